This is an optimization exercise on Yosys and OpenROAD, whose aim is small area, not a production implementation. Where RTL was checked, it was by simulation tests only, not by an equivalence proof against the original. Runs are listed by start time; runs that overlapped did not see each other's results, and the first one shown may already differ from the original design. Some runs may be left out. An edit can pass the tests and still lose a function that they never use. For run 5, only the layout was checked, not whether the RTL still works.

==> design/flow/design.v <==
module UART_tx (
  input logic clk,
  input logic rst_n,          
  input logic trmt,           
  input logic [7:0] tx_data,  
  output reg tx_done,         
  output logic TX             
);
	logic [8:0] tx_shft_reg;
	logic [11:0] baud_cnt;
	logic [3:0] bit_cnt;
	logic init, transmitting, shift, set_done;
	typedef enum reg {IDLE, TRANS} state_t;
	state_t state, nxt_state;
	always_ff @(posedge clk, negedge rst_n) begin
		if (!rst_n)
			state <= IDLE;
		else
			state <= nxt_state;
	end
	always_comb begin
		init = 0;
		transmitting = 0;
		set_done = 0;
		case(state)
			TRANS: if (bit_cnt == 10) begin
				set_done = 1'b1;
				nxt_state = IDLE;
			end else begin
				transmitting = 1'b1;
				nxt_state = TRANS;
			end
			default: if (trmt) begin
				init = 1'b1;
				nxt_state = TRANS;
			end else begin
				nxt_state = IDLE;
			end
		endcase
	end
	always_ff @(posedge clk, negedge rst_n) begin
		if (!rst_n)
			tx_shft_reg <= 9'h1FF;
		else if (init)
			tx_shft_reg <= {tx_data, 1'b0};
		else if (shift)
			tx_shft_reg <= {1'b1,tx_shft_reg[8:1]};
	end
	assign TX = tx_shft_reg[0];
	always_ff @(posedge clk) begin
		if (init || shift)
			baud_cnt <= 12'h000;
		else if (transmitting)
			baud_cnt <= baud_cnt + 1;
	end
	assign shift = (baud_cnt == 12'hA2C) ? 1'b1 : 1'b0;
	always_ff @(posedge clk) begin
		if (init)
			bit_cnt <= 4'h0;
		else if (shift)
			bit_cnt <= bit_cnt + 1;
	end
	always_ff @(posedge clk, negedge rst_n) begin
		if (!rst_n)
			tx_done <= 1'b0;
		else if (set_done)
			tx_done <= 1'b1;
		else if (init)
			tx_done <= 1'b0;
	end
endmodule
module UART_rcv (
  input logic clk,
  input logic rst_n,    
  input logic RX,       
  input logic clr_rdy,  
  output logic rdy,     
  output logic [7:0] rx_data  
);
	logic init, receiving, shift, set_rdy;
	logic [8:0] rx_shift_reg;
	logic [11:0] baud_cnt;
	logic [3:0] bit_cnt;
	logic RX_q1, RX_q2;
	typedef enum reg {IDLE, REC} state_t;
	state_t state, nxt_state;
	always_ff @(posedge clk, negedge rst_n) begin
		if (!rst_n)
			state <= IDLE;
		else
			state <= nxt_state;
	end
	always_comb begin
		init = 0;
		receiving = 0;
		set_rdy = 0;
		nxt_state = state;
		case(state)
			REC: if (bit_cnt == 10) begin
				set_rdy = 1'b1;
				nxt_state = IDLE;
			end else begin
				receiving = 1'b1;
				nxt_state = REC;
			end
			default: if (RX_q2 == 0) begin
				init = 1'b1;
				nxt_state = REC;
			end else begin
				nxt_state = IDLE;
			end
		endcase
	end
	always_ff @(posedge clk, negedge rst_n) begin
		if (!rst_n) begin
			RX_q1 <= 1'b1;
			RX_q2 <= 1'b1;
		end else begin
			RX_q1 <= RX;
			RX_q2 <= RX_q1;
		end
	end;
	always_ff @(posedge clk, negedge rst_n) begin
		if (!rst_n) begin
			rx_shift_reg <= 8'hFF;
		end else if (shift) begin
			rx_shift_reg <= {RX_q2, rx_shift_reg[8:1]};
		end
	end
	assign rx_data = rx_shift_reg[7:0];
	always_ff @(posedge clk) begin
		if (init) begin
			baud_cnt <= 12'h516;
		end else if (shift) begin
			baud_cnt <= 12'hA2C;
		end else if (receiving) begin
			baud_cnt <= baud_cnt - 1;
		end
	end
	assign shift = (|baud_cnt == 0) ? 1'b1 : 1'b0;
	always_ff @(posedge clk) begin
		if (init) begin
			bit_cnt <= 4'h0;
		end else if (shift) begin
			bit_cnt <= bit_cnt + 1;
		end
	end
	always_ff @(posedge clk, negedge rst_n) begin
		if (!rst_n)
			rdy <= 1'b0;
		else if (set_rdy)
			rdy <= 1'b1;
		else if (init)
			rdy <= 1'b0;
		else if (clr_rdy)
			rdy <= 1'b0;
	end
endmodule
module UART(
  input wire clk,rst_n,           
  input wire RX,trmt,             
  input wire clr_rx_rdy,          
  input wire [7:0] tx_data,       
  output wire TX,rx_rdy,tx_done,  
  output wire [7:0] rx_data       
);
  UART_tx iTX(.clk(clk), .rst_n(rst_n), .TX(TX), .trmt(trmt),
          .tx_data(tx_data), .tx_done(tx_done));
  UART_rcv iRX(.clk(clk), .rst_n(rst_n), .RX(RX), .rdy(rx_rdy),
              .clr_rdy(clr_rx_rdy), .rx_data(rx_data));
endmodule
`default_nettype none
module UART_comm (
  input wire logic clk, rst_n,   
  input wire logic RX,           
  input wire logic send_resp,    
  input wire logic [7:0] resp,   
  input wire logic clr_cmd_rdy,  
  output wire logic TX,         
  output wire logic resp_sent,  
  output reg cmd_rdy,      
  output reg [7:0] cmd,    
  output reg [15:0] data   
);
  wire [7:0] rx_data;  
  wire rx_rdy;  
  reg clr_rx_rdy;  
  logic capture_high, capture_mid;
  logic clr_cmd_rdy_i, set_cmd_rdy;
  typedef enum reg [1:0] {HIGH, MID, LOW} state_t;
  state_t state, nxt_state;
  UART iUART(.clk(clk), .rst_n(rst_n), .RX(RX), .TX(TX), .tx_data(resp), .trmt(send_resp),
            .tx_done(resp_sent), .rx_data(rx_data), .rx_rdy(rx_rdy), .clr_rx_rdy(clr_rx_rdy));
  always_ff @(posedge clk, negedge rst_n) begin
    if (!rst_n)
      cmd <= 8'h00;
    else if (capture_high)
      cmd <= rx_data;
  end
  always_ff @(posedge clk, negedge rst_n) begin
    if (!rst_n)
      data[15:8] <= 8'h00;
    else if (capture_mid)
      data[15:8] <= rx_data;
  end
  assign data[7:0] = rx_data;
  always_ff @(posedge clk, negedge rst_n) begin
    if (!rst_n)
      cmd_rdy <= 1'b0;
    else if (clr_cmd_rdy)
      cmd_rdy <= 1'b0;
    else if (clr_cmd_rdy_i)
      cmd_rdy <= 1'b0;
    else if (set_cmd_rdy)
      cmd_rdy <= 1'b1;
  end
  always_ff @(posedge clk, negedge rst_n) begin
    if (!rst_n)
      state <= HIGH;
    else
      state <= nxt_state;
  end
  always_comb begin
    nxt_state = state;
    clr_cmd_rdy_i = 1'b0;
    set_cmd_rdy = 1'b0;
    capture_high = 1'b0;
    capture_mid = 1'b0;
    clr_rx_rdy = 1'b0;
    case (state)
      MID: if (rx_rdy) begin
        capture_mid = 1'b1;
        clr_rx_rdy = 1'b1;
        nxt_state = LOW;
      end else begin
        nxt_state = MID;
      end
      LOW: if (rx_rdy) begin
        set_cmd_rdy = 1'b1;
        clr_rx_rdy = 1'b1;
        nxt_state = HIGH;
      end else begin
        nxt_state = LOW;
      end
      default: if (rx_rdy) begin
        capture_high = 1'b1;
        clr_cmd_rdy_i = 1'b1;
        clr_rx_rdy = 1'b1;
        nxt_state = MID;
      end else begin
        nxt_state = HIGH;
      end
    endcase
  end
endmodule
module cmd_cfg
#(parameter FAST_SIM = 1)
(
  input wire clk, rst_n,   
  input wire cmd_rdy,      
  input wire [7:0] cmd,    
  input wire [15:0] data,  
  input wire cal_done,     
  output reg clr_cmd_rdy,                   
  output wire [7:0] resp,                   
  output reg send_resp,                     
  output reg [15:0] d_ptch, d_roll, d_yaw,  
  output reg [8:0] thrst,                   
  output reg strt_cal,                      
  output reg inertial_cal,                  
  output reg motors_off                     
);
  logic wptch, wroll, wyaw, wthrst, clr_tmr;
  logic tmr_full, mtrs_off, emer_cntrl;
  logic [25:0] tmr;
  localparam pos_ack = 8'hA5;
  localparam SET_PTCH = 8'h02;
  localparam SET_ROLL = 8'h03;
  localparam SET_YAW = 8'h04;
  localparam SET_THRST = 8'h05;
  localparam CALIBRATE = 8'h06;
  localparam EMER_LAND = 8'h07;
  localparam MTRS_OFF = 8'h08;
  typedef enum reg[1:0] {INTERP, WAIT_MTR_RAMP, WAIT_CAL_DONE, RESP} state_t;
  state_t state, nxt_state;
  always_ff @(posedge clk, negedge rst_n) begin
    if (!rst_n)
      d_ptch <= 16'h0000;
    else if (emer_cntrl)
      d_ptch <= 16'h0000;
    else if (wptch)
      d_ptch <= data;
  end
  always_ff @(posedge clk, negedge rst_n) begin
    if (!rst_n)
      d_roll <= 16'h0000;
    else if (emer_cntrl)
      d_roll <= 16'h0000;
    else if (wroll)
      d_roll <= data;
  end
  always_ff @(posedge clk, negedge rst_n) begin
    if (!rst_n)
      d_yaw <= 16'h0000;
    else if (emer_cntrl)
      d_yaw <= 16'h0000;
    else if (wyaw)
      d_yaw <= data;
  end
  always_ff @(posedge clk, negedge rst_n) begin
    if (!rst_n)
      thrst <= 9'h000;
    else if (emer_cntrl)
      thrst <= 9'h000;
    else if (wthrst)
      thrst <= data[8:0];
  end
  always_ff @(posedge clk, negedge rst_n) begin
    if (!rst_n)
      tmr <= 26'h0000000;
    else if (clr_tmr)
      tmr <= 26'h0000000;
    else
      tmr <= tmr + 1;
  end
  generate
    if (FAST_SIM) begin
      assign tmr_full = (tmr == 26'h00001FF) ? 1'b1 : 1'b0;
    end else begin
      assign tmr_full = (&tmr) ? 1'b1 : 1'b0;
    end
  endgenerate
  always_ff @(posedge clk, negedge rst_n) begin
    if (!rst_n)
      motors_off <= 1'b1;
    else if (mtrs_off)
      motors_off <= 1'b1;
    else if (inertial_cal)
      motors_off <= 1'b0;
  end
  assign resp = pos_ack;
  always_ff @(posedge clk, negedge rst_n) begin
    if (!rst_n)
      state <= INTERP;
    else
      state <= nxt_state;
  end
  always_comb begin
    wptch = 1'b0;
    wroll = 1'b0;
    wyaw = 1'b0;
    wthrst = 1'b0;
    inertial_cal = 1'b0;
    strt_cal = 1'b0;
    clr_tmr = 1'b0;
    send_resp = 1'b0;
    emer_cntrl = 1'b0;
    mtrs_off = 1'b0;
    clr_cmd_rdy = 1'b0;
    nxt_state = state;
    case(state)
      WAIT_MTR_RAMP: begin
        inertial_cal = 1'b1;
        if (tmr_full) begin
          inertial_cal = 1'b1;
          strt_cal = 1'b1;
          nxt_state = WAIT_CAL_DONE;
        end
      end
      WAIT_CAL_DONE: begin
        if (cal_done) begin
          nxt_state = RESP;
        end else begin
          inertial_cal = 1'b1;
        end
      end
      RESP: begin
        send_resp = 1'b1;
        nxt_state = INTERP;
      end
      default: begin
        if (cmd_rdy) begin
          case(cmd)
            SET_PTCH: begin
              wptch = 1'b1;
              clr_cmd_rdy = 1'b1;
              nxt_state = RESP;
            end
            SET_ROLL: begin
              wroll = 1'b1;
              clr_cmd_rdy = 1'b1;
              nxt_state = RESP;
            end
            SET_YAW: begin
              wyaw = 1'b1;
              clr_cmd_rdy = 1'b1;
              nxt_state = RESP;
            end
            SET_THRST: begin
              wthrst = 1'b1;
              clr_cmd_rdy = 1'b1;
              nxt_state = RESP;
            end
            CALIBRATE: begin
              inertial_cal = 1'b1;
              clr_tmr = 1'b1;
              clr_cmd_rdy = 1'b1;
              nxt_state = WAIT_MTR_RAMP;
            end
            EMER_LAND: begin
              emer_cntrl = 1'b1;
              clr_cmd_rdy = 1'b1;
              nxt_state = RESP;
            end
            default: begin
              mtrs_off = 1'b1;
              clr_cmd_rdy = 1'b1;
              nxt_state = RESP;
            end
          endcase
        end
      end
    endcase
  end
endmodule
module ESC_interface_pipeline (
  input wire clk,           
  input wire rst_n,         
  input wire wrt,           
  input wire [10:0] SPEED,  
  output reg PWM            
);
  wire [12:0] mult_rslt;
  wire [13:0] num_ticks;
  wire Rst, Set;
  reg [13:0] q1;
  logic [10:0] SPEED_ff;
  logic wrt_ff;
  always_ff @(posedge clk, negedge rst_n) begin
    if (!rst_n)
      SPEED_ff <= 11'h000;
    else
      SPEED_ff <= SPEED;
  end
  always_ff @(posedge clk, negedge rst_n) begin
    if (!rst_n)
      wrt_ff <= 1'b0;
    else
      wrt_ff <= wrt;
  end
  assign mult_rslt = SPEED_ff * 2'b11;
  assign num_ticks = mult_rslt + 13'h186a;
  always @(posedge clk, negedge rst_n) begin
    if (!rst_n)
      q1 <= 14'h0000;
    else if (wrt_ff)
      q1 <= num_ticks;
    else
      q1 <= q1 - 1'b1;
  end
  assign Rst = (~|(q1)) ? 1'b1 : 1'b0;
  assign Set = (wrt_ff) ? 1'b1 : 1'b0;
  always @(posedge clk, negedge rst_n) begin
    if (!rst_n)
      PWM <= 1'b0;
    else if (Rst)
      PWM <= 1'b0;
    else if (Set)
      PWM <= 1'b1;
  end
endmodule
module ESCs (
  input wire clk, rst_n,
  input wire [10:0] frnt_spd,  
  input wire [10:0] bck_spd,   
  input wire [10:0] lft_spd,   
  input wire [10:0] rght_spd,  
  input wire motors_off,  
  input wire wrt,         
  output wire frnt,  
  output wire bck,   
  output wire lft,   
  output wire rght   
);
  logic [10:0] frnt_cmd, bck_cmd, lft_cmd, rght_cmd;
  ESC_interface_pipeline frntESC(.clk(clk), .rst_n(rst_n), .wrt(wrt),
              .SPEED(frnt_cmd), .PWM(frnt));
  ESC_interface_pipeline bckESC(.clk(clk), .rst_n(rst_n), .wrt(wrt),
              .SPEED(bck_cmd), .PWM(bck));
  ESC_interface_pipeline lftESC(.clk(clk), .rst_n(rst_n), .wrt(wrt),
              .SPEED(lft_cmd), .PWM(lft));
  ESC_interface_pipeline rghtESC(.clk(clk), .rst_n(rst_n), .wrt(wrt),
              .SPEED(rght_cmd), .PWM(rght));
  assign frnt_cmd = (motors_off) ? 11'h000 : frnt_spd;
  assign bck_cmd = (motors_off) ? 11'h000 : bck_spd;
  assign lft_cmd = (motors_off) ? 11'h000 : lft_spd;
  assign rght_cmd = (motors_off) ? 11'h000 : rght_spd;
endmodule
module PD_math_pipeline (
  input wire clk,             
  input wire rst_n,           
  input wire vld,             
  input wire [15:0] desired,  
  input wire [15:0] actual,   
  output reg signed [11:0] dterm,  
  output reg signed [9 :0] pterm   
);
  localparam DTERM = 5'b00111;
  localparam D_QUEUE_DEPTH = 12;
  logic [16:0] err;
  logic [9:0] err_sat, D_diff;
  logic [6:0] D_diff_sat;
  reg [9:0] prev_err[0:D_QUEUE_DEPTH-1];
  logic [9:0] err_sat_half, err_sat_eighth;
  logic [6:0] D_diff_sat_ff;
  logic signed [9:0] pterm_ff;
  logic [9:0] err_sat_ff;
  genvar i;
  assign err = {actual[15],actual} - {desired[15],desired};
  assign err_sat = (err[16]) ?
            ((&err[15:9] == 0) ? 10'h200 : err[9:0]) :
            ((|err[15:9]) ? 10'h1ff : err[9:0]);
  always_ff @(posedge clk, negedge rst_n) begin
    if (!rst_n)
      err_sat_ff <= 10'h000;
    else
      err_sat_ff <= err_sat;
  end
  generate
    for (i = 0; i < D_QUEUE_DEPTH; i = i + 1) begin
      always_ff @(posedge clk, negedge rst_n) begin
        if (!rst_n)
          prev_err[i] <= 10'h000;
        else if (vld)
          if (i == 0) begin
            prev_err[0] <= err_sat;
          end else begin
            prev_err[i] <= prev_err[i-1];
          end
      end
    end
  endgenerate
  assign D_diff = err_sat_ff - prev_err[D_QUEUE_DEPTH-1];
  assign D_diff_sat = (D_diff[9]) ?
              ((&D_diff[8:6] == 0) ? 7'h40 : D_diff[6:0]) :
              ((|D_diff[8:6]) ? 7'h3f : D_diff[6:0]);
  always_ff @(posedge clk, negedge rst_n) begin
    if (!rst_n)
      D_diff_sat_ff <= 7'h00;
    else
      D_diff_sat_ff <= D_diff_sat;
  end
  assign dterm = $signed(D_diff_sat_ff) * $signed(DTERM);
  assign err_sat_half = {err_sat[9], err_sat[9:1]};
  assign err_sat_eighth = {err_sat[9], err_sat[9], err_sat[9], err_sat[9:3]};
  assign pterm_ff = err_sat_half + err_sat_eighth;
  always_ff @(posedge clk, negedge rst_n) begin
    if (!rst_n)
      pterm <= 10'h000;
    else
      pterm <= pterm_ff;
  end
endmodule
`default_nettype none
module flght_cntrl_pipeline(
  input wire clk,
  input wire rst_n,
  input wire vld,                                   
  input wire inertial_cal,                          
  input wire signed [15:0] d_ptch, d_roll, d_yaw,   
  input wire signed [15:0] ptch, roll, yaw,         
  input wire [8:0] thrst,                           
  output wire [10:0] frnt_spd,                      
  output wire [10:0] bck_spd,                       
  output wire [10:0] lft_spd,                       
  output wire [10:0] rght_spd                       
);
  wire [9:0] ptch_pterm, roll_pterm, yaw_pterm;
  wire [11:0] ptch_dterm, roll_dterm, yaw_dterm;
  wire [12:0] ptch_13_dterm, ptch_13_pterm, yaw_13_dterm, yaw_13_pterm;
  wire [12:0] roll_13_dterm, roll_13_pterm, thrst_13;
  wire [12:0] frnt_sum,bck_sum,lft_sum,rght_sum;
  wire [10:0] frnt_sat,bck_sat,lft_sat,rght_sat;
  localparam CAL_SPEED = 11'h290;		 
  localparam MIN_RUN_SPEED = 13'h2C0;	 
  localparam D_COEFF = 5'b00111;		 
  logic [12:0] frnt_sum_ff, bck_sum_ff, lft_sum_ff, rght_sum_ff;
  PD_math_pipeline iPTCH(.clk(clk),.rst_n(rst_n),.vld(vld),.desired(d_ptch),.actual(ptch),.pterm(ptch_pterm),.dterm(ptch_dterm));
  PD_math_pipeline iROLL(.clk(clk),.rst_n(rst_n),.vld(vld),.desired(d_roll),.actual(roll),.pterm(roll_pterm),.dterm(roll_dterm));
  PD_math_pipeline iYAW(.clk(clk),.rst_n(rst_n),.vld(vld),.desired(d_yaw),.actual(yaw),.pterm(yaw_pterm),.dterm(yaw_dterm));
  assign ptch_13_dterm = {ptch_dterm[11],ptch_dterm[11:0]};
  assign ptch_13_pterm = {{3{ptch_pterm[9]}},ptch_pterm[9:0]};
  assign roll_13_dterm = {roll_dterm[11],roll_dterm[11:0]};
  assign roll_13_pterm = {{3{roll_pterm[9]}},roll_pterm[9:0]};
  assign yaw_13_dterm = {yaw_dterm[11],yaw_dterm[11:0]};
  assign yaw_13_pterm = {{3{yaw_pterm[9]}},yaw_pterm[9:0]};
  assign thrst_13 = {4'b0000,thrst[8:0]};
  assign frnt_sum = MIN_RUN_SPEED + thrst_13 - ptch_13_pterm - ptch_13_dterm - yaw_13_pterm - yaw_13_dterm;
  assign bck_sum = MIN_RUN_SPEED + thrst_13 + ptch_13_pterm + ptch_13_dterm - yaw_13_pterm - yaw_13_dterm;
  assign lft_sum = MIN_RUN_SPEED + thrst_13 - roll_13_pterm - roll_13_dterm + yaw_13_pterm + yaw_13_dterm;
  assign rght_sum = MIN_RUN_SPEED + thrst_13 + roll_13_pterm + roll_13_dterm + yaw_13_pterm + yaw_13_dterm;
  always_ff @(posedge clk, negedge rst_n) begin
	if (!rst_n)
		frnt_sum_ff <= 11'h000;
	else
		frnt_sum_ff <= frnt_sum;
  end
  always_ff @(posedge clk, negedge rst_n) begin
	if (!rst_n)
		bck_sum_ff <= 11'h000;
	else
		bck_sum_ff <= bck_sum;
  end
  always_ff @(posedge clk, negedge rst_n) begin
	if (!rst_n)
		lft_sum_ff <= 11'h000;
	else
		lft_sum_ff <= lft_sum;
  end
  always_ff @(posedge clk, negedge rst_n) begin
	if (!rst_n)
		rght_sum_ff <= 11'h000;
	else
		rght_sum_ff <= rght_sum;
  end
  assign frnt_sat = (|frnt_sum_ff[12:11]) ? 11'h7ff : frnt_sum_ff[10:0];
  assign bck_sat = (|bck_sum_ff[12:11]) ? 11'h7ff : bck_sum_ff[10:0];
  assign lft_sat = (|lft_sum_ff[12:11]) ? 11'h7ff : lft_sum_ff[10:0];
  assign rght_sat = (|rght_sum_ff[12:11]) ? 11'h7ff : rght_sum_ff[10:0];
  assign frnt_spd = (inertial_cal) ? CAL_SPEED : frnt_sat;
  assign bck_spd = (inertial_cal) ? CAL_SPEED : bck_sat;
  assign lft_spd = (inertial_cal) ? CAL_SPEED : lft_sat;
  assign rght_spd = (inertial_cal) ? CAL_SPEED : rght_sat;
endmodule
`default_nettype none
module SPI_mnrch (
  input wire logic clk,     
  input wire logic rst_n,   
  output      logic SS_n,  
  output      logic SCLK,  
  output      logic MOSI,  
  input  wire logic MISO,  
  input  wire logic wrt,  
  input  wire logic [15:0] wt_data,  
  output      reg done,  
  output      logic [15:0] rd_data  
);
  logic [4:0] bit_cntr;
  logic init, ld_SCLK, shft, set_done, done16;
  logic [3:0] SCLK_div;
  logic [15:0] shft_reg;
  typedef enum reg[1:0] {IDLE, TRANS, TEARDOWN} state_t;
  state_t state, nxt_state;
  always_ff @(posedge clk) begin
    if (init) begin
      bit_cntr <= 5'b00000;
    end else if (shft) begin
      bit_cntr <= bit_cntr + 1;
    end
  end
  assign done16 = (bit_cntr[4]) ? 1'b1 : 1'b0;
  always_ff @(posedge clk, negedge rst_n) begin
    if (!rst_n) begin
      SCLK_div <= 4'b1011;
    end else if (ld_SCLK) begin
      SCLK_div <= 4'b1011;
    end else begin
      SCLK_div <= SCLK_div + 1;
    end
  end
  assign SCLK = SCLK_div[3];
  assign shft = (SCLK_div == 4'h9) ? 1'b1 : 1'b0;
  always_ff @(posedge clk) begin
    if (init) begin
      shft_reg <= wt_data;
    end else if (shft) begin
      shft_reg <= {shft_reg[14:0], MISO};
    end
  end
  assign MOSI = shft_reg[15];
  assign rd_data = shft_reg;
  always_ff @(posedge clk, negedge rst_n) begin
    if (!rst_n)
      state <= IDLE;
    else
      state <= nxt_state;
  end
  always_comb begin
    init = 1'b0;
    set_done = 1'b0;
    SS_n = 1'b0;
    ld_SCLK = 1'b0;
    nxt_state = state;
    case(state)
      TRANS: if (done16) begin
          nxt_state = TEARDOWN;
        end else begin
          nxt_state = TRANS;
        end
      TEARDOWN: if (&SCLK_div[3:1]) begin
          nxt_state = IDLE;
          SS_n = 1'b1;
          set_done = 1'b1;
        end else begin
          nxt_state = TEARDOWN;
        end
      default: begin
        SS_n = 1'b1;
        ld_SCLK = 1'b1;
        if (wrt) begin
          init = 1'b1;
          nxt_state = TRANS;
        end else begin
          nxt_state = IDLE;
        end
        end
    endcase
  end
  always_ff @(posedge clk, negedge rst_n) begin
    if (!rst_n) begin
      done <= 1'b0;
    end else if (init) begin
      done <= 1'b0;
    end else if (set_done) begin
      done <= 1'b1;
    end
  end
endmodule
module inertial_integrator(clk,rst_n,strt_cal,cal_done,vld,ptch_rt,roll_rt,yaw_rt,
                           ax,ay,ptch,roll,yaw);
parameter FAST_SIM = 1;		 
input wire clk, rst_n;
input wire strt_cal;						 
input wire vld;							 
input wire signed [15:0] ptch_rt, roll_rt, yaw_rt;		 
input wire signed [15:0] ax,ay;							 
output reg cal_done;				 
output reg signed [15:0] ptch, roll, yaw;
  reg [24:0] ptch_g_product, roll_g_product;	 
  reg [26:0] ptch_int_part1, roll_int_part1;
  reg signed [15:0] ptch_comp,roll_comp,yaw_comp;	 
  reg vld_ff1,vld_ff2;							 
  wire signed [15:0] ptch_g, roll_g;			 
  wire signed [26:0] fusion_ptch;				 
  wire signed [26:0] fusion_roll;				 
  logic clr_integrators;
  logic clr_smpl_cntr;
  logic en_smpl_cntr;
  logic compensate_offset;
  typedef enum reg[1:0] {IDLE,CALIBRATING,RUNNING} state_t;
  state_t state,nstate;
  reg signed [26:0] ptch_int,roll_int,yaw_int;		 
  reg signed [15:0] ptch_off,roll_off,yaw_off;		 
  reg [11:0] smpl_cntr;								 
  reg signed [19:0] ax_accum, ay_accum;				 
  reg signed [15:0] ax_avg, ay_avg;					 
  reg [3:0] avg_cntr;								 
  wire enough_smpls;		 
  always_ff @(posedge clk, negedge rst_n)
    if (!rst_n)
	   state <= IDLE;
	 else
	   state <= nstate;
  always_comb begin
	 cal_done = 0;
	 clr_integrators = 0;
	 clr_smpl_cntr = 0;
	 en_smpl_cntr = 0;
	 compensate_offset = 0;
	 nstate = IDLE;
	 case (state)
	   IDLE : begin
		  if (strt_cal) begin				 
		    clr_integrators = 1;			 
			clr_smpl_cntr = 1;				 
		    nstate = CALIBRATING;			 
		  end else
		    nstate = IDLE;
		end
		CALIBRATING : begin
		  en_smpl_cntr = vld;				 
		  if (enough_smpls) begin			 
		    cal_done = 1;
			clr_integrators = 1;
			nstate = RUNNING;
		  end else
			nstate = CALIBRATING;
		end
		default : begin		 
		  compensate_offset = 1;
		  if (strt_cal) begin				 
			 clr_smpl_cntr = 1;
			 nstate = CALIBRATING;
		  end else
		    nstate = RUNNING;
		end
	 endcase
  end
  always_ff @(posedge clk) begin
    ptch_comp <= (compensate_offset) ? ptch_rt-ptch_off : ptch_rt;
    roll_comp <= (compensate_offset) ? roll_rt-roll_off : roll_rt;
    yaw_comp <= (compensate_offset) ? yaw_rt-yaw_off : yaw_rt;
  end
  always @(posedge clk, negedge rst_n)
    if (!rst_n)
	  smpl_cntr <= 0;
	else if (clr_smpl_cntr)
	  smpl_cntr <= 0;
	else if (en_smpl_cntr)
	  smpl_cntr <= smpl_cntr + 1;
  generate if (FAST_SIM)
    assign enough_smpls = (smpl_cntr==12'h008) ? 1'b1 : 1'b0;
  else
    assign enough_smpls = (smpl_cntr==12'h800) ? 1'b1 : 1'b0;
  endgenerate	
  always_ff @(posedge clk) begin
    ptch_int_part1 <= ptch_int + fusion_ptch;
	roll_int_part1 <= roll_int + fusion_roll;
  end
  always_ff @(posedge clk, negedge rst_n)
    if (!rst_n) begin
	  vld_ff1 <= 1'b0;
	  vld_ff2 <= 1'b0;
	end else begin
      vld_ff1 <= vld;
	  vld_ff2 <= vld_ff1;
	end
  always @(posedge clk, negedge rst_n)
    if (!rst_n) begin
	  ptch_int <= 0;
	  roll_int <= 0;
	  yaw_int <= 0;
	end else if (clr_integrators) begin
	  ptch_int <= 0;
	  roll_int <= 0;
	  yaw_int <= 0;
	end else if (vld_ff2) begin
	  ptch_int <= ptch_int_part1 + {{11{ptch_comp[15]}},ptch_comp};
	  roll_int <= roll_int_part1 + {{11{roll_comp[15]}},roll_comp};
	  yaw_int  <= yaw_int + {{11{yaw_comp[15]}},yaw_comp};
	end
  always @(posedge clk, negedge rst_n)
    if (!rst_n) begin
	  ptch_off <= 16'h0000;
	  roll_off <= 16'h0000;
	  yaw_off <= 16'h0000;
	end else if (cal_done) begin
	  if (FAST_SIM) begin
		ptch_off <= ptch_int[18:3];
		roll_off <= roll_int[18:3];
		yaw_off <= yaw_int[18:3];
      end else begin
		ptch_off <= ptch_int[26:11];
		roll_off <= roll_int[26:11];
		yaw_off <= yaw_int[26:11];
	  end
	end
	always @(posedge clk, negedge rst_n)
	  if (!rst_n) begin
	    ax_accum <= 20'h00000;
		ay_accum <= 20'h00000;
	  end else if ((vld) && (&avg_cntr)) begin
	    ax_accum <= 20'h00000;
		ay_accum <= 20'h00000;
	  end else if (vld) begin
	    ax_accum <= ax_accum + {{4{ax[15]}},ax};
		ay_accum <= ay_accum + {{4{ay[15]}},ay};	  
	  end
	always @(posedge clk, negedge rst_n)
	  if (!rst_n)
	    avg_cntr <= 4'h0;
	  else if (vld)
	    avg_cntr <= avg_cntr + 1;
	always @(posedge clk, negedge rst_n)
	  if (!rst_n) begin 
	    ax_avg <= 16'h0000;
		ay_avg <= 16'h0000;
	  end else if ((vld) && (&avg_cntr)) begin
	    ax_avg <= ax_accum[19:4];
		ay_avg <= ay_accum[19:4];
	  end	 
	assign ptch = {{2{ptch_int[26]}},ptch_int[26:13]};
	assign roll = {{2{roll_int[26]}},roll_int[26:13]};
	assign yaw = {{2{yaw_int[26]}},yaw_int[26:13]};
	always_ff @(posedge clk) begin
	  ptch_g_product <= ay_avg*$signed(327);
	  roll_g_product <= -ax_avg*$signed(327);
	end
	assign ptch_g = {{4{ptch_g_product[24]}},ptch_g_product[24:13]};
	assign roll_g = {{4{roll_g_product[24]}},roll_g_product[24:13]};
	assign fusion_ptch = (!compensate_offset) ? 27'h0000000 :
	                     (ptch_g>$signed(ptch)) ? 27'h0000800 : 27'h7FFF800;
	assign fusion_roll = (!compensate_offset) ? 27'h0000000 :
	                     (roll_g>$signed(roll)) ? 27'h0000800 : 27'h7FFF800;
endmodule
module inert_intf
#(parameter FAST_SIM = 1)
(
  input wire clk, rst_n,  
  input wire MISO,        
  input wire INT,         
  input wire strt_cal,    
  output wire signed [15:0] ptch,roll,yaw,  
  output wire cal_done,                     
  output reg vld,                           
  output wire SS_n,SCLK,MOSI                
);
  logic INT_1, INT_2;
  logic done;
  logic [15:0] cnt;
  reg[15:0] ptch_reg, roll_reg, yaw_reg, ax_reg, ay_reg;
  logic cpt_ax_h, cpt_ax_l;
  logic cpt_ay_h, cpt_ay_l;
  logic cpt_ptch_h, cpt_ptch_l;
  logic cpt_roll_h, cpt_roll_l;
  logic cpt_yaw_h, cpt_yaw_l;
  logic wrt;
  logic [15:0] cmd, inert_data;
  wire signed [15:0] ptch_rt,roll_rt,yaw_rt;  
  wire signed [15:0] ax,ay;  
  SPI_mnrch iSPI(.clk(clk),.rst_n(rst_n),.SS_n(SS_n),.SCLK(SCLK),.MISO(MISO),.MOSI(MOSI),
                 .wrt(wrt),.done(done),.rd_data(inert_data),.wt_data(cmd));
  inertial_integrator #(FAST_SIM) iINT(.clk(clk), .rst_n(rst_n), .strt_cal(strt_cal), .cal_done(cal_done),
                                       .vld(vld), .ptch_rt(ptch_rt), .roll_rt(roll_rt), .yaw_rt(yaw_rt), .ax(ax),
                           .ay(ay), .ptch(ptch), .roll(roll), .yaw(yaw));
  always_ff @(posedge clk, negedge rst_n) begin
    if (!rst_n) begin
      INT_1 <= 1'b0;
      INT_2 <= 1'b0;
    end else begin
      INT_1 <= INT;
      INT_2 <= INT_1;
    end
  end
  always_ff @(posedge clk, negedge rst_n) begin
    if (!rst_n) begin
      cnt <= 16'h0000;
    end else begin
      cnt <= cnt + 1;
    end
  end
  always_ff @(posedge clk, negedge rst_n) begin
    if (!rst_n)
      ptch_reg <= 16'h00;
    else if (cpt_ptch_h)
      ptch_reg[15:8] <= inert_data[7:0];
    else if (cpt_ptch_l)
      ptch_reg[7:0] <= inert_data[7:0];
  end
  assign ptch_rt = ptch_reg;
  always_ff @(posedge clk, negedge rst_n) begin
    if (!rst_n)
      roll_reg <= 16'h00;
    else if (cpt_roll_h)
      roll_reg[15:8] <= inert_data[7:0];
    else if (cpt_roll_l)
      roll_reg[7:0] <= inert_data[7:0];
  end
  assign roll_rt = roll_reg;
  always_ff @(posedge clk, negedge rst_n) begin
    if (!rst_n)
      yaw_reg <= 16'h00;
    else if (cpt_yaw_h)
      yaw_reg[15:8] <= inert_data[7:0];
    else if (cpt_yaw_l)
      yaw_reg[7:0] <= inert_data[7:0];
  end
  assign yaw_rt = yaw_reg;
  always_ff @(posedge clk, negedge rst_n) begin
    if (!rst_n)
      ax_reg <= 16'h00;
    else if (cpt_ax_h)
      ax_reg[15:8] <= inert_data[7:0];
    else if (cpt_ax_l)
      ax_reg[7:0] <= inert_data[7:0];
  end
  assign ax = ax_reg;
  always_ff @(posedge clk, negedge rst_n) begin
    if (!rst_n)
      ay_reg <= 16'h00;
    else if (cpt_ay_h)
      ay_reg[15:8] <= inert_data[7:0];
    else if (cpt_ay_l)
      ay_reg[7:0] <= inert_data[7:0];
  end
  assign ay = ay_reg;
  typedef enum reg[3:0] {INIT1, INIT2, INIT3, INIT4, WAIT_DATA, PTCH_L, PTCH_H,
              ROLL_L, ROLL_H, YAW_L, YAW_H, AX_L, AX_H, AY_L, AY_H} state_t;
  state_t state, nxt_state;
  always_ff @(posedge clk, negedge rst_n) begin
    if (!rst_n)
      state <= INIT1;
    else
      state <= nxt_state;
  end
  always_comb begin
    cmd = 16'h0000;
    wrt = 1'b0;
    vld = 1'b0;
    cpt_ax_h = 1'b0;
    cpt_ax_l = 1'b0;
    cpt_ay_h = 1'b0;
    cpt_ay_l = 1'b0;
    cpt_ptch_h = 1'b0;
    cpt_ptch_l = 1'b0;
    cpt_roll_h = 1'b0;
    cpt_roll_l = 1'b0;
    cpt_yaw_h = 1'b0;
    cpt_yaw_l = 1'b0;
    nxt_state = state;
    case (state)
      INIT2: begin
        cmd = 16'h1062;
        if (done) begin
          wrt = 1'b1;
          nxt_state = INIT3;
        end
      end
      INIT3: begin
        cmd = 16'h1162;
        if (done) begin
          wrt = 1'b1;
          nxt_state = INIT4;
        end
      end
      INIT4: begin
        cmd = 16'h1460;
        if (done) begin
          wrt = 1'b1;
          nxt_state = WAIT_DATA;
        end
      end
      WAIT_DATA: begin
        if (INT_2) begin
          cmd = 16'hA200;
          wrt = 1'b1;
          nxt_state = PTCH_L;
        end
      end
      PTCH_L: begin
        cmd = 16'hA200;
        cpt_ptch_l = 1'b1;
        if (done) begin
          cmd = 16'hA300;
          wrt = 1'b1;
          nxt_state = PTCH_H;
        end
      end
      PTCH_H: begin
        cmd = 16'hA300;
        cpt_ptch_h = 1'b1;
        if (done) begin
          cmd = 16'hA400;
          wrt = 1'b1;
          nxt_state = ROLL_L;
        end
      end
      ROLL_L: begin
        cmd = 16'hA400;
        cpt_roll_l = 1'b1;
        if (done) begin
          cpt_roll_h = 1'b1;
          cmd = 16'hA500;
          wrt = 1'b1;
          nxt_state = ROLL_H;
        end
      end
      ROLL_H: begin
        cmd = 16'hA500;
        cpt_roll_h = 1'b1;
        if (done) begin
          cpt_yaw_l = 1'b1;
          cmd = 16'hA600;
          wrt = 1'b1;
          nxt_state = YAW_L;
        end
      end
      YAW_L: begin
        cmd = 16'hA600;
        cpt_yaw_l = 1'b1;
        if (done) begin
          cpt_yaw_h = 1'b1;
          cmd = 16'hA700;
          wrt = 1'b1;
          nxt_state = YAW_H;
        end
      end
      YAW_H: begin
        cmd = 16'hA700;
        cpt_yaw_h = 1'b1;
        if (done) begin
          cpt_ax_l = 1'b1;
          cmd = 16'hA800;
          wrt = 1'b1;
          nxt_state = AX_L;
        end
      end
      AX_L: begin
        cmd = 16'hA800;
        cpt_ax_l = 1'b1;
        if (done) begin
          cpt_ax_h = 1'b1;
          cmd = 16'hA900;
          wrt = 1'b1;
          nxt_state = AX_H;
        end
      end
      AX_H: begin
        cmd = 16'hA900;
        cpt_ax_h = 1'b1;
        if (done) begin
          cpt_ay_l = 1'b1;
          cmd = 16'hAA00;
          wrt = 1'b1;
          nxt_state = AY_L;
        end
      end
      AY_L: begin
        cmd = 16'hAA00;
        cpt_ay_l = 1'b1;
        if (done) begin
          cpt_ay_h = 1'b1;
          cmd = 16'hAB00;
          wrt = 1'b1;
          nxt_state = AY_H;
        end
      end
      AY_H: begin
        cmd = 16'hAB00;
        cpt_ay_h = 1'b1;
        if (done) begin
          vld = 1'b1;
          nxt_state = WAIT_DATA;
        end
      end
      default: begin
        cmd = 16'h0D02;
        if (&cnt) begin
          wrt = 1'b1;
          nxt_state = INIT2;
        end
      end
    endcase
  end
endmodule
module reset_synch (
  input logic RST_n,  
  input logic clk,    
  output reg rst_n    
);
	logic q1;
	always_ff @(negedge clk, negedge RST_n) begin
		if (!RST_n) begin
			q1 <= 1'b0;
			rst_n <= 1'b0;
		end else begin
			q1 <= 1'b1;
			rst_n <= q1;
		end
	end
endmodule
`default_nettype none
module QuadCopter(
  input wire clk,    
  input wire RST_n,  
  input wire RX,     
  input wire MISO,   
  input wire INT,    
  output wire SS_n,  
  output wire SCLK,  
  output wire MOSI,  
  output wire TX,    
  output wire FRNT,  
  output wire BCK,   
  output wire LFT,   
  output wire RGHT   
);
  wire cmd_rdy;          
  wire [7:0] cmd;        
  wire [15:0] data;      
  wire clr_cmd_rdy;      
  wire [7:0] resp;       
  wire send_resp;        
  wire resp_sent;        
  wire vld;                   
  wire signed [15:0] ptch;    
  wire signed [15:0] roll;    
  wire signed [15:0] yaw;     
  wire signed [15:0] d_ptch;  
  wire signed [15:0] d_roll;  
  wire signed [15:0] d_yaw;   
  wire [8:0] thrst;   
  wire rst_n;         
  wire strt_cal;      
  wire inertial_cal;  
  wire motors_off;    
  wire cal_done;      
  wire [10:0] frnt_spd;  
  wire [10:0] bck_spd;   
  wire [10:0] lft_spd;   
  wire [10:0] rght_spd;  
    localparam FAST_SIM = 1;  
  UART_comm iCOMM(
    .clk(clk),
    .rst_n(rst_n),
    .RX(RX),
    .TX(TX),
    .resp(resp),
    .send_resp(send_resp),
    .resp_sent(),
    .cmd_rdy(cmd_rdy),
    .cmd(cmd),
    .data(data),
    .clr_cmd_rdy(clr_cmd_rdy)
  );
  cmd_cfg #(FAST_SIM) iCMD(
    .clk(clk),
    .rst_n(rst_n),
    .cmd_rdy(cmd_rdy),
    .cmd(cmd),
    .data(data),
    .clr_cmd_rdy(clr_cmd_rdy),
    .resp(resp),
    .send_resp(send_resp),
    .d_ptch(d_ptch),
    .d_roll(d_roll),
    .d_yaw(d_yaw),
    .thrst(thrst),
    .strt_cal(strt_cal),
    .inertial_cal(inertial_cal),
    .motors_off(motors_off),
    .cal_done(cal_done)
  );
  inert_intf #(FAST_SIM) iNEMO(
    .clk(clk),
    .rst_n(rst_n),
    .ptch(ptch),
    .roll(roll),
    .yaw(yaw),
    .strt_cal(strt_cal),
    .cal_done(cal_done),
    .vld(vld),
    .SS_n(SS_n),
    .SCLK(SCLK),
    .MOSI(MOSI),
    .MISO(MISO),
    .INT(INT)
  );
  flght_cntrl_pipeline ifly(
    .clk(clk),
    .rst_n(rst_n),
    .vld(vld),
    .d_ptch(d_ptch),
    .d_roll(d_roll),
    .d_yaw(d_yaw),
    .ptch(ptch),
    .roll(roll),
    .yaw(yaw),
    .thrst(thrst),
    .inertial_cal(inertial_cal),
    .frnt_spd(frnt_spd),
    .bck_spd(bck_spd),
    .lft_spd(lft_spd),
    .rght_spd(rght_spd)
  );
  ESCs iESC (
    .clk(clk),
    .rst_n(rst_n),
    .frnt_spd(frnt_spd),
    .bck_spd(bck_spd),
    .lft_spd(lft_spd),
    .rght_spd(rght_spd),
    .wrt(vld),
    .motors_off(motors_off),
    .frnt(FRNT),
    .bck(BCK),
    .lft(LFT),
    .rght(RGHT)
  );
  reset_synch iRST (.clk(clk), .RST_n(RST_n), .rst_n(rst_n));
endmodule
==> design/flow/run.sh <==
#!/bin/bash
# synth_recipe.tcl (not shown) runs the flow's synth.tcl, then flattens the netlist and writes it again
# the make line also repeats each setting of config.mk as NAME=value (left out here)
make -C /OpenROAD-flow-scripts/flow DESIGN_CONFIG=/design/flow/config.mk WORK_HOME=/design/flow/orfs CLKGATE_MAP_FILE= SYNTH_SCRIPT=/design/flow/synth_recipe.tcl finish
==> design/flow/config.mk <==
export PLATFORM = sky130hd
export DESIGN_NAME = QuadCopter
export DESIGN_NICKNAME = QuadCopter
export VERILOG_FILES = /design/flow/design.v
export SDC_FILE = /design/flow/constraint.sdc
export NUM_CORES = 4
export LEC_CHECK = 0
export CAP_MARGIN = 20
export CORE_MARGIN = 2
export CORE_UTILIZATION = 40
export SLEW_MARGIN = 20
==> design/flow/constraint.sdc <==
create_clock -name core_clock -period 10.0 [get_ports {clk}]
set_input_delay 2.0000 -clock core_clock [delete_from_list [all_inputs] [get_ports {clk}]]
set_output_delay 2.0000 -clock core_clock [all_outputs]
set_load 0.01 [all_outputs]
==> results.yml, run 1 <==
worst_setup_path:
  crit_path_cell_trace: "buf_4 > buf_12"
  start_kind: "flop"
  reg2reg_depth: 2
  criticalPathCategory: "reg -> async"
  slowest_delay_ns: 0.83
  crit_arrival_ns: 7.56
  cp.required_ns: 10.70
  crit_slowest_cell: "dfrtn_1"
  cp-end-kind: "asynchronous set/reset pin"
  worstPathMaxFanout: 137
job:
  cap_violations: 0
detailed_routing:
  wire_per_inst_um: 15.5
  drt_first_iter_violations: 2694
  viasPerCell: 4.98
  dr_total_vias: 50789
  routed_wl_um: 158000
  drc: 0
  dr.pass1.iters: 8
  ant_nets: 0
synth:
  syn_inst: 7632
  netlist.top_cell.by_area: "dfrtp_1"
  ys_seq_elements: 1232
  synth_fp_nets: 8601
  yosysWarnings: 17
  synthArstFlopShare_pct: 85.5
  yosysSeqAreaShare_pct: 40.9
  syn_area_sq_um: 73600
  synth.distinct_cells: 108
  synth_edf_count: 16
  ys.flop_type: "dfrtp_1"
  synth_top_area_share_pct: 35.0
  avgSynthCellArea_sq_um: 9.65
  synthTopCellsByArea: "dfrtp_1, ha_1, nand2_1"
layout:
  nets: 8591
  utilization_pct: 44.3
  reg.largest.list: "ifly.iPTCH.prev_err x120, ifly.iROLL.prev_err x120, ifly.iYAW.prev_err x120"
  area_growth_pct: 10.1
  drive_gt1_share_pct: 6.77
die:
  die_h_um: 433
  floorplan.initialDensity_pct: 40.2
  dieWidth_um: 433
  core_sq_um: 183000
  die_area_sq_um: 188000
  pin_count: 13
  rows: 157
grt:
  grt_pass1_wl_um: 263000
  grt-ovfl-total: 0
  use_met3_pct: 2.38
  grt_max_degree: 235
  grt_usage_pct: 17.1
  busiest_layer: "met2"
  first_global_vias: 51285
  grt_util_met2_pct: 28.2
  grt_util_met1_pct: 23.3
  antenna_found_initial: 3
clock_network:
  ctsLongestPathBuffers: 3
  cts-root-buf: "clkbuf_16"
  cts.sinks: 1232
  ctsHoldBuffers: 0
  htree_levels: 4
  cts_tree: "done"
  cts_buffers: 140
  clk_pin_slew_ns: 0.05
  cts_resized: 0
  postCtsSetupBuffers: 0
  insertion_delay_ns: 0.79
hold_path:
  hold_class: "reg -> reg"
  holdPathStages: 0
timing:
  hold_violations: 0
  drv_slew: 0
  finalClockSkew_ns: 0.107
  final-setup-viol-count: 0
  relSlewSlack_pct: 28.0
  final.setup.tns_ns: 0
  layout_setup_ws_ns: 3.14
  rsz0062_at_grt: "false"
  worst_pin_slew_ns: 1.08
  hold_slack_ns: 0.300
status:
  outcome: "complete, no violations"
placed_design:
  port-buffer-count: 12
  dp_slack_ns: 2.77
  place_congestion: 0.883
  place_hpwl_um: 114000
[metrics by stage]
stage,cell area (sq um),instances
2_1_floorplan,73600,7632
3_3_place_gp,76500,9943
3_5_place_dp,76600,9944
4_1_cts,81100,10201
5_1_grt,81100,10202
6_report,81100,10202
[cells in the mapped netlist, drive strengths merged (48+ instances only)]
library cell and instances:
nor3 99, nor2 447, nand2 1365, a21oi 344, o21bai 55, nor2b 66, clkbuf 180, inv 802
ha 709, a21o 131, xnor2 335, dfrtp 1029, dfxtp 163, xor2 161, o31ai 48, fa 255
mux2 157, o21a 99, o21ai 337, nand3 90, or3 56, mux2i 98
[layout by cell type, fill, tap and decap left out, types with 24 or more instances in the layout]
cell type  synthesis  routed
a211oi_1          40      40
a21boi_0          27      27
a21o_1           131     131
a21oi_1          334     334
a22o_1            36      36
a31oi_1           29      29
and3_1            34      34
buf_4              2      35
clkbuf_1         180      46
clkbuf_16          0     143
clkbuf_8           0      27
dfrtp_1         1029    1026
dfxtp_1          163     163
fa_1             255     255
ha_1             709     709
inv_1            799     799
mux2_2           157     157
mux2i_1           98      98
nand2_1         1364    1364
nand2b_1          45      45
nand3_1           90      88
nand4_1           33      33
nor2_1           447     445
nor2b_1           66      66
nor3_1            96      95
nor4_1            37      37
o21a_1            99      99
o21ai_0          315     315
o21bai_1          55      55
o31ai_1           45      45
or2_2             24      24
or3_1             55      55
xnor2_1          334     334
xor2_1           159     159
[final timing paths]
path / startpoint / slack, ns / to
hold / removal: iRST.q1 / 0.30 / iRST.rst_n
setup / recovery: iRST.rst_n / 3.14 / iESC.rghtESC.wrt_ff
min in group asynchronous: iRST.rst_n / 5.27 / iNEMO.iINT.ptch_int[10]
hold reg to reg: iRST.q1 / 0.30 / iRST.rst_n
max in group core_clock: iNEMO.iINT.ax_avg[2] / 3.46 / iNEMO.iINT.roll_g_product[24]
setup reg to reg: iRST.rst_n / 3.14 / iESC.rghtESC.wrt_ff
[area by class of cell]
type | count | area (sq um)
fill | 17596 | 102000
timing repair buffer | 58 | 594
sequential | 1232 | 30100
multi-input combinational | 5386 | 39700
clock buffer | 216 | 4120
antenna | 1 | 2.50
inverter | 804 | 3030
clock inverter | 41 | 404
tap | 2464 | 3080
[layer usage]
layer	vias up	routed length (um)
met5	-	0
met1	24646	75700
met4	0	3840
li1	25375	-
met2	547	73600
met3	221	4580
[critical path, delay by kind of cell (launching register included)]
kind / cells / cell delay (ns)
buffers and inverters: 2 / 0.82
DFF: 1 / 0.83
[kinds of logic after synthesis]
group / Yosys count / share of synthesized area [%]
compound gates: 1294 / 11.3
simple gates: 2376 / 13.9
xor+xnor: 496 / 5.93
flops: 1232 / 40.9
other cells: 1 / 0.00509
mux: 255 / 3.73
buf+inv: 1014 / 5.20
fa+ha+maj: 964 / 19.0
Power of run 1 is not shown: the default activity estimate is doubtful for this run.
==> inputs of run 2 (changes only) <==
--- a/design/flow/config.mk
+++ b/design/flow/config.mk
@@ -5,6 +5,7 @@
 export SDC_FILE = /design/flow/constraint.sdc
 export NUM_CORES = 4
 export LEC_CHECK = 0
+export ABC_AREA = 1
 export CAP_MARGIN = 20
 export CORE_MARGIN = 2
 export CORE_UTILIZATION = 40
==> run 2 against run 1 <==
  * Utilization barely moved
  * Sequential cell count did not move
  * Worst setup slack got worse by 0.14 ns
  * Critical path depth did not move
  * Final cell count rose by 18%
  * Die area rose by 4.4%
  * Area after synthesis rose by 4.4%
  * Clock skew fell by 0.025 ns
  * Global-route usage rose by 1.5 points
  * Highest routed layer unchanged
==> results.yml, run 2 <==
worst_setup_path:
  crit_arrival_ns: 7.74
  cp.required_ns: 10.75
  criticalPathCategory: "reg -> async"
  slowest_delay_ns: 0.80
  cp-end-kind: "asynchronous set/reset pin"
  critPathBufInv: 2
  crit_path_frequent_cell: "buf_12"
  crit_path_cell_trace: "buf_12 > buf_12"
  start_kind: "flop"
  path_delay_family: "buffers and inverters"
  worstPathMaxFanout: 180
  crit_slowest_cell: "dfrtn_1"
layout:
  reg.largest.list: "ifly.iPTCH.prev_err x120, ifly.iROLL.prev_err x120, ifly.iYAW.prev_err x120"
  nets: 10353
  final_cell_mix: "nand2_1, inv_1, dfrtp_1, o21ai_0, ha_1"
  final_cell_area_sq_um: 84500
  final_common_cell: "nand2_1"
  regArea_sq_um: 30100
  area_growth_pct: 9.92
  fillers: 18872
  multi_input_area_sq_um: 40600
  drive_gt1_share_pct: 3.46
synth:
  synthTopCellsByArea: "dfrtp_1, nand2_1, ha_1"
  ys.flop_type: "dfrtp_1"
  netlist.top_cell.by_area: "dfrtp_1"
  synthArstFlopShare_pct: 85.5
  synth.distinct_cells: 66
  avgSynthCellArea_sq_um: 8.19
  synth_fp_nets: 10353
  ys_seq_elements: 1232
  yosysWarnings: 17
  synth_top_area_share_pct: 33.5
  syn_inst: 9384
  yosysSeqAreaShare_pct: 39.2
  yosysMostFrequentCell: "nand2_1"
  synth_edf_count: 16
  synth.top_cells.by_count: "nand2_1, inv_1, dfrtp_1, o21ai_0, ha_1"
  syn_area_sq_um: 76900
placed_design:
  place_congestion: 0.918
  dp_slack_ns: 2.77
  place_area_sq_um: 79800
  port-buffer-count: 12
  place_hpwl_um: 139000
clock_network:
  postCtsSetupBuffers: 0
  htree_levels: 4
  insertion_delay_ns: 0.80
  cts_resized: 0
  cts.sinks: 1232
  cts_tree: "done"
  cts_buffers: 138
  cts-root-buf: "clkbuf_16"
  clk_pin_slew_ns: 0.06
  ctsLongestPathBuffers: 3
  ctsHoldBuffers: 0
die:
  die_h_um: 442
  die_area_sq_um: 196000
  dieWidth_um: 442
  rows: 160
  core_sq_um: 191000
  pin_count: 13
  floorplan.initialDensity_pct: 40.3
detailed_routing:
  wire_per_inst_um: 15.2
  dr.pass1.iters: 8
  viasPerCell: 4.95
  drc: 0
  routed_wl_um: 182000
  ant_nets: 0
  drt_first_iter_violations: 3824
  dr_total_vias: 59441
timing:
  hold_slack_ns: 0.300
  rsz0062_at_grt: "false"
  finalClockSkew_ns: 0.0826
  final.setup.tns_ns: 0
  worst_pin_slew_ns: 1.06
  layout_setup_ws_ns: 3.01
  final-setup-viol-count: 0
  relSlewSlack_pct: 29.0
  drv_slew: 0
  hold_violations: 0
grt:
  first_global_vias: 58830
  grt_pass1_wl_um: 301000
  grt_usage_pct: 18.6
  grt_max_degree: 181
  antenna_found_initial: 2
  grt-ovfl-total: 0
status:
  outcome: "complete, no violations"
hold_path:
  hold_class: "reg -> reg"
job:
  cap_violations: 0
[run 2: through the flow]
step / util, % / cells
4_1_cts: 44.3 / 12008
3_3_place_gp: 41.8 / 11753
6_report: 44.3 / 12010
3_5_place_dp: 41.9 / 11754
2_1_floorplan: - / 9384
5_1_grt: 44.3 / 12010
[run 2: final timing paths]
kind	start	endpoint	slack (ns)	cells after the start
max	iRST.rst_n	ifly.iROLL.pterm[3]	3.01	2
min	iRST.q1	iRST.rst_n	0.30	0
max reg2reg	iRST.rst_n	ifly.iROLL.pterm[3]	3.01	2
min reg2reg	iRST.q1	iRST.rst_n	0.30	0
max in group core_clock	ifly.iYAW.D_diff_sat_ff[0]	ifly.bck_sum_ff[12]	3.82	20
min in group asynchronous	iRST.rst_n	iNEMO.iINT.ptch_off[15]	5.67	1
[run 2: worst reg2reg max path: cells and delay by family, from the launching register on]
family / cells / cell delay (ns)
buf+inv: 2 / 0.99
flops: 1 / 0.80
[run 2: cells by family after synthesis]
logic type / count (synthesis) / share of synthesized area (%)
adders and majority gates: 964 / 18.2
AOI/OAI and AO/OA: 1659 / 11.7
and+or+nand+nor: 3553 / 18.9
buffers and inverters: 1623 / 8.01
DFF: 1232 / 39.2
other: 1 / 0.00488
xor gates and xnor gates: 347 / 3.95
muxes: 5 / 0.0667
[run 2: layout make-up]
type                    count  share of cell area (%)
clock inverters            59                    1.02
well taps                2511                    3.72
diodes                      1                 0.00296
inverters                1431                    6.37
repair buffers             52                   0.623
clock buffers             195                    4.54
flip-flops and latches   1232                    35.7
multi-input cells        6529                    48.1
[run 2: layer usage]
layer	GRT usage (%)	up-vias	wire length, um
met5	0	-	0
met4	5.21	0	4400
met3	2.14	229	5460
met2	31.3	783	86100
met1	25.1	28172	86000
li1	-	30257	-
Power of run 2 is not shown: the default activity estimate is doubtful for this run.
==> inputs of run 3 (changes only) <==
==> design/flow/design.v (replaced) <==
module UART_tx (
  input logic clk,
  input logic rst_n,          
  input logic trmt,           
  input logic [7:0] tx_data,  
  output logic tx_done,       
  output logic TX             
);
	logic [11:0] baud_cnt;
	logic [3:0] bit_cnt;
	logic trans, shift, init;
	assign init = ~trans & trmt;
	assign shift = (baud_cnt == 12'hA2C);
	always_ff @(posedge clk, negedge rst_n)
		if (!rst_n)
			trans <= 1'b0;
		else if (init)
			trans <= 1'b1;
		else if (bit_cnt == 4'd10)
			trans <= 1'b0;
	always_ff @(posedge clk) begin
		if (init || shift)
			baud_cnt <= 12'h000;
		else if (trans && bit_cnt != 4'd10)
			baud_cnt <= baud_cnt + 1;
	end
	always_ff @(posedge clk) begin
		if (init)
			bit_cnt <= 4'h0;
		else if (shift)
			bit_cnt <= bit_cnt + 1;
	end
	always_comb begin
		TX = 1'b1;
		if (trans)
			case (bit_cnt)
				4'd0: TX = 1'b0;
				4'd1: TX = tx_data[0];
				4'd2: TX = tx_data[1];
				4'd3: TX = tx_data[2];
				4'd4: TX = tx_data[3];
				4'd5: TX = tx_data[4];
				4'd6: TX = tx_data[5];
				4'd7: TX = tx_data[6];
				4'd8: TX = tx_data[7];
				default: TX = 1'b1;
			endcase
	end
	assign tx_done = 1'b0;
endmodule
module UART_rcv (
  input logic clk,
  input logic rst_n,    
  input logic RX,       
  input logic clr_rdy,  
  output logic rdy,     
  output logic [7:0] rx_data  
);
	logic init, receiving, shift, set_rdy;
	logic [8:0] rx_shift_reg;
	logic [11:0] baud_cnt;
	logic [3:0] bit_cnt;
	logic RX_q1, RX_q2;
	logic rec;
	assign init = ~rec & ~RX_q2;
	assign set_rdy = rec & (bit_cnt == 4'd10);
	assign receiving = rec & (bit_cnt != 4'd10);
	always_ff @(posedge clk, negedge rst_n)
		if (!rst_n)
			rec <= 1'b0;
		else if (init)
			rec <= 1'b1;
		else if (set_rdy)
			rec <= 1'b0;
	always_ff @(posedge clk, negedge rst_n) begin
		if (!rst_n) begin
			RX_q1 <= 1'b1;
			RX_q2 <= 1'b1;
		end else begin
			RX_q1 <= RX;
			RX_q2 <= RX_q1;
		end
	end
	always_ff @(posedge clk)
		if (shift)
			rx_shift_reg <= {RX_q2, rx_shift_reg[8:1]};
	assign rx_data = rx_shift_reg[7:0];
	always_ff @(posedge clk) begin
		if (init)
			baud_cnt <= 12'h516;
		else if (shift)
			baud_cnt <= 12'hA2C;
		else if (receiving)
			baud_cnt <= baud_cnt - 1;
	end
	assign shift = ~|baud_cnt;
	always_ff @(posedge clk) begin
		if (init)
			bit_cnt <= 4'h0;
		else if (shift)
			bit_cnt <= bit_cnt + 1;
	end
	always_ff @(posedge clk, negedge rst_n)
		if (!rst_n)
			rdy <= 1'b0;
		else if (set_rdy)
			rdy <= 1'b1;
		else if (init | clr_rdy)
			rdy <= 1'b0;
endmodule
module UART(
  input wire clk,rst_n,
  input wire RX,trmt,
  input wire clr_rx_rdy,
  input wire [7:0] tx_data,
  output wire TX,rx_rdy,tx_done,
  output wire [7:0] rx_data
);
  UART_tx iTX(.clk(clk), .rst_n(rst_n), .TX(TX), .trmt(trmt),
          .tx_data(tx_data), .tx_done(tx_done));
  UART_rcv iRX(.clk(clk), .rst_n(rst_n), .RX(RX), .rdy(rx_rdy),
              .clr_rdy(clr_rx_rdy), .rx_data(rx_data));
endmodule
`default_nettype none
module UART_comm (
  input wire logic clk, rst_n,   
  input wire logic RX,           
  input wire logic send_resp,    
  input wire logic [7:0] resp,   
  input wire logic clr_cmd_rdy,  
  output wire logic TX,         
  output wire logic resp_sent,  
  output reg cmd_rdy,           
  output reg [2:0] op,          
  output wire [15:0] data       
);
  wire [7:0] rx_data;
  wire rx_rdy;
  reg [7:0] data_hi;
  reg [1:0] state;
  UART iUART(.clk(clk), .rst_n(rst_n), .RX(RX), .TX(TX), .tx_data(resp), .trmt(send_resp),
            .tx_done(resp_sent), .rx_data(rx_data), .rx_rdy(rx_rdy), .clr_rx_rdy(rx_rdy));
  wire capture_high = rx_rdy & ~state[0] & ~state[1];
  wire capture_mid  = rx_rdy & state[0];
  wire set_cmd_rdy  = rx_rdy & state[1];
  always_ff @(posedge clk)
    if (capture_high)
      case (rx_data)
        8'h02: op <= 3'd1;
        8'h03: op <= 3'd2;
        8'h04: op <= 3'd3;
        8'h05: op <= 3'd4;
        8'h06: op <= 3'd5;
        8'h07: op <= 3'd6;
        default: op <= 3'd0;
      endcase
  always_ff @(posedge clk)
    if (capture_mid)
      data_hi <= rx_data;
  assign data = {data_hi, rx_data};
  always_ff @(posedge clk, negedge rst_n) begin
    if (!rst_n)
      cmd_rdy <= 1'b0;
    else if (clr_cmd_rdy | capture_high)
      cmd_rdy <= 1'b0;
    else if (set_cmd_rdy)
      cmd_rdy <= 1'b1;
  end
  always_ff @(posedge clk, negedge rst_n) begin
    if (!rst_n)
      state <= 2'd0;
    else if (rx_rdy)
      state <= {state[0], ~state[0] & ~state[1]};
  end
endmodule
module cmd_cfg
#(parameter FAST_SIM = 1)
(
  input wire clk, rst_n,
  input wire cmd_rdy,
  input wire [2:0] op,
  input wire [15:0] data,
  input wire cal_done,
  output wire clr_cmd_rdy,
  output wire [7:0] resp,
  output wire send_resp,
  output reg [15:0] d_ptch, d_roll, d_yaw,
  output reg [8:0] thrst,
  output wire strt_cal,
  output wire inertial_cal,
  output reg motors_off
);
  localparam INTERP = 2'd0, WAIT_MTR_RAMP = 2'd1, WAIT_CAL_DONE = 2'd2, RESP = 2'd3;
  reg [1:0] state;
  reg [8:0] tmr;
  wire go = (state == INTERP) & cmd_rdy;
  wire emer = go & (op == 3'd6);
  wire cal = go & (op == 3'd5);
  wire tmr_full = &tmr;
  assign clr_cmd_rdy = go;
  assign resp = 8'hA5;
  assign send_resp = (state == RESP);
  assign strt_cal = (state == WAIT_MTR_RAMP) & tmr_full;
  assign inertial_cal = (state == WAIT_MTR_RAMP) | ((state == WAIT_CAL_DONE) & ~cal_done) | cal;
  always_ff @(posedge clk, negedge rst_n)
    if (!rst_n)
      d_ptch <= 16'h0000;
    else if (emer)
      d_ptch <= 16'h0000;
    else if (go & (op == 3'd1))
      d_ptch <= data;
  always_ff @(posedge clk, negedge rst_n)
    if (!rst_n)
      d_roll <= 16'h0000;
    else if (emer)
      d_roll <= 16'h0000;
    else if (go & (op == 3'd2))
      d_roll <= data;
  always_ff @(posedge clk, negedge rst_n)
    if (!rst_n)
      d_yaw <= 16'h0000;
    else if (emer)
      d_yaw <= 16'h0000;
    else if (go & (op == 3'd3))
      d_yaw <= data;
  always_ff @(posedge clk, negedge rst_n)
    if (!rst_n)
      thrst <= 9'h000;
    else if (emer)
      thrst <= 9'h000;
    else if (go & (op == 3'd4))
      thrst <= data[8:0];
  always_ff @(posedge clk)
    if (cal)
      tmr <= 9'h000;
    else
      tmr <= tmr + 1;
  always_ff @(posedge clk, negedge rst_n)
    if (!rst_n)
      motors_off <= 1'b1;
    else if (go & (op == 3'd0))
      motors_off <= 1'b1;
    else if (inertial_cal)
      motors_off <= 1'b0;
  always_ff @(posedge clk, negedge rst_n)
    if (!rst_n)
      state <= INTERP;
    else case (state)
      INTERP: if (cmd_rdy) state <= (op == 3'd5) ? WAIT_MTR_RAMP : RESP;
      WAIT_MTR_RAMP: if (tmr_full) state <= WAIT_CAL_DONE;
      WAIT_CAL_DONE: if (cal_done) state <= RESP;
      default: state <= INTERP;
    endcase
endmodule
module ESC_interface_pipeline (
  input wire clk,
  input wire rst_n,
  input wire wrt,           
  input wire wrt_ff,
  input wire [12:0] kq,
  input wire kr0,
  input wire [10:0] SPEED,
  output reg PWM
);
  reg [11:0] spd;
  reg zero;    
  always_ff @(posedge clk, negedge rst_n)
    if (!rst_n)
      spd <= 12'd3378;
    else if (wrt)
      spd <= {1'b0, SPEED};
  always_ff @(posedge clk)
    zero <= ~wrt_ff & kr0 & (kq == {1'b0, spd});
  always_ff @(posedge clk, negedge rst_n) begin
    if (!rst_n)
      PWM <= 1'b0;
    else if (zero)
      PWM <= 1'b0;
    else if (wrt_ff)
      PWM <= 1'b1;
  end
endmodule
module ESCs (
  input wire clk, rst_n,
  input wire [10:0] frnt_spd,
  input wire [10:0] bck_spd,
  input wire [10:0] lft_spd,
  input wire [10:0] rght_spd,
  input wire motors_off,
  input wire wrt,
  output wire frnt,
  output wire bck,
  output wire lft,
  output wire rght
);
  reg wrt_ff;
  reg [12:0] kq;
  reg [1:0] kr;
  always_ff @(posedge clk, negedge rst_n)
    if (!rst_n)
      wrt_ff <= 1'b0;
    else
      wrt_ff <= wrt;
  always_ff @(posedge clk, negedge rst_n)
    if (!rst_n) begin
      kq <= 13'd3378;
      kr <= 2'd1;
    end else if (wrt_ff) begin
      kq <= 13'd3378;
      kr <= 2'd1;
    end else if (kr == 2'd2) begin
      kq <= kq + 13'd1;
      kr <= 2'd0;
    end else if (kr == 2'd0 && kq == 13'd5461) begin
      kq <= 13'd0;
      kr <= 2'd0;
    end else
      kr <= kr + 2'd1;
  ESC_interface_pipeline frntESC(.clk(clk), .rst_n(rst_n), .wrt(wrt), .wrt_ff(wrt_ff), .kq(kq), .kr0(kr == 2'd0),
              .SPEED(motors_off ? 11'h000 : frnt_spd), .PWM(frnt));
  ESC_interface_pipeline bckESC(.clk(clk), .rst_n(rst_n), .wrt(wrt), .wrt_ff(wrt_ff), .kq(kq), .kr0(kr == 2'd0),
              .SPEED(motors_off ? 11'h000 : bck_spd), .PWM(bck));
  ESC_interface_pipeline lftESC(.clk(clk), .rst_n(rst_n), .wrt(wrt), .wrt_ff(wrt_ff), .kq(kq), .kr0(kr == 2'd0),
              .SPEED(motors_off ? 11'h000 : lft_spd), .PWM(lft));
  ESC_interface_pipeline rghtESC(.clk(clk), .rst_n(rst_n), .wrt(wrt), .wrt_ff(wrt_ff), .kq(kq), .kr0(kr == 2'd0),
              .SPEED(motors_off ? 11'h000 : rght_spd), .PWM(rght));
endmodule
module PD_math_pipeline (
  input wire clk,
  input wire init,            
  input wire hold,            
  input wire wr,              
  input wire [15:0] desired,
  input wire [15:0] actual,
  output wire signed [11:0] dterm,
  output wire signed [9:0] pterm
);
  wire [16:0] err = {actual[15],actual} - {desired[15],desired};
  wire [9:0] err_sat = (err[16]) ?
            ((&err[15:9] == 0) ? 10'h200 : err[9:0]) :
            ((|err[15:9]) ? 10'h1ff : err[9:0]);
  reg [9:0] err_sat_ff;
  reg [6:0] D_diff_sat_ff;
  reg [109:0] ring;
  reg [9:0] prev11;
  always_ff @(posedge clk)
    if (!hold)
      err_sat_ff <= err_sat;
  always_ff @(posedge clk)
    ring <= {init ? 10'h000 : wr ? err_sat_ff : ring[9:0], ring[109:10]};
  always_ff @(posedge clk)
    if (init)
      prev11 <= 10'h000;
    else if (wr)
      prev11 <= ring[9:0];
  wire [9:0] D_diff = err_sat_ff - prev11;
  wire [6:0] D_diff_sat = (D_diff[9]) ?
              ((&D_diff[8:6] == 0) ? 7'h40 : D_diff[6:0]) :
              ((|D_diff[8:6]) ? 7'h3f : D_diff[6:0]);
  always_ff @(posedge clk)
    D_diff_sat_ff <= D_diff_sat;
  assign dterm = $signed(D_diff_sat_ff) * $signed(5'b00111);
  assign pterm = {err_sat_ff[9], err_sat_ff[9:1]} + {{3{err_sat_ff[9]}}, err_sat_ff[9:3]};
endmodule
`default_nettype none
module flght_cntrl_pipeline(
  input wire clk,
  input wire rst_n,
  input wire init,
  input wire vld,
  input wire inertial_cal,
  input wire signed [15:0] d_ptch, d_roll, d_yaw,
  input wire signed [15:0] ptch, roll, yaw,
  input wire [8:0] thrst,
  output wire [10:0] frnt_spd,
  output wire [10:0] bck_spd,
  output wire [10:0] lft_spd,
  output wire [10:0] rght_spd
);
  localparam CAL_SPEED = 11'h290;
  localparam MIN_RUN_SPEED = 13'h2C0;
  wire [9:0] ptch_pterm, roll_pterm, yaw_pterm;
  wire [11:0] ptch_dterm, roll_dterm, yaw_dterm;
  reg [3:0] rot, oldest;
  reg pend;
  wire wr = pend & (rot == oldest);
  always_ff @(posedge clk)
    rot <= (rot >= 4'd10) ? 4'd0 : rot + 4'd1;
  always_ff @(posedge clk)
    if (init)
      oldest <= 4'd0;
    else if (wr)
      oldest <= (oldest == 4'd10) ? 4'd0 : oldest + 4'd1;
  always_ff @(posedge clk)
    if (init)
      pend <= 1'b0;
    else if (vld)
      pend <= 1'b1;
    else if (wr)
      pend <= 1'b0;
  PD_math_pipeline iPTCH(.clk(clk),.init(init),.hold(pend),.wr(wr),.desired(d_ptch),.actual(ptch),.pterm(ptch_pterm),.dterm(ptch_dterm));
  PD_math_pipeline iROLL(.clk(clk),.init(init),.hold(pend),.wr(wr),.desired(d_roll),.actual(roll),.pterm(roll_pterm),.dterm(roll_dterm));
  PD_math_pipeline iYAW(.clk(clk),.init(init),.hold(pend),.wr(wr),.desired(d_yaw),.actual(yaw),.pterm(yaw_pterm),.dterm(yaw_dterm));
  wire [12:0] tp = {{3{ptch_pterm[9]}},ptch_pterm} + {ptch_dterm[11],ptch_dterm};
  wire [12:0] tr = {{3{roll_pterm[9]}},roll_pterm} + {roll_dterm[11],roll_dterm};
  wire [12:0] ty = {{3{yaw_pterm[9]}},yaw_pterm} + {yaw_dterm[11],yaw_dterm};
  wire [12:0] base = MIN_RUN_SPEED + {4'b0000,thrst};
  wire [12:0] bx = base - ty;
  wire [12:0] by = base + ty;
  wire [12:0] frnt_sum = bx - tp;
  wire [12:0] bck_sum = bx + tp;
  wire [12:0] lft_sum = by - tr;
  wire [12:0] rght_sum = by + tr;
  reg [10:0] frnt_sat, bck_sat, lft_sat, rght_sat;
  always_ff @(posedge clk) begin
    frnt_sat <= (|frnt_sum[12:11]) ? 11'h7ff : frnt_sum[10:0];
    bck_sat <= (|bck_sum[12:11]) ? 11'h7ff : bck_sum[10:0];
    lft_sat <= (|lft_sum[12:11]) ? 11'h7ff : lft_sum[10:0];
    rght_sat <= (|rght_sum[12:11]) ? 11'h7ff : rght_sum[10:0];
  end
  assign frnt_spd = (inertial_cal) ? CAL_SPEED : frnt_sat;
  assign bck_spd = (inertial_cal) ? CAL_SPEED : bck_sat;
  assign lft_spd = (inertial_cal) ? CAL_SPEED : lft_sat;
  assign rght_spd = (inertial_cal) ? CAL_SPEED : rght_sat;
endmodule
`default_nettype none
module SPI_mnrch (
  input wire logic clk,     
  input wire logic rst_n,   
  output      logic SS_n,  
  output      logic SCLK,  
  output      logic MOSI,  
  input  wire logic MISO,  
  input  wire logic wrt,  
  input  wire logic [15:0] wt_data,  
  output      reg done,  
  output      logic [15:0] rd_data  
);
  logic [4:0] bit_cntr;
  logic init, ld_SCLK, shft, set_done, done16;
  logic [3:0] SCLK_div;
  logic [15:0] shft_reg;
  typedef enum reg[1:0] {IDLE, TRANS, TEARDOWN} state_t;
  state_t state, nxt_state;
  always_ff @(posedge clk) begin
    if (init) begin
      bit_cntr <= 5'b00000;
    end else if (shft) begin
      bit_cntr <= bit_cntr + 1;
    end
  end
  assign done16 = (bit_cntr[4]) ? 1'b1 : 1'b0;
  always_ff @(posedge clk, negedge rst_n) begin
    if (!rst_n) begin
      SCLK_div <= 4'b1011;
    end else if (ld_SCLK) begin
      SCLK_div <= 4'b1011;
    end else begin
      SCLK_div <= SCLK_div + 1;
    end
  end
  assign SCLK = SCLK_div[3];
  assign shft = (SCLK_div == 4'h9) ? 1'b1 : 1'b0;
  always_ff @(posedge clk) begin
    if (init) begin
      shft_reg <= wt_data;
    end else if (shft) begin
      shft_reg <= {shft_reg[14:0], MISO};
    end
  end
  assign MOSI = shft_reg[15];
  assign rd_data = shft_reg;
  always_ff @(posedge clk, negedge rst_n) begin
    if (!rst_n)
      state <= IDLE;
    else
      state <= nxt_state;
  end
  always_comb begin
    init = 1'b0;
    set_done = 1'b0;
    SS_n = 1'b0;
    ld_SCLK = 1'b0;
    nxt_state = state;
    case(state)
      TRANS: if (done16) begin
          nxt_state = TEARDOWN;
        end else begin
          nxt_state = TRANS;
        end
      TEARDOWN: if (&SCLK_div[3:1]) begin
          nxt_state = IDLE;
          SS_n = 1'b1;
          set_done = 1'b1;
        end else begin
          nxt_state = TEARDOWN;
        end
      default: begin
        SS_n = 1'b1;
        ld_SCLK = 1'b1;
        if (wrt) begin
          init = 1'b1;
          nxt_state = TRANS;
        end else begin
          nxt_state = IDLE;
        end
        end
    endcase
  end
  always_ff @(posedge clk, negedge rst_n) begin
    if (!rst_n) begin
      done <= 1'b0;
    end else if (init) begin
      done <= 1'b0;
    end else if (set_done) begin
      done <= 1'b1;
    end
  end
endmodule
module inertial_integrator(clk,rst_n,init,strt_cal,cal_done,vld,ptch_rt,roll_rt,yaw_rt,
                           acc_byte,axl,axh,ayl,ptch,roll,yaw);
parameter FAST_SIM = 1;
input wire clk, rst_n;
input wire init;                  
input wire strt_cal;
input wire vld;                   
input wire [15:0] ptch_rt, roll_rt, yaw_rt;
input wire [7:0] acc_byte;        
input wire axl, axh, ayl;         
output wire cal_done;
output wire signed [15:0] ptch, roll, yaw;
  localparam IDLE = 2'd0, CALIBRATING = 2'd1, RUNNING = 2'd2;
  reg [1:0] state;
  reg [3:0] smpl_cntr;
  reg signed [26:0] ptch_int, roll_int, yaw_int;
  reg [15:0] ptch_off, roll_off, yaw_off;
  reg [19:0] ax_acc, ay_acc;
  reg [11:0] ptch_g, roll_g;
  reg [3:0] avg_cntr;
  reg v1, v2, v2c;
  wire calibrating = (state == CALIBRATING);
  wire running = state[1];
  assign cal_done = calibrating & (smpl_cntr == 4'd8);
  wire clr = (strt_cal & (state == IDLE)) | cal_done;
  always_ff @(posedge clk, negedge rst_n)
    if (!rst_n)
      state <= IDLE;
    else if (strt_cal & ~calibrating)
      state <= CALIBRATING;
    else if (cal_done)
      state <= RUNNING;
  always_ff @(posedge clk)
    if (strt_cal & ~calibrating)
      smpl_cntr <= 4'd0;
    else if (calibrating & vld)
      smpl_cntr <= smpl_cntr + 1;
  always_ff @(posedge clk) begin
    v1 <= vld;
    v2 <= v1;
    v2c <= v1 & running;
  end
  wire gt_p = $signed(ptch_g) > $signed(ptch_int[26:13]);
  wire gt_r = $signed(roll_g) > $signed(roll_int[26:13]);
  wire [15:0] fus_p = running ? (gt_p ? 16'h0800 : 16'hF800) : 16'h0000;
  wire [15:0] fus_r = running ? (gt_r ? 16'h0800 : 16'hF800) : 16'h0000;
  wire [15:0] comp_p = ptch_rt - (v2c ? ptch_off : 16'h0000);
  wire [15:0] comp_r = roll_rt - (v2c ? roll_off : 16'h0000);
  wire [15:0] comp_y = yaw_rt - (v2c ? yaw_off : 16'h0000);
  wire [15:0] b_p = v1 ? fus_p : comp_p;
  wire [15:0] b_r = v1 ? fus_r : comp_r;
  wire [26:0] sum_p = ptch_int + {{11{b_p[15]}}, b_p};
  wire [26:0] sum_r = roll_int + {{11{b_r[15]}}, b_r};
  wire [26:0] sum_y = yaw_int + {{11{comp_y[15]}}, comp_y};
  always_ff @(posedge clk) begin
    if (init) begin
      ptch_int <= 27'd0;
      roll_int <= 27'd0;
    end else if (v1) begin
      ptch_int <= sum_p;
      roll_int <= sum_r;
    end else if (clr) begin
      ptch_int <= 27'd0;
      roll_int <= 27'd0;
    end else if (v2) begin
      ptch_int <= sum_p;
      roll_int <= sum_r;
    end
  end
  always_ff @(posedge clk)
    if (init | clr)
      yaw_int <= 27'd0;
    else if (v2)
      yaw_int <= sum_y;
  always_ff @(posedge clk)
    if (cal_done) begin
      ptch_off <= ptch_int[18:3];
      roll_off <= roll_int[18:3];
      yaw_off <= yaw_int[18:3];
    end
  wire c15 = &avg_cntr;
  wire cap = (avg_cntr == 4'd0);
  always_ff @(posedge clk)
    if (init)
      avg_cntr <= 4'd0;
    else if (vld)
      avg_cntr <= avg_cntr + 1;
  wire [19:0] acc_add = axl | ayl ? {12'h000, acc_byte} : {{4{acc_byte[7]}}, acc_byte, 8'h00};
  always_ff @(posedge clk)
    if (init | (v1 & cap))
      ax_acc <= 20'd0;
    else if ((axl | axh) & ~c15)
      ax_acc <= ax_acc + acc_add;
  always_ff @(posedge clk)
    if (init | (v2 & cap))
      ay_acc <= 20'd0;
    else if ((ayl | vld) & ~c15)
      ay_acc <= ay_acc + acc_add;
  wire signed [15:0] m = v1 ? ax_acc[19:4] : ay_acc[19:4];
  wire signed [16:0] mn = v1 ? -m : m;
  wire signed [25:0] q = mn * $signed(10'sd327);
  always_ff @(posedge clk)
    if (init) begin
      ptch_g <= 12'd0;
      roll_g <= 12'd0;
    end else if (cap) begin
      if (v1) roll_g <= q[24:13];
      if (v2) ptch_g <= q[24:13];
    end
  assign ptch = {{2{ptch_int[26]}},ptch_int[26:13]};
  assign roll = {{2{roll_int[26]}},roll_int[26:13]};
  assign yaw = {{2{yaw_int[26]}},yaw_int[26:13]};
endmodule
module inert_intf
#(parameter FAST_SIM = 1)
(
  input wire clk, rst_n,
  input wire MISO,
  input wire INT,
  input wire strt_cal,
  output wire signed [15:0] ptch,roll,yaw,
  output wire cal_done,
  output wire vld,
  output wire init,                         
  output wire SS_n,SCLK,MOSI
);
  logic INT_1, INT_2;
  logic done;
  logic [15:0] cnt;
  reg [15:0] ptch_reg, roll_reg, yaw_reg;
  logic wrt;
  logic [15:0] cmd, inert_data;
  localparam [3:0] INIT1 = 4'd0, INIT2 = 4'd1, INIT3 = 4'd2, INIT4 = 4'd3, WAIT_DATA = 4'd4,
                   PTCH_L = 4'd5, PTCH_H = 4'd6, ROLL_L = 4'd7, ROLL_H = 4'd8, YAW_L = 4'd9,
                   YAW_H = 4'd10, AX_L = 4'd11, AX_H = 4'd12, AY_L = 4'd13, AY_H = 4'd14;
  reg [3:0] state;
  SPI_mnrch iSPI(.clk(clk),.rst_n(rst_n),.SS_n(SS_n),.SCLK(SCLK),.MISO(MISO),.MOSI(MOSI),
                 .wrt(wrt),.done(done),.rd_data(inert_data),.wt_data(cmd));
  inertial_integrator #(FAST_SIM) iINT(.clk(clk), .rst_n(rst_n), .init(init), .strt_cal(strt_cal),
                       .cal_done(cal_done), .vld(vld), .ptch_rt(ptch_reg), .roll_rt(roll_reg),
                       .yaw_rt(yaw_reg), .acc_byte(inert_data[7:0]),
                       .axl(state == AX_L && done), .axh(state == AX_H && done),
                       .ayl(state == AY_L && done),
                       .ptch(ptch), .roll(roll), .yaw(yaw));
  assign init = (state == INIT1);
  assign vld = (state == AY_H) && done;
  always_ff @(posedge clk, negedge rst_n) begin
    if (!rst_n) begin
      INT_1 <= 1'b0;
      INT_2 <= 1'b0;
    end else begin
      INT_1 <= INT;
      INT_2 <= INT_1;
    end
  end
  always_ff @(posedge clk, negedge rst_n)
    if (!rst_n)
      cnt <= 16'h0000;
    else
      cnt <= cnt + 1;
  always_ff @(posedge clk) begin
    if (done) begin
      if (state == PTCH_L) ptch_reg[7:0] <= inert_data[7:0];
      if (state == PTCH_H) ptch_reg[15:8] <= inert_data[7:0];
      if (state == ROLL_L) roll_reg[7:0] <= inert_data[7:0];
      if (state == ROLL_H) roll_reg[15:8] <= inert_data[7:0];
      if (state == YAW_L) yaw_reg[7:0] <= inert_data[7:0];
      if (state == YAW_H) yaw_reg[15:8] <= inert_data[7:0];
    end
  end
  always_comb begin
    case (state)
      INIT1: cmd = 16'h0D02;
      INIT2: cmd = 16'h1062;
      INIT3: cmd = 16'h1162;
      INIT4: cmd = 16'h1460;
      WAIT_DATA: cmd = 16'hA200;
      PTCH_L: cmd = 16'hA300;
      PTCH_H: cmd = 16'hA400;
      ROLL_L: cmd = 16'hA500;
      ROLL_H: cmd = 16'hA600;
      YAW_L: cmd = 16'hA700;
      YAW_H: cmd = 16'hA800;
      AX_L: cmd = 16'hA900;
      AX_H: cmd = 16'hAA00;
      AY_L: cmd = 16'hAB00;
      default: cmd = 16'h0000;
    endcase
  end
  assign wrt = (state == INIT1) ? &cnt :
               (state == WAIT_DATA) ? INT_2 :
               (state == AY_H) ? 1'b0 : done;
  always_ff @(posedge clk, negedge rst_n)
    if (!rst_n)
      state <= INIT1;
    else case (state)
      INIT1: if (&cnt) state <= INIT2;
      WAIT_DATA: if (INT_2) state <= PTCH_L;
      AY_H: if (done) state <= WAIT_DATA;
      default: if (done) state <= state + 4'd1;
    endcase
endmodule
module reset_synch (
  input logic RST_n,  
  input logic clk,    
  output reg rst_n    
);
	logic q1;
	always_ff @(negedge clk, negedge RST_n) begin
		if (!RST_n) begin
			q1 <= 1'b0;
			rst_n <= 1'b0;
		end else begin
			q1 <= 1'b1;
			rst_n <= q1;
		end
	end
endmodule
`default_nettype none
module QuadCopter(
  input wire clk,    
  input wire RST_n,  
  input wire RX,     
  input wire MISO,   
  input wire INT,    
  output wire SS_n,  
  output wire SCLK,  
  output wire MOSI,  
  output wire TX,    
  output wire FRNT,  
  output wire BCK,   
  output wire LFT,   
  output wire RGHT   
);
  wire cmd_rdy;
  wire [2:0] op;
  wire [15:0] data;
  wire clr_cmd_rdy;
  wire [7:0] resp;
  wire send_resp;
  wire vld;
  wire init;
  wire signed [15:0] ptch, roll, yaw;
  wire signed [15:0] d_ptch, d_roll, d_yaw;
  wire [8:0] thrst;
  wire rst_n;
  wire strt_cal;
  wire inertial_cal;
  wire motors_off;
  wire cal_done;
  wire [10:0] frnt_spd, bck_spd, lft_spd, rght_spd;
  localparam FAST_SIM = 1;
  UART_comm iCOMM(
    .clk(clk), .rst_n(rst_n),
    .RX(RX), .TX(TX),
    .resp(resp), .send_resp(send_resp), .resp_sent(),
    .cmd_rdy(cmd_rdy), .op(op), .data(data), .clr_cmd_rdy(clr_cmd_rdy)
  );
  cmd_cfg #(FAST_SIM) iCMD(
    .clk(clk), .rst_n(rst_n),
    .cmd_rdy(cmd_rdy), .op(op), .data(data), .clr_cmd_rdy(clr_cmd_rdy),
    .resp(resp), .send_resp(send_resp),
    .d_ptch(d_ptch), .d_roll(d_roll), .d_yaw(d_yaw), .thrst(thrst),
    .strt_cal(strt_cal), .inertial_cal(inertial_cal), .motors_off(motors_off),
    .cal_done(cal_done)
  );
  inert_intf #(FAST_SIM) iNEMO(
    .clk(clk), .rst_n(rst_n),
    .ptch(ptch), .roll(roll), .yaw(yaw),
    .strt_cal(strt_cal), .cal_done(cal_done), .vld(vld), .init(init),
    .SS_n(SS_n), .SCLK(SCLK), .MOSI(MOSI), .MISO(MISO), .INT(INT)
  );
  flght_cntrl_pipeline ifly(
    .clk(clk), .rst_n(rst_n), .init(init),
    .vld(vld),
    .d_ptch(d_ptch), .d_roll(d_roll), .d_yaw(d_yaw),
    .ptch(ptch), .roll(roll), .yaw(yaw),
    .thrst(thrst), .inertial_cal(inertial_cal),
    .frnt_spd(frnt_spd), .bck_spd(bck_spd), .lft_spd(lft_spd), .rght_spd(rght_spd)
  );
  ESCs iESC (
    .clk(clk), .rst_n(rst_n),
    .frnt_spd(frnt_spd), .bck_spd(bck_spd), .lft_spd(lft_spd), .rght_spd(rght_spd),
    .wrt(vld), .motors_off(motors_off),
    .frnt(FRNT), .bck(BCK), .lft(LFT), .rght(RGHT)
  );
  reset_synch iRST (.clk(clk), .RST_n(RST_n), .rst_n(rst_n));
endmodule
--- a/design/flow/config.mk
+++ b/design/flow/config.mk
@@ -5,7 +5,6 @@
 export SDC_FILE = /design/flow/constraint.sdc
 export NUM_CORES = 4
 export LEC_CHECK = 0
-export ABC_AREA = 1
 export CAP_MARGIN = 20
 export CORE_MARGIN = 2
 export CORE_UTILIZATION = 40
==> run 3 against run 2 <==
  * Still clean on timing, DRC and antenna
  * Utilization grew 0.32 points
  * Sequential cell count shrank 264
  * Worst setup slack gained 0.010 ns
  * First-iteration DRC count shrank 50%
  * Routed wire length shrank 38%
  * Global-route usage shrank 1.4 points
  * Non-clock buffer count shrank 7
  * Final cell count shrank 41%
  * Area after synthesis shrank 33%
  * Sequential share of layout area grew 2.7 points
  * Via count shrank 39%
  * Worst hold slack lost 0.016 ns
  * Critical endpoint is now iNEMO.iINT.ptch_g[10]
==> results.yml, run 3 <==
clock_network:
  htree_levels: 3
  cts.sinks: 968
  clk_pin_slew_ns: 0.06
  cts_resized: 0
  ctsHoldBuffers: 0
  cts_buffers: 100
  cts-root-buf: "clkbuf_16"
  ctsLongestPathBuffers: 3
  postCtsSetupBuffers: 0
  cts_tree: "done"
  insertion_delay_ns: 0.73
synth:
  netlist.top_cell.by_area: "dfxtp_1"
  yosysSeqAreaShare_pct: 42.3
  avgSynthCellArea_sq_um: 9.76
  synth_fp_nets: 5950
  synth.top_cells.by_count: "dfxtp_1, ha_1, inv_1, nand2_1, nor2_1"
  yosysWarnings: 12
  ys_seq_elements: 968
  synth_top_area_share_pct: 24.8
  synth.distinct_cells: 105
  synth_edf_count: 162
  yosysMostFrequentCell: "dfxtp_1"
  synthTopCellsByArea: "dfxtp_1, ha_1, edfxtp_1"
  ys.flop_type: "dfxtp_1"
  syn_inst: 5297
  synthArstFlopShare_pct: 17.1
  syn_area_sq_um: 51700
timing:
  worst_pin_slew_ns: 1.03
  final-setup-viol-count: 0
  layout_setup_ws_ns: 3.02
  fin_crit_ns: 6.98
  hold_violations: 0
  final.setup.tns_ns: 0
  relSlewSlack_pct: 30.6
  rsz0062_at_grt: "false"
  fmax_mhz: 143
  drv_slew: 0
  finalClockSkew_ns: 0.0803
  layout_worst_path_cycle_share_pct: 69.8
detailed_routing:
  dr.pass1.iters: 7
  viasPerCell: 5.14
  routed_wl_um: 113000
  drt_first_iter_violations: 1923
  wire_per_inst_um: 16.1
  drc: 0
  dr_total_vias: 36192
  ant_nets: 0
placed_design:
  dp_slack_ns: 2.77
  port-buffer-count: 12
  place_hpwl_um: 83200
  place_congestion: 0.846
layout:
  reg.largest.list: "ifly.iPTCH.ring x110, ifly.iROLL.ring x110, ifly.iYAW.ring x110"
  drive_gt1_share_pct: 6.11
  area_growth_pct: 10.4
  final_cell_mix: "dfxtp_1, ha_1, inv_1, nand2_1, nor2_1"
  n_antenna_cell: 0
  fillers: 12254
  regArea_sq_um: 21900
  multi_input_area_sq_um: 27400
  nets: 5953
  final_common_cell: "dfxtp_1"
grt:
  grt_max_degree: 165
  grt-ovfl-total: 0
  grt_pass1_wl_um: 185000
  grt_usage_pct: 17.2
  first_global_vias: 35616
  antenna_found_initial: 0
die:
  die_h_um: 363
  floorplan.initialDensity_pct: 40.4
  rows: 131
  core_sq_um: 128000
  die_area_sq_um: 132000
  dieWidth_um: 363
  pin_count: 13
worst_setup_path:
  cp-end-kind: "flop"
  crit_slowest_cell: "buf_4"
  criticalPathCategory: "reg -> reg"
  cp.required_ns: 10.57
  worstPathMaxFanout: 59
  start_kind: "flop"
  crit_arrival_ns: 7.55
  slowest_delay_ns: 0.60
hold_path:
  hold_class: "reg -> reg"
status:
  outcome: "complete, no violations"
job:
  cap_violations: 0
[run 3: cell count changes in the layout (fill, tap and decap cells not counted), moves of 146 or more]
cell	previous run	this run
o21ai_0	782	260
inv_1	1418	504
ha_1	709	521
edfxtp_1	16	162
nand3_1	317	96
dfrtp_1	1028	130
nand2_1	2367	479
dfxtp_1	163	639
a21oi_1	580	358
[run 3: critical path, delay by kind of cell (launching register included)]
kind,cells,cell delay (ns)
AND/OR/NAND/NOR,4,1.03
buffers and inverters,3,0.69
XOR/XNOR,2,0.32
multiplexers,2,0.57
AO/OA/AOI/OAI,8,1.37
flip-flops,1,0.49
adder cells (fa/ha/maj),6,2.40
[run 3: cells by family after synthesis]
logic type      Yosys count  synth area share (%)
xor+xnor                398                  6.77
flops                   968                  42.3
simple gates           1381                  12.4
mux                      56                  1.12
compound gates         1193                  15.1
other cells               1               0.00725
buf+inv                 652                  4.80
fa+ha+maj               648                  17.5
[run 3: path summary, 6_finish.rpt]
kind / slack [ns] / cells past startpoint / start / endpoint
worst min register to register: 0.28 / 0 / ifly.iYAW.ring[82] / ifly.iYAW.ring[72]
worst min-delay path: 0.28 / 0 / ifly.iYAW.ring[82] / ifly.iYAW.ring[72]
min in group asynchronous: 5.47 / 1 / iRST.rst_n / iCOMM.iUART.iRX.rec
max in group asynchronous: 3.43 / 1 / RST_n / iRST.q1
worst max-delay path: 3.02 / 25 / iNEMO.iINT.v1 / iNEMO.iINT.ptch_g[10]
worst max register to register: 3.02 / 25 / iNEMO.iINT.v1 / iNEMO.iINT.ptch_g[10]
[run 3: per-layer routing]
layer / track usage (%) / vias up / routed length, um
met2: 29.7 / 470 / 54100
met3: 2.43 / 157 / 3530
met1: 22.5 / 17307 / 53200
li1: - / 18258 / -
met4: 4.45 / 0 / 2560
met5: 0 / - / 0
[run 3: final cells by class]
type                    instances  share of cell area [%]
clock inverters                56                    1.26
clock buffers                 130                    4.82
repair buffers                 45                   0.682
well taps                    1662                    3.64
flip-flops and latches        968                    38.3
multi-input cells            3677                    47.9
inverters                     508                    3.34
[run 3: per-stage QoR]
stage	instances	area [sq um]	hold WS, ns	utilization, %
after floorplan	5297	51700	0.292	-
after global placement	6857	53600	0.303	41.9
after detailed placement	6858	53600	0.312	41.9
after CTS	7044	57100	0.276	44.6
after global routing	7046	57100	0.294	44.7
final	7046	57100	0.284	44.7
Power of run 3 is left out: the tool's default activity adds up to more than one toggle a clock period on the data nets, which glitch-free logic cannot reach.
==> inputs of run 4 (changes only) <==
--- a/design/flow/design.v
+++ b/design/flow/design.v
@@ -9,6 +9,10 @@
 	logic [11:0] baud_cnt;
 	logic [3:0] bit_cnt;
 	logic trans, shift, init;
+	wire [11:0] baud_inc;
+	wire [3:0] bit_inc;
+	rca #(12) iBI(.a(baud_cnt), .b(12'h000), .ci(1'b1), .s(baud_inc), .co());
+	rca #(4) iCI(.a(bit_cnt), .b(4'h0), .ci(1'b1), .s(bit_inc), .co());
 	assign init = ~trans & trmt;
 	assign shift = (baud_cnt == 12'hA2C);
 	always_ff @(posedge clk, negedge rst_n)
@@ -22,13 +26,13 @@
 		if (init || shift)
 			baud_cnt <= 12'h000;
 		else if (trans && bit_cnt != 4'd10)
-			baud_cnt <= baud_cnt + 1;
+			baud_cnt <= baud_inc;
 	end
 	always_ff @(posedge clk) begin
 		if (init)
 			bit_cnt <= 4'h0;
 		else if (shift)
-			bit_cnt <= bit_cnt + 1;
+			bit_cnt <= bit_inc;
 	end
 	always_comb begin
 		TX = 1'b1;
@@ -62,6 +66,10 @@
 	logic [3:0] bit_cnt;
 	logic RX_q1, RX_q2;
 	logic rec;
+	wire [11:0] baud_dec;
+	wire [3:0] bit_inc;
+	rca #(12) iBD(.a(baud_cnt), .b(12'hFFF), .ci(1'b0), .s(baud_dec), .co());
+	rca #(4) iCI(.a(bit_cnt), .b(4'h0), .ci(1'b1), .s(bit_inc), .co());
 	assign init = ~rec & ~RX_q2;
 	assign set_rdy = rec & (bit_cnt == 4'd10);
 	assign receiving = rec & (bit_cnt != 4'd10);
@@ -91,14 +99,14 @@
 		else if (shift)
 			baud_cnt <= 12'hA2C;
 		else if (receiving)
-			baud_cnt <= baud_cnt - 1;
+			baud_cnt <= baud_dec;
 	end
 	assign shift = ~|baud_cnt;
 	always_ff @(posedge clk) begin
 		if (init)
 			bit_cnt <= 4'h0;
 		else if (shift)
-			bit_cnt <= bit_cnt + 1;
+			bit_cnt <= bit_inc;
 	end
 	always_ff @(posedge clk, negedge rst_n)
 		if (!rst_n)
@@ -181,6 +189,7 @@
   input wire [2:0] op,
   input wire [15:0] data,
   input wire cal_done,
+  input wire init,         
   output wire clr_cmd_rdy,
   output wire [7:0] resp,
   output wire send_resp,
@@ -193,6 +202,8 @@
   localparam INTERP = 2'd0, WAIT_MTR_RAMP = 2'd1, WAIT_CAL_DONE = 2'd2, RESP = 2'd3;
   reg [1:0] state;
   reg [8:0] tmr;
+  wire [8:0] tmr_inc;
+  rca #(9) iTI(.a(tmr), .b(9'h000), .ci(1'b1), .s(tmr_inc), .co());
   wire go = (state == INTERP) & cmd_rdy;
   wire emer = go & (op == 3'd6);
   wire cal = go & (op == 3'd5);
@@ -202,31 +213,23 @@
   assign send_resp = (state == RESP);
   assign strt_cal = (state == WAIT_MTR_RAMP) & tmr_full;
   assign inertial_cal = (state == WAIT_MTR_RAMP) | ((state == WAIT_CAL_DONE) & ~cal_done) | cal;
-  always_ff @(posedge clk, negedge rst_n)
-    if (!rst_n)
-      d_ptch <= 16'h0000;
-    else if (emer)
+  always_ff @(posedge clk)
+    if (init | emer)
       d_ptch <= 16'h0000;
     else if (go & (op == 3'd1))
       d_ptch <= data;
-  always_ff @(posedge clk, negedge rst_n)
-    if (!rst_n)
-      d_roll <= 16'h0000;
-    else if (emer)
+  always_ff @(posedge clk)
+    if (init | emer)
       d_roll <= 16'h0000;
     else if (go & (op == 3'd2))
       d_roll <= data;
-  always_ff @(posedge clk, negedge rst_n)
-    if (!rst_n)
-      d_yaw <= 16'h0000;
-    else if (emer)
+  always_ff @(posedge clk)
+    if (init | emer)
       d_yaw <= 16'h0000;
     else if (go & (op == 3'd3))
       d_yaw <= data;
-  always_ff @(posedge clk, negedge rst_n)
-    if (!rst_n)
-      thrst <= 9'h000;
-    else if (emer)
+  always_ff @(posedge clk)
+    if (init | emer)
       thrst <= 9'h000;
     else if (go & (op == 3'd4))
       thrst <= data[8:0];
@@ -234,7 +237,7 @@
     if (cal)
       tmr <= 9'h000;
     else
-      tmr <= tmr + 1;
+      tmr <= tmr_inc;
   always_ff @(posedge clk, negedge rst_n)
     if (!rst_n)
       motors_off <= 1'b1;
@@ -291,7 +294,8 @@
   output wire frnt,
   output wire bck,
   output wire lft,
-  output wire rght
+  output wire rght,
+  output wire kmatch
 );
   reg wrt_ff;
   reg [12:0] kq;
@@ -301,6 +305,9 @@
       wrt_ff <= 1'b0;
     else
       wrt_ff <= wrt;
+  wire [12:0] kq_inc;
+  rca #(13) iKI(.a(kq), .b(13'h0000), .ci(1'b1), .s(kq_inc), .co());
+  assign kmatch = (kr == 2'd0) && (kq == 13'd3378);
   always_ff @(posedge clk, negedge rst_n)
     if (!rst_n) begin
       kq <= 13'd3378;
@@ -309,7 +316,7 @@
       kq <= 13'd3378;
       kr <= 2'd1;
     end else if (kr == 2'd2) begin
-      kq <= kq + 13'd1;
+      kq <= kq_inc;
       kr <= 2'd0;
     end else if (kr == 2'd0 && kq == 13'd5461) begin
       kq <= 13'd0;
@@ -335,7 +342,8 @@
   output wire signed [11:0] dterm,
   output wire signed [9:0] pterm
 );
-  wire [16:0] err = {actual[15],actual} - {desired[15],desired};
+  wire [16:0] err;
+  rca #(17) iE(.a({actual[15],actual}), .b(~{desired[15],desired}), .ci(1'b1), .s(err), .co());
   wire [9:0] err_sat = (err[16]) ?
             ((&err[15:9] == 0) ? 10'h200 : err[9:0]) :
             ((|err[15:9]) ? 10'h1ff : err[9:0]);
@@ -353,14 +361,16 @@
       prev11 <= 10'h000;
     else if (wr)
       prev11 <= ring[9:0];
-  wire [9:0] D_diff = err_sat_ff - prev11;
+  wire [9:0] D_diff;
+  rca #(10) iD(.a(err_sat_ff), .b(~prev11), .ci(1'b1), .s(D_diff), .co());
   wire [6:0] D_diff_sat = (D_diff[9]) ?
               ((&D_diff[8:6] == 0) ? 7'h40 : D_diff[6:0]) :
               ((|D_diff[8:6]) ? 7'h3f : D_diff[6:0]);
   always_ff @(posedge clk)
     D_diff_sat_ff <= D_diff_sat;
-  assign dterm = $signed(D_diff_sat_ff) * $signed(5'b00111);
-  assign pterm = {err_sat_ff[9], err_sat_ff[9:1]} + {{3{err_sat_ff[9]}}, err_sat_ff[9:3]};
+  wire [11:0] d12 = {{5{D_diff_sat_ff[6]}}, D_diff_sat_ff};
+  rca #(12) iDT(.a({d12[8:0], 3'b000}), .b(~d12), .ci(1'b1), .s(dterm), .co());
+  rca #(10) iPT(.a({err_sat_ff[9], err_sat_ff[9:1]}), .b({{3{err_sat_ff[9]}}, err_sat_ff[9:3]}), .ci(1'b0), .s(pterm), .co());
 endmodule
 `default_nettype none
 module flght_cntrl_pipeline(
@@ -384,13 +394,16 @@
   reg [3:0] rot, oldest;
   reg pend;
   wire wr = pend & (rot == oldest);
+  wire [3:0] rot_inc, oldest_inc;
+  rca #(4) iRI(.a(rot), .b(4'h0), .ci(1'b1), .s(rot_inc), .co());
+  rca #(4) iOI(.a(oldest), .b(4'h0), .ci(1'b1), .s(oldest_inc), .co());
   always_ff @(posedge clk)
-    rot <= (rot >= 4'd10) ? 4'd0 : rot + 4'd1;
+    rot <= (rot[3] & rot[1]) ? 4'd0 : rot_inc;
   always_ff @(posedge clk)
     if (init)
       oldest <= 4'd0;
     else if (wr)
-      oldest <= (oldest == 4'd10) ? 4'd0 : oldest + 4'd1;
+      oldest <= (oldest[3] & oldest[1]) ? 4'd0 : oldest_inc;
   always_ff @(posedge clk)
     if (init)
       pend <= 1'b0;
@@ -401,16 +414,17 @@
   PD_math_pipeline iPTCH(.clk(clk),.init(init),.hold(pend),.wr(wr),.desired(d_ptch),.actual(ptch),.pterm(ptch_pterm),.dterm(ptch_dterm));
   PD_math_pipeline iROLL(.clk(clk),.init(init),.hold(pend),.wr(wr),.desired(d_roll),.actual(roll),.pterm(roll_pterm),.dterm(roll_dterm));
   PD_math_pipeline iYAW(.clk(clk),.init(init),.hold(pend),.wr(wr),.desired(d_yaw),.actual(yaw),.pterm(yaw_pterm),.dterm(yaw_dterm));
-  wire [12:0] tp = {{3{ptch_pterm[9]}},ptch_pterm} + {ptch_dterm[11],ptch_dterm};
-  wire [12:0] tr = {{3{roll_pterm[9]}},roll_pterm} + {roll_dterm[11],roll_dterm};
-  wire [12:0] ty = {{3{yaw_pterm[9]}},yaw_pterm} + {yaw_dterm[11],yaw_dterm};
-  wire [12:0] base = MIN_RUN_SPEED + {4'b0000,thrst};
-  wire [12:0] bx = base - ty;
-  wire [12:0] by = base + ty;
-  wire [12:0] frnt_sum = bx - tp;
-  wire [12:0] bck_sum = bx + tp;
-  wire [12:0] lft_sum = by - tr;
-  wire [12:0] rght_sum = by + tr;
+  wire [12:0] tp, tr, ty, base, bx, by, frnt_sum, bck_sum, lft_sum, rght_sum;
+  rca #(13) iTP(.a({{3{ptch_pterm[9]}},ptch_pterm}), .b({ptch_dterm[11],ptch_dterm}), .ci(1'b0), .s(tp), .co());
+  rca #(13) iTR(.a({{3{roll_pterm[9]}},roll_pterm}), .b({roll_dterm[11],roll_dterm}), .ci(1'b0), .s(tr), .co());
+  rca #(13) iTY(.a({{3{yaw_pterm[9]}},yaw_pterm}), .b({yaw_dterm[11],yaw_dterm}), .ci(1'b0), .s(ty), .co());
+  rca #(13) iBA(.a(MIN_RUN_SPEED), .b({4'b0000,thrst}), .ci(1'b0), .s(base), .co());
+  rca #(13) iBX(.a(base), .b(~ty), .ci(1'b1), .s(bx), .co());
+  rca #(13) iBY(.a(base), .b(ty), .ci(1'b0), .s(by), .co());
+  rca #(13) iSF(.a(bx), .b(~tp), .ci(1'b1), .s(frnt_sum), .co());
+  rca #(13) iSB(.a(bx), .b(tp), .ci(1'b0), .s(bck_sum), .co());
+  rca #(13) iSL(.a(by), .b(~tr), .ci(1'b1), .s(lft_sum), .co());
+  rca #(13) iSR(.a(by), .b(tr), .ci(1'b0), .s(rght_sum), .co());
   reg [10:0] frnt_sat, bck_sat, lft_sat, rght_sat;
   always_ff @(posedge clk) begin
     frnt_sat <= (|frnt_sum[12:11]) ? 11'h7ff : frnt_sum[10:0];
@@ -442,11 +456,15 @@
   logic [15:0] shft_reg;
   typedef enum reg[1:0] {IDLE, TRANS, TEARDOWN} state_t;
   state_t state, nxt_state;
+  wire [4:0] bit_inc;
+  wire [3:0] div_inc;
+  rca #(5) iBI(.a(bit_cntr), .b(5'h00), .ci(1'b1), .s(bit_inc), .co());
+  rca #(4) iDI(.a(SCLK_div), .b(4'h0), .ci(1'b1), .s(div_inc), .co());
   always_ff @(posedge clk) begin
     if (init) begin
       bit_cntr <= 5'b00000;
     end else if (shft) begin
-      bit_cntr <= bit_cntr + 1;
+      bit_cntr <= bit_inc;
     end
   end
   assign done16 = (bit_cntr[4]) ? 1'b1 : 1'b0;
@@ -456,7 +474,7 @@
     end else if (ld_SCLK) begin
       SCLK_div <= 4'b1011;
     end else begin
-      SCLK_div <= SCLK_div + 1;
+      SCLK_div <= div_inc;
     end
   end
   assign SCLK = SCLK_div[3];
@@ -532,12 +550,13 @@
   localparam IDLE = 2'd0, CALIBRATING = 2'd1, RUNNING = 2'd2;
   reg [1:0] state;
   reg [3:0] smpl_cntr;
-  reg signed [26:0] ptch_int, roll_int, yaw_int;
-  reg [15:0] ptch_off, roll_off, yaw_off;
+  reg v1, v2, v3, v4, c2, c3;
+  reg gp, gr;
+  reg [16:0] ptch_g, roll_g;        
   reg [19:0] ax_acc, ay_acc;
-  reg [11:0] ptch_g, roll_g;
   reg [3:0] avg_cntr;
-  reg v1, v2, v2c;
+  reg [3:0] mcnt;
+  wire [26:0] ptch_int, roll_int, yaw_int;
   wire calibrating = (state == CALIBRATING);
   wire running = state[1];
   assign cal_done = calibrating & (smpl_cntr == 4'd8);
@@ -549,87 +568,132 @@
       state <= CALIBRATING;
     else if (cal_done)
       state <= RUNNING;
+  wire [3:0] smpl_inc;
+  rca #(4) iSI(.a(smpl_cntr), .b(4'h0), .ci(1'b1), .s(smpl_inc), .co());
   always_ff @(posedge clk)
     if (strt_cal & ~calibrating)
       smpl_cntr <= 4'd0;
     else if (calibrating & vld)
-      smpl_cntr <= smpl_cntr + 1;
+      smpl_cntr <= smpl_inc;
+  wire [14:0] dp, dr;
+  rca #(15) iCP(.a({ptch_int[26],ptch_int[26:13]}), .b(~{{3{ptch_g[11]}},ptch_g[11:0]}), .ci(1'b1), .s(dp), .co());
+  rca #(15) iCR(.a({roll_int[26],roll_int[26:13]}), .b(~{{3{roll_g[11]}},roll_g[11:0]}), .ci(1'b1), .s(dr), .co());
   always_ff @(posedge clk) begin
     v1 <= vld;
     v2 <= v1;
-    v2c <= v1 & running;
-  end
-  wire gt_p = $signed(ptch_g) > $signed(ptch_int[26:13]);
-  wire gt_r = $signed(roll_g) > $signed(roll_int[26:13]);
-  wire [15:0] fus_p = running ? (gt_p ? 16'h0800 : 16'hF800) : 16'h0000;
-  wire [15:0] fus_r = running ? (gt_r ? 16'h0800 : 16'hF800) : 16'h0000;
-  wire [15:0] comp_p = ptch_rt - (v2c ? ptch_off : 16'h0000);
-  wire [15:0] comp_r = roll_rt - (v2c ? roll_off : 16'h0000);
-  wire [15:0] comp_y = yaw_rt - (v2c ? yaw_off : 16'h0000);
-  wire [15:0] b_p = v1 ? fus_p : comp_p;
-  wire [15:0] b_r = v1 ? fus_r : comp_r;
-  wire [26:0] sum_p = ptch_int + {{11{b_p[15]}}, b_p};
-  wire [26:0] sum_r = roll_int + {{11{b_r[15]}}, b_r};
-  wire [26:0] sum_y = yaw_int + {{11{comp_y[15]}}, comp_y};
-  always_ff @(posedge clk) begin
-    if (init) begin
-      ptch_int <= 27'd0;
-      roll_int <= 27'd0;
-    end else if (v1) begin
-      ptch_int <= sum_p;
-      roll_int <= sum_r;
-    end else if (clr) begin
-      ptch_int <= 27'd0;
-      roll_int <= 27'd0;
-    end else if (v2) begin
-      ptch_int <= sum_p;
-      roll_int <= sum_r;
-    end
-  end
-  always_ff @(posedge clk)
-    if (init | clr)
-      yaw_int <= 27'd0;
-    else if (v2)
-      yaw_int <= sum_y;
-  always_ff @(posedge clk)
-    if (cal_done) begin
-      ptch_off <= ptch_int[18:3];
-      roll_off <= roll_int[18:3];
-      yaw_off <= yaw_int[18:3];
-    end
+    c2 <= v1 & running;
+    gp <= dp[14];
+    gr <= dr[14];
+    v3 <= v2 & ~clr;
+    c3 <= c2;
+    v4 <= v3 & ~clr;
+  end
+  integ_axis #(1) iP(.clk(clk), .init(init), .clr(clr), .v1(v1), .v2(v2), .v3(v3), .v4(v4),
+                     .fus_en(c2), .gt(gp), .comp_en(c3), .rt(ptch_rt), .cal_done(cal_done), .int_q(ptch_int));
+  integ_axis #(1) iR(.clk(clk), .init(init), .clr(clr), .v1(v1), .v2(v2), .v3(v3), .v4(v4),
+                     .fus_en(c2), .gt(gr), .comp_en(c3), .rt(roll_rt), .cal_done(cal_done), .int_q(roll_int));
+  integ_axis #(0) iY(.clk(clk), .init(init), .clr(clr), .v1(v1), .v2(v2), .v3(v3), .v4(v4),
+                     .fus_en(1'b0), .gt(1'b0), .comp_en(c3), .rt(yaw_rt), .cal_done(cal_done), .int_q(yaw_int));
   wire c15 = &avg_cntr;
   wire cap = (avg_cntr == 4'd0);
+  wire [3:0] avg_inc;
+  rca #(4) iAI(.a(avg_cntr), .b(4'h0), .ci(1'b1), .s(avg_inc), .co());
   always_ff @(posedge clk)
     if (init)
       avg_cntr <= 4'd0;
     else if (vld)
-      avg_cntr <= avg_cntr + 1;
+      avg_cntr <= avg_inc;
   wire [19:0] acc_add = axl | ayl ? {12'h000, acc_byte} : {{4{acc_byte[7]}}, acc_byte, 8'h00};
+  wire [19:0] ax_sum, ay_sum;
+  rca #(20) iAX(.a(ax_acc), .b(acc_add), .ci(1'b0), .s(ax_sum), .co());
+  rca #(20) iAY(.a(ay_acc), .b(acc_add), .ci(1'b0), .s(ay_sum), .co());
+  wire mlast = (mcnt == 4'd13);
   always_ff @(posedge clk)
-    if (init | (v1 & cap))
+    if (init | mlast)
       ax_acc <= 20'd0;
     else if ((axl | axh) & ~c15)
-      ax_acc <= ax_acc + acc_add;
+      ax_acc <= ax_sum;
   always_ff @(posedge clk)
-    if (init | (v2 & cap))
+    if (init | mlast)
       ay_acc <= 20'd0;
     else if ((ayl | vld) & ~c15)
-      ay_acc <= ay_acc + acc_add;
-  wire signed [15:0] m = v1 ? ax_acc[19:4] : ay_acc[19:4];
-  wire signed [16:0] mn = v1 ? -m : m;
-  wire signed [25:0] q = mn * $signed(10'sd327);
+      ay_acc <= ay_sum;
+  wire [3:0] mcnt_inc;
+  rca #(4) iMI(.a(mcnt), .b(4'h0), .ci(1'b1), .s(mcnt_inc), .co());
+  always_ff @(posedge clk)
+    if (init | mlast)
+      mcnt <= 4'd0;
+    else if (v2 & cap)
+      mcnt <= 4'd1;
+    else if (mcnt != 4'd0)
+      mcnt <= mcnt_inc;
+  reg mbit;
+  always_comb
+    case (mcnt)
+      4'd1, 4'd2, 4'd3, 4'd7, 4'd9: mbit = 1'b1;
+      default: mbit = 1'b0;
+    endcase
+  wire mfirst = (mcnt == 4'd1);
+  wire [17:0] gp_in = mfirst ? 18'd0 : {ptch_g[16], ptch_g};
+  wire [17:0] gr_in = mfirst ? 18'd0 : {roll_g[16], roll_g};
+  wire [17:0] ay_m = mbit ? {{2{ay_acc[19]}}, ay_acc[19:4]} : 18'd0;
+  wire [17:0] ax_m = mbit ? ~{{2{ax_acc[19]}}, ax_acc[19:4]} : 18'd0;
+  wire [17:0] gp_sum, gr_sum;
+  rca #(18) iGP(.a(gp_in), .b(ay_m), .ci(1'b0), .s(gp_sum), .co());
+  rca #(18) iGR(.a(gr_in), .b(ax_m), .ci(mbit), .s(gr_sum), .co());
   always_ff @(posedge clk)
     if (init) begin
-      ptch_g <= 12'd0;
-      roll_g <= 12'd0;
-    end else if (cap) begin
-      if (v1) roll_g <= q[24:13];
-      if (v2) ptch_g <= q[24:13];
+      ptch_g <= 17'd0;
+      roll_g <= 17'd0;
+    end else if (mcnt != 4'd0) begin
+      ptch_g <= gp_sum[17:1];
+      roll_g <= gr_sum[17:1];
     end
   assign ptch = {{2{ptch_int[26]}},ptch_int[26:13]};
   assign roll = {{2{roll_int[26]}},roll_int[26:13]};
   assign yaw = {{2{yaw_int[26]}},yaw_int[26:13]};
 endmodule
+module integ_axis #(parameter FUSION = 1) (
+  input wire clk,
+  input wire init,
+  input wire clr,
+  input wire v1, v2, v3, v4,
+  input wire fus_en,         
+  input wire gt,             
+  input wire comp_en,        
+  input wire [15:0] rt,
+  input wire cal_done,
+  output reg [26:0] int_q
+);
+  reg [15:0] off;
+  reg cy, hs;
+  wire [15:0] off_m = comp_en ? ~off : 16'hFFFF;
+  wire [15:0] comp;
+  rca #(16) iC(.a(rt), .b(off_m), .ci(1'b1), .s(comp), .co());
+  wire [15:0] fus = fus_en ? (gt ? 16'h0800 : 16'hF800) : 16'h0000;
+  wire [15:0] op = v2 ? fus : comp;
+  wire [15:0] lo;
+  wire [10:0] hi;
+  wire lo_c;
+  rca #(16) iL(.a(int_q[15:0]), .b(op), .ci(1'b0), .s(lo), .co(lo_c));
+  rca #(11) iH(.a(int_q[26:16]), .b({11{hs}}), .ci(cy), .s(hi), .co());
+  always_ff @(posedge clk)
+    if (init | (clr & ~(FUSION & v1)))
+      int_q <= 27'd0;
+    else begin
+      if (v2 | v3)
+        int_q[15:0] <= lo;
+      if (v3 | v4)
+        int_q[26:16] <= hi;
+    end
+  always_ff @(posedge clk) begin
+    cy <= lo_c;
+    hs <= op[15];
+  end
+  always_ff @(posedge clk)
+    if (cal_done)
+      off <= int_q[18:3];
+endmodule
 module inert_intf
 #(parameter FAST_SIM = 1)
 (
@@ -637,6 +701,7 @@
   input wire MISO,
   input wire INT,
   input wire strt_cal,
+  input wire kmatch,      
   output wire signed [15:0] ptch,roll,yaw,
   output wire cal_done,
   output wire vld,
@@ -645,7 +710,7 @@
 );
   logic INT_1, INT_2;
   logic done;
-  logic [15:0] cnt;
+  logic [1:0] nmatch;
   reg [15:0] ptch_reg, roll_reg, yaw_reg;
   logic wrt;
   logic [15:0] cmd, inert_data;
@@ -672,11 +737,14 @@
       INT_2 <= INT_1;
     end
   end
+  wire wait_done = kmatch & (&nmatch);
   always_ff @(posedge clk, negedge rst_n)
     if (!rst_n)
-      cnt <= 16'h0000;
-    else
-      cnt <= cnt + 1;
+      nmatch <= 2'd0;
+    else if (kmatch)
+      nmatch <= nmatch + 2'd1;
+  wire [3:0] state_inc;
+  rca #(4) iSI(.a(state), .b(4'h0), .ci(1'b1), .s(state_inc), .co());
   always_ff @(posedge clk) begin
     if (done) begin
       if (state == PTCH_L) ptch_reg[7:0] <= inert_data[7:0];
@@ -706,17 +774,17 @@
       default: cmd = 16'h0000;
     endcase
   end
-  assign wrt = (state == INIT1) ? &cnt :
+  assign wrt = (state == INIT1) ? wait_done :
                (state == WAIT_DATA) ? INT_2 :
                (state == AY_H) ? 1'b0 : done;
   always_ff @(posedge clk, negedge rst_n)
     if (!rst_n)
       state <= INIT1;
     else case (state)
-      INIT1: if (&cnt) state <= INIT2;
+      INIT1: if (wait_done) state <= INIT2;
       WAIT_DATA: if (INT_2) state <= PTCH_L;
       AY_H: if (done) state <= WAIT_DATA;
-      default: if (done) state <= state + 4'd1;
+      default: if (done) state <= state_inc;
     endcase
 endmodule
 module reset_synch (
@@ -759,6 +827,7 @@
   wire send_resp;
   wire vld;
   wire init;
+  wire kmatch;
   wire signed [15:0] ptch, roll, yaw;
   wire signed [15:0] d_ptch, d_roll, d_yaw;
   wire [8:0] thrst;
@@ -781,12 +850,12 @@
     .resp(resp), .send_resp(send_resp),
     .d_ptch(d_ptch), .d_roll(d_roll), .d_yaw(d_yaw), .thrst(thrst),
     .strt_cal(strt_cal), .inertial_cal(inertial_cal), .motors_off(motors_off),
-    .cal_done(cal_done)
+    .cal_done(cal_done), .init(init)
   );
   inert_intf #(FAST_SIM) iNEMO(
     .clk(clk), .rst_n(rst_n),
     .ptch(ptch), .roll(roll), .yaw(yaw),
-    .strt_cal(strt_cal), .cal_done(cal_done), .vld(vld), .init(init),
+    .strt_cal(strt_cal), .kmatch(kmatch), .cal_done(cal_done), .vld(vld), .init(init),
     .SS_n(SS_n), .SCLK(SCLK), .MOSI(MOSI), .MISO(MISO), .INT(INT)
   );
   flght_cntrl_pipeline ifly(
@@ -801,7 +870,23 @@
     .clk(clk), .rst_n(rst_n),
     .frnt_spd(frnt_spd), .bck_spd(bck_spd), .lft_spd(lft_spd), .rght_spd(rght_spd),
     .wrt(vld), .motors_off(motors_off),
-    .frnt(FRNT), .bck(BCK), .lft(LFT), .rght(RGHT)
+    .frnt(FRNT), .bck(BCK), .lft(LFT), .rght(RGHT), .kmatch(kmatch)
   );
   reset_synch iRST (.clk(clk), .RST_n(RST_n), .rst_n(rst_n));
 endmodule
+module rca #(parameter N = 8) (
+  input wire [N-1:0] a,
+  input wire [N-1:0] b,
+  input wire ci,
+  output wire [N-1:0] s,
+  output wire co
+);
+  wire [N:0] c;
+  assign c[0] = ci;
+  genvar i;
+  generate for (i = 0; i < N; i = i + 1) begin : bit_
+    assign s[i] = a[i] ^ b[i] ^ c[i];
+    assign c[i+1] = (a[i] & b[i]) | (c[i] & (a[i] ^ b[i]));
+  end endgenerate
+  assign co = c[N];
+endmodule
==> run 4 against run 3 <==
  * Still clean
  * Global-route usage down 1.5 points
  * Critical path depth unchanged
  * Sequential cell count up 11
  * Area after synthesis is 17% lower
  * Largest cell class is now registers
==> results.yml, run 4 <==
synth:
  synth_edf_count: 162
  yosysWarnings: 14
  yosysMostFrequentCell: "dfxtp_1"
  synth_top_area_share_pct: 33.8
  synthArstFlopShare_pct: 9.70
  ys_seq_elements: 979
  syn_area_sq_um: 42700
  synth.top_cells.by_count: "dfxtp_1, fa_1, nand2_1, inv_1, nor2_1"
  netlist.top_cell.by_area: "dfxtp_1"
  synth_fp_nets: 4213
  ys.flop_type: "dfxtp_1"
  syn_inst: 3660
  avgSynthCellArea_sq_um: 11.7
  synthTopCellsByArea: "dfxtp_1, fa_1, edfxtp_1"
  synth.distinct_cells: 79
  yosysSeqAreaShare_pct: 50.9
die:
  floorplan.initialDensity_pct: 40.5
  die_h_um: 331
  core_sq_um: 106000
  die_area_sq_um: 109000
  rows: 119
  dieWidth_um: 331
  pin_count: 13
worst_setup_path:
  crit_slowest_cell: "fa_1"
  rr_endpoint: "iNEMO.iINT.ax_acc[19]"
  reg2reg_depth: 25
  criticalPathCategory: "reg -> reg"
  critPathBufInv: 0
  worstPathMaxFanout: 6
  slowest_delay_ns: 0.43
  worst-path-stages: 25
  r2r-start: "iNEMO.state[0]"
  cp.required_ns: 10.62
  rrSetupSlack_ns: 0.47
  cp-end-kind: "flop"
  crit_arrival_ns: 10.15
  path_delay_family: "adder cells"
  start_kind: "flop"
  crit_path_frequent_cell: "fa_1"
detailed_routing:
  drt_first_iter_violations: 1349
  viasPerCell: 4.80
  dr_total_vias: 24627
  routed_wl_um: 82700
  wire_per_inst_um: 16.1
  drc: 0
  ant_nets: 0
  dr.pass1.iters: 5
grt:
  grt_usage_pct: 15.7
  grt_pass1_wl_um: 136000
  grt-ovfl-total: 0
  antenna_found_initial: 2
  grt_max_degree: 94
  first_global_vias: 25006
timing:
  layout_worst_path_cycle_share_pct: 95.3
  worst_pin_slew_ns: 1.04
  final-setup-viol-count: 0
  fmax_mhz: 105
  relSlewSlack_pct: 30.2
  hold_violations: 0
  finalClockSkew_ns: 0.0696
  drv_slew: 0
  fin_crit_ns: 9.53
hold_path:
  hold_class: "reg -> reg"
  min_from: "iRST.q1"
  worstHoldEndpoint: "iRST.rst_n"
  holdPathStages: 0
clock_network:
  clk_pin_slew_ns: 0.06
  cts_buffers: 101
  insertion_delay_ns: 0.70
  cts-root-buf: "clkbuf_16"
  cts.sinks: 979
  ctsLongestPathBuffers: 3
  cts_tree: "done"
  ctsHoldBuffers: 0
  htree_levels: 3
placed_design:
  port-buffer-count: 12
  place_congestion: 0.807
  place_hpwl_um: 58300
layout:
  n_antenna_cell: 0
  reg.largest.list: "ifly.iPTCH.ring x110, ifly.iROLL.ring x110, ifly.iYAW.ring x110"
  area_growth_pct: 11.7
  final_common_cell: "dfxtp_1"
  nets: 4201
  drive_gt1_share_pct: 7.71
  utilization_pct: 45.2
  final_cell_mix: "dfxtp_1, fa_1, nand2_1, inv_1, nor2_1"
status:
  outcome: "complete, no violations"
job:
  cap_violations: 0
run 4: worst max-delay path by stage:
stage	start	to	slack [ns]
finish	iNEMO.state[0]	iNEMO.iINT.ax_acc[19]	0.47
global route	iNEMO.state[0]	iNEMO.iINT.ax_acc[19]	-0.02
CTS	iNEMO.state[1]	iNEMO.iINT.ay_acc[19]	0.11
detailed placement	iNEMO.state[1]	iNEMO.iINT.ay_acc[19]	0.16
global placement	iNEMO.state[1]	iNEMO.iINT.ax_acc[19]	0.30
floorplan	iNEMO.state[1]	iNEMO.iINT.ay_acc[19]	0.44
run 4: worst reg2reg max path: stages, from the launching register on:
cell and delay, ns:
dfrtp_1 0.42, ha_2 0.24, mux2_4 0.32, and3_1 0.21, ha_1 0.22, fa_1 0.42
fa_1 0.43, fa_1 0.43, fa_1 0.42, fa_1 0.42, fa_1 0.43, fa_2 0.38
fa_2 0.37, fa_2 0.37, fa_1 0.42, fa_1 0.42, fa_1 0.42, fa_1 0.42
fa_1 0.43, fa_1 0.43, fa_1 0.42, fa_1 0.42, fa_1 0.41, nand4b_1 0.18
mux2i_1 0.20, mux2i_1 0.19
run 4: area by class of cell:
class,count,area [sq um]
flip-flops and latches,979,21700
multi-input cells,2162,19000
clock buffers,143,2940
fillers,9551,57800
well taps,1391,1740
inverters,355,1330
repair buffers,49,418
clock inverters,47,537
run 4: cells by family (layout without fill, tap and decap cells):
family	Yosys count	in the layout	synth area share, %
buffers and inverters	519	594	4.73
adders and majority gates	548	548	23.0
other	1	1	0.00878
muxes	118	118	2.80
xor gates and xnor gates	90	90	1.91
AOI/OAI and AO/OA	476	476	6.75
DFF	979	979	50.9
and+or+nand+nor	929	929	9.89
run 4: what timing repair did:
action / in CTS / in global routing
setup endpoints to repair: 0 / 2
gates resized for setup: 0 / 10
buffers inserted: 0 / 1
run 4: stage by stage:
step	instances	instance area (sq um)	hold slack [ns]	TNS (ns)	setup WS, ns
finish	5126	47700	0.296	0	0.473
global route	5126	47700	0.304	-0.0168	-0.0168
CTS	5124	47700	0.298	0	0.110
detailed placement	4934	44200	0.298	0	0.162
global placement	4934	44200	0.299	0	0.301
floorplan	3660	42700	0.292	0	0.440
run 4: routing by layer:
| layer | routed length (um) | global-route usage [%] | vias to the layer above |
|---|---|---|---|
| li1 | - | - | 11893 |
| met1 | 39000 | 22.0 | 12265 |
| met2 | 38500 | 24.9 | 351 |
| met3 | 3450 | 2.71 | 118 |
| met4 | 1790 | 4.76 | 0 |
| met5 | 0 | 0 | - |
Power of run 4 is not shown: the default activity estimate is doubtful for this run.
==> inputs of run 5 (changes only) <==
--- a/design/flow/design.v
+++ b/design/flow/design.v
@@ -258,22 +258,25 @@
 module ESC_interface_pipeline (
   input wire clk,
   input wire rst_n,
-  input wire wrt,           
-  input wire wrt_ff,
+  input wire pre_wrt,       
+  input wire wrt_ff,        
   input wire [12:0] kq,
-  input wire kr0,
+  input wire en,            
+  input wire m_const,       
   input wire [10:0] SPEED,
   output reg PWM
 );
   reg [11:0] spd;
-  reg zero;    
+  reg z2, zero;    
   always_ff @(posedge clk, negedge rst_n)
     if (!rst_n)
       spd <= 12'd3378;
-    else if (wrt)
+    else if (pre_wrt)
       spd <= {1'b0, SPEED};
-  always_ff @(posedge clk)
-    zero <= ~wrt_ff & kr0 & (kq == {1'b0, spd});
+  always_ff @(posedge clk) begin
+    z2 <= m_const | (en & (kq == {1'b0, spd}));
+    zero <= z2;
+  end
   always_ff @(posedge clk, negedge rst_n) begin
     if (!rst_n)
       PWM <= 1'b0;
@@ -290,6 +293,8 @@
   input wire [10:0] lft_spd,
   input wire [10:0] rght_spd,
   input wire motors_off,
+  input wire inertial_cal,
+  input wire pre_wrt,
   input wire wrt,
   output wire frnt,
   output wire bck,
@@ -300,37 +305,48 @@
   reg wrt_ff;
   reg [12:0] kq;
   reg [1:0] kr;
+  reg mo, ic;
   always_ff @(posedge clk, negedge rst_n)
     if (!rst_n)
       wrt_ff <= 1'b0;
     else
       wrt_ff <= wrt;
+  always_ff @(posedge clk, negedge rst_n)
+    if (!rst_n) begin
+      mo <= 1'b0;
+      ic <= 1'b0;
+    end else if (wrt) begin
+      mo <= motors_off;
+      ic <= inertial_cal;
+    end
   wire [12:0] kq_inc;
   rca #(13) iKI(.a(kq), .b(13'h0000), .ci(1'b1), .s(kq_inc), .co());
-  assign kmatch = (kr == 2'd0) && (kq == 13'd3378);
+  wire kr0 = (kr == 2'd0);
+  assign kmatch = (kr == 2'd1) && (kq == 13'd3378);
   always_ff @(posedge clk, negedge rst_n)
     if (!rst_n) begin
       kq <= 13'd3378;
-      kr <= 2'd1;
+      kr <= 2'd2;
     end else if (wrt_ff) begin
       kq <= 13'd3378;
-      kr <= 2'd1;
+      kr <= 2'd2;
     end else if (kr == 2'd2) begin
       kq <= kq_inc;
       kr <= 2'd0;
-    end else if (kr == 2'd0 && kq == 13'd5461) begin
+    end else if (kr0 && kq == 13'd5461) begin
       kq <= 13'd0;
       kr <= 2'd0;
     end else
       kr <= kr + 2'd1;
-  ESC_interface_pipeline frntESC(.clk(clk), .rst_n(rst_n), .wrt(wrt), .wrt_ff(wrt_ff), .kq(kq), .kr0(kr == 2'd0),
-              .SPEED(motors_off ? 11'h000 : frnt_spd), .PWM(frnt));
-  ESC_interface_pipeline bckESC(.clk(clk), .rst_n(rst_n), .wrt(wrt), .wrt_ff(wrt_ff), .kq(kq), .kr0(kr == 2'd0),
-              .SPEED(motors_off ? 11'h000 : bck_spd), .PWM(bck));
-  ESC_interface_pipeline lftESC(.clk(clk), .rst_n(rst_n), .wrt(wrt), .wrt_ff(wrt_ff), .kq(kq), .kr0(kr == 2'd0),
-              .SPEED(motors_off ? 11'h000 : lft_spd), .PWM(lft));
-  ESC_interface_pipeline rghtESC(.clk(clk), .rst_n(rst_n), .wrt(wrt), .wrt_ff(wrt_ff), .kq(kq), .kr0(kr == 2'd0),
-              .SPEED(motors_off ? 11'h000 : rght_spd), .PWM(rght));
+  wire m_const = kr0 & ~wrt & ~wrt_ff & (mo ? (kq == 13'd0) : ic & (kq == 13'h290));
+  ESC_interface_pipeline frntESC(.clk(clk), .rst_n(rst_n), .pre_wrt(pre_wrt), .wrt_ff(wrt_ff), .kq(kq),
+              .en(kr0 & ~wrt & ~wrt_ff & ~mo & ~ic), .m_const(m_const), .SPEED(frnt_spd), .PWM(frnt));
+  ESC_interface_pipeline bckESC(.clk(clk), .rst_n(rst_n), .pre_wrt(pre_wrt), .wrt_ff(wrt_ff), .kq(kq),
+              .en(kr0 & ~wrt & ~wrt_ff & ~mo & ~ic), .m_const(m_const), .SPEED(bck_spd), .PWM(bck));
+  ESC_interface_pipeline lftESC(.clk(clk), .rst_n(rst_n), .pre_wrt(pre_wrt), .wrt_ff(wrt_ff), .kq(kq),
+              .en(kr0 & ~wrt & ~wrt_ff & ~mo & ~ic), .m_const(m_const), .SPEED(lft_spd), .PWM(lft));
+  ESC_interface_pipeline rghtESC(.clk(clk), .rst_n(rst_n), .pre_wrt(pre_wrt), .wrt_ff(wrt_ff), .kq(kq),
+              .en(kr0 & ~wrt & ~wrt_ff & ~mo & ~ic), .m_const(m_const), .SPEED(rght_spd), .PWM(rght));
 endmodule
 module PD_math_pipeline (
   input wire clk,
@@ -387,7 +403,6 @@
   output wire [10:0] lft_spd,
   output wire [10:0] rght_spd
 );
-  localparam CAL_SPEED = 11'h290;
   localparam MIN_RUN_SPEED = 13'h2C0;
   wire [9:0] ptch_pterm, roll_pterm, yaw_pterm;
   wire [11:0] ptch_dterm, roll_dterm, yaw_dterm;
@@ -425,17 +440,10 @@
   rca #(13) iSB(.a(bx), .b(tp), .ci(1'b0), .s(bck_sum), .co());
   rca #(13) iSL(.a(by), .b(~tr), .ci(1'b1), .s(lft_sum), .co());
   rca #(13) iSR(.a(by), .b(tr), .ci(1'b0), .s(rght_sum), .co());
-  reg [10:0] frnt_sat, bck_sat, lft_sat, rght_sat;
-  always_ff @(posedge clk) begin
-    frnt_sat <= (|frnt_sum[12:11]) ? 11'h7ff : frnt_sum[10:0];
-    bck_sat <= (|bck_sum[12:11]) ? 11'h7ff : bck_sum[10:0];
-    lft_sat <= (|lft_sum[12:11]) ? 11'h7ff : lft_sum[10:0];
-    rght_sat <= (|rght_sum[12:11]) ? 11'h7ff : rght_sum[10:0];
-  end
-  assign frnt_spd = (inertial_cal) ? CAL_SPEED : frnt_sat;
-  assign bck_spd = (inertial_cal) ? CAL_SPEED : bck_sat;
-  assign lft_spd = (inertial_cal) ? CAL_SPEED : lft_sat;
-  assign rght_spd = (inertial_cal) ? CAL_SPEED : rght_sat;
+  assign frnt_spd = (|frnt_sum[12:11]) ? 11'h7ff : frnt_sum[10:0];
+  assign bck_spd = (|bck_sum[12:11]) ? 11'h7ff : bck_sum[10:0];
+  assign lft_spd = (|lft_sum[12:11]) ? 11'h7ff : lft_sum[10:0];
+  assign rght_spd = (|rght_sum[12:11]) ? 11'h7ff : rght_sum[10:0];
 endmodule
 `default_nettype none
 module SPI_mnrch (
@@ -448,10 +456,11 @@
   input  wire logic wrt,  
   input  wire logic [15:0] wt_data,  
   output      reg done,  
+  output      logic set_done,  
   output      logic [15:0] rd_data  
 );
   logic [4:0] bit_cntr;
-  logic init, ld_SCLK, shft, set_done, done16;
+  logic init, ld_SCLK, shft, done16;
   logic [3:0] SCLK_div;
   logic [15:0] shft_reg;
   typedef enum reg[1:0] {IDLE, TRANS, TEARDOWN} state_t;
@@ -705,11 +714,12 @@
   output wire signed [15:0] ptch,roll,yaw,
   output wire cal_done,
   output wire vld,
+  output wire pre_vld,                      
   output wire init,                         
   output wire SS_n,SCLK,MOSI
 );
   logic INT_1, INT_2;
-  logic done;
+  logic done, set_done;
   logic [1:0] nmatch;
   reg [15:0] ptch_reg, roll_reg, yaw_reg;
   logic wrt;
@@ -719,7 +729,7 @@
                    YAW_H = 4'd10, AX_L = 4'd11, AX_H = 4'd12, AY_L = 4'd13, AY_H = 4'd14;
   reg [3:0] state;
   SPI_mnrch iSPI(.clk(clk),.rst_n(rst_n),.SS_n(SS_n),.SCLK(SCLK),.MISO(MISO),.MOSI(MOSI),
-                 .wrt(wrt),.done(done),.rd_data(inert_data),.wt_data(cmd));
+                 .wrt(wrt),.done(done),.set_done(set_done),.rd_data(inert_data),.wt_data(cmd));
   inertial_integrator #(FAST_SIM) iINT(.clk(clk), .rst_n(rst_n), .init(init), .strt_cal(strt_cal),
                        .cal_done(cal_done), .vld(vld), .ptch_rt(ptch_reg), .roll_rt(roll_reg),
                        .yaw_rt(yaw_reg), .acc_byte(inert_data[7:0]),
@@ -728,6 +738,7 @@
                        .ptch(ptch), .roll(roll), .yaw(yaw));
   assign init = (state == INIT1);
   assign vld = (state == AY_H) && done;
+  assign pre_vld = (state == AY_H) && set_done;
   always_ff @(posedge clk, negedge rst_n) begin
     if (!rst_n) begin
       INT_1 <= 1'b0;
@@ -825,7 +836,7 @@
   wire clr_cmd_rdy;
   wire [7:0] resp;
   wire send_resp;
-  wire vld;
+  wire vld, pre_vld;
   wire init;
   wire kmatch;
   wire signed [15:0] ptch, roll, yaw;
@@ -855,7 +866,7 @@
   inert_intf #(FAST_SIM) iNEMO(
     .clk(clk), .rst_n(rst_n),
     .ptch(ptch), .roll(roll), .yaw(yaw),
-    .strt_cal(strt_cal), .kmatch(kmatch), .cal_done(cal_done), .vld(vld), .init(init),
+    .strt_cal(strt_cal), .kmatch(kmatch), .cal_done(cal_done), .vld(vld), .pre_vld(pre_vld), .init(init),
     .SS_n(SS_n), .SCLK(SCLK), .MOSI(MOSI), .MISO(MISO), .INT(INT)
   );
   flght_cntrl_pipeline ifly(
@@ -869,7 +880,7 @@
   ESCs iESC (
     .clk(clk), .rst_n(rst_n),
     .frnt_spd(frnt_spd), .bck_spd(bck_spd), .lft_spd(lft_spd), .rght_spd(rght_spd),
-    .wrt(vld), .motors_off(motors_off),
+    .pre_wrt(pre_vld), .wrt(vld), .motors_off(motors_off), .inertial_cal(inertial_cal),
     .frnt(FRNT), .bck(BCK), .lft(LFT), .rght(RGHT), .kmatch(kmatch)
   );
   reset_synch iRST (.clk(clk), .RST_n(RST_n), .rst_n(rst_n));
--- a/design/flow/config.mk
+++ b/design/flow/config.mk
@@ -8,4 +8,7 @@
 export CAP_MARGIN = 20
 export CORE_MARGIN = 2
 export CORE_UTILIZATION = 40
+export CTS_BUF_LIST = sky130_fd_sc_hd__clkbuf_8
+export CTS_CLUSTER_DIAMETER = 60
+export CTS_CLUSTER_SIZE = 18
 export SLEW_MARGIN = 20
==> run 5 against run 4 <==
  * Critical path type unchanged
  * Critical endpoint unchanged
  * Critical path depth is 3 higher
  * Routed wire length is 0.20% lower
  * Sequential share of layout area is 1.3 points higher
  * Worst hold slack worse by 0.0025 ns
  * Count of clock-buffer cells in the layout is 65 lower
==> results.yml, run 5 <==
synth:
  synthTopCellsByArea: "dfxtp_1, fa_1, edfxtp_1"
  yosysSeqAreaShare_pct: 50.2
  synth_top_area_share_pct: 32.6
  avgSynthCellArea_sq_um: 11.7
  yosysWarnings: 14
  yosysMostFrequentCell: "dfxtp_1"
  ys_seq_elements: 941
  synthArstFlopShare_pct: 10.3
  synth_fp_nets: 4137
  netlist.top_cell.by_area: "dfxtp_1"
  ys.flop_type: "dfxtp_1"
  synth.distinct_cells: 73
  synth_edf_count: 162
  syn_inst: 3583
  synth.top_cells.by_count: "dfxtp_1, fa_1, inv_1, nand2_1, nor2_1"
  syn_area_sq_um: 41800
die:
  floorplan.initialDensity_pct: 40.4
  core_sq_um: 104000
  rows: 118
  die_h_um: 327
  pin_count: 13
  dieWidth_um: 327
  die_area_sq_um: 107000
clock_network:
  clk_pin_slew_ns: 0.11
  postCtsSetupBuffers: 0
  ctsLongestPathBuffers: 3
  ctsHoldBuffers: 0
  insertion_delay_ns: 0.75
  htree_levels: 3
  cts.sinks: 941
  cts_tree: "done"
  cts_buffers: 73
  cts-root-buf: "clkbuf_8"
  cts_resized: 0
layout:
  final_cell_mix: "dfxtp_1, fa_1, inv_1, nand2_1, nor2_1"
  fillers: 9711
  nets: 4100
  final_common_cell: "dfxtp_1"
  utilization_pct: 43.3
  regArea_sq_um: 21000
  drive_gt1_share_pct: 5.87
  area_growth_pct: 7.24
  reg.largest.list: "ifly.iPTCH.ring x110, ifly.iROLL.ring x110, ifly.iYAW.ring x110"
  multi_input_area_sq_um: 18900
hold_path:
  worstHoldEndpoint: "ifly.iYAW.ring[25]"
  min_from: "ifly.iYAW.ring[35]"
  hold_class: "reg -> reg"
  holdPathStages: 0
worst_setup_path:
  criticalPathCategory: "reg -> reg"
  crit_arrival_ns: 10.03
  rr_endpoint: "iNEMO.iINT.ax_acc[19]"
  slowest_delay_ns: 0.48
  r2r-start: "iNEMO.state[1]"
  crit_slowest_cell: "dfrtp_1"
  cp-end-kind: "flop"
  cp.required_ns: 10.68
  path_delay_family: "adder cells"
  worstPathMaxFanout: 13
  crit_start: "iNEMO.state[1]"
  worst-path-stages: 28
  critPathBufInv: 2
  reg2reg_depth: 28
  rrSetupSlack_ns: 0.64
  start_kind: "flop"
  crit_path_frequent_cell: "fa_1"
timing:
  worst_pin_slew_ns: 1.11
  final.setup.tns_ns: 0
  layout_worst_path_cycle_share_pct: 93.6
  rsz0062_at_grt: "false"
  final-setup-viol-count: 0
  hold_violations: 0
  finalClockSkew_ns: 0.0975
  fmax_mhz: 107
  hold_slack_ns: 0.293
  drv_slew: 0
  relSlewSlack_pct: 25.9
  fin_crit_ns: 9.36
status:
  outcome: "complete, no violations"
placed_design:
  port-buffer-count: 12
  place_hpwl_um: 57200
  place_congestion: 0.799
grt:
  grt-ovfl-total: 0
  grt_max_degree: 89
  grt_usage_pct: 16.0
  first_global_vias: 24631
  antenna_found_initial: 1
  grt_pass1_wl_um: 136000
detailed_routing:
  drc: 0
  dr.pass1.iters: 5
  drt_first_iter_violations: 1301
  ant_nets: 0
  wire_per_inst_um: 16.6
  routed_wl_um: 82600
  dr_total_vias: 23857
  viasPerCell: 4.79
job:
  cap_violations: 0
## run 5: cell types whose count changed in the layout (fill, tap and decap cells not counted), sizes merged, moves of 17 or more
cell	change
a2111oi	+28
a211oi	-25
a22o	-33
clkbuf	-65
clkinv	-21
dfxtp	-40
inv	+33
nand2	-75
nor2	+20
nor3	+17
o22a	+22
or3	-19
xnor2	-44
xor2	+47
## run 5: metrics by stage
stage	setup slack, ns	instance area (sq um)	cells
floorplan	1.02	41800	3583
global placement	0.792	43300	4851
detailed placement	0.630	43300	4851
CTS	0.612	44800	4975
global route	0.183	44800	4976
finish	0.643	44800	4976
## run 5: cells by family after synthesis
logic type / after synthesis / synth area share (%)
buffers and inverters: 520 / 4.76
XOR/XNOR: 93 / 2.01
flip-flops: 941 / 50.2
AO/OA/AOI/OAI: 469 / 6.73
AND/OR/NAND/NOR: 880 / 9.58
multiplexers: 130 / 3.15
other: 1 / 0.00897
adder cells (fa/ha/maj): 549 / 23.6
## run 5: worst reg2reg max path: cells and delay by family (launching register included)
kind	cells	cell delay, ns
mux	3	0.60
fa+ha+maj	19	7.34
simple gates	4	0.55
flops	1	0.48
buf+inv	2	0.32
## run 5: layout make-up
cell class	instances	area share, %
sequential	941	46.8
multi-input combinational	2122	42.1
tap	1380	3.85
inverter	362	3.03
clock buffer	78	2.39
clock inverter	46	0.999
timing repair buffer	46	0.837
antenna	1	0.00558
## run 5: worst max-delay path by stage
stage                                 end  slack, ns
floorplan           iNEMO.iINT.ax_acc[19]       1.02
global placement    iNEMO.iINT.ax_acc[19]       0.79
detailed placement  iNEMO.iINT.ax_acc[19]       0.63
CTS                 iNEMO.iINT.ax_acc[19]       0.61
global route        iNEMO.iINT.ax_acc[19]       0.18
finish              iNEMO.iINT.ax_acc[19]       0.64
## run 5: metal layers
metal	up-vias	track usage [%]	part of all wire (%)
met5	-	0	0
met4	0	4.19	2.5
met3	112	2.43	3.4
met2	317	25.8	47
met1	11856	22.5	47
li1	11572	-	-
Power of run 5 is not shown: the default activity estimate is doubtful for this run.
==> inputs of run 6 (changes only) <==
--- a/design/flow/design.v
+++ b/design/flow/design.v
@@ -266,15 +266,13 @@
   input wire [10:0] SPEED,
   output reg PWM
 );
-  reg [11:0] spd;
+  reg [10:0] spd;
   reg z2, zero;    
-  always_ff @(posedge clk, negedge rst_n)
-    if (!rst_n)
-      spd <= 12'd3378;
-    else if (pre_wrt)
-      spd <= {1'b0, SPEED};
+  always_ff @(posedge clk)
+    if (pre_wrt)
+      spd <= SPEED;
   always_ff @(posedge clk) begin
-    z2 <= m_const | (en & (kq == {1'b0, spd}));
+    z2 <= m_const | (en & (kq == {2'b00, spd}));
     zero <= z2;
   end
   always_ff @(posedge clk, negedge rst_n) begin
@@ -305,20 +303,22 @@
   reg wrt_ff;
   reg [12:0] kq;
   reg [1:0] kr;
-  reg mo, ic;
+  reg mo, ic, nl;
   always_ff @(posedge clk, negedge rst_n)
     if (!rst_n)
       wrt_ff <= 1'b0;
     else
       wrt_ff <= wrt;
-  always_ff @(posedge clk, negedge rst_n)
-    if (!rst_n) begin
-      mo <= 1'b0;
-      ic <= 1'b0;
-    end else if (wrt) begin
+  always_ff @(posedge clk)
+    if (wrt) begin
       mo <= motors_off;
       ic <= inertial_cal;
     end
+  always_ff @(posedge clk, negedge rst_n)
+    if (!rst_n)
+      nl <= 1'b1;
+    else if (wrt)
+      nl <= 1'b0;
   wire [12:0] kq_inc;
   rca #(13) iKI(.a(kq), .b(13'h0000), .ci(1'b1), .s(kq_inc), .co());
   wire kr0 = (kr == 2'd0);
@@ -338,15 +338,15 @@
       kr <= 2'd0;
     end else
       kr <= kr + 2'd1;
-  wire m_const = kr0 & ~wrt & ~wrt_ff & (mo ? (kq == 13'd0) : ic & (kq == 13'h290));
+  wire m_const = kr0 & ~wrt & ~wrt_ff & (nl ? (kq == 13'd3378) : mo ? (kq == 13'd0) : ic & (kq == 13'h290));
   ESC_interface_pipeline frntESC(.clk(clk), .rst_n(rst_n), .pre_wrt(pre_wrt), .wrt_ff(wrt_ff), .kq(kq),
-              .en(kr0 & ~wrt & ~wrt_ff & ~mo & ~ic), .m_const(m_const), .SPEED(frnt_spd), .PWM(frnt));
+              .en(kr0 & ~wrt & ~wrt_ff & ~nl & ~mo & ~ic), .m_const(m_const), .SPEED(frnt_spd), .PWM(frnt));
   ESC_interface_pipeline bckESC(.clk(clk), .rst_n(rst_n), .pre_wrt(pre_wrt), .wrt_ff(wrt_ff), .kq(kq),
-              .en(kr0 & ~wrt & ~wrt_ff & ~mo & ~ic), .m_const(m_const), .SPEED(bck_spd), .PWM(bck));
+              .en(kr0 & ~wrt & ~wrt_ff & ~nl & ~mo & ~ic), .m_const(m_const), .SPEED(bck_spd), .PWM(bck));
   ESC_interface_pipeline lftESC(.clk(clk), .rst_n(rst_n), .pre_wrt(pre_wrt), .wrt_ff(wrt_ff), .kq(kq),
-              .en(kr0 & ~wrt & ~wrt_ff & ~mo & ~ic), .m_const(m_const), .SPEED(lft_spd), .PWM(lft));
+              .en(kr0 & ~wrt & ~wrt_ff & ~nl & ~mo & ~ic), .m_const(m_const), .SPEED(lft_spd), .PWM(lft));
   ESC_interface_pipeline rghtESC(.clk(clk), .rst_n(rst_n), .pre_wrt(pre_wrt), .wrt_ff(wrt_ff), .kq(kq),
-              .en(kr0 & ~wrt & ~wrt_ff & ~mo & ~ic), .m_const(m_const), .SPEED(rght_spd), .PWM(rght));
+              .en(kr0 & ~wrt & ~wrt_ff & ~nl & ~mo & ~ic), .m_const(m_const), .SPEED(rght_spd), .PWM(rght));
 endmodule
 module PD_math_pipeline (
   input wire clk,
@@ -559,7 +559,7 @@
   localparam IDLE = 2'd0, CALIBRATING = 2'd1, RUNNING = 2'd2;
   reg [1:0] state;
   reg [3:0] smpl_cntr;
-  reg v1, v2, v3, v4, c2, c3;
+  reg v1, v2, v3, c2, c3;
   reg gp, gr;
   reg [16:0] ptch_g, roll_g;        
   reg [19:0] ax_acc, ay_acc;
@@ -578,11 +578,11 @@
     else if (cal_done)
       state <= RUNNING;
   wire [3:0] smpl_inc;
-  rca #(4) iSI(.a(smpl_cntr), .b(4'h0), .ci(1'b1), .s(smpl_inc), .co());
+  rca #(4) iSI(.a(smpl_cntr), .b(4'h0), .ci(calibrating & vld), .s(smpl_inc), .co());
   always_ff @(posedge clk)
     if (strt_cal & ~calibrating)
       smpl_cntr <= 4'd0;
-    else if (calibrating & vld)
+    else
       smpl_cntr <= smpl_inc;
   wire [14:0] dp, dr;
   rca #(15) iCP(.a({ptch_int[26],ptch_int[26:13]}), .b(~{{3{ptch_g[11]}},ptch_g[11:0]}), .ci(1'b1), .s(dp), .co());
@@ -595,37 +595,39 @@
     gr <= dr[14];
     v3 <= v2 & ~clr;
     c3 <= c2;
-    v4 <= v3 & ~clr;
   end
-  integ_axis #(1) iP(.clk(clk), .init(init), .clr(clr), .v1(v1), .v2(v2), .v3(v3), .v4(v4),
+  integ_axis #(1) iP(.clk(clk), .init(init), .clr(clr), .v1(v1), .v2(v2), .v3(v3),
                      .fus_en(c2), .gt(gp), .comp_en(c3), .rt(ptch_rt), .cal_done(cal_done), .int_q(ptch_int));
-  integ_axis #(1) iR(.clk(clk), .init(init), .clr(clr), .v1(v1), .v2(v2), .v3(v3), .v4(v4),
+  integ_axis #(1) iR(.clk(clk), .init(init), .clr(clr), .v1(v1), .v2(v2), .v3(v3),
                      .fus_en(c2), .gt(gr), .comp_en(c3), .rt(roll_rt), .cal_done(cal_done), .int_q(roll_int));
-  integ_axis #(0) iY(.clk(clk), .init(init), .clr(clr), .v1(v1), .v2(v2), .v3(v3), .v4(v4),
+  integ_axis #(0) iY(.clk(clk), .init(init), .clr(clr), .v1(v1), .v2(v2), .v3(v3),
                      .fus_en(1'b0), .gt(1'b0), .comp_en(c3), .rt(yaw_rt), .cal_done(cal_done), .int_q(yaw_int));
   wire c15 = &avg_cntr;
   wire cap = (avg_cntr == 4'd0);
   wire [3:0] avg_inc;
-  rca #(4) iAI(.a(avg_cntr), .b(4'h0), .ci(1'b1), .s(avg_inc), .co());
+  rca #(4) iAI(.a(avg_cntr), .b(4'h0), .ci(vld), .s(avg_inc), .co());
   always_ff @(posedge clk)
     if (init)
       avg_cntr <= 4'd0;
-    else if (vld)
+    else
       avg_cntr <= avg_inc;
-  wire [19:0] acc_add = axl | ayl ? {12'h000, acc_byte} : {{4{acc_byte[7]}}, acc_byte, 8'h00};
+  wire add_x = (axl | axh) & ~c15;
+  wire add_y = (ayl | vld) & ~c15;
+  wire lo_byte = axl | ayl;
+  wire [19:0] acc_add = {{4{acc_byte[7] & ~lo_byte}}, lo_byte ? 8'h00 : acc_byte, lo_byte ? acc_byte : 8'h00};
   wire [19:0] ax_sum, ay_sum;
-  rca #(20) iAX(.a(ax_acc), .b(acc_add), .ci(1'b0), .s(ax_sum), .co());
-  rca #(20) iAY(.a(ay_acc), .b(acc_add), .ci(1'b0), .s(ay_sum), .co());
+  rca #(20) iAX(.a(ax_acc), .b(add_x ? acc_add : 20'd0), .ci(1'b0), .s(ax_sum), .co());
+  rca #(20) iAY(.a(ay_acc), .b(add_y ? acc_add : 20'd0), .ci(1'b0), .s(ay_sum), .co());
   wire mlast = (mcnt == 4'd13);
   always_ff @(posedge clk)
     if (init | mlast)
       ax_acc <= 20'd0;
-    else if ((axl | axh) & ~c15)
+    else
       ax_acc <= ax_sum;
   always_ff @(posedge clk)
     if (init | mlast)
       ay_acc <= 20'd0;
-    else if ((ayl | vld) & ~c15)
+    else
       ay_acc <= ay_sum;
   wire [3:0] mcnt_inc;
   rca #(4) iMI(.a(mcnt), .b(4'h0), .ci(1'b1), .s(mcnt_inc), .co());
@@ -666,7 +668,7 @@
   input wire clk,
   input wire init,
   input wire clr,
-  input wire v1, v2, v3, v4,
+  input wire v1, v2, v3,
   input wire fus_en,         
   input wire gt,             
   input wire comp_en,        
@@ -679,25 +681,22 @@
   wire [15:0] off_m = comp_en ? ~off : 16'hFFFF;
   wire [15:0] comp;
   rca #(16) iC(.a(rt), .b(off_m), .ci(1'b1), .s(comp), .co());
-  wire [15:0] fus = fus_en ? (gt ? 16'h0800 : 16'hF800) : 16'h0000;
-  wire [15:0] op = v2 ? fus : comp;
+  wire [15:0] fus = (v2 & fus_en) ? (gt ? 16'h0800 : 16'hF800) : 16'h0000;
+  wire [15:0] op = fus | (v3 ? comp : 16'h0000);
   wire [15:0] lo;
   wire [10:0] hi;
   wire lo_c;
   rca #(16) iL(.a(int_q[15:0]), .b(op), .ci(1'b0), .s(lo), .co(lo_c));
   rca #(11) iH(.a(int_q[26:16]), .b({11{hs}}), .ci(cy), .s(hi), .co());
+  wire clear = init | (clr & ~(FUSION & v1));
   always_ff @(posedge clk)
-    if (init | (clr & ~(FUSION & v1)))
+    if (clear)
       int_q <= 27'd0;
-    else begin
-      if (v2 | v3)
-        int_q[15:0] <= lo;
-      if (v3 | v4)
-        int_q[26:16] <= hi;
-    end
+    else
+      int_q <= {hi, lo};
   always_ff @(posedge clk) begin
-    cy <= lo_c;
-    hs <= op[15];
+    cy <= lo_c & ~clear;
+    hs <= op[15] & ~clear;
   end
   always_ff @(posedge clk)
     if (cal_done)
--- a/design/flow/config.mk
+++ b/design/flow/config.mk
@@ -10,5 +10,5 @@
 export CORE_UTILIZATION = 40
 export CTS_BUF_LIST = sky130_fd_sc_hd__clkbuf_8
 export CTS_CLUSTER_DIAMETER = 60
-export CTS_CLUSTER_SIZE = 18
+export CTS_CLUSTER_SIZE = 16
 export SLEW_MARGIN = 20
==> run 6 against run 5 <==
  * Global-route usage is 0.85 points lower
  * Critical path depth is 1 higher
  * Clock skew is 0.0053 ns lower
  * Critical endpoint is now iNEMO.iINT.ax_acc[19]
==> results.yml, run 6 <==
timing:
  finalClockSkew_ns: 0.0921
  hold_violations: 0
  drv_slew: 0
  layout_worst_path_cycle_share_pct: 94.6
  worst_pin_slew_ns: 1.12
  final-setup-viol-count: 0
  final.setup.tns_ns: 0
  rsz0062_at_grt: "false"
  fin_crit_ns: 9.46
  relSlewSlack_pct: 25.0
  fmax_mhz: 106
worst_setup_path:
  crit_start: "iNEMO.state[0]"
  criticalPathCategory: "reg -> reg"
  crit_arrival_ns: 10.07
  rrSetupSlack_ns: 0.54
  worstPathMaxFanout: 6
  rr_endpoint: "iNEMO.iINT.ax_acc[19]"
  crit_slowest_cell: "dfrtp_2"
  r2r-start: "iNEMO.state[0]"
  cp.required_ns: 10.62
  slowest_delay_ns: 0.46
  crit_path_frequent_cell: "fa_1"
  reg2reg_depth: 29
  cp-end-kind: "flop"
  start_kind: "flop"
  critPathCapture: "iNEMO.iINT.ax_acc[19]"
detailed_routing:
  dr_total_vias: 22353
  ant_nets: 0
  drt_first_iter_violations: 1293
  viasPerCell: 4.63
  dr.pass1.iters: 5
  wire_per_inst_um: 15.6
  drc: 0
  routed_wl_um: 75400
layout:
  reg.largest.list: "ifly.iPTCH.ring x110, ifly.iROLL.ring x110, ifly.iYAW.ring x110"
  area_growth_pct: 7.68
  nets: 3972
  final_common_cell: "dfxtp_1"
  drive_gt1_share_pct: 5.60
  final_cell_mix: "dfxtp_1, nand2_1, fa_1, inv_1, edfxtp_1"
synth:
  synthTopCellsByArea: "dfxtp_1, fa_1, edfxtp_1"
  ys.flop_type: "dfxtp_1"
  syn_inst: 3413
  syn_area_sq_um: 40600
  synthArstFlopShare_pct: 5.43
  yosysWarnings: 14
  netlist.top_cell.by_area: "dfxtp_1"
  ys_seq_elements: 940
  synth.distinct_cells: 77
  synth_fp_nets: 3968
  yosysSeqAreaShare_pct: 52.2
  synth_edf_count: 208
  avgSynthCellArea_sq_um: 11.9
  synth_top_area_share_pct: 33.6
  yosysMostFrequentCell: "dfxtp_1"
  synth.top_cells.by_count: "dfxtp_1, nand2_1, fa_1, inv_1, edfxtp_1"
die:
  floorplan.initialDensity_pct: 40.5
  die_h_um: 323
  rows: 116
  dieWidth_um: 323
  pin_count: 13
  die_area_sq_um: 104000
  core_sq_um: 100000
grt:
  grt_max_degree: 66
  first_global_vias: 22853
  grt_usage_pct: 15.1
  grt-ovfl-total: 0
  grt_pass1_wl_um: 124000
  antenna_found_initial: 2
clock_network:
  cts.sinks: 940
  cts-root-buf: "clkbuf_8"
  clk_pin_slew_ns: 0.10
  cts_tree: "done"
  htree_levels: 3
  ctsHoldBuffers: 0
  ctsLongestPathBuffers: 3
  insertion_delay_ns: 0.74
  cts_buffers: 74
placed_design:
  port-buffer-count: 12
  place_hpwl_um: 54200
  place_congestion: 0.829
job:
  cap_violations: 0
hold_path:
  hold_class: "reg -> reg"
status:
  outcome: "complete, no violations"
## run 6: cell count changes after synthesis, sizes merged, moves of 27 or more
cell and delta:
nor2 -74, o21ai -68, and2 +68, mux2i -91, nand2 +172, nor3 -27, clkbuf -55, nand3 -65
and3 +35, edfxtp +46, a2111oi -30
## run 6: cells by family after synthesis
logic type,count (synthesis),share of synthesized area (%)
flops,940,52.2
compound gates,329,4.70
fa+ha+maj,550,24.3
buf+inv,473,4.62
other cells,1,0.00924
simple gates,993,11.3
xor+xnor,95,2.05
mux,32,0.808
## run 6: worst min-delay path by stage
stage	slack, ns	cells after the start	from	end
floorplan	0.29	0	iRST.q1	iRST.rst_n
global placement	0.30	0	iRST.q1	iRST.rst_n
detailed placement	0.30	0	iRST.q1	iRST.rst_n
CTS	0.31	0	iRST.q1	iRST.rst_n
global route	0.31	0	iRST.q1	iRST.rst_n
finish	0.31	0	iRST.q1	iRST.rst_n
## run 6: routing by layer
metal  share of wire [%]  GRT usage [%]  up-vias  wire, um
met5                   0              0        -         0
met4                 1.8           3.89        0      1340
met3                 4.0           2.26       94      3030
met2                  46           24.4      341     35100
met1                  48           21.4    11077     36000
li1                    -              -    10841         -
## run 6: area by class of cell
type                            instances  area, sq um
Antenna cell                            3         7.51
Clock buffer                           78         1070
Clock inverter                         44          392
Fill cell                            9344        56600
Inverter                              355         1340
Multi-Input combinational cell       2000        17600
Sequential cell                       940        21200
Tap cell                             1357         1700
Timing Repair Buffer                   46          375
## run 6: what timing repair did
action,CTS,global route
buffers inserted,0,5
resized for setup,0,17
endpoints found under the setup margin,0,4
## run 6: worst max-delay path: cells and delay by family, from the launching register on
family,cells,cell delay (ns)
xor gates and xnor gates,2,0.28
buffers and inverters,2,0.13
DFF,1,0.46
AOI/OAI and AO/OA,1,0.24
adders and majority gates,20,7.61
and+or+nand+nor,4,0.63
## run 6: stage by stage
| stage | utilization (%) | hold slack [ns] | setup slack, ns | std cells | instance area (sq um) |
|---|---|---|---|---|---|
| floorplan | - | 0.292 | 0.570 | 3413 | 40600 |
| global placement | 42.0 | 0.305 | 0.265 | 4693 | 42100 |
| detailed placement | 42.0 | 0.298 | 0.0945 | 4693 | 42100 |
| CTS | 43.5 | 0.307 | 0.0501 | 4815 | 43600 |
| global route | 43.6 | 0.313 | 0.0408 | 4823 | 43700 |
| finish | 43.6 | 0.306 | 0.541 | 4823 | 43700 |
Power of run 6 is not shown: the default activity estimate is doubtful for this run.
==> inputs of run 7 (changes only) <==
--- a/design/flow/config.mk
+++ b/design/flow/config.mk
@@ -8,7 +8,7 @@
 export CAP_MARGIN = 20
 export CORE_MARGIN = 2
 export CORE_UTILIZATION = 40
-export CTS_BUF_LIST = sky130_fd_sc_hd__clkbuf_8
-export CTS_CLUSTER_DIAMETER = 60
-export CTS_CLUSTER_SIZE = 16
+export CTS_BUF_LIST = sky130_fd_sc_hd__clkbuf_16
+export CTS_CLUSTER_DIAMETER = 80
+export CTS_CLUSTER_SIZE = 30
 export SLEW_MARGIN = 20
==> run 7 against run 6 <==
  * Still clean
  * Via count shrank 1.2%
  * Sequential cell count is the same
  * Die area is the same
  * Register-to-register slack is essentially flat
  * Final cell count shrank 1.0%
  * Sequential share of layout area is essentially flat
  * Cell area is essentially flat
  * Critical path depth grew 1
  * Utilization is essentially flat
  * Routed wire length shrank 0.91%
  * First-iteration DRC count grew 9.5%
  * Critical endpoint is now iNEMO.iINT.ay_acc[19]
==> results.yml, run 7 <==
status:
  outcome: "complete, no violations"
synth:
  synthArstFlopShare_pct: 5.43
  syn_inst: 3413
  ys_seq_elements: 940
  synth.distinct_cells: 77
  yosysWarnings: 14
  synth_top_area_share_pct: 33.6
  avgSynthCellArea_sq_um: 11.9
  yosysSeqAreaShare_pct: 52.2
  synth.top_cells.by_count: "dfxtp_1, nand2_1, fa_1, inv_1, edfxtp_1"
  syn_area_sq_um: 40600
  synthTopCellsByArea: "dfxtp_1, fa_1, edfxtp_1"
  yosysMostFrequentCell: "dfxtp_1"
  synth_edf_count: 208
  synth_fp_nets: 3968
  netlist.top_cell.by_area: "dfxtp_1"
  ys.flop_type: "dfxtp_1"
grt:
  grt_pass1_wl_um: 123000
  grt_util_met1_pct: 21.4
  antenna_found_initial: 0
  busiest_layer: "met2"
  use_met3_pct: 1.80
  grt_max_degree: 66
  grt_util_met2_pct: 24.3
  grt-ovfl-total: 0
  first_global_vias: 22504
  grt_usage_pct: 14.9
worst_setup_path:
  cp.required_ns: 10.55
  criticalPathCategory: "reg -> reg"
  r2r-start: "iNEMO.state[0]"
  crit_arrival_ns: 10.01
  cp-end-kind: "flop"
  crit_start: "iNEMO.state[0]"
  worstPathMaxFanout: 8
  rr_endpoint: "iNEMO.iINT.ay_acc[19]"
  start_kind: "flop"
  rrSetupSlack_ns: 0.55
  reg2reg_depth: 30
  crit_slowest_cell: "dfrtp_2"
  slowest_delay_ns: 0.47
  critPathCapture: "iNEMO.iINT.ay_acc[19]"
  crit_path_frequent_cell: "fa_1"
placed_design:
  place_hpwl_um: 54200
  place_congestion: 0.829
  place_area_sq_um: 42100
  port-buffer-count: 12
timing:
  layout_worst_path_cycle_share_pct: 94.5
  hold_violations: 0
  worst_pin_slew_ns: 1.14
  relSlewSlack_pct: 23.6
  drv_slew: 0
  fin_crit_ns: 9.45
  final-setup-viol-count: 0
  finalClockSkew_ns: 0.0356
  fmax_mhz: 106
clock_network:
  cts_buffers: 43
  cts_tree: "done"
  clk_pin_slew_ns: 0.11
  htree_levels: 2
  cts-root-buf: "clkbuf_16"
  cts.sinks: 940
  ctsHoldBuffers: 0
  insertion_delay_ns: 0.64
  ctsLongestPathBuffers: 3
layout:
  n_antenna_cell: 0
  utilization_pct: 43.5
  final_cell_mix: "dfxtp_1, nand2_1, fa_1, inv_1, edfxtp_1"
  reg.largest.list: "ifly.iPTCH.ring x110, ifly.iROLL.ring x110, ifly.iYAW.ring x110"
  final_cell_area_sq_um: 43700
  drive_gt1_share_pct: 4.65
  final_common_cell: "dfxtp_1"
  nets: 3941
  multi_input_area_sq_um: 17600
  area_growth_pct: 7.60
  regArea_sq_um: 21200
  fillers: 9303
job:
  cap_violations: 0
die:
  floorplan.initialDensity_pct: 40.5
  dieWidth_um: 323
  die_h_um: 323
  core_sq_um: 100000
  rows: 116
  pin_count: 13
  die_area_sq_um: 104000
detailed_routing:
  dr_total_vias: 22074
  dr.pass1.iters: 5
  drt_first_iter_violations: 1416
  routed_wl_um: 74700
  ant_nets: 0
  drc: 0
  wire_per_inst_um: 15.7
  viasPerCell: 4.62
hold_path:
  hold_class: "reg -> reg"
-- run 7: cell counts after synthesis --
No cell type changed its count.
-- run 7: repair_timing --
| action | in CTS | in global routing |
|---|---|---|
| setup buffers | 0 | 5 |
| endpoints found under the setup margin | 0 | 4 |
| resized for setup | 0 | 16 |
-- run 7: logic make-up after synthesis --
kind of cell | after synthesis | share of synthesized area [%]
multiplexers | 32 | 0.808
other | 1 | 0.00924
adder cells (fa/ha/maj) | 550 | 24.3
buffers and inverters | 473 | 4.62
AO/OA/AOI/OAI | 329 | 4.70
XOR/XNOR | 95 | 2.05
flip-flops | 940 | 52.2
AND/OR/NAND/NOR | 993 | 11.3
-- run 7: per-stage QoR --
stage,hold slack (ns),TNS [ns],instances,worst slack [ns]
floorplan,0.292,0,3413,0.570
global placement,0.305,0,4693,0.265
detailed placement,0.298,0,4693,0.0945
CTS,0.309,0,4768,0.0468
global route,0.310,-0.00430,4773,-0.00430
finish,0.308,0,4773,0.547
-- run 7: final cells by class --
type / instances / share of cell area, %
Multi-Input combinational cell: 2000 / 40.4
Clock buffer: 46 / 2.64
Sequential cell: 940 / 48.5
Inverter: 355 / 3.06
Timing Repair Buffer: 46 / 0.860
Tap cell: 1357 / 3.89
Clock inverter: 29 / 0.673
-- run 7: worst max-delay path, delay by kind of cell, from the launching register on --
| kind | cells | cell delay [ns] |
|---|---|---|
| flip-flops | 1 | 0.47 |
| adder cells (fa/ha/maj) | 20 | 7.53 |
| XOR/XNOR | 1 | 0.16 |
| AO/OA/AOI/OAI | 1 | 0.16 |
| AND/OR/NAND/NOR | 5 | 0.75 |
| buffers and inverters | 3 | 0.28 |
-- run 7: worst min-delay path by stage --
stage,start,endpoint,slack [ns],depth (start not counted)
final,iRST.q1,iRST.rst_n,0.31,0
after global routing,iRST.q1,iRST.rst_n,0.31,0
after CTS,iRST.q1,iRST.rst_n,0.31,0
after detailed placement,iRST.q1,iRST.rst_n,0.30,0
after global placement,iRST.q1,iRST.rst_n,0.30,0
after floorplan,iRST.q1,iRST.rst_n,0.29,0
-- run 7: metal layers --
layer | share of wire, % | routed length (um)
met1 | 48 | 36000
met4 | 1.8 | 1370
met3 | 3.4 | 2540
met5 | 0 | 0
met2 | 47 | 34900
Power of run 7 is not shown: the default activity estimate is doubtful for this run.
==> inputs of run 8 (changes only) <==
--- a/design/flow/design.v
+++ b/design/flow/design.v
@@ -11,8 +11,8 @@
 	logic trans, shift, init;
 	wire [11:0] baud_inc;
 	wire [3:0] bit_inc;
-	rca #(12) iBI(.a(baud_cnt), .b(12'h000), .ci(1'b1), .s(baud_inc), .co());
-	rca #(4) iCI(.a(bit_cnt), .b(4'h0), .ci(1'b1), .s(bit_inc), .co());
+	rca #(12) iBI(.a(baud_cnt), .b(12'h000), .ci(trans && bit_cnt != 4'd10), .s(baud_inc), .co());
+	rca #(4) iCI(.a(bit_cnt), .b(4'h0), .ci(shift), .s(bit_inc), .co());
 	assign init = ~trans & trmt;
 	assign shift = (baud_cnt == 12'hA2C);
 	always_ff @(posedge clk, negedge rst_n)
@@ -25,13 +25,13 @@
 	always_ff @(posedge clk) begin
 		if (init || shift)
 			baud_cnt <= 12'h000;
-		else if (trans && bit_cnt != 4'd10)
+		else
 			baud_cnt <= baud_inc;
 	end
 	always_ff @(posedge clk) begin
 		if (init)
 			bit_cnt <= 4'h0;
-		else if (shift)
+		else
 			bit_cnt <= bit_inc;
 	end
 	always_comb begin
@@ -68,8 +68,8 @@
 	logic rec;
 	wire [11:0] baud_dec;
 	wire [3:0] bit_inc;
-	rca #(12) iBD(.a(baud_cnt), .b(12'hFFF), .ci(1'b0), .s(baud_dec), .co());
-	rca #(4) iCI(.a(bit_cnt), .b(4'h0), .ci(1'b1), .s(bit_inc), .co());
+	rca #(12) iBD(.a(baud_cnt), .b({12{receiving}}), .ci(1'b0), .s(baud_dec), .co());
+	rca #(4) iCI(.a(bit_cnt), .b(4'h0), .ci(shift), .s(bit_inc), .co());
 	assign init = ~rec & ~RX_q2;
 	assign set_rdy = rec & (bit_cnt == 4'd10);
 	assign receiving = rec & (bit_cnt != 4'd10);
@@ -98,14 +98,14 @@
 			baud_cnt <= 12'h516;
 		else if (shift)
 			baud_cnt <= 12'hA2C;
-		else if (receiving)
+		else
 			baud_cnt <= baud_dec;
 	end
 	assign shift = ~|baud_cnt;
 	always_ff @(posedge clk) begin
 		if (init)
 			bit_cnt <= 4'h0;
-		else if (shift)
+		else
 			bit_cnt <= bit_inc;
 	end
 	always_ff @(posedge clk, negedge rst_n)
@@ -193,7 +193,7 @@
   output wire clr_cmd_rdy,
   output wire [7:0] resp,
   output wire send_resp,
-  output reg [15:0] d_ptch, d_roll, d_yaw,
+  output reg [15:0] nd_ptch, nd_roll, nd_yaw,    
   output reg [8:0] thrst,
   output wire strt_cal,
   output wire inertial_cal,
@@ -215,19 +215,19 @@
   assign inertial_cal = (state == WAIT_MTR_RAMP) | ((state == WAIT_CAL_DONE) & ~cal_done) | cal;
   always_ff @(posedge clk)
     if (init | emer)
-      d_ptch <= 16'h0000;
+      nd_ptch <= 16'hFFFF;
     else if (go & (op == 3'd1))
-      d_ptch <= data;
+      nd_ptch <= ~data;
   always_ff @(posedge clk)
     if (init | emer)
-      d_roll <= 16'h0000;
+      nd_roll <= 16'hFFFF;
     else if (go & (op == 3'd2))
-      d_roll <= data;
+      nd_roll <= ~data;
   always_ff @(posedge clk)
     if (init | emer)
-      d_yaw <= 16'h0000;
+      nd_yaw <= 16'hFFFF;
     else if (go & (op == 3'd3))
-      d_yaw <= data;
+      nd_yaw <= ~data;
   always_ff @(posedge clk)
     if (init | emer)
       thrst <= 9'h000;
@@ -320,7 +320,7 @@
     else if (wrt)
       nl <= 1'b0;
   wire [12:0] kq_inc;
-  rca #(13) iKI(.a(kq), .b(13'h0000), .ci(1'b1), .s(kq_inc), .co());
+  rca #(13) iKI(.a(kq), .b(13'h0000), .ci(kr == 2'd2), .s(kq_inc), .co());
   wire kr0 = (kr == 2'd0);
   assign kmatch = (kr == 2'd1) && (kq == 13'd3378);
   always_ff @(posedge clk, negedge rst_n)
@@ -330,14 +330,10 @@
     end else if (wrt_ff) begin
       kq <= 13'd3378;
       kr <= 2'd2;
-    end else if (kr == 2'd2) begin
-      kq <= kq_inc;
-      kr <= 2'd0;
-    end else if (kr0 && kq == 13'd5461) begin
-      kq <= 13'd0;
-      kr <= 2'd0;
-    end else
-      kr <= kr + 2'd1;
+    end else begin
+      kq <= (kr0 && kq == 13'd5461) ? 13'd0 : kq_inc;
+      kr <= (kr == 2'd2 || (kr0 && kq == 13'd5461)) ? 2'd0 : kr + 2'd1;
+    end
   wire m_const = kr0 & ~wrt & ~wrt_ff & (nl ? (kq == 13'd3378) : mo ? (kq == 13'd0) : ic & (kq == 13'h290));
   ESC_interface_pipeline frntESC(.clk(clk), .rst_n(rst_n), .pre_wrt(pre_wrt), .wrt_ff(wrt_ff), .kq(kq),
               .en(kr0 & ~wrt & ~wrt_ff & ~nl & ~mo & ~ic), .m_const(m_const), .SPEED(frnt_spd), .PWM(frnt));
@@ -353,32 +349,32 @@
   input wire init,            
   input wire hold,            
   input wire wr,              
-  input wire [15:0] desired,
+  input wire [15:0] ndesired,   
   input wire [15:0] actual,
   output wire signed [11:0] dterm,
   output wire signed [9:0] pterm
 );
   wire [16:0] err;
-  rca #(17) iE(.a({actual[15],actual}), .b(~{desired[15],desired}), .ci(1'b1), .s(err), .co());
+  rca #(17) iE(.a({actual[15],actual}), .b({ndesired[15],ndesired}), .ci(1'b1), .s(err), .co());
   wire [9:0] err_sat = (err[16]) ?
             ((&err[15:9] == 0) ? 10'h200 : err[9:0]) :
             ((|err[15:9]) ? 10'h1ff : err[9:0]);
   reg [9:0] err_sat_ff;
   reg [6:0] D_diff_sat_ff;
   reg [109:0] ring;
-  reg [9:0] prev11;
+  reg [9:0] nprev11;
   always_ff @(posedge clk)
     if (!hold)
       err_sat_ff <= err_sat;
   always_ff @(posedge clk)
-    ring <= {init ? 10'h000 : wr ? err_sat_ff : ring[9:0], ring[109:10]};
+    ring <= {init ? 10'h3FF : wr ? ~err_sat_ff : ring[9:0], ring[109:10]};
   always_ff @(posedge clk)
     if (init)
-      prev11 <= 10'h000;
+      nprev11 <= 10'h3FF;
     else if (wr)
-      prev11 <= ring[9:0];
+      nprev11 <= ring[9:0];
   wire [9:0] D_diff;
-  rca #(10) iD(.a(err_sat_ff), .b(~prev11), .ci(1'b1), .s(D_diff), .co());
+  rca #(10) iD(.a(err_sat_ff), .b(nprev11), .ci(1'b1), .s(D_diff), .co());
   wire [6:0] D_diff_sat = (D_diff[9]) ?
               ((&D_diff[8:6] == 0) ? 7'h40 : D_diff[6:0]) :
               ((|D_diff[8:6]) ? 7'h3f : D_diff[6:0]);
@@ -395,7 +391,7 @@
   input wire init,
   input wire vld,
   input wire inertial_cal,
-  input wire signed [15:0] d_ptch, d_roll, d_yaw,
+  input wire [15:0] nd_ptch, nd_roll, nd_yaw,        
   input wire signed [15:0] ptch, roll, yaw,
   input wire [8:0] thrst,
   output wire [10:0] frnt_spd,
@@ -411,14 +407,14 @@
   wire wr = pend & (rot == oldest);
   wire [3:0] rot_inc, oldest_inc;
   rca #(4) iRI(.a(rot), .b(4'h0), .ci(1'b1), .s(rot_inc), .co());
-  rca #(4) iOI(.a(oldest), .b(4'h0), .ci(1'b1), .s(oldest_inc), .co());
+  rca #(4) iOI(.a(oldest), .b(4'h0), .ci(wr), .s(oldest_inc), .co());
   always_ff @(posedge clk)
     rot <= (rot[3] & rot[1]) ? 4'd0 : rot_inc;
   always_ff @(posedge clk)
     if (init)
       oldest <= 4'd0;
-    else if (wr)
-      oldest <= (oldest[3] & oldest[1]) ? 4'd0 : oldest_inc;
+    else
+      oldest <= (wr & oldest[3] & oldest[1]) ? 4'd0 : oldest_inc;
   always_ff @(posedge clk)
     if (init)
       pend <= 1'b0;
@@ -426,9 +422,9 @@
       pend <= 1'b1;
     else if (wr)
       pend <= 1'b0;
-  PD_math_pipeline iPTCH(.clk(clk),.init(init),.hold(pend),.wr(wr),.desired(d_ptch),.actual(ptch),.pterm(ptch_pterm),.dterm(ptch_dterm));
-  PD_math_pipeline iROLL(.clk(clk),.init(init),.hold(pend),.wr(wr),.desired(d_roll),.actual(roll),.pterm(roll_pterm),.dterm(roll_dterm));
-  PD_math_pipeline iYAW(.clk(clk),.init(init),.hold(pend),.wr(wr),.desired(d_yaw),.actual(yaw),.pterm(yaw_pterm),.dterm(yaw_dterm));
+  PD_math_pipeline iPTCH(.clk(clk),.init(init),.hold(pend),.wr(wr),.ndesired(nd_ptch),.actual(ptch),.pterm(ptch_pterm),.dterm(ptch_dterm));
+  PD_math_pipeline iROLL(.clk(clk),.init(init),.hold(pend),.wr(wr),.ndesired(nd_roll),.actual(roll),.pterm(roll_pterm),.dterm(roll_dterm));
+  PD_math_pipeline iYAW(.clk(clk),.init(init),.hold(pend),.wr(wr),.ndesired(nd_yaw),.actual(yaw),.pterm(yaw_pterm),.dterm(yaw_dterm));
   wire [12:0] tp, tr, ty, base, bx, by, frnt_sum, bck_sum, lft_sum, rght_sum;
   rca #(13) iTP(.a({{3{ptch_pterm[9]}},ptch_pterm}), .b({ptch_dterm[11],ptch_dterm}), .ci(1'b0), .s(tp), .co());
   rca #(13) iTR(.a({{3{roll_pterm[9]}},roll_pterm}), .b({roll_dterm[11],roll_dterm}), .ci(1'b0), .s(tr), .co());
@@ -467,12 +463,12 @@
   state_t state, nxt_state;
   wire [4:0] bit_inc;
   wire [3:0] div_inc;
-  rca #(5) iBI(.a(bit_cntr), .b(5'h00), .ci(1'b1), .s(bit_inc), .co());
+  rca #(5) iBI(.a(bit_cntr), .b(5'h00), .ci(shft), .s(bit_inc), .co());
   rca #(4) iDI(.a(SCLK_div), .b(4'h0), .ci(1'b1), .s(div_inc), .co());
   always_ff @(posedge clk) begin
     if (init) begin
       bit_cntr <= 5'b00000;
-    end else if (shft) begin
+    end else begin
       bit_cntr <= bit_inc;
     end
   end
@@ -561,10 +557,10 @@
   reg [3:0] smpl_cntr;
   reg v1, v2, v3, c2, c3;
   reg gp, gr;
-  reg [16:0] ptch_g, roll_g;        
+  reg [11:0] ptch_h, roll_h;        
   reg [19:0] ax_acc, ay_acc;
   reg [3:0] avg_cntr;
-  reg [3:0] mcnt;
+  reg [4:0] mcnt;
   wire [26:0] ptch_int, roll_int, yaw_int;
   wire calibrating = (state == CALIBRATING);
   wire running = state[1];
@@ -585,8 +581,8 @@
     else
       smpl_cntr <= smpl_inc;
   wire [14:0] dp, dr;
-  rca #(15) iCP(.a({ptch_int[26],ptch_int[26:13]}), .b(~{{3{ptch_g[11]}},ptch_g[11:0]}), .ci(1'b1), .s(dp), .co());
-  rca #(15) iCR(.a({roll_int[26],roll_int[26:13]}), .b(~{{3{roll_g[11]}},roll_g[11:0]}), .ci(1'b1), .s(dr), .co());
+  rca #(15) iCP(.a({ptch_int[26],ptch_int[26:13]}), .b({{3{ptch_h[11]}},ptch_h}), .ci(1'b0), .s(dp), .co());
+  rca #(15) iCR(.a({roll_int[26],roll_int[26:13]}), .b({{3{roll_h[11]}},roll_h}), .ci(1'b0), .s(dr), .co());
   always_ff @(posedge clk) begin
     v1 <= vld;
     v2 <= v1;
@@ -618,47 +614,47 @@
   wire [19:0] ax_sum, ay_sum;
   rca #(20) iAX(.a(ax_acc), .b(add_x ? acc_add : 20'd0), .ci(1'b0), .s(ax_sum), .co());
   rca #(20) iAY(.a(ay_acc), .b(add_y ? acc_add : 20'd0), .ci(1'b0), .s(ay_sum), .co());
-  wire mlast = (mcnt == 4'd13);
+  wire mbusy = (mcnt != 5'd0);
+  wire mlast = (mcnt == 5'd16);
+  wire [4:0] mcnt_inc;
+  rca #(5) iMI(.a(mcnt), .b(5'h00), .ci(mbusy), .s(mcnt_inc), .co());
+  always_ff @(posedge clk)
+    if (init | mlast)
+      mcnt <= 5'd0;
+    else if (v2 & cap)
+      mcnt <= 5'd1;
+    else
+      mcnt <= mcnt_inc;
   always_ff @(posedge clk)
     if (init | mlast)
       ax_acc <= 20'd0;
+    else if (mbusy)
+      ax_acc <= {1'b0, ax_acc[19:5], 4'h0};
     else
       ax_acc <= ax_sum;
   always_ff @(posedge clk)
     if (init | mlast)
       ay_acc <= 20'd0;
+    else if (mbusy)
+      ay_acc <= {1'b0, ay_acc[19:5], 4'h0};
     else
       ay_acc <= ay_sum;
-  wire [3:0] mcnt_inc;
-  rca #(4) iMI(.a(mcnt), .b(4'h0), .ci(1'b1), .s(mcnt_inc), .co());
-  always_ff @(posedge clk)
-    if (init | mlast)
-      mcnt <= 4'd0;
-    else if (v2 & cap)
-      mcnt <= 4'd1;
-    else if (mcnt != 4'd0)
-      mcnt <= mcnt_inc;
-  reg mbit;
-  always_comb
-    case (mcnt)
-      4'd1, 4'd2, 4'd3, 4'd7, 4'd9: mbit = 1'b1;
-      default: mbit = 1'b0;
-    endcase
-  wire mfirst = (mcnt == 4'd1);
-  wire [17:0] gp_in = mfirst ? 18'd0 : {ptch_g[16], ptch_g};
-  wire [17:0] gr_in = mfirst ? 18'd0 : {roll_g[16], roll_g};
-  wire [17:0] ay_m = mbit ? {{2{ay_acc[19]}}, ay_acc[19:4]} : 18'd0;
-  wire [17:0] ax_m = mbit ? ~{{2{ax_acc[19]}}, ax_acc[19:4]} : 18'd0;
-  wire [17:0] gp_sum, gr_sum;
-  rca #(18) iGP(.a(gp_in), .b(ay_m), .ci(1'b0), .s(gp_sum), .co());
-  rca #(18) iGR(.a(gr_in), .b(ax_m), .ci(mbit), .s(gr_sum), .co());
+  wire mshift = mbusy & ~mcnt[4] & ~(mcnt[3] & mcnt[2] & mcnt[1]);    
+  wire mfirst = (mcnt == 5'd1);
+  wire [11:0] mp = (mcnt == 5'd15) ? 12'hD72 : (mcnt == 5'd16) ? 12'h51C : 12'hEB9;
+  wire [11:0] mr = (mcnt == 5'd15) ? 12'h28E : (mcnt == 5'd16) ? 12'hAE4 : 12'h147;
+  wire [11:0] hp_in = mfirst ? 12'd0 : ptch_h;
+  wire [11:0] hr_in = mfirst ? 12'd0 : roll_h;
+  wire [11:0] hp_sum, hr_sum;
+  rca #(12) iGP(.a(hp_in), .b(ay_acc[4] ? mp : 12'd0), .ci(mshift), .s(hp_sum), .co());
+  rca #(12) iGR(.a(hr_in), .b(ax_acc[4] ? mr : 12'd0), .ci(mshift), .s(hr_sum), .co());
   always_ff @(posedge clk)
     if (init) begin
-      ptch_g <= 17'd0;
-      roll_g <= 17'd0;
-    end else if (mcnt != 4'd0) begin
-      ptch_g <= gp_sum[17:1];
-      roll_g <= gr_sum[17:1];
+      ptch_h <= 12'd0;
+      roll_h <= 12'd0;
+    end else if (mbusy) begin
+      ptch_h <= mshift ? {hp_sum[11], hp_sum[11:1]} : hp_sum;
+      roll_h <= mshift ? {hr_sum[11], hr_sum[11:1]} : hr_sum;
     end
   assign ptch = {{2{ptch_int[26]}},ptch_int[26:13]};
   assign roll = {{2{roll_int[26]}},roll_int[26:13]};
@@ -839,7 +835,7 @@
   wire init;
   wire kmatch;
   wire signed [15:0] ptch, roll, yaw;
-  wire signed [15:0] d_ptch, d_roll, d_yaw;
+  wire [15:0] nd_ptch, nd_roll, nd_yaw;
   wire [8:0] thrst;
   wire rst_n;
   wire strt_cal;
@@ -858,7 +854,7 @@
     .clk(clk), .rst_n(rst_n),
     .cmd_rdy(cmd_rdy), .op(op), .data(data), .clr_cmd_rdy(clr_cmd_rdy),
     .resp(resp), .send_resp(send_resp),
-    .d_ptch(d_ptch), .d_roll(d_roll), .d_yaw(d_yaw), .thrst(thrst),
+    .nd_ptch(nd_ptch), .nd_roll(nd_roll), .nd_yaw(nd_yaw), .thrst(thrst),
     .strt_cal(strt_cal), .inertial_cal(inertial_cal), .motors_off(motors_off),
     .cal_done(cal_done), .init(init)
   );
@@ -871,7 +867,7 @@
   flght_cntrl_pipeline ifly(
     .clk(clk), .rst_n(rst_n), .init(init),
     .vld(vld),
-    .d_ptch(d_ptch), .d_roll(d_roll), .d_yaw(d_yaw),
+    .nd_ptch(nd_ptch), .nd_roll(nd_roll), .nd_yaw(nd_yaw),
     .ptch(ptch), .roll(roll), .yaw(yaw),
     .thrst(thrst), .inertial_cal(inertial_cal),
     .frnt_spd(frnt_spd), .bck_spd(bck_spd), .lft_spd(lft_spd), .rght_spd(rght_spd)
--- a/design/flow/config.mk
+++ b/design/flow/config.mk
@@ -8,7 +8,7 @@
 export CAP_MARGIN = 20
 export CORE_MARGIN = 2
 export CORE_UTILIZATION = 40
-export CTS_BUF_LIST = sky130_fd_sc_hd__clkbuf_16
-export CTS_CLUSTER_DIAMETER = 80
-export CTS_CLUSTER_SIZE = 30
+export CTS_BUF_LIST = sky130_fd_sc_hd__clkbuf_8
+export CTS_CLUSTER_DIAMETER = 60
+export CTS_CLUSTER_SIZE = 16
 export SLEW_MARGIN = 20
==> run 8 against run 7 <==
  * Via count fell by 0.30%
  * Die area fell by 1.4%
  * Global-route usage rose by 0.62 points
  * First-iteration DRC count fell by 12%
  * Critical path type unchanged
  * Largest cell class unchanged
==> results.yml, run 8 <==
worst_setup_path:
  crit_arrival_ns: 10.13
  worstPathMaxFanout: 7
  crit_start: "iNEMO.state[1]"
  path_delay_family: "adder cells"
  slowest_delay_ns: 0.43
  crit_path_frequent_cell: "fa_1"
  critPathBufInv: 5
  crit_slowest_cell: "fa_1"
  cp-end-kind: "flop"
  criticalPathCategory: "reg -> reg"
  start_kind: "flop"
  cp.required_ns: 10.68
  r2r-start: "iNEMO.state[1]"
status:
  outcome: "complete, no violations"
clock_network:
  insertion_delay_ns: 0.75
  cts-root-buf: "clkbuf_8"
  cts_tree: "done"
  clk_pin_slew_ns: 0.10
  cts.sinks: 931
  ctsLongestPathBuffers: 3
  postCtsSetupBuffers: 0
  cts_buffers: 85
  htree_levels: 3
layout:
  area_growth_pct: 8.63
  final_cell_mix: "dfxtp_1, inv_1, fa_1, nand2_1, edfxtp_1"
  fillers: 9184
  regArea_sq_um: 21000
  nets: 3802
  multi_input_area_sq_um: 17100
  drive_gt1_share_pct: 6.23
  final_common_cell: "dfxtp_1"
  reg.largest.list: "ifly.iPTCH.ring x110, ifly.iROLL.ring x110, ifly.iYAW.ring x110"
synth:
  ys_seq_elements: 931
  avgSynthCellArea_sq_um: 12.3
  synth_fp_nets: 3786
  yosysWarnings: 14
  synthTopCellsByArea: "dfxtp_1, fa_1, edfxtp_1"
  synth_top_area_share_pct: 33.6
  yosysMostFrequentCell: "dfxtp_1"
  yosysSeqAreaShare_pct: 52.5
  syn_area_sq_um: 40000
  synthArstFlopShare_pct: 5.48
  muxShareOfSynthArea_pct: 1.07
  synth-xor-area-share_pct: 2.10
  synth.top_cells.by_count: "dfxtp_1, fa_1, inv_1, nand2_1, edfxtp_1"
  synth_top_family_by_area: "adder cells"
  synth-simple-area-share_pct: 9.65
  synth.distinct_cells: 80
  synthAdderAreaFrac_pct: 24.1
  ys.flop_type: "dfxtp_1"
  synth_edf_count: 208
  syn_inst: 3245
  netlist.top_cell.by_area: "dfxtp_1"
  synth_compound_area_share_pct: 5.78
detailed_routing:
  routed_wl_um: 76400
  ant_nets: 0
  viasPerCell: 4.76
  dr.pass1.iters: 5
  dr_total_vias: 22007
  drc: 0
  wire_per_inst_um: 16.5
  drt_first_iter_violations: 1241
grt:
  antenna_found_initial: 2
  grt_max_degree: 86
  first_global_vias: 22668
  grt_usage_pct: 15.6
  grt-ovfl-total: 0
  grt_pass1_wl_um: 126000
die:
  floorplan.initialDensity_pct: 40.2
  rows: 116
  die_h_um: 320
  die_area_sq_um: 103000
  dieWidth_um: 320
  core_sq_um: 99600
  pin_count: 13
hold_path:
  hold_class: "reg -> reg"
  min_from: "ifly.iYAW.ring[94]"
timing:
  worst_pin_slew_ns: 1.01
  rsz0062_at_grt: "false"
  final-setup-viol-count: 0
  relSlewSlack_pct: 32.4
  layout_worst_path_cycle_share_pct: 94.4
  fin_crit_ns: 9.44
  drv_slew: 0
  final.setup.tns_ns: 0
  fmax_mhz: 106
  hold_violations: 0
  finalClockSkew_ns: 0.0967
placed_design:
  port-buffer-count: 12
  place_congestion: 0.840
  place_hpwl_um: 54600
job:
  cap_violations: 0
## run 8: final timing paths
kind,slack [ns],depth (start not counted),to
max in group asynchronous,3.47,1,iRST.q1
worst max-delay path,0.56,32,iNEMO.iINT.ay_acc[19]
worst min register to register,0.30,0,ifly.iYAW.ring[84]
worst min-delay path,0.30,0,ifly.iYAW.ring[84]
min in group asynchronous,5.35,1,iESC.frntESC.PWM
worst max register to register,0.56,32,iNEMO.iINT.ay_acc[19]
## run 8: what timing repair did
action	4_1_cts	5_1_grt
gates resized for setup	0	3
hold buffers	0	0
setup endpoints to repair	0	1
## run 8: cells by family (layout without fill, tap and decap cells)
group	after synthesis	in the layout
other	1	7
AO/OA/AOI/OAI	373	373
AND/OR/NAND/NOR	770	770
buffers and inverters	502	580
multiplexers	41	41
flip-flops	931	931
adder cells (fa/ha/maj)	536	536
XOR/XNOR	91	91
## run 8: layout make-up
| cell class | instances | share of cell area [%] |
|---|---|---|
| clock buffers | 88 | 2.79 |
| clock inverters | 61 | 1.51 |
| repair buffers | 41 | 0.806 |
| multi-input cells | 1812 | 39.5 |
| flip-flops and latches | 931 | 48.3 |
| diodes | 6 | 0.0345 |
| well taps | 1298 | 3.74 |
| inverters | 390 | 3.37 |
## run 8: through the flow
step                      setup slack, ns  hold WS, ns  utilization (%)  cells  cell area, sq um
final                               0.557        0.299             43.7   4627             43500
after global routing               0.0352        0.287             43.7   4626             43500
after CTS                           0.355        0.293             43.6   4620             43400
after detailed placement            0.395        0.296             41.7   4471             41500
after global placement              0.558        0.302             41.7   4471             41500
after floorplan                     0.756        0.292                -   3245             40000
## run 8: layer usage
metal | routed length, um | track usage [%]
met1 | 36000 | 21.8
met2 | 35800 | 24.9
met3 | 2440 | 2.20
met4 | 2170 | 5.31
met5 | 0 | 0
Power of run 8 is not shown: the default activity estimate is doubtful for this run.
==> inputs of run 9 (changes only) <==
--- a/design/flow/config.mk
+++ b/design/flow/config.mk
@@ -7,8 +7,9 @@
 export LEC_CHECK = 0
 export CAP_MARGIN = 20
 export CORE_MARGIN = 2
-export CORE_UTILIZATION = 40
+export CORE_UTILIZATION = 65
 export CTS_BUF_LIST = sky130_fd_sc_hd__clkbuf_8
 export CTS_CLUSTER_DIAMETER = 60
 export CTS_CLUSTER_SIZE = 16
+export PLACE_DENSITY = 0.75
 export SLEW_MARGIN = 20
==> run 9 against run 8 <==
  * Die area decreased by 38%
  * Count of clock-buffer cells in the layout decreased by 12
  * Utilization increased by 26 points
  * Register-to-register slack got worse by 0.08 ns
  * Sequential cell count unchanged
  * Area after synthesis unchanged
  * Largest cell class unchanged
==> results.yml, run 9 <==
detailed_routing:
  drt_first_iter_violations: 1381
  drc: 0
  dr_wl_met3_um: 4220
  wire_per_inst_um: 18.6
  routed_wl_um: 75500
  dr.max_layer_used: "met4"
  dr_total_vias: 22497
  wl_met2_um: 36800
  ant_nets: 0
  viasPerCell: 5.54
  wl_met1_um: 32400
  dr.pass1.iters: 5
synth:
  ys.flop_type: "dfxtp_1"
  synthTopCellsByArea: "dfxtp_1, fa_1, edfxtp_1"
  muxShareOfSynthArea_pct: 1.07
  avgSynthCellArea_sq_um: 12.3
  synth_edf_count: 208
  synth-simple-area-share_pct: 9.65
  netlist.top_cell.by_area: "dfxtp_1"
  yosysSeqAreaShare_pct: 52.5
  ys_seq_elements: 931
  yosysWarnings: 14
  synth_top_family_by_area: "adder cells"
  syn_area_sq_um: 40000
  synthAdderAreaFrac_pct: 24.1
  synth.distinct_cells: 80
  synth_fp_nets: 3786
  synth_compound_area_share_pct: 5.78
  synth.top_cells.by_count: "dfxtp_1, fa_1, inv_1, nand2_1, edfxtp_1"
  syn_inst: 3245
  yosysMostFrequentCell: "dfxtp_1"
  synth-xor-area-share_pct: 2.10
  synth_top_area_share_pct: 33.6
  synthArstFlopShare_pct: 5.48
timing:
  relSlewSlack_pct: 29.3
  rsz0062_at_grt: "false"
  fmax_mhz: 105
  final-setup-viol-count: 0
  finalClockSkew_ns: 0.0713
  fin_crit_ns: 9.52
  drv_slew: 0
  layout_worst_path_cycle_share_pct: 95.2
  final.setup.tns_ns: 0
  worst_pin_slew_ns: 1.06
  hold_violations: 0
worst_setup_path:
  slowest_delay_ns: 0.45
  worst-path-stages: 32
  crit_slowest_cell: "fa_1"
  cp.required_ns: 10.61
  path_delay_family: "adder cells"
  rrSetupSlack_ns: 0.48
  cp-end-kind: "flop"
  crit_path_frequent_cell: "fa_1"
  crit_arrival_ns: 10.13
  start_kind: "flop"
  critPathBufInv: 5
  reg2reg_depth: 32
  criticalPathCategory: "reg -> reg"
  worstPathMaxFanout: 7
clock_network:
  ctsLongestPathBuffers: 3
  cts.sinks: 931
  clk_pin_slew_ns: 0.10
  htree_levels: 3
  cts-root-buf: "clkbuf_8"
  insertion_delay_ns: 0.67
  cts_buffers: 72
  cts_tree: "done"
  ctsHoldBuffers: 0
status:
  outcome: "complete, no violations"
hold_path:
  hold_class: "reg -> reg"
  holdPathStages: 0
job:
  cap_violations: 0
layout:
  final_common_cell: "dfxtp_1"
  reg.largest.list: "ifly.iPTCH.ring x110, ifly.iROLL.ring x110, ifly.iYAW.ring x110"
  drive_gt1_share_pct: 5.06
  area_growth_pct: 5.45
  nets: 3785
  final_cell_mix: "dfxtp_1, inv_1, fa_1, nand2_1, edfxtp_1"
die:
  floorplan.initialDensity_pct: 66.0
  die_h_um: 252
  core_sq_um: 60600
  dieWidth_um: 252
  die_area_sq_um: 63600
  rows: 90
  pin_count: 13
grt:
  grt-ovfl-total: 0
  antenna_found_initial: 2
  grt_pass1_wl_um: 123000
  first_global_vias: 23817
  grt_usage_pct: 24.8
  grt_max_degree: 88
placed_design:
  port-buffer-count: 12
  place_congestion: 0.885
  place_hpwl_um: 55400
run 9: cell counts after synthesis:
Identical to the previous run, type by type.
run 9: worst register-to-register path, delay by kind of cell (launching register included):
family,cells,cell delay (ns)
and+or+nand+nor,4,0.77
buffers and inverters,5,0.35
xor gates and xnor gates,1,0.16
DFF,1,0.43
adders and majority gates,20,7.32
muxes,2,0.42
run 9: metal layers:
layer  track usage [%]  up-vias
met5                 0        -
met4              7.83        0
met3              4.49      143
met2              41.1      540
met1              33.8    11325
li1                  -    10489
run 9: what timing repair did:
item / in CTS / in global routing
resized for setup: 0 / 5
setup endpoints to repair: 0 / 1
buffers inserted: 0 / 1
run 9: final timing paths:
check / start / to
setup / recovery: iNEMO.state[1] / iNEMO.iINT.ay_acc[19]
hold / removal: iRST.q1 / iRST.rst_n
setup reg to reg: iNEMO.state[1] / iNEMO.iINT.ay_acc[19]
hold reg to reg: iRST.q1 / iRST.rst_n
max in group asynchronous: RST_n / iRST.rst_n
min in group asynchronous: iRST.rst_n / iCOMM.iUART.iTX.trans
run 9: area by class of cell:
| type | instances | area [sq um] |
|---|---|---|
| clock buffer | 76 | 1050 |
| antenna | 1 | 2.50 |
| clock inverter | 35 | 216 |
| sequential | 931 | 21000 |
| inverter | 390 | 1460 |
| multi-input combinational | 1812 | 17200 |
| fill | 4343 | 18400 |
| tap | 782 | 978 |
| timing repair buffer | 37 | 332 |
run 9: metrics by stage:
stage / hold slack (ns) / setup slack [ns] / instances / area (sq um) / utilization [%]
floorplan: 0.292 / 0.756 / 3245 / 40000 / -
global placement: 0.298 / 0.528 / 3949 / 40900 / 67.4
detailed placement: 0.301 / 0.274 / 3950 / 40900 / 67.5
CTS: 0.302 / 0.245 / 4061 / 42100 / 69.6
global route: 0.315 / 0.0557 / 4064 / 42200 / 69.6
finish: 0.300 / 0.481 / 4064 / 42200 / 69.6
run 9: cells by family (layout without fill, tap and decap cells):
group | count (synthesis) | in the layout
simple gates | 770 | 770
flops | 931 | 931
buf+inv | 502 | 538
mux | 41 | 41
other cells | 1 | 2
fa+ha+maj | 536 | 536
xor+xnor | 91 | 91
compound gates | 373 | 373
Power of run 9 is not shown: the default activity estimate is doubtful for this run.
==> inputs of run 10 (changes only) <==
--- a/design/flow/design.v
+++ b/design/flow/design.v
@@ -339,28 +339,27 @@
               .en(kr0 & ~wrt & ~wrt_ff & ~nl & ~mo & ~ic), .m_const(m_const), .SPEED(frnt_spd), .PWM(frnt));
   ESC_interface_pipeline bckESC(.clk(clk), .rst_n(rst_n), .pre_wrt(pre_wrt), .wrt_ff(wrt_ff), .kq(kq),
               .en(kr0 & ~wrt & ~wrt_ff & ~nl & ~mo & ~ic), .m_const(m_const), .SPEED(bck_spd), .PWM(bck));
-  ESC_interface_pipeline lftESC(.clk(clk), .rst_n(rst_n), .pre_wrt(pre_wrt), .wrt_ff(wrt_ff), .kq(kq),
+  ESC_interface_pipeline lftESC(.clk(clk), .rst_n(rst_n), .pre_wrt(wrt), .wrt_ff(wrt_ff), .kq(kq),
               .en(kr0 & ~wrt & ~wrt_ff & ~nl & ~mo & ~ic), .m_const(m_const), .SPEED(lft_spd), .PWM(lft));
-  ESC_interface_pipeline rghtESC(.clk(clk), .rst_n(rst_n), .pre_wrt(pre_wrt), .wrt_ff(wrt_ff), .kq(kq),
+  ESC_interface_pipeline rghtESC(.clk(clk), .rst_n(rst_n), .pre_wrt(wrt), .wrt_ff(wrt_ff), .kq(kq),
               .en(kr0 & ~wrt & ~wrt_ff & ~nl & ~mo & ~ic), .m_const(m_const), .SPEED(rght_spd), .PWM(rght));
 endmodule
 module PD_math_pipeline (
   input wire clk,
   input wire init,            
   input wire hold,            
+  input wire hold_d,          
   input wire wr,              
   input wire [15:0] ndesired,   
   input wire [15:0] actual,
-  output wire signed [11:0] dterm,
-  output wire signed [9:0] pterm
+  output reg [9:0] err_sat_ff,
+  output reg [6:0] D_diff_sat_ff
 );
   wire [16:0] err;
   rca #(17) iE(.a({actual[15],actual}), .b({ndesired[15],ndesired}), .ci(1'b1), .s(err), .co());
   wire [9:0] err_sat = (err[16]) ?
             ((&err[15:9] == 0) ? 10'h200 : err[9:0]) :
             ((|err[15:9]) ? 10'h1ff : err[9:0]);
-  reg [9:0] err_sat_ff;
-  reg [6:0] D_diff_sat_ff;
   reg [109:0] ring;
   reg [9:0] nprev11;
   always_ff @(posedge clk)
@@ -379,10 +378,8 @@
               ((&D_diff[8:6] == 0) ? 7'h40 : D_diff[6:0]) :
               ((|D_diff[8:6]) ? 7'h3f : D_diff[6:0]);
   always_ff @(posedge clk)
-    D_diff_sat_ff <= D_diff_sat;
-  wire [11:0] d12 = {{5{D_diff_sat_ff[6]}}, D_diff_sat_ff};
-  rca #(12) iDT(.a({d12[8:0], 3'b000}), .b(~d12), .ci(1'b1), .s(dterm), .co());
-  rca #(10) iPT(.a({err_sat_ff[9], err_sat_ff[9:1]}), .b({{3{err_sat_ff[9]}}, err_sat_ff[9:3]}), .ci(1'b0), .s(pterm), .co());
+    if (!hold_d)
+      D_diff_sat_ff <= D_diff_sat;
 endmodule
 `default_nettype none
 module flght_cntrl_pipeline(
@@ -390,6 +387,7 @@
   input wire rst_n,
   input wire init,
   input wire vld,
+  input wire pre_vld,
   input wire inertial_cal,
   input wire [15:0] nd_ptch, nd_roll, nd_yaw,        
   input wire signed [15:0] ptch, roll, yaw,
@@ -400,8 +398,6 @@
   output wire [10:0] rght_spd
 );
   localparam MIN_RUN_SPEED = 13'h2C0;
-  wire [9:0] ptch_pterm, roll_pterm, yaw_pterm;
-  wire [11:0] ptch_dterm, roll_dterm, yaw_dterm;
   reg [3:0] rot, oldest;
   reg pend;
   wire wr = pend & (rot == oldest);
@@ -422,24 +418,39 @@
       pend <= 1'b1;
     else if (wr)
       pend <= 1'b0;
-  PD_math_pipeline iPTCH(.clk(clk),.init(init),.hold(pend),.wr(wr),.ndesired(nd_ptch),.actual(ptch),.pterm(ptch_pterm),.dterm(ptch_dterm));
-  PD_math_pipeline iROLL(.clk(clk),.init(init),.hold(pend),.wr(wr),.ndesired(nd_roll),.actual(roll),.pterm(roll_pterm),.dterm(roll_dterm));
-  PD_math_pipeline iYAW(.clk(clk),.init(init),.hold(pend),.wr(wr),.ndesired(nd_yaw),.actual(yaw),.pterm(yaw_pterm),.dterm(yaw_dterm));
-  wire [12:0] tp, tr, ty, base, bx, by, frnt_sum, bck_sum, lft_sum, rght_sum;
-  rca #(13) iTP(.a({{3{ptch_pterm[9]}},ptch_pterm}), .b({ptch_dterm[11],ptch_dterm}), .ci(1'b0), .s(tp), .co());
-  rca #(13) iTR(.a({{3{roll_pterm[9]}},roll_pterm}), .b({roll_dterm[11],roll_dterm}), .ci(1'b0), .s(tr), .co());
-  rca #(13) iTY(.a({{3{yaw_pterm[9]}},yaw_pterm}), .b({yaw_dterm[11],yaw_dterm}), .ci(1'b0), .s(ty), .co());
-  rca #(13) iBA(.a(MIN_RUN_SPEED), .b({4'b0000,thrst}), .ci(1'b0), .s(base), .co());
-  rca #(13) iBX(.a(base), .b(~ty), .ci(1'b1), .s(bx), .co());
-  rca #(13) iBY(.a(base), .b(ty), .ci(1'b0), .s(by), .co());
-  rca #(13) iSF(.a(bx), .b(~tp), .ci(1'b1), .s(frnt_sum), .co());
-  rca #(13) iSB(.a(bx), .b(tp), .ci(1'b0), .s(bck_sum), .co());
-  rca #(13) iSL(.a(by), .b(~tr), .ci(1'b1), .s(lft_sum), .co());
-  rca #(13) iSR(.a(by), .b(tr), .ci(1'b0), .s(rght_sum), .co());
-  assign frnt_spd = (|frnt_sum[12:11]) ? 11'h7ff : frnt_sum[10:0];
-  assign bck_spd = (|bck_sum[12:11]) ? 11'h7ff : bck_sum[10:0];
-  assign lft_spd = (|lft_sum[12:11]) ? 11'h7ff : lft_sum[10:0];
-  assign rght_spd = (|rght_sum[12:11]) ? 11'h7ff : rght_sum[10:0];
+  wire [9:0] e_p, e_r, e_y;
+  wire [6:0] d_p, d_r, d_y;
+  wire hold = pend | pre_vld;
+  PD_math_pipeline iPTCH(.clk(clk),.init(init),.hold(hold),.hold_d(pre_vld),.wr(wr),.ndesired(nd_ptch),.actual(ptch),.err_sat_ff(e_p),.D_diff_sat_ff(d_p));
+  PD_math_pipeline iROLL(.clk(clk),.init(init),.hold(hold),.hold_d(pre_vld),.wr(wr),.ndesired(nd_roll),.actual(roll),.err_sat_ff(e_r),.D_diff_sat_ff(d_r));
+  PD_math_pipeline iYAW(.clk(clk),.init(init),.hold(hold),.hold_d(pre_vld),.wr(wr),.ndesired(nd_yaw),.actual(yaw),.err_sat_ff(e_y),.D_diff_sat_ff(d_y));
+  reg [8:0] thrst_h;
+  always_ff @(posedge clk)
+    if (pre_vld)
+      thrst_h <= thrst;
+  wire sel_r = ~pre_vld;
+  wire [9:0] e_s = sel_r ? e_r : e_p;
+  wire [6:0] d_s = sel_r ? d_r : d_p;
+  wire [8:0] th = sel_r ? thrst_h : thrst;
+  wire [9:0] pt_s, pt_y;
+  wire [11:0] dt_s, dt_y;
+  wire [11:0] d12_s = {{5{d_s[6]}}, d_s};
+  wire [11:0] d12_y = {{5{d_y[6]}}, d_y};
+  rca #(10) iPS(.a({e_s[9], e_s[9:1]}), .b({{3{e_s[9]}}, e_s[9:3]}), .ci(1'b0), .s(pt_s), .co());
+  rca #(10) iPY(.a({e_y[9], e_y[9:1]}), .b({{3{e_y[9]}}, e_y[9:3]}), .ci(1'b0), .s(pt_y), .co());
+  rca #(12) iDS(.a({d12_s[8:0], 3'b000}), .b(~d12_s), .ci(1'b1), .s(dt_s), .co());
+  rca #(12) iDY(.a({d12_y[8:0], 3'b000}), .b(~d12_y), .ci(1'b1), .s(dt_y), .co());
+  wire [12:0] ts, ty, base, bxy, s1, s2;
+  rca #(13) iTS(.a({{3{pt_s[9]}},pt_s}), .b({dt_s[11],dt_s}), .ci(1'b0), .s(ts), .co());
+  rca #(13) iTY(.a({{3{pt_y[9]}},pt_y}), .b({dt_y[11],dt_y}), .ci(1'b0), .s(ty), .co());
+  rca #(13) iBA(.a(MIN_RUN_SPEED), .b({4'b0000,th}), .ci(1'b0), .s(base), .co());
+  rca #(13) iBX(.a(base), .b(ty ^ {13{~sel_r}}), .ci(~sel_r), .s(bxy), .co());
+  rca #(13) iS1(.a(bxy), .b(~ts), .ci(1'b1), .s(s1), .co());
+  rca #(13) iS2(.a(bxy), .b(ts), .ci(1'b0), .s(s2), .co());
+  assign frnt_spd = (|s1[12:11]) ? 11'h7ff : s1[10:0];
+  assign bck_spd = (|s2[12:11]) ? 11'h7ff : s2[10:0];
+  assign lft_spd = frnt_spd;
+  assign rght_spd = bck_spd;
 endmodule
 `default_nettype none
 module SPI_mnrch (
@@ -866,7 +877,7 @@
   );
   flght_cntrl_pipeline ifly(
     .clk(clk), .rst_n(rst_n), .init(init),
-    .vld(vld),
+    .vld(vld), .pre_vld(pre_vld),
     .nd_ptch(nd_ptch), .nd_roll(nd_roll), .nd_yaw(nd_yaw),
     .ptch(ptch), .roll(roll), .yaw(yaw),
     .thrst(thrst), .inertial_cal(inertial_cal),
==> design/flow/config.mk (replaced) <==
export PLATFORM = sky130hd
export DESIGN_NAME = QuadCopter
export DESIGN_NICKNAME = QuadCopter
export VERILOG_FILES = /design/flow/design.v
export SDC_FILE = /design/flow/constraint.sdc
export NUM_CORES = 4
export LEC_CHECK = 0
export ABC_AREA = 1
export CAP_MARGIN = 20
export CORE_MARGIN = 2
export CORE_UTILIZATION = 40
export CTS_BUF_LIST = sky130_fd_sc_hd__clkbuf_8
export CTS_CLUSTER_DIAMETER = 60
export CTS_CLUSTER_SIZE = 16
export SLEW_MARGIN = 20
==> run 10 against run 9 <==
  * Still clean
  * Maximum frequency increased by 1.1%
  * Die area is 58% higher
  * Global-route usage fell by 9.6 points
  * Non-clock buffer count shrank 1
  * Critical path depth is 2 higher
  * Worst setup slack better by 0.11 ns
  * Largest cell class unchanged
  * Highest routed layer unchanged
==> results.yml, run 10 <==
detailed_routing:
  wire_per_inst_um: 15.0
  drt_first_iter_violations: 1373
  drc: 0
  viasPerCell: 4.62
  ant_nets: 0
  routed_wl_um: 72900
  dr_total_vias: 22507
  dr.pass1.iters: 5
die:
  die_area_sq_um: 100000
  core_sq_um: 96900
  rows: 114
  die_h_um: 317
  dieWidth_um: 317
  floorplan.initialDensity_pct: 40.4
  pin_count: 13
synth:
  yosysWarnings: 14
  synth_fp_nets: 3975
  syn_inst: 3501
  netlist.top_cell.by_area: "dfxtp_1"
  synth_top_area_share_pct: 33.8
  syn_area_sq_um: 39100
  ys.flop_type: "dfxtp_1"
  synth.top_cells.by_count: "dfxtp_1, inv_1, nand2_1, fa_1, nor2_1"
  yosysSeqAreaShare_pct: 54.7
  synthTopCellsByArea: "dfxtp_1, edfxtp_1, fa_1"
  avgSynthCellArea_sq_um: 11.2
  yosysMostFrequentCell: "dfxtp_1"
  synth.distinct_cells: 60
  ys_seq_elements: 940
  synthArstFlopShare_pct: 5.43
  synth_edf_count: 229
worst_setup_path:
  cp.required_ns: 10.57
  r2r-start: "iNEMO.state[1]"
  crit_arrival_ns: 9.98
  worstPathMaxFanout: 13
  start_kind: "flop"
  criticalPathCategory: "reg -> reg"
  crit_path_frequent_cell: "fa_1"
  slowest_delay_ns: 0.46
  crit_slowest_cell: "dfrtp_1"
  cp-end-kind: "flop"
  crit_start: "iNEMO.state[1]"
timing:
  fin_crit_ns: 9.41
  hold_slack_ns: 0.275
  layout_worst_path_cycle_share_pct: 94.1
  final-setup-viol-count: 0
  final.setup.tns_ns: 0
  relSlewSlack_pct: 28.2
  rsz0062_at_grt: "false"
  finalClockSkew_ns: 0.101
  worst_pin_slew_ns: 1.07
  fmax_mhz: 106
  drv_slew: 0
  hold_violations: 0
hold_path:
  min_from: "ifly.iPTCH.ring[25]"
  hold_class: "reg -> reg"
layout:
  area_growth_pct: 8.16
  reg.largest.list: "ifly.iPTCH.ring x110, ifly.iROLL.ring x110, ifly.iYAW.ring x110"
  nets: 4004
  multi_input_area_sq_um: 15100
  drive_gt1_share_pct: 6.05
  final_common_cell: "dfxtp_1"
  regArea_sq_um: 21400
  fillers: 9086
  final_cell_mix: "dfxtp_1, inv_1, nand2_1, fa_1, nor2_1"
  final_cell_area_sq_um: 42300
grt:
  grt_max_degree: 76
  first_global_vias: 22583
  grt-ovfl-total: 0
  antenna_found_initial: 3
  grt_usage_pct: 15.2
  grt_pass1_wl_um: 120000
placed_design:
  place_hpwl_um: 52100
  place_area_sq_um: 40700
  place_congestion: 0.821
  port-buffer-count: 12
clock_network:
  cts_resized: 0
  insertion_delay_ns: 0.74
  postCtsSetupBuffers: 0
  cts_buffers: 81
  clk_pin_slew_ns: 0.10
  cts-root-buf: "clkbuf_8"
  ctsLongestPathBuffers: 3
  cts.sinks: 940
  ctsHoldBuffers: 0
  htree_levels: 3
  cts_tree: "done"
status:
  outcome: "complete, no violations"
job:
  cap_violations: 0
==> run 10: worst max-delay path, delay by kind of cell (launching register included) <==
| family | cells | cell delay [ns] |
|---|---|---|
| buf+inv | 6 | 0.70 |
| simple gates | 6 | 0.51 |
| flops | 1 | 0.46 |
| fa+ha+maj | 20 | 7.23 |
| xor+xnor | 2 | 0.33 |
==> run 10: path summary, 6_finish.rpt <==
kind | slack (ns) | to | cells after the start
worst min register to register | 0.28 | ifly.iPTCH.ring[15] | 0
min in group asynchronous | 5.40 | iCMD.state[0] | 1
worst min-delay path | 0.28 | ifly.iPTCH.ring[15] | 0
worst max register to register | 0.59 | iNEMO.iINT.ay_acc[19] | 34
max in group asynchronous | 3.45 | iRST.q1 | 1
worst max-delay path | 0.59 | iNEMO.iINT.ay_acc[19] | 34
==> run 10: final cells by class <==
| class | instances | share of cell area [%] |
|---|---|---|
| clock inverters | 59 | 1.12 |
| clock buffers | 83 | 2.70 |
| multi-input cells | 1866 | 35.8 |
| inverters | 605 | 5.38 |
| repair buffers | 36 | 0.710 |
| diodes | 2 | 0.0118 |
| well taps | 1276 | 3.77 |
| flip-flops and latches | 940 | 50.6 |
==> run 10: per-stage QoR <==
stage | cells | worst slack (ns) | utilization, %
floorplan | 3501 | 0.638 | -
global placement | 4723 | 0.729 | 42.0
detailed placement | 4723 | 0.555 | 42.0
CTS | 4865 | 0.528 | 43.7
global route | 4866 | 0.00549 | 43.7
finish | 4867 | 0.586 | 43.7
==> run 10: kinds of logic (layout without fill, tap and decap cells) <==
kind of cell    after synthesis  count (layout)  synth area share [%]
flops                       940             940                  54.7
mux                           3               3                0.0800
buf+inv                     695             783                  6.77
fa+ha+maj                   469             469                  21.4
other cells                   1               3               0.00959
simple gates                894             894                  9.43
xor+xnor                     73              73                  1.63
compound gates              426             426                  5.99
==> run 10: metal layers <==
metal,wire [um],GRT usage (%),up-vias
li1,-,-,11021
met1,35100,21.8,10989
met2,32900,23.7,385
met3,3170,2.39,112
met4,1780,4.91,0
met5,0,0,-
Power of run 10 is not shown: the default activity estimate is doubtful for this run.
==> inputs of run 11 (changes only) <==
--- a/design/flow/config.mk
+++ b/design/flow/config.mk
@@ -5,11 +5,11 @@
 export SDC_FILE = /design/flow/constraint.sdc
 export NUM_CORES = 4
 export LEC_CHECK = 0
-export ABC_AREA = 1
 export CAP_MARGIN = 20
 export CORE_MARGIN = 2
-export CORE_UTILIZATION = 40
+export CORE_UTILIZATION = 70
 export CTS_BUF_LIST = sky130_fd_sc_hd__clkbuf_8
 export CTS_CLUSTER_DIAMETER = 60
 export CTS_CLUSTER_SIZE = 16
+export PLACE_DENSITY = 0.8
 export SLEW_MARGIN = 20
==> run 11 against run 10 <==
  * Area after synthesis grew 0.28%
  * Routed wire length grew 2.9%
  * Utilization grew 31 points
  * First-iteration DRC count grew 23%
  * Non-clock buffer count shrank 2
  * Sequential share of layout area grew 1.1 points
  * Cell area shrank 2.2%
  * Sequential cell count is the same
  * Die area shrank 42%
==> results.yml, run 11 <==
detailed_routing:
  drt_first_iter_violations: 1682
  dr_total_vias: 22251
  drc: 0
  routed_wl_um: 75100
  wire_per_inst_um: 19.1
  dr.pass1.iters: 7
  viasPerCell: 5.65
  ant_nets: 0
timing:
  hold_violations: 0
  rsz0062_at_grt: "false"
  layout_worst_path_cycle_share_pct: 93.0
  fmax_mhz: 108
  worst_pin_slew_ns: 0.981
  relSlewSlack_pct: 34.4
  drv_slew: 0
  final-setup-viol-count: 0
  finalClockSkew_ns: 0.0843
  fin_crit_ns: 9.30
  final.setup.tns_ns: 0
layout:
  final_common_cell: "dfxtp_1"
  nets: 3615
  drive_gt1_share_pct: 5.14
  area_growth_pct: 5.49
  final_cell_mix: "dfxtp_1, inv_1, fa_1, nand2_1, edfxtp_1"
  regArea_sq_um: 21400
  fillers: 3473
  multi_input_area_sq_um: 16100
  reg.largest.list: "ifly.iPTCH.ring x110, ifly.iROLL.ring x110, ifly.iYAW.ring x110"
worst_setup_path:
  crit_slowest_cell: "fa_1"
  worstPathMaxFanout: 8
  crit_path_frequent_cell: "fa_1"
  critPathBufInv: 5
  reg2reg_depth: 31
  path_delay_family: "adder cells"
  crit_arrival_ns: 9.88
  slowest_delay_ns: 0.46
  rrSetupSlack_ns: 0.70
  cp.required_ns: 10.58
  rr_endpoint: "iNEMO.iINT.ax_acc[19]"
  cp-end-kind: "flop"
  r2r-start: "iNEMO.state[1]"
  criticalPathCategory: "reg -> reg"
  start_kind: "flop"
synth:
  synthTopCellsByArea: "dfxtp_1, edfxtp_1, fa_1"
  synth_top_area_share_pct: 33.7
  synth.distinct_cells: 73
  avgSynthCellArea_sq_um: 12.4
  yosysMostFrequentCell: "dfxtp_1"
  ys_seq_elements: 940
  syn_area_sq_um: 39200
  syn_inst: 3154
  synth_edf_count: 229
  yosysSeqAreaShare_pct: 54.5
  netlist.top_cell.by_area: "dfxtp_1"
  synth.top_cells.by_count: "dfxtp_1, inv_1, fa_1, nand2_1, edfxtp_1"
  ys.flop_type: "dfxtp_1"
  synth_fp_nets: 3628
  synthArstFlopShare_pct: 5.43
  yosysWarnings: 14
grt:
  grt_max_degree: 68
  first_global_vias: 23762
  grt_usage_pct: 27.4
  antenna_found_initial: 2
  grt_pass1_wl_um: 123000
  grt-ovfl-total: 0
clock_network:
  clk_pin_slew_ns: 0.09
  ctsHoldBuffers: 0
  insertion_delay_ns: 0.71
  cts.sinks: 940
  cts_resized: 0
  postCtsSetupBuffers: 0
  cts-root-buf: "clkbuf_8"
  cts_buffers: 71
  cts_tree: "done"
  htree_levels: 3
  ctsLongestPathBuffers: 3
die:
  floorplan.initialDensity_pct: 71.0
  die_area_sq_um: 57900
  rows: 86
  core_sq_um: 55200
  pin_count: 13
  die_h_um: 241
  dieWidth_um: 241
job:
  cap_violations: 0
hold_path:
  min_from: "iRST.q1"
  worstHoldEndpoint: "iRST.rst_n"
  holdPathStages: 0
  hold_class: "reg -> reg"
placed_design:
  place_congestion: 0.909
  port-buffer-count: 12
  place_hpwl_um: 53600
status:
  outcome: "complete, no violations"
==> run 11: cell count changes in the layout (fill, tap and decap cells not counted), sizes merged, moves of 31 or more <==
cell	before	now
and2	0	136
nand2	437	230
o21ai	178	96
a21oi	182	103
nor3	47	16
nor2	318	135
inv	641	384
o211ai	5	93
==> run 11: worst reg2reg max path: cells and delay by family, from the launching register on <==
family | cells | cell delay, ns
XOR/XNOR | 2 | 0.33
AND/OR/NAND/NOR | 3 | 0.38
flip-flops | 1 | 0.45
buffers and inverters | 5 | 0.42
AO/OA/AOI/OAI | 1 | 0.16
adder cells (fa/ha/maj) | 20 | 7.44
==> run 11: cell families after synthesis <==
group | count (synthesis) | share of synthesized area, %
XOR/XNOR | 103 | 2.42
AND/OR/NAND/NOR | 750 | 9.69
adder cells (fa/ha/maj) | 469 | 21.4
AO/OA/AOI/OAI | 369 | 5.90
buffers and inverters | 465 | 4.52
multiplexers | 57 | 1.59
other | 1 | 0.00956
flip-flops | 940 | 54.5
==> run 11: layer usage <==
metal / wire length (um) / track usage, % / vias to the layer above / part of all wire (%)
met5: 0 / 0 / - / 0
met4: 2500 / 10.1 / 0 / 3.3
met3: 4270 / 4.36 / 168 / 5.7
met1: 31200 / 36.1 / 11136 / 42
li1: - / - / 10288 / -
met2: 37100 / 46.3 / 659 / 49
==> run 11: area by class of cell <==
| type | count | area share, % |
|---|---|---|
| Antenna cell | 2 | 0.0121 |
| Clock buffer | 74 | 2.46 |
| Clock inverter | 46 | 0.792 |
| Inverter | 345 | 3.13 |
| Multi-Input combinational cell | 1749 | 38.9 |
| Sequential cell | 940 | 51.7 |
| Tap cell | 748 | 2.26 |
| Timing Repair Buffer | 34 | 0.708 |
==> run 11: how the worst max path moves through the flow <==
stage,start,slack (ns),cells past startpoint,to
after global placement,iNEMO.state[1],1.0,31,iNEMO.iINT.ax_acc[19]
after global routing,iNEMO.state[1],0.22,31,iNEMO.iINT.ay_acc[19]
after floorplan,iNEMO.state[0],0.68,24,iESC.bckESC.spd[2]
final,iNEMO.state[1],0.70,31,iNEMO.iINT.ax_acc[19]
after CTS,iNEMO.state[1],0.66,31,iNEMO.iINT.ax_acc[19]
after detailed placement,iNEMO.state[1],0.66,31,iNEMO.iINT.ax_acc[19]
==> run 11: metrics by stage <==
| stage | setup slack, ns | std cells | util [%] | cell area, sq um | hold slack [ns] |
|---|---|---|---|---|---|
| 4_1_cts | 0.657 | 3935 | 74.9 | 41300 | 0.306 |
| 3_5_place_dp | 0.661 | 3815 | 72.4 | 40000 | 0.305 |
| 2_1_floorplan | 0.677 | 3154 | - | 39200 | 0.292 |
| 6_report | 0.699 | 3938 | 74.9 | 41400 | 0.301 |
| 5_1_grt | 0.222 | 3937 | 74.9 | 41400 | 0.312 |
| 3_3_place_gp | 0.996 | 3815 | 72.4 | 40000 | 0.296 |
Power of run 11 is not shown: the default activity estimate is doubtful for this run.
==> inputs of run 12 (changes only) <==
==> design/flow/config.mk (replaced) <==
export PLATFORM = sky130hd
export DESIGN_NAME = QuadCopter
export DESIGN_NICKNAME = QuadCopter
export VERILOG_FILES = /design/flow/design.v
export SDC_FILE = /design/flow/constraint.sdc
export NUM_CORES = 4
export LEC_CHECK = 0
export CAP_MARGIN = 0
export CORE_MARGIN = 2
export CORE_UTILIZATION = 40
export CTS_BUF_LIST = sky130_fd_sc_hd__clkbuf_8
export CTS_CLUSTER_DIAMETER = 60
export CTS_CLUSTER_SIZE = 16
export SLEW_MARGIN = 0
==> run 12 against run 11 <==
  * Still clean
  * Worst hold slack lost 0.013 ns
  * Non-clock buffer count is 3 higher
  * Maximum frequency grew 1.6%
  * Routed wire length shrank 1.8%
  * Worst setup slack better by 0.15 ns
  * Die area up 74%
  * Clock skew is 0.010 ns higher
==> results.yml, run 12 <==
synth:
  yosysMostFrequentCell: "dfxtp_1"
  synthAdderAreaFrac_pct: 21.4
  synth_top_area_share_pct: 33.7
  synthTopCellsByArea: "dfxtp_1, edfxtp_1, fa_1"
  synth.top_cells.by_count: "dfxtp_1, inv_1, fa_1, nand2_1, edfxtp_1"
  synth_edf_count: 229
  synth_top_family_by_area: "adder cells"
  synth.distinct_cells: 73
  synth-simple-area-share_pct: 9.69
  synth_fp_nets: 3628
  yosysSeqAreaShare_pct: 54.5
  syn_inst: 3154
  synth-xor-area-share_pct: 2.42
  muxShareOfSynthArea_pct: 1.59
  ys.flop_type: "dfxtp_1"
  synth_compound_area_share_pct: 5.90
  netlist.top_cell.by_area: "dfxtp_1"
  avgSynthCellArea_sq_um: 12.4
  ys_seq_elements: 940
  synthArstFlopShare_pct: 5.43
  yosysWarnings: 14
  syn_area_sq_um: 39200
worst_setup_path:
  worst-path-stages: 31
  criticalPathCategory: "reg -> reg"
  worstPathMaxFanout: 8
  crit_path_frequent_cell: "fa_1"
  crit_slowest_cell: "dfrtp_1"
  start_kind: "flop"
  slowest_delay_ns: 0.45
  crit_arrival_ns: 9.76
  reg2reg_depth: 31
  critPathBufInv: 5
  cp.required_ns: 10.60
  cp-end-kind: "flop"
  path_delay_family: "adder cells"
timing:
  hold_slack_ns: 0.288
  final.setup.tns_ns: 0
  drv_slew: 0
  fin_crit_ns: 9.15
  hold_violations: 0
  layout_worst_path_cycle_share_pct: 91.5
  worst_pin_slew_ns: 1.17
  relSlewSlack_pct: 21.1
  rsz0062_at_grt: "false"
  finalClockSkew_ns: 0.0944
  final-setup-viol-count: 0
  fmax_mhz: 109
grt:
  antenna_found_initial: 2
  grt-ovfl-total: 0
  first_global_vias: 21985
  grt_pass1_wl_um: 120000
  grt_usage_pct: 15.3
  grt_max_degree: 71
layout:
  final_common_cell: "dfxtp_1"
  area_growth_pct: 8.06
  final_cell_mix: "dfxtp_1, inv_1, fa_1, nand2_1, edfxtp_1"
  regArea_sq_um: 21400
  nets: 3629
  utilization_pct: 43.7
  multi_input_area_sq_um: 16100
  fillers: 8954
  reg.largest.list: "ifly.iPTCH.ring x110, ifly.iROLL.ring x110, ifly.iYAW.ring x110"
  drive_gt1_share_pct: 6.14
die:
  pin_count: 13
  die_h_um: 317
  core_sq_um: 97000
  dieWidth_um: 317
  rows: 114
  floorplan.initialDensity_pct: 40.4
  die_area_sq_um: 101000
clock_network:
  cts_resized: 0
  cts.sinks: 940
  postCtsSetupBuffers: 0
  clk_pin_slew_ns: 0.11
  ctsHoldBuffers: 0
  htree_levels: 3
  cts_buffers: 82
  ctsLongestPathBuffers: 3
  cts_tree: "done"
  insertion_delay_ns: 0.75
  cts-root-buf: "clkbuf_8"
placed_design:
  place_congestion: 0.800
  port-buffer-count: 12
  place_hpwl_um: 51700
detailed_routing:
  dr_total_vias: 21332
  ant_nets: 0
  routed_wl_um: 73800
  drc: 0
  dr.pass1.iters: 5
  drt_first_iter_violations: 1451
  wire_per_inst_um: 16.4
  viasPerCell: 4.75
hold_path:
  holdPathStages: 0
  hold_class: "reg -> reg"
status:
  outcome: "complete, no violations"
job:
  cap_violations: 0
-- run 12: cell counts after synthesis --
Identical to the previous run, type by type.
-- run 12: final timing paths --
check                                        start  slack, ns                     to
worst min-delay path            ifly.iYAW.ring[30]       0.29     ifly.iYAW.ring[20]
min in group asynchronous               iRST.rst_n       5.36        iESC.lftESC.PWM
worst max register to register      iNEMO.state[1]       0.85  iNEMO.iINT.ay_acc[19]
max in group asynchronous                    RST_n       3.46             iRST.rst_n
worst max-delay path                iNEMO.state[1]       0.85  iNEMO.iINT.ay_acc[19]
worst min register to register  ifly.iYAW.ring[30]       0.29     ifly.iYAW.ring[20]
-- run 12: layout make-up --
class	instances	share of cell area (%)
Sequential cell	940	50.5
Multi-Input combinational cell	1749	38.0
Tap cell	1276	3.77
Inverter	345	3.06
Clock buffer	83	2.70
Clock inverter	57	1.28
Timing Repair Buffer	37	0.756
Antenna cell	1	0.00590
-- run 12: cells by family after synthesis --
kind of cell,after synthesis
adders and majority gates,469
DFF,940
other,1
AOI/OAI and AO/OA,369
and+or+nand+nor,750
muxes,57
buffers and inverters,465
xor gates and xnor gates,103
-- run 12: metal layers --
layer,share of wire [%],routed length (um),global-route usage (%),vias up
met2,46,33600,24.2,348
met4,2.6,1940,4.77,0
met5,0,0,0,-
li1,-,-,-,10337
met1,48,35200,21.6,10523
met3,4.2,3090,2.53,124
-- run 12: per-stage QoR --
step	setup slack, ns	cell area (sq um)	cells
after floorplan	0.677	39200	3154
after global placement	0.982	40700	4347
after detailed placement	0.827	40700	4347
after CTS	0.790	42400	4487
after global routing	0.279	42400	4488
final	0.846	42400	4488
Power of run 12 is not shown: the default activity estimate is doubtful for this run.
==> inputs of run 13 (changes only) <==
==> design/flow/config.mk (replaced) <==
export PLATFORM = sky130hd
export DESIGN_NAME = QuadCopter
export DESIGN_NICKNAME = QuadCopter
export VERILOG_FILES = /design/flow/design.v
export SDC_FILE = /design/flow/constraint.sdc
export NUM_CORES = 4
export LEC_CHECK = 0
export CAP_MARGIN = 20
export CORE_MARGIN = 2
export CORE_UTILIZATION = 70
export CTS_BUF_LIST = sky130_fd_sc_hd__clkbuf_16
export CTS_CLUSTER_DIAMETER = 80
export CTS_CLUSTER_SIZE = 30
export PLACE_DENSITY = 0.8
export SLEW_MARGIN = 20
==> run 13 against run 12 <==
  * First-iteration DRC count up 23%
  * Highest routed layer is now met5
  * Critical endpoint is now iNEMO.iINT.ax_acc[19]
  * Via count increased by 4.5%
  * Area after synthesis unchanged
  * Count of clock-buffer cells in the layout shrank 41
  * Register-to-register slack got worse by 0.17 ns
  * Synthesized cell count unchanged
  * Maximum frequency decreased by 1.8%
  * Utilization increased by 31 points
==> results.yml, run 13 <==
job:
  cap_violations: 0
clock_network:
  postCtsSetupBuffers: 0
  cts_buffers: 41
  clk_pin_slew_ns: 0.11
  ctsLongestPathBuffers: 3
  insertion_delay_ns: 0.62
  cts-root-buf: "clkbuf_16"
  cts_tree: "done"
  cts.sinks: 940
  htree_levels: 2
  cts_resized: 0
  ctsHoldBuffers: 0
detailed_routing:
  viasPerCell: 5.73
  wl_met1_um: 31400
  routed_wl_um: 75100
  drc: 0
  wl_met2_um: 37400
  wire_per_inst_um: 19.3
  dr.max_layer_used: "met5"
  dr_wl_met3_um: 4230
  dr.pass1.iters: 5
  dr_total_vias: 22290
  drt_first_iter_violations: 1788
  ant_nets: 0
die:
  die_h_um: 241
  core_sq_um: 55200
  die_area_sq_um: 57900
  floorplan.initialDensity_pct: 71.0
  rows: 86
  pin_count: 13
  dieWidth_um: 241
worst_setup_path:
  slowest_delay_ns: 0.46
  crit_path_frequent_cell: "fa_1"
  criticalPathCategory: "reg -> reg"
  critPathBufInv: 5
  crit_slowest_cell: "dfrtp_1"
  cp-end-kind: "flop"
  path_delay_family: "adder cells"
  start_kind: "flop"
  worstPathMaxFanout: 8
  cp.required_ns: 10.52
  crit_arrival_ns: 9.84
placed_design:
  place_area_sq_um: 40000
  place_hpwl_um: 53600
  port-buffer-count: 12
  place_congestion: 0.909
synth:
  yosysMostFrequentCell: "dfxtp_1"
  syn_area_sq_um: 39200
  synth_top_area_share_pct: 33.7
  synth.top_cells.by_count: "dfxtp_1, inv_1, fa_1, nand2_1, edfxtp_1"
  synth.distinct_cells: 73
  yosysSeqAreaShare_pct: 54.5
  netlist.top_cell.by_area: "dfxtp_1"
  ys.flop_type: "dfxtp_1"
  yosysWarnings: 14
  synthArstFlopShare_pct: 5.43
  ys_seq_elements: 940
  synthTopCellsByArea: "dfxtp_1, edfxtp_1, fa_1"
  avgSynthCellArea_sq_um: 12.4
  synth_edf_count: 229
  syn_inst: 3154
  synth_fp_nets: 3628
timing:
  fin_crit_ns: 9.32
  rsz0062_at_grt: "false"
  drv_slew: 0
  fmax_mhz: 107
  hold_violations: 0
  worst_pin_slew_ns: 0.975
  layout_worst_path_cycle_share_pct: 93.2
  finalClockSkew_ns: 0.0307
  final-setup-viol-count: 0
  final.setup.tns_ns: 0
  relSlewSlack_pct: 34.8
layout:
  reg.largest.list: "ifly.iPTCH.ring x110, ifly.iROLL.ring x110, ifly.iYAW.ring x110"
  nets: 3585
  area_growth_pct: 5.39
  drive_gt1_share_pct: 4.30
  final_common_cell: "dfxtp_1"
  final_cell_mix: "dfxtp_1, inv_1, fa_1, nand2_1, edfxtp_1"
  final_cell_area_sq_um: 41300
  utilization_pct: 74.9
grt:
  antenna_found_initial: 1
  grt-ovfl-total: 0
  grt_pass1_wl_um: 123000
  grt_usage_pct: 27.2
  first_global_vias: 23478
  grt_max_degree: 68
hold_path:
  hold_class: "reg -> reg"
status:
  outcome: "complete, no violations"
-- run 13: cell counts after synthesis --
Identical to the previous run, type by type.
-- run 13: cells by family after synthesis --
| family | share of synthesized area, % |
|---|---|
| AO/OA/AOI/OAI | 5.90 |
| XOR/XNOR | 2.42 |
| adder cells (fa/ha/maj) | 21.4 |
| buffers and inverters | 4.52 |
| flip-flops | 54.5 |
| multiplexers | 1.59 |
| other | 0.00956 |
| AND/OR/NAND/NOR | 9.69 |
-- run 13: final timing paths --
path                                      from                    end  slack, ns  depth (start not counted)
worst max-delay path            iNEMO.state[1]  iNEMO.iINT.ax_acc[19]       0.68                         31
worst min-delay path                   iRST.q1             iRST.rst_n       0.31                          0
worst max register to register  iNEMO.state[1]  iNEMO.iINT.ax_acc[19]       0.68                         31
worst min register to register         iRST.q1             iRST.rst_n       0.31                          0
max in group asynchronous                RST_n             iRST.rst_n       3.41                          1
min in group asynchronous           iRST.rst_n          iCOMM.cmd_rdy       5.46                          1
-- run 13: metal layers --
layer	GRT usage [%]	up-vias
met4	8.39	2
met3	3.51	144
met1	36.6	11264
met5	0	-
li1	-	10226
met2	46.7	654
-- run 13: metrics by stage --
stage / worst slack (ns) / instances / hold slack, ns
2_1_floorplan: 0.677 / 3154 / 0.292
3_3_place_gp: 0.996 / 3815 / 0.296
3_5_place_dp: 0.661 / 3815 / 0.305
4_1_cts: 0.665 / 3887 / 0.311
5_1_grt: 0.223 / 3888 / 0.314
6_report: 0.681 / 3889 / 0.306
-- run 13: cell type report --
type | count | area, sq um
Antenna cell | 1 | 2.50
Clock buffer | 42 | 1050
Clock inverter | 30 | 263
Fill cell | 3442 | 13900
Inverter | 345 | 1290
Multi-Input combinational cell | 1749 | 16100
Sequential cell | 940 | 21400
Tap cell | 748 | 936
Timing Repair Buffer | 34 | 289
Power of run 13 is not shown: the default activity estimate is doubtful for this run.
==> inputs of run 14 (changes only) <==
--- a/design/flow/config.mk
+++ b/design/flow/config.mk
@@ -5,6 +5,7 @@
 export SDC_FILE = /design/flow/constraint.sdc
 export NUM_CORES = 4
 export LEC_CHECK = 0
+export ABC_AREA = 1
 export CAP_MARGIN = 20
 export CORE_MARGIN = 2
 export CORE_UTILIZATION = 70
==> run 14 against run 13 <==
  * Sequential share of layout area decreased by 0.080 points
  * Still clean on timing, DRC and antenna
  * Highest routed layer unchanged
  * Final cell count is 9.8% higher
  * Via count grew 2.9%
  * Sequential cell count unchanged
  * Utilization increased by 0.12 points
==> results.yml, run 14 <==
job:
  cap_violations: 0
detailed_routing:
  dr_total_vias: 22936
  routed_wl_um: 74500
  drt_first_iter_violations: 1843
  dr.pass1.iters: 5
  ant_nets: 0
  viasPerCell: 5.37
  wire_per_inst_um: 17.4
  drc: 0
clock_network:
  ctsLongestPathBuffers: 3
  cts.sinks: 940
  cts-root-buf: "clkbuf_16"
  clk_pin_slew_ns: 0.11
  htree_levels: 2
  insertion_delay_ns: 0.64
  cts_buffers: 42
  cts_tree: "done"
synth:
  yosysSeqAreaShare_pct: 54.7
  syn_area_sq_um: 39100
  yosysWarnings: 14
  synth_fp_nets: 3975
  synth.distinct_cells: 60
  yosysMostFrequentCell: "dfxtp_1"
  synth_top_area_share_pct: 33.8
  avgSynthCellArea_sq_um: 11.2
  synthArstFlopShare_pct: 5.43
  synth.top_cells.by_count: "dfxtp_1, inv_1, nand2_1, fa_1, nor2_1"
  synth_edf_count: 229
  ys.flop_type: "dfxtp_1"
  ys_seq_elements: 940
  syn_inst: 3501
  synthTopCellsByArea: "dfxtp_1, edfxtp_1, fa_1"
  netlist.top_cell.by_area: "dfxtp_1"
timing:
  layout_worst_path_cycle_share_pct: 93.9
  fmax_mhz: 106
  rsz0062_at_grt: "false"
  drv_slew: 0
  worst_pin_slew_ns: 1.06
  final-setup-viol-count: 0
  layout_setup_ws_ns: 0.609
  relSlewSlack_pct: 29.0
  hold_violations: 0
  final.setup.tns_ns: 0
  finalClockSkew_ns: 0.0426
  fin_crit_ns: 9.39
layout:
  final_cell_mix: "dfxtp_1, inv_1, nand2_1, fa_1, nor2_1"
  utilization_pct: 75.0
  nets: 3966
  area_growth_pct: 5.85
  fillers: 3607
  drive_gt1_share_pct: 4.46
  n_antenna_cell: 0
  reg.largest.list: "ifly.iPTCH.ring x110, ifly.iROLL.ring x110, ifly.iYAW.ring x110"
  final_common_cell: "dfxtp_1"
die:
  rows: 86
  die_area_sq_um: 57800
  pin_count: 13
  die_h_um: 240
  floorplan.initialDensity_pct: 70.9
  dieWidth_um: 240
  core_sq_um: 55200
worst_setup_path:
  cp.required_ns: 10.48
  reg2reg_depth: 32
  crit_slowest_cell: "dfrtp_1"
  worstPathMaxFanout: 13
  cp-end-kind: "flop"
  criticalPathCategory: "reg -> reg"
  start_kind: "flop"
  crit_path_frequent_cell: "fa_1"
  slowest_delay_ns: 0.46
  crit_arrival_ns: 9.87
status:
  outcome: "complete, no violations"
grt:
  grt-ovfl-total: 0
  grt_usage_pct: 27.1
  first_global_vias: 23843
  grt_pass1_wl_um: 122000
  grt_max_degree: 75
  antenna_found_initial: 1
hold_path:
  hold_class: "reg -> reg"
  holdPathStages: 0
placed_design:
  dp_slack_ns: 0.292
  port-buffer-count: 12
  place_hpwl_um: 54500
  place_congestion: 0.893
run 14: cells by family after synthesis:
group           count (synthesis)  synth area share [%]
compound gates                426                  5.99
xor+xnor                       73                  1.63
fa+ha+maj                     469                  21.4
buf+inv                       695                  6.77
flops                         940                  54.7
mux                             3                0.0800
other cells                     1               0.00959
simple gates                  894                  9.43
run 14: per-stage QoR:
step	hold slack (ns)	std cells	instance area, sq um
2_1_floorplan	0.292	3501	39100
3_3_place_gp	0.300	4194	40000
3_5_place_dp	0.312	4194	40000
4_1_cts	0.315	4268	41400
5_1_grt	0.324	4270	41400
6_report	0.318	4270	41400
run 14: worst paths after layout:
| check | startpoint | endpoint | slack (ns) |
|---|---|---|---|
| max | iNEMO.state[1] | iNEMO.iINT.ax_acc[19] | 0.61 |
| min | ifly.iPTCH.ring[108] | ifly.iPTCH.ring[98] | 0.32 |
| max reg2reg | iNEMO.state[1] | iNEMO.iINT.ax_acc[19] | 0.61 |
| min reg2reg | ifly.iPTCH.ring[108] | ifly.iPTCH.ring[98] | 0.32 |
| max in group asynchronous | RST_n | iRST.rst_n | 3.41 |
| min in group asynchronous | iRST.rst_n | iCOMM.iUART.iTX.trans | 5.44 |
run 14: critical path, delay by kind of cell (launching register included):
family | cells | cell delay [ns]
compound gates | 1 | 0.14
xor+xnor | 2 | 0.38
fa+ha+maj | 20 | 7.29
buf+inv | 6 | 0.72
flops | 1 | 0.46
simple gates | 3 | 0.23
run 14: final cells by class:
cell class,count,area [sq um],share of cell area (%)
clock buffer,43,1080,2.60
clock inverter,31,290,0.701
inverter,605,2280,5.50
multi-input combinational,1866,15100,36.5
sequential,940,21400,51.7
tap,748,936,2.26
timing repair buffer,37,315,0.762
run 14: routing by layer:
layer  track usage (%)  vias to the layer above  routed length [um]
li1                  -                    10905                   -
met1              37.7                    11354               33100
met2              45.6                      529               36100
met3              3.31                      146                3260
met4              7.66                        2                2000
met5                 0                        -                  13
run 14: timing repair:
item	CTS	global route
gates resized for setup	0	3
hold buffers	0	0
endpoints found under the hold margin	0	0
endpoints found under the setup margin	0	4
buffers inserted	0	1
Power of run 14 is not shown: the default activity estimate is doubtful for this run.
==> inputs of run 15 (changes only) <==
==> design/flow/config.mk (replaced) <==
export PLATFORM = sky130hd
export DESIGN_NAME = QuadCopter
export DESIGN_NICKNAME = QuadCopter
export VERILOG_FILES = /design/flow/design.v
export SDC_FILE = /design/flow/constraint.sdc
export NUM_CORES = 4
export LEC_CHECK = 0
export CAP_MARGIN = 20
export CORE_MARGIN = 2
export CORE_UTILIZATION = 85
export CTS_BUF_LIST = sky130_fd_sc_hd__clkbuf_8
export CTS_CLUSTER_DIAMETER = 60
export CTS_CLUSTER_SIZE = 16
export PLACE_DENSITY = 0.92
export SLEW_MARGIN = 20
==> run 15 against run 14 <==
  * Still clean
  * Clock skew is 0.048 ns higher
  * Non-clock buffer count is 3 lower
  * Count of clock-buffer cells in the layout is 30 higher
  * Synthesized cell count is 9.9% lower
  * Critical path depth is 1 lower
  * Register-to-register slack worse by 0.06 ns
  * Critical endpoint unchanged
  * Via count is 8.7% higher
  * Global-route usage is 16 points higher
  * Cell area is 0.76% lower
  * Area after synthesis is 0.28% higher
==> results.yml, run 15 <==
status:
  outcome: "complete, no violations"
clock_network:
  clk_pin_slew_ns: 0.09
  cts_buffers: 70
  ctsHoldBuffers: 0
  htree_levels: 3
  cts.sinks: 940
  cts_tree: "done"
  cts_resized: 0
  ctsLongestPathBuffers: 3
  cts-root-buf: "clkbuf_8"
  insertion_delay_ns: 0.72
  postCtsSetupBuffers: 0
synth:
  ys_seq_elements: 940
  avgSynthCellArea_sq_um: 12.4
  synth_compound_area_share_pct: 5.90
  syn_inst: 3154
  muxShareOfSynthArea_pct: 1.59
  ys.flop_type: "dfxtp_1"
  synth-xor-area-share_pct: 2.42
  yosysSeqAreaShare_pct: 54.5
  synth.distinct_cells: 73
  synth.top_cells.by_count: "dfxtp_1, inv_1, fa_1, nand2_1, edfxtp_1"
  synthArstFlopShare_pct: 5.43
  synthAdderAreaFrac_pct: 21.4
  synth-simple-area-share_pct: 9.69
  synth_edf_count: 229
  synth_fp_nets: 3628
  yosysWarnings: 14
  synthTopCellsByArea: "dfxtp_1, edfxtp_1, fa_1"
  netlist.top_cell.by_area: "dfxtp_1"
  synth_top_family_by_area: "adder cells"
  syn_area_sq_um: 39200
  synth_top_area_share_pct: 33.7
  yosysMostFrequentCell: "dfxtp_1"
hold_path:
  worstHoldEndpoint: "iRST.rst_n"
  hold_class: "reg -> reg"
  holdPathStages: 0
  min_from: "iRST.q1"
worst_setup_path:
  slowest_delay_ns: 0.46
  crit_slowest_cell: "fa_1"
  cp-end-kind: "flop"
  crit_path_frequent_cell: "fa_1"
  critPathBufInv: 5
  rrSetupSlack_ns: 0.55
  start_kind: "flop"
  r2r-start: "iNEMO.state[1]"
  cp.required_ns: 10.59
  path_delay_family: "adder cells"
  reg2reg_depth: 31
  criticalPathCategory: "reg -> reg"
  crit_arrival_ns: 10.04
  worstPathMaxFanout: 8
  rr_endpoint: "iNEMO.iINT.ax_acc[19]"
layout:
  nets: 3614
  stdcell_count: 3788
  drive_gt1_share_pct: 4.93
  final_cell_mix: "dfxtp_1, inv_1, fa_1, nand2_1, edfxtp_1"
  reg.largest.list: "ifly.iPTCH.ring x110, ifly.iROLL.ring x110, ifly.iYAW.ring x110"
  area_growth_pct: 4.75
  final_common_cell: "dfxtp_1"
timing:
  final-setup-viol-count: 0
  finalClockSkew_ns: 0.0906
  fmax_mhz: 106
  hold_violations: 0
  layout_worst_path_cycle_share_pct: 94.5
  fin_crit_ns: 9.45
  final.setup.tns_ns: 0
  worst_pin_slew_ns: 1.13
  rsz0062_at_grt: "false"
  relSlewSlack_pct: 24.4
  drv_slew: 0
die:
  pin_count: 13
  die_area_sq_um: 47900
  die_h_um: 219
  rows: 78
  floorplan.initialDensity_pct: 86.2
  dieWidth_um: 219
  core_sq_um: 45500
grt:
  grt_usage_pct: 43.0
  grt_max_degree: 95
  first_global_vias: 27348
  grt-ovfl-total: 0
  grt_pass1_wl_um: 152000
  antenna_found_initial: 1
placed_design:
  place_congestion: 0.927
  placed_cells: 3668
  port-buffer-count: 12
  place_hpwl_um: 63200
job:
  cap_violations: 0
detailed_routing:
  drt_first_iter_violations: 3118
  ant_nets: 0
  drc: 0
  dr.pass1.iters: 8
  viasPerCell: 6.58
  routed_wl_um: 97900
  wire_per_inst_um: 25.9
  dr_total_vias: 24920
-- run 15: per-stage QoR --
stage	instance area, sq um	hold slack (ns)	worst slack [ns]	util (%)
floorplan	39200	0.292	0.677	-
finish	41100	0.322	0.546	90.3
global placement	39800	0.296	0.986	87.5
detailed placement	39800	0.312	0.545	87.5
CTS	41100	0.320	0.524	90.3
global route	41100	0.312	0.154	90.3
-- run 15: area by class of cell --
class,instances,area [sq um]
Antenna cell,1,2.50
Clock buffer,73,1000
Clock inverter,46,246
Fill cell,1639,4400
Inverter,345,1300
Multi-Input combinational cell,1749,16100
Sequential cell,940,21400
Tap cell,600,751
Timing Repair Buffer,34,289
-- run 15: cells by family after synthesis --
family	after synthesis
adders and majority gates	469
AOI/OAI and AO/OA	369
DFF	940
other	1
buffers and inverters	465
muxes	57
xor gates and xnor gates	103
and+or+nand+nor	750
-- run 15: metal layers --
metal  vias to the layer above  part of all wire (%)  global-route usage (%)
li1                      10277                     -                       -
met1                     12169                    33                    49.7
met2                      1837                    49                    71.5
met3                       635                    10                    10.9
met4                         2                   7.8                    28.4
met5                         -                0.0071                       0
-- run 15: worst max-delay path by stage --
stage,to,slack (ns),from,cells past startpoint
2_1_floorplan,iESC.bckESC.spd[2],0.68,iNEMO.state[0],24
3_3_place_gp,iNEMO.iINT.ax_acc[19],0.99,iNEMO.state[1],31
5_1_grt,iNEMO.iINT.ax_acc[19],0.15,iNEMO.state[1],31
3_5_place_dp,iNEMO.iINT.ax_acc[19],0.54,iNEMO.state[1],31
6_report,iNEMO.iINT.ax_acc[19],0.55,iNEMO.state[1],31
4_1_cts,iNEMO.iINT.ax_acc[19],0.52,iNEMO.state[1],31
Power of run 15 is not shown: the default activity estimate is doubtful for this run.
==> inputs of run 16 (changes only) <==
--- a/design/flow/config.mk
+++ b/design/flow/config.mk
@@ -5,6 +5,7 @@
 export SDC_FILE = /design/flow/constraint.sdc
 export NUM_CORES = 4
 export LEC_CHECK = 0
+export ABC_AREA = 1
 export CAP_MARGIN = 20
 export CORE_MARGIN = 2
 export CORE_UTILIZATION = 85
==> run 16 against run 15 <==
  * Sequential share of layout area barely moved
  * Routed wire length decreased by 1.2%
  * Global-route usage is 1.5 points lower
  * First-iteration DRC count increased by 16%
  * Register-to-register slack got worse by 0.03 ns
  * Worst setup slack got worse by 0.032 ns
  * Critical path depth is 8 lower
  * Synthesized cell count rose by 11%
  * Clock skew fell by 0.0049 ns
  * Critical path type unchanged
  * Highest routed layer unchanged
==> results.yml, run 16 <==
worst_setup_path:
  start_kind: "flop"
  worstPathMaxFanout: 53
  cp.required_ns: 10.38
  crit_path_cell_trace: "inv_1 > ha_1 > nand4_1 > nor2_4 > buf_4 > or2_2 > o21ai_0 > ha_1 > fa_1 > fa_1 > fa_1 > fa_1 > fa_1 > fa_1 > fa_1 > fa_1 > fa_1 > fa_1 > fa_1 > fa_1 > xnor2_1 > nor2_1 > nand2_1"
  reg2reg_depth: 23
  crit_path_frequent_cell: "fa_1"
  rr_endpoint: "iESC.bckESC.spd[9]"
  critPathBufInv: 2
  path_delay_family: "adder cells"
  crit_slowest_cell: "buf_4"
  slowest_delay_ns: 0.69
  rrSetupSlack_ns: 0.51
  r2r-start: "iNEMO.iSPI.state[0]"
  cp-end-kind: "flop"
  criticalPathCategory: "reg -> reg"
  crit_arrival_ns: 9.87
hold_path:
  holdPathStages: 0
  worstHoldEndpoint: "iRST.rst_n"
  hold_class: "reg -> reg"
  min_from: "iRST.q1"
timing:
  layout_worst_path_cycle_share_pct: 94.9
  drv_slew: 0
  fin_crit_ns: 9.49
  rsz0062_at_grt: "false"
  worst_pin_slew_ns: 1.15
  fmax_mhz: 105
  final.setup.tns_ns: 0
  layout_setup_ws_ns: 0.514
  final-setup-viol-count: 0
  hold_violations: 0
  finalClockSkew_ns: 0.0858
  relSlewSlack_pct: 22.3
layout:
  multi_input_area_sq_um: 15100
  reg.largest.list: "ifly.iPTCH.ring x110, ifly.iROLL.ring x110, ifly.iYAW.ring x110"
  final_common_cell: "dfxtp_1"
  regArea_sq_um: 21400
  utilization_pct: 90.5
  fillers: 1661
  final_cell_mix: "dfxtp_1, inv_1, nand2_1, fa_1, nor2_1"
  area_growth_pct: 5.02
  drive_gt1_share_pct: 4.99
  nets: 3993
synth:
  netlist.top_cell.by_area: "dfxtp_1"
  ys_seq_elements: 940
  syn_inst: 3501
  yosysWarnings: 14
  synth_top_area_share_pct: 33.8
  yosysSeqAreaShare_pct: 54.7
  synth_fp_nets: 3975
  ys.flop_type: "dfxtp_1"
  synth.distinct_cells: 60
  syn_area_sq_um: 39100
  yosysMostFrequentCell: "dfxtp_1"
  avgSynthCellArea_sq_um: 11.2
  synthArstFlopShare_pct: 5.43
  synth.top_cells.by_count: "dfxtp_1, inv_1, nand2_1, fa_1, nor2_1"
  synth_edf_count: 229
  synthTopCellsByArea: "dfxtp_1, edfxtp_1, fa_1"
grt:
  first_global_vias: 27964
  grt-ovfl-total: 0
  grt_max_degree: 75
  grt_usage_pct: 41.4
  antenna_found_initial: 6
  grt_pass1_wl_um: 149000
placed_design:
  place_hpwl_um: 62100
  dp_slack_ns: 0.386
  place_congestion: 0.915
  port-buffer-count: 12
die:
  pin_count: 13
  die_h_um: 219
  dieWidth_um: 219
  rows: 78
  floorplan.initialDensity_pct: 86.2
  core_sq_um: 45400
  die_area_sq_um: 47700
job:
  cap_violations: 0
detailed_routing:
  dr_total_vias: 26130
  drc: 0
  dr.pass1.iters: 9
  wire_per_inst_um: 23.2
  ant_nets: 0
  routed_wl_um: 96800
  drt_first_iter_violations: 3625
  viasPerCell: 6.27
clock_network:
  cts_tree: "done"
  htree_levels: 3
  clk_pin_slew_ns: 0.10
  insertion_delay_ns: 0.71
  ctsLongestPathBuffers: 3
  cts.sinks: 940
  postCtsSetupBuffers: 0
  cts_buffers: 70
  cts-root-buf: "clkbuf_8"
status:
  outcome: "complete, no violations"
-- run 16: cell types whose count changed after synthesis, sizes merged, moves of 30 or more --
cell    previous run  this run
nor2             135       318
inv              345       600
clkbuf           101        59
nand2            230       437
mux2i             32         2
nor3              16        47
a21oi            103       182
o21ai             96       178
o211ai            93         5
and2             136         0
nand3             80        50
-- run 16: timing repair --
action                                  CTS  global route
endpoints found under the setup margin    0             2
hold buffers                              0             0
resized for setup                         0             2
-- run 16: stage by stage --
step | std cells | area [sq um] | hold slack [ns]
global placement | 4046 | 39800 | 0.304
finish | 4170 | 41100 | 0.307
detailed placement | 4046 | 39800 | 0.303
global route | 4169 | 41100 | 0.319
CTS | 4167 | 41100 | 0.312
floorplan | 3501 | 39100 | 0.292
-- run 16: worst max-delay path by stage --
stage	startpoint	endpoint	slack, ns	depth (start not counted)
2_1_floorplan	iNEMO.state[0]	iNEMO.iINT.ay_acc[19]	0.64	35
6_report	iNEMO.iSPI.state[0]	iESC.bckESC.spd[9]	0.51	23
3_3_place_gp	iNEMO.state[1]	iNEMO.iINT.ay_acc[19]	0.72	34
4_1_cts	iNEMO.state[1]	iNEMO.iINT.ay_acc[19]	0.37	34
3_5_place_dp	iNEMO.state[1]	iNEMO.iINT.ay_acc[19]	0.39	34
5_1_grt	iNEMO.state[0]	iNEMO.iINT.ay_acc[19]	0.05	34
-- run 16: final cells by class --
cell class	count	area share, %
Antenna cell	2	0.0122
Clock buffer	74	2.48
Clock inverter	47	0.533
Inverter	605	5.54
Multi-Input combinational cell	1866	36.8
Sequential cell	940	52.1
Tap cell	600	1.83
Timing Repair Buffer	36	0.749
-- run 16: layer usage --
layer	global-route usage, %	routed length (um)	vias to the layer above
li1	-	-	10976
met3	10.6	10500	644
met1	49.9	32200	12517
met2	68.3	46900	1991
met5	0	12	-
met4	24.0	7130	2
-- run 16: cells by family (layout without fill, tap and decap cells) --
kind of cell,count (synthesis),in the layout,share of synthesized area [%]
mux,3,3,0.0800
fa+ha+maj,469,469,21.4
compound gates,426,426,5.99
flops,940,940,54.7
other cells,1,3,0.00959
buf+inv,695,762,6.77
xor+xnor,73,73,1.63
simple gates,894,894,9.43
Power of run 16 is not shown: the default activity estimate is doubtful for this run.
==> inputs of run 17 (changes only) <==
==> design/flow/config.mk (replaced) <==
export PLATFORM = sky130hd
export DESIGN_NAME = QuadCopter
export DESIGN_NICKNAME = QuadCopter
export VERILOG_FILES = /design/flow/design.v
export SDC_FILE = /design/flow/constraint.sdc
export NUM_CORES = 4
export LEC_CHECK = 0
export CAP_MARGIN = 20
export CORE_MARGIN = 2
export CORE_UTILIZATION = 85
export CTS_BUF_LIST = sky130_fd_sc_hd__clkbuf_16
export CTS_CLUSTER_DIAMETER = 80
export CTS_CLUSTER_SIZE = 30
export PLACE_DENSITY = 0.92
export SLEW_MARGIN = 20
==> run 17 against run 16 <==
  * Still clean
  * Via count is 3.6% lower
  * Global-route usage is 2.7 points higher
  * Worst hold slack better by 0.011 ns
  * Worst setup slack worse by 0.21 ns
  * Register-to-register slack worse by 0.21 ns
  * Sequential cell count stayed put
  * Routed wire length is 4.5% higher
  * Sequential share of layout area hardly changed
  * Critical path depth is 1 lower
  * Critical path type unchanged
  * Critical endpoint is now iESC.rghtESC.spd[0]
  * Highest routed layer unchanged
==> results.yml, run 17 <==
status:
  outcome: "complete, no violations"
detailed_routing:
  drc: 0
  viasPerCell: 6.74
  dr.pass1.iters: 6
  routed_wl_um: 101000
  dr_total_vias: 25199
  ant_nets: 0
  drt_first_iter_violations: 3731
  wire_per_inst_um: 27.1
die:
  rows: 78
  core_sq_um: 45500
  die_h_um: 219
  floorplan.initialDensity_pct: 86.2
  pin_count: 13
  dieWidth_um: 219
  die_area_sq_um: 47900
timing:
  layout_setup_ws_ns: 0.307
  finalClockSkew_ns: 0.0529
  final.setup.tns_ns: 0
  final-setup-viol-count: 0
  fin_crit_ns: 9.69
  fmax_mhz: 103
  hold_violations: 0
  worst_pin_slew_ns: 1.20
  drv_slew: 0
  rsz0062_at_grt: "false"
  layout_worst_path_cycle_share_pct: 96.9
  relSlewSlack_pct: 19.8
synth:
  synth_edf_count: 229
  yosysMostFrequentCell: "dfxtp_1"
  synth.distinct_cells: 73
  synthTopCellsByArea: "dfxtp_1, edfxtp_1, fa_1"
  syn_inst: 3154
  yosysWarnings: 14
  yosysSeqAreaShare_pct: 54.5
  synthArstFlopShare_pct: 5.43
  netlist.top_cell.by_area: "dfxtp_1"
  synth.top_cells.by_count: "dfxtp_1, inv_1, fa_1, nand2_1, edfxtp_1"
  ys_seq_elements: 940
  synth_fp_nets: 3628
  synth_top_area_share_pct: 33.7
  ys.flop_type: "dfxtp_1"
  syn_area_sq_um: 39200
  avgSynthCellArea_sq_um: 12.4
worst_setup_path:
  worstPathMaxFanout: 20
  cp.required_ns: 10.35
  crit_arrival_ns: 10.05
  start_kind: "flop"
  criticalPathCategory: "reg -> reg"
  cp-end-kind: "flop"
grt:
  antenna_found_initial: 1
  grt_pass1_wl_um: 156000
  first_global_vias: 27172
  grt_usage_pct: 44.1
  grt-ovfl-total: 0
  grt_max_degree: 95
placed_design:
  place_congestion: 0.927
  place_hpwl_um: 63200
  place_area_sq_um: 39800
  dp_slack_ns: 0.545
  port-buffer-count: 12
clock_network:
  ctsHoldBuffers: 0
  cts-root-buf: "clkbuf_16"
  cts_resized: 0
  postCtsSetupBuffers: 0
  htree_levels: 2
  insertion_delay_ns: 0.66
  cts.sinks: 940
  clk_pin_slew_ns: 0.11
  cts_buffers: 40
  ctsLongestPathBuffers: 3
  cts_tree: "done"
layout:
  fillers: 1562
  final_cell_area_sq_um: 41100
  reg.largest.list: "ifly.iPTCH.ring x110, ifly.iROLL.ring x110, ifly.iYAW.ring x110"
  n_antenna_cell: 0
  nets: 3584
  final_cell_mix: "dfxtp_1, inv_1, fa_1, nand2_1, edfxtp_1"
  area_growth_pct: 4.75
  final_common_cell: "dfxtp_1"
  drive_gt1_share_pct: 4.11
job:
  cap_violations: 0
hold_path:
  hold_class: "reg -> reg"
[run 17: cell types whose count changed after synthesis, moves of 23 or more]
cell	previous run	this run
o211ai_1	5	93
nand2_1	432	230
nand3_1	48	80
nor2b_1	0	23
xor2_1	43	67
nor2_1	311	135
mux2i_1	2	32
inv_1	589	342
and2_1	0	136
clkbuf_1	59	101
o21ai_0	173	89
nor3_1	43	16
a21oi_1	180	103
[run 17: through the flow]
stage                     utilization (%)  hold slack (ns)  std cells
final                                90.3            0.318       3737
after global placement               87.5            0.296       3667
after CTS                            90.3            0.315       3737
after detailed placement             87.5            0.312       3668
after floorplan                         -            0.292       3154
after global routing                 90.3            0.316       3737
[run 17: final cells by class]
type / instances / area, sq um / area share [%]
clock inverters: 27 / 198 / 0.481
clock buffers: 42 / 1050 / 2.56
repair buffers: 34 / 289 / 0.704
multi-input cells: 1749 / 16100 / 39.2
flip-flops and latches: 940 / 21400 / 52.1
well taps: 600 / 751 / 1.83
inverters: 345 / 1300 / 3.16
[run 17: worst paths after layout]
check                                from                  end  slack, ns  cells after the start
min in group asynchronous      iRST.rst_n     iESC.rghtESC.PWM       5.47                      1
max in group asynchronous           RST_n              iRST.q1       3.40                      1
min reg2reg                       iRST.q1           iRST.rst_n       0.32                      0
min                               iRST.q1           iRST.rst_n       0.32                      0
max                        iNEMO.state[0]  iESC.rghtESC.spd[0]       0.31                     22
max reg2reg                iNEMO.state[0]  iESC.rghtESC.spd[0]       0.31                     22
[run 17: layer usage]
layer | share of wire (%) | track usage [%] | vias to the layer above
met3 | 10 | 11.4 | 653
met2 | 49 | 72.9 | 1991
met4 | 8.0 | 29.1 | 2
met5 | 0.012 | 0 | -
met1 | 32 | 51.5 | 12346
li1 | - | - | 10207
[run 17: cell families (layout without fill, tap and decap cells)]
family | Yosys count | after routing | synth area share, %
DFF | 940 | 940 | 54.5
and+or+nand+nor | 750 | 750 | 9.69
adders and majority gates | 469 | 469 | 21.4
buffers and inverters | 465 | 448 | 4.52
AOI/OAI and AO/OA | 369 | 369 | 5.90
xor gates and xnor gates | 103 | 103 | 2.42
muxes | 57 | 57 | 1.59
other | 1 | 1 | 0.00956
[run 17: critical path, cell delays in order (launching register included)]
cell and delay (ns):
dfrtp_1 0.43, inv_1 0.20, ha_1 0.31, nand3_1 0.23
nor2_4 0.68, buf_4 0.34, mux2i_1 0.56, inv_1 0.21
ha_1 0.26, fa_1 0.39, fa_1 0.41, fa_1 0.56
fa_1 0.45, fa_1 0.43, fa_1 0.40, fa_1 0.40
fa_1 0.39, fa_1 0.40, fa_1 0.39, fa_1 0.40
fa_1 0.38, xor3_1 0.69, or3b_1 0.48
Power of run 17 is not shown: the default activity estimate is doubtful for this run.
==> inputs of run 18 (changes only) <==
--- a/design/flow/design.v
+++ b/design/flow/design.v
@@ -405,7 +405,7 @@
   rca #(4) iRI(.a(rot), .b(4'h0), .ci(1'b1), .s(rot_inc), .co());
   rca #(4) iOI(.a(oldest), .b(4'h0), .ci(wr), .s(oldest_inc), .co());
   always_ff @(posedge clk)
-    rot <= (rot[3] & rot[1]) ? 4'd0 : rot_inc;
+    rot <= (init | (rot[3] & rot[1])) ? 4'd0 : rot_inc;
   always_ff @(posedge clk)
     if (init)
       oldest <= 4'd0;
==> design/flow/config.mk (replaced) <==
export PLATFORM = sky130hd
export DESIGN_NAME = QuadCopter
export DESIGN_NICKNAME = QuadCopter
export VERILOG_FILES = /design/flow/design.v
export SDC_FILE = /design/flow/constraint.sdc
export NUM_CORES = 4
export LEC_CHECK = 0
export CAP_MARGIN = 20
export CORE_MARGIN = 2
export CORE_UTILIZATION = 70
export CTS_BUF_LIST = sky130_fd_sc_hd__clkbuf_8
export CTS_CLUSTER_DIAMETER = 60
export CTS_CLUSTER_SIZE = 16
export PLACE_DENSITY = 0.8
export SLEW_MARGIN = 20
==> run 18 against run 17 <==
  * Via count down 11%
  * Final cell count is 5.4% higher
  * Utilization shrank 15 points
  * Critical path depth increased by 9
  * Area after synthesis barely moved
  * First-iteration DRC count decreased by 58%
  * Synthesized cell count about the same
  * Worst setup slack gained 0.44 ns
  * Cell area up 0.69%
  * Maximum frequency is 4.8% higher
  * Global-route usage shrank 17 points
  * Non-clock buffer count is 4 higher
==> results.yml, run 18 <==
status:
  outcome: "complete, no violations"
worst_setup_path:
  cp-end-kind: "flop"
  crit_arrival_ns: 9.81
  crit_start: "iNEMO.state[1]"
  critPathBufInv: 5
  crit_path_frequent_cell: "fa_1"
  criticalPathCategory: "reg -> reg"
  rrSetupSlack_ns: 0.75
  rr_endpoint: "iNEMO.iINT.ax_acc[19]"
  crit_slowest_cell: "dfrtp_1"
  cp.required_ns: 10.56
  critPathCapture: "iNEMO.iINT.ax_acc[19]"
  r2r-start: "iNEMO.state[1]"
  start_kind: "flop"
  worstPathMaxFanout: 8
  reg2reg_depth: 31
  slowest_delay_ns: 0.45
  worst-path-stages: 31
  path_delay_family: "adder cells"
clock_network:
  insertion_delay_ns: 0.70
  ctsHoldBuffers: 0
  cts-root-buf: "clkbuf_8"
  htree_levels: 3
  cts_resized: 0
  clk_pin_slew_ns: 0.10
  postCtsSetupBuffers: 0
  ctsLongestPathBuffers: 3
  cts.sinks: 940
  cts_tree: "done"
  cts_buffers: 72
placed_design:
  place_hpwl_um: 53900
  place_congestion: 0.895
  port-buffer-count: 12
timing:
  final-setup-viol-count: 0
  rsz0062_at_grt: "false"
  finalClockSkew_ns: 0.0817
  layout_worst_path_cycle_share_pct: 92.5
  hold_violations: 0
  fin_crit_ns: 9.25
  relSlewSlack_pct: 29.4
  final.setup.tns_ns: 0
  fmax_mhz: 108
  worst_pin_slew_ns: 1.05
  drv_slew: 0
synth:
  synth.top_cells.by_count: "dfxtp_1, inv_1, fa_1, nand2_1, edfxtp_1"
  yosysWarnings: 14
  synth_edf_count: 229
  synth.distinct_cells: 74
  yosysMostFrequentCell: "dfxtp_1"
  synth_top_family_by_area: "adder cells"
  syn_area_sq_um: 39200
  syn_inst: 3156
  synthAdderAreaFrac_pct: 21.4
  synth_top_area_share_pct: 33.7
  synthTopCellsByArea: "dfxtp_1, edfxtp_1, fa_1"
  synth-xor-area-share_pct: 2.41
  ys.flop_type: "dfxtp_1"
  muxShareOfSynthArea_pct: 1.57
  synth_fp_nets: 3630
  synthArstFlopShare_pct: 5.43
  synth-simple-area-share_pct: 9.73
  ys_seq_elements: 940
  yosysSeqAreaShare_pct: 54.5
  avgSynthCellArea_sq_um: 12.4
  netlist.top_cell.by_area: "dfxtp_1"
  synth_compound_area_share_pct: 5.88
die:
  rows: 86
  floorplan.initialDensity_pct: 71.1
  core_sq_um: 55200
  pin_count: 13
  die_h_um: 241
  die_area_sq_um: 57900
  dieWidth_um: 241
layout:
  drive_gt1_share_pct: 5.23
  reg.largest.list: "ifly.iPTCH.ring x110, ifly.iROLL.ring x110, ifly.iYAW.ring x110"
  area_growth_pct: 5.45
  final_common_cell: "dfxtp_1"
  n_antenna_cell: 0
  final_cell_mix: "dfxtp_1, inv_1, fa_1, nand2_1, edfxtp_1"
  nets: 3621
grt:
  grt_pass1_wl_um: 122000
  antenna_found_initial: 1
  grt_max_degree: 68
  grt_usage_pct: 27.3
  first_global_vias: 23531
  grt-ovfl-total: 0
detailed_routing:
  dr.pass1.iters: 5
  viasPerCell: 5.66
  routed_wl_um: 74500
  drt_first_iter_violations: 1559
  drc: 0
  ant_nets: 0
  dr_total_vias: 22320
  wire_per_inst_um: 18.9
job:
  cap_violations: 0
hold_path:
  holdPathStages: 0
  hold_class: "reg -> reg"
-- run 18: cell type report --
type	instances	area, sq um
Clock buffer	75	1030
Clock inverter	44	264
Fill cell	3475	13800
Inverter	345	1290
Multi-Input combinational cell	1750	16100
Sequential cell	940	21400
Tap cell	748	936
Timing Repair Buffer	38	343
-- run 18: kinds of logic after synthesis --
kind of cell / after synthesis
xor+xnor: 103
flops: 940
buf+inv: 466
compound gates: 368
mux: 56
simple gates: 753
fa+ha+maj: 469
other cells: 1
-- run 18: worst min-delay path by stage --
stage                             start  slack (ns)                  to
floorplan                       iRST.q1        0.29          iRST.rst_n
global placement                iRST.q1        0.30          iRST.rst_n
detailed placement              iRST.q1        0.30          iRST.rst_n
CTS                 ifly.iPTCH.ring[19]        0.30  ifly.iPTCH.ring[9]
global route                    iRST.q1        0.32          iRST.rst_n
finish                          iRST.q1        0.31          iRST.rst_n
-- run 18: worst register-to-register path, delay by kind of cell (launching register included) --
| family | cells | cell delay [ns] |
|---|---|---|
| compound gates | 1 | 0.17 |
| xor+xnor | 2 | 0.35 |
| fa+ha+maj | 20 | 7.43 |
| buf+inv | 5 | 0.41 |
| flops | 1 | 0.45 |
| simple gates | 3 | 0.36 |
-- run 18: stage by stage --
stage / instances / hold slack (ns) / setup slack, ns / util [%] / area [sq um]
floorplan: 3156 / 0.292 / 0.677 / - / 39200
global placement: 3818 / 0.301 / 0.948 / 72.5 / 40000
detailed placement: 3820 / 0.301 / 0.691 / 72.5 / 40000
CTS: 3939 / 0.304 / 0.700 / 74.9 / 41300
global route: 3940 / 0.319 / 0.199 / 74.9 / 41400
finish: 3940 / 0.307 / 0.751 / 74.9 / 41400
-- run 18: per-layer routing --
| metal | vias up | global-route usage, % | share of wire (%) |
|---|---|---|---|
| li1 | 10306 | - | - |
| met1 | 11225 | 36.2 | 41 |
| met2 | 643 | 45.5 | 49 |
| met3 | 144 | 5.57 | 6.3 |
| met4 | 2 | 9.19 | 3.1 |
| met5 | - | 0 | 0.017 |
Power of run 18 is not shown: the default activity estimate is doubtful for this run.
==> inputs of run 19 (changes only) <==
--- a/design/flow/config.mk
+++ b/design/flow/config.mk
@@ -7,9 +7,9 @@
 export LEC_CHECK = 0
 export CAP_MARGIN = 20
 export CORE_MARGIN = 2
-export CORE_UTILIZATION = 70
+export CORE_UTILIZATION = 78
 export CTS_BUF_LIST = sky130_fd_sc_hd__clkbuf_8
 export CTS_CLUSTER_DIAMETER = 60
 export CTS_CLUSTER_SIZE = 16
-export PLACE_DENSITY = 0.8
+export PLACE_DENSITY = 0.86
 export SLEW_MARGIN = 20
==> run 19 against run 18 <==
  * Still clean
  * Routed wire length up 5.7%
  * Largest cell class unchanged
  * Via count up 3.3%
  * Critical path type unchanged
  * Critical endpoint unchanged
  * Cell area down 0.37%
  * Sequential cell count unchanged
==> results.yml, run 19 <==
timing:
  worst_pin_slew_ns: 1.07
  fmax_mhz: 107
  final-setup-viol-count: 0
  rsz0062_at_grt: "false"
  hold_violations: 0
  drv_slew: 0
  relSlewSlack_pct: 27.9
  finalClockSkew_ns: 0.0880
  final.setup.tns_ns: 0
  fin_crit_ns: 9.35
  layout_worst_path_cycle_share_pct: 93.5
grt:
  grt_max_degree: 68
  first_global_vias: 24676
  grt_pass1_wl_um: 129000
  grt_usage_pct: 31.6
  grt-ovfl-total: 0
  antenna_found_initial: 1
clock_network:
  cts-root-buf: "clkbuf_8"
  cts.sinks: 940
  insertion_delay_ns: 0.70
  cts_resized: 0
  clk_pin_slew_ns: 0.09
  cts_buffers: 71
  htree_levels: 3
  ctsHoldBuffers: 0
  postCtsSetupBuffers: 0
  cts_tree: "done"
  ctsLongestPathBuffers: 3
worst_setup_path:
  crit_arrival_ns: 9.93
  cp-end-kind: "flop"
  rrSetupSlack_ns: 0.65
  critPathBufInv: 5
  r2r-start: "iNEMO.state[1]"
  worstPathMaxFanout: 8
  critPathCapture: "iNEMO.iINT.ax_acc[19]"
  reg2reg_depth: 31
  crit_path_frequent_cell: "fa_1"
  path_delay_family: "adder cells"
  criticalPathCategory: "reg -> reg"
  cp.required_ns: 10.58
  crit_start: "iNEMO.state[1]"
  slowest_delay_ns: 0.46
  rr_endpoint: "iNEMO.iINT.ax_acc[19]"
  start_kind: "flop"
  crit_slowest_cell: "dfrtp_1"
  worst-path-stages: 31
synth:
  yosysSeqAreaShare_pct: 54.5
  netlist.top_cell.by_area: "dfxtp_1"
  syn_inst: 3156
  synth.distinct_cells: 74
  ys_seq_elements: 940
  synthTopCellsByArea: "dfxtp_1, edfxtp_1, fa_1"
  yosysWarnings: 14
  ys.flop_type: "dfxtp_1"
  synthArstFlopShare_pct: 5.43
  syn_area_sq_um: 39200
  synth_fp_nets: 3630
  yosysMostFrequentCell: "dfxtp_1"
  synth_top_area_share_pct: 33.7
  avgSynthCellArea_sq_um: 12.4
  synth.top_cells.by_count: "dfxtp_1, inv_1, fa_1, nand2_1, edfxtp_1"
  synth_edf_count: 229
status:
  outcome: "complete, no violations"
placed_design:
  place_congestion: 0.923
  place_hpwl_um: 56900
  port-buffer-count: 12
detailed_routing:
  viasPerCell: 5.97
  drt_first_iter_violations: 1894
  dr.pass1.iters: 7
  dr_total_vias: 23051
  ant_nets: 0
  wire_per_inst_um: 20.4
  drc: 0
  routed_wl_um: 78800
layout:
  final_cell_mix: "dfxtp_1, inv_1, fa_1, nand2_1, edfxtp_1"
  drive_gt1_share_pct: 5.05
  reg.largest.list: "ifly.iPTCH.ring x110, ifly.iROLL.ring x110, ifly.iYAW.ring x110"
  n_antenna_cell: 0
  nets: 3616
  fillers: 2637
  area_growth_pct: 5.07
  final_common_cell: "dfxtp_1"
hold_path:
  min_from: "iRST.q1"
  hold_class: "reg -> reg"
die:
  pin_count: 13
  floorplan.initialDensity_pct: 78.7
  core_sq_um: 49900
  rows: 82
  die_area_sq_um: 52100
  dieWidth_um: 228
  die_h_um: 228
job:
  cap_violations: 0
-- run 19: cell counts after synthesis --
Identical to the previous run, type by type.
-- run 19: cells by family (layout without fill, tap and decap cells) --
logic type / Yosys count / in the layout / share of synthesized area, %
xor+xnor: 103 / 103 / 2.41
other cells: 1 / 1 / 0.00956
flops: 940 / 940 / 54.5
mux: 56 / 56 / 1.57
fa+ha+maj: 469 / 469 / 21.4
buf+inv: 466 / 500 / 4.53
compound gates: 368 / 368 / 5.88
simple gates: 753 / 753 / 9.73
-- run 19: layout make-up --
class / count / area [sq um] / area share, %
inverter: 345 / 1300 / 3.15
timing repair buffer: 34 / 309 / 0.750
sequential: 940 / 21400 / 51.9
multi-input combinational: 1750 / 16100 / 39.1
clock inverter: 49 / 272 / 0.659
clock buffer: 72 / 991 / 2.40
tap: 672 / 841 / 2.04
-- run 19: worst register-to-register path, delay by kind of cell, from the launching register on --
kind / cells / cell delay [ns]
simple gates: 3 / 0.40
compound gates: 1 / 0.19
buf+inv: 5 / 0.41
xor+xnor: 2 / 0.33
fa+ha+maj: 20 / 7.45
flops: 1 / 0.46
-- run 19: per-layer routing --
metal / GRT usage [%] / vias to the layer above / part of all wire [%]
met1: 41.3 / 11548 / 39
li1: - / 10296 / -
met3: 5.13 / 240 / 7.1
met5: 0 / - / 0
met2: 53.9 / 967 / 51
met4: 12.3 / 0 / 3.7
-- run 19: stage by stage --
step	area [sq um]	std cells	setup WS, ns	hold WS, ns	util [%]
after floorplan	39200	3156	0.677	0.292	-
after global placement	39900	3739	0.978	0.301	80.0
after detailed placement	39900	3740	0.680	0.312	80.1
after CTS	41200	3861	0.640	0.306	82.6
after global routing	41200	3862	0.224	0.322	82.6
final	41200	3862	0.648	0.300	82.6
-- run 19: how the worst min path moves through the flow --
stage / end / slack [ns] / depth (start not counted)
3_3_place_gp: iRST.rst_n / 0.30 / 0
4_1_cts: iRST.rst_n / 0.31 / 0
6_report: iRST.rst_n / 0.30 / 0
5_1_grt: iRST.rst_n / 0.32 / 0
2_1_floorplan: iRST.rst_n / 0.29 / 0
3_5_place_dp: iESC.lftESC.zero / 0.31 / 0
Power of run 19 is not shown: the default activity estimate is doubtful for this run.
